Background: an optimization exercise with open tools, aiming at small area. Do not read the settings as production practice.
In this exercise RTL edits were held to simulation tests only and were not proved equivalent to the original.
Order is by start time. A run may have started before the one above it ended, and the first run may already hold edits.
Some runs may be left out. An edit can pass the tests and still lose a function that they never use.
No activity file was given, so power comes from the tool's default toggle rates.

===== config.mk =====
export PLATFORM = sky130hd
export DESIGN_NAME = flash_adc_encoder_top
export DESIGN_NICKNAME = flash_adc_encoder_top
export VERILOG_FILES = /design/flow/design.v
export SDC_FILE = /design/flow/constraint.sdc
export NUM_CORES = 4
export LEC_CHECK = 0
export CAP_MARGIN = 20
export CORE_AREA = 2.5 2.5 107.5 107.5
export DIE_AREA = 0 0 110 110
export SLEW_MARGIN = 20

===== run.sh =====
#!/bin/bash
# synth_recipe.tcl (not shown) runs the flow's synth.tcl, then flattens the netlist and writes it again
# the make line also repeats each setting of config.mk as NAME=value (left out here)
make -C /OpenROAD-flow-scripts/flow DESIGN_CONFIG=/design/flow/config.mk WORK_HOME=/design/flow/orfs CLKGATE_MAP_FILE= SYNTH_SCRIPT=/design/flow/synth_recipe.tcl finish

===== constraint.sdc =====
create_clock -name core_clock -period 3.0 [get_ports {clk}]
set_input_delay 0.6000 -clock core_clock [delete_from_list [all_inputs] [get_ports {clk}]]
set_output_delay 0.6000 -clock core_clock [all_outputs]
set_load 0.01 [all_outputs]

===== design.v =====
`timescale 1ns / 1ps
module bubble_corrector#(parameter N = 255)(input  [N-1:0] therm_in,
    output [N-1:0] therm_clean
    );
    genvar i;
    generate
        for (i = 0; i < N; i = i + 1) begin : bubble_fix
            if (i == 0) begin
                assign therm_clean[i] = therm_in[i] | therm_in[i+1];
            end
            else if (i == N-1) begin
                assign therm_clean[i] = therm_in[i] | therm_in[i-1];
            end
            else begin
                assign therm_clean[i] =
                    therm_in[i] | (therm_in[i-1] & therm_in[i+1]);
            end
        end
    endgenerate
endmodule
`timescale 1ns / 1ps
module priority_encoder #(parameter N = 255)(
    input  [N-1:0] therm,
    output reg [7:0] bin_out
);
    integer i;
    always @(*) begin
        bin_out = 8'd0;
        for (i = 0; i < N; i = i + 1) begin
            if (therm[i] == 1'b1)
                bin_out = i;    
        end
    end
endmodule
`timescale 1ns / 1ps
module flash_adc_encoder_top #(parameter N = 255)(
    input               clk,
    input  [N-1:0]      therm_in,
    output reg [7:0]    code_out
);
    wire [N-1:0] therm_clean;
    wire [7:0]   bin_code;
    bubble_corrector #(N) u1 (
        .therm_in(therm_in),
        .therm_clean(therm_clean)
    );
    priority_encoder #(N) u2 (
        .therm(therm_clean),
        .bin_out(bin_code)
    );
    always @(posedge clk) begin
        code_out <= bin_code;
    end
endmodule

==> results.py, run 1 <==
metrics = {
    "worst_setup_path": {
        "worst_setup_path_start_kind": "input port",
        "max_stage_delay_ns": 0.49,
        "crit_slowest_cell": "clkdlybuf4s50_1",
        "path_depth": 9,
        "worst-path-buf-inv": 2,
        "end_kind": "flip-flop",
        "crit_top_cell": "o21ai_0",
        "crit_family": "compound AO/OA/AOI/OAI gates",
        "cp.arrival_ns": 2.93,
        "path_max_fanout": 5,
        "cp_cell_sequence": "clkdlybuf4s50_1 > o21ai_0 > nor4b_1 > o2111ai_1 > a2111oi_1 > buf_4 > a21boi_0 > o21ai_0 > o211ai_1",
        "cp_data_required_time_ns": 3.15,
        "critical_path_class": "input port to flip-flop",
    },
    "sta": {
        "worst_pin_slew_ns": 0.6556,
        "maxSlewViolCount": 0,
        "setup_viol": 0,
        "timing.fmax_ghz": 0.3608,
        "rsz0062_at_grt": "no",
        "finalSetupTns_ns": 0,
        "fin_crit_sh_pct": 92.39,
        "relSlewSlack_pct": 55.16,
        "finalHoldViolations": 0,
        "setup_ws_ns": 0.2282,
        "hold_ws_ns": 1.145,
        "min_period_ns": 2.772,
    },
    "routing": {
        "routed_via_density": 6.109,
        "final_antenna_net_count": 0,
        "vias": 6757,
        "wl_um": 18540,
        "wl_per_cell_um": 16.77,
        "drc_errors": 0,
        "firstDrtPassIters": 5,
        "first_iter_violations": 477,
    },
    "cells_and_area": {
        "reg.largest.list": "code_out (8)",
        "fillers": 1005,
        "largest_reg_flops": 8,
        "nets": 1224,
        "post_route_cells_drive_above_1_share_pct": 4.555,
        "seq_area_sq_um": 160.2,
        "n_antenna_cell": 0,
        "final_common_cell": "clkdlybuf4s50_1",
        "synthToLayoutAreaGrowth_pct": 73.65,
        "multiInputGateArea_sq_um": 3809,
        "top_register": "code_out",
        "final_cell_mix": "clkdlybuf4s50_1 (262), nor2_1 (98), nor4_1 (65), nor3_1 (58), nand2_1 (55)",
    },
    "die": {
        "dieWidth_um": 110,
        "start_util_pct": 37.53,
        "num_io_pins": 264,
        "rows": 38,
        "dieArea_sq_um": 12100,
        "core_sq_um": 10790,
        "die_h_um": 110,
    },
    "cts": {
        "cts.clk_slew.worst_paths_ns": 0.04,
        "cts.htree.levels": 1,
        "cts_root_buffer": "clkbuf_8",
        "cts_setup_buffers": 0,
        "ctsHoldBuffers": 0,
        "cts_buffers": 3,
        "cts_tree": "done",
        "cts.sinks": 8,
        "clock_path_buffers": 2,
    },
    "power": {
        "peakVddDrop_mv": 0.1043,
        "power-per-cell-area_nw_per_um2": 138.2,
        "p_leak_nw": 2.167,
    },
    "logic_synthesis": {
        "synth_largest_area_cell": "nor4_1",
        "synth-edff-count": 0,
        "async_flop_share_pct": 0,
        "synth_cell_types": 61,
        "ys_ff_latch": 8,
        "synth.cell_area_sq_um": 4050,
        "synth_top_area_share_pct": 10.04,
        "syn_avg_cell_area_sq_um": 5.939,
        "netlist_top_cells_area": "nor4_1 (10%), nor2_1 (9.1%), nor3_1 (7.2%)",
        "synthesis.nets": 938,
        "ys.flop_type": "dfxtp_1",
        "synthCells": 682,
        "yosys_warnings": 2,
        "synth_seq_area_share_pct": 3.954,
    },
    "grt": {
        "grt_max_degree": 8,
        "grt_pass1_wl_um": 28410,
        "track_usage_pct": 28.66,
        "antenna_found_initial": 0,
        "globalRouteOverflowTotal": 0,
        "grt_pass1_vias": 6385,
    },
    "place": {
        "place_ws_ns": -0.07039,
        "detailed_place_hpwl_um": 16010,
        "io_buffers": 262,
        "finalWeightedCongestion": 0.9241,
    },
    "worst_hold_path": {
        "min_path_type": "input port to flip-flop",
        "hold_depth": 4,
        "min_from": "therm_in[254]",
        "min_delay_worst_endpoint": "code_out[1]",
    },
    "status": {
        "status": "timing/DRC/antenna clean",
    },
    "flow_run": {
        "drv_cap": 0,
    },
}
## cell usage after synthesis (6+ instances only)
library cell and n:
a31oi_1 10, nor4_1 65, a211oi_1 16, o31ai_1 38, nor2b_1 32, inv_1 22, nand3_1 28, o2111ai_1 10
or4_1 15, a21oi_1 36, nor3_1 58, nor2_1 98, dfxtp_1 8, nand4_1 11, o21ai_1 7, o21a_1 6
nand2_1 55, o21ai_0 52, nand2b_1 29
## power breakdown
group | total [W] | switching [W] | internal, W
sequential | 0.000110 | 0.000000893 | 0.000109
clock | 0.000130 | 0.0000427 | 0.0000869
combinational | 0.000733 | 0.000317 | 0.000415
total | 0.000972 | 0.000361 | 0.000611
## metal layers
layer  routed length, um  GRT usage [%]
met5                   0              0
met1                7369          33.30
met4                 552          8.839
met2                9297          54.49
met3                1324          3.092
## logic make-up (layout without fill, tap and decap cells)
logic type	after synthesis	in the layout	synth area share (%)
buffers and inverters	22	306	2.039
muxes	1	1	0.2472
and+or+nand+nor	424	424	55.98
DFF	8	8	3.954
AOI/OAI and AO/OA	227	227	37.78
## worst max-delay path by stage
stage	start	to	slack, ns
detailed placement	therm_in[173]	code_out[0]	-0.07
finish	therm_in[173]	code_out[0]	0.23
CTS	therm_in[173]	code_out[0]	0.13
global route	therm_in[173]	code_out[0]	0.02
floorplan	therm_in[34]	code_out[4]	0.85
global placement	therm_in[173]	code_out[0]	-0.04
## stage by stage
| stage | util [%] | instance area (sq um) | power [W] | instances |
|---|---|---|---|---|
| finish | 65.16 | 7033 | 0.0009721 | 1106 |
| global route | 65.16 | 7033 | 0.001034 | 1106 |
| CTS | 65.15 | 7032 | 0.0009601 | 1106 |
| detailed placement | 64.77 | 6990 | 0.0008311 | 1103 |
| global placement | 64.77 | 6990 | 0.0008187 | 1103 |
| floorplan | - | 4050 | 0.0003027 | 682 |
## cell type report
cell class / count / share of cell area (%)
clock buffer: 3 / 0.5871
inverter: 22 / 1.174
multi-input combinational: 652 / 54.15
sequential: 8 / 2.277
tap: 140 / 2.491
timing repair buffer: 281 / 39.32
## what timing repair did
item | CTS | global route
gates resized for setup | 0 | 1
hold endpoints to repair | 0 | 0
endpoints found under the setup margin | 0 | 1
==> run 2, diff against run 1 <==
==> design.v (replaced) <==
module flash_adc_encoder_top #(parameter N = 255)(
    input               clk,
    input  [N-1:0]      therm_in,
    output reg [7:0]    code_out
);
    wire [255:0] x;
    assign x[0] = 1'b0;
    assign x[252:1] = therm_in[252:1];
    assign x[253] = 1'b0;
    assign x[254] = therm_in[254] | therm_in[253];
    assign x[255] = 1'b0;
    wire v1_0 = x[1] | x[0];
    wire v1_1 = x[3] | x[2];
    wire v1_2 = x[5] | x[4];
    wire v1_3 = x[7] | x[6];
    wire v1_4 = x[9] | x[8];
    wire v1_5 = x[11] | x[10];
    wire v1_6 = x[13] | x[12];
    wire v1_7 = x[15] | x[14];
    wire v1_8 = x[17] | x[16];
    wire v1_9 = x[19] | x[18];
    wire v1_10 = x[21] | x[20];
    wire v1_11 = x[23] | x[22];
    wire v1_12 = x[25] | x[24];
    wire v1_13 = x[27] | x[26];
    wire v1_14 = x[29] | x[28];
    wire v1_15 = x[31] | x[30];
    wire v1_16 = x[33] | x[32];
    wire v1_17 = x[35] | x[34];
    wire v1_18 = x[37] | x[36];
    wire v1_19 = x[39] | x[38];
    wire v1_20 = x[41] | x[40];
    wire v1_21 = x[43] | x[42];
    wire v1_22 = x[45] | x[44];
    wire v1_23 = x[47] | x[46];
    wire v1_24 = x[49] | x[48];
    wire v1_25 = x[51] | x[50];
    wire v1_26 = x[53] | x[52];
    wire v1_27 = x[55] | x[54];
    wire v1_28 = x[57] | x[56];
    wire v1_29 = x[59] | x[58];
    wire v1_30 = x[61] | x[60];
    wire v1_31 = x[63] | x[62];
    wire v1_32 = x[65] | x[64];
    wire v1_33 = x[67] | x[66];
    wire v1_34 = x[69] | x[68];
    wire v1_35 = x[71] | x[70];
    wire v1_36 = x[73] | x[72];
    wire v1_37 = x[75] | x[74];
    wire v1_38 = x[77] | x[76];
    wire v1_39 = x[79] | x[78];
    wire v1_40 = x[81] | x[80];
    wire v1_41 = x[83] | x[82];
    wire v1_42 = x[85] | x[84];
    wire v1_43 = x[87] | x[86];
    wire v1_44 = x[89] | x[88];
    wire v1_45 = x[91] | x[90];
    wire v1_46 = x[93] | x[92];
    wire v1_47 = x[95] | x[94];
    wire v1_48 = x[97] | x[96];
    wire v1_49 = x[99] | x[98];
    wire v1_50 = x[101] | x[100];
    wire v1_51 = x[103] | x[102];
    wire v1_52 = x[105] | x[104];
    wire v1_53 = x[107] | x[106];
    wire v1_54 = x[109] | x[108];
    wire v1_55 = x[111] | x[110];
    wire v1_56 = x[113] | x[112];
    wire v1_57 = x[115] | x[114];
    wire v1_58 = x[117] | x[116];
    wire v1_59 = x[119] | x[118];
    wire v1_60 = x[121] | x[120];
    wire v1_61 = x[123] | x[122];
    wire v1_62 = x[125] | x[124];
    wire v1_63 = x[127] | x[126];
    wire v1_64 = x[129] | x[128];
    wire v1_65 = x[131] | x[130];
    wire v1_66 = x[133] | x[132];
    wire v1_67 = x[135] | x[134];
    wire v1_68 = x[137] | x[136];
    wire v1_69 = x[139] | x[138];
    wire v1_70 = x[141] | x[140];
    wire v1_71 = x[143] | x[142];
    wire v1_72 = x[145] | x[144];
    wire v1_73 = x[147] | x[146];
    wire v1_74 = x[149] | x[148];
    wire v1_75 = x[151] | x[150];
    wire v1_76 = x[153] | x[152];
    wire v1_77 = x[155] | x[154];
    wire v1_78 = x[157] | x[156];
    wire v1_79 = x[159] | x[158];
    wire v1_80 = x[161] | x[160];
    wire v1_81 = x[163] | x[162];
    wire v1_82 = x[165] | x[164];
    wire v1_83 = x[167] | x[166];
    wire v1_84 = x[169] | x[168];
    wire v1_85 = x[171] | x[170];
    wire v1_86 = x[173] | x[172];
    wire v1_87 = x[175] | x[174];
    wire v1_88 = x[177] | x[176];
    wire v1_89 = x[179] | x[178];
    wire v1_90 = x[181] | x[180];
    wire v1_91 = x[183] | x[182];
    wire v1_92 = x[185] | x[184];
    wire v1_93 = x[187] | x[186];
    wire v1_94 = x[189] | x[188];
    wire v1_95 = x[191] | x[190];
    wire v1_96 = x[193] | x[192];
    wire v1_97 = x[195] | x[194];
    wire v1_98 = x[197] | x[196];
    wire v1_99 = x[199] | x[198];
    wire v1_100 = x[201] | x[200];
    wire v1_101 = x[203] | x[202];
    wire v1_102 = x[205] | x[204];
    wire v1_103 = x[207] | x[206];
    wire v1_104 = x[209] | x[208];
    wire v1_105 = x[211] | x[210];
    wire v1_106 = x[213] | x[212];
    wire v1_107 = x[215] | x[214];
    wire v1_108 = x[217] | x[216];
    wire v1_109 = x[219] | x[218];
    wire v1_110 = x[221] | x[220];
    wire v1_111 = x[223] | x[222];
    wire v1_112 = x[225] | x[224];
    wire v1_113 = x[227] | x[226];
    wire v1_114 = x[229] | x[228];
    wire v1_115 = x[231] | x[230];
    wire v1_116 = x[233] | x[232];
    wire v1_117 = x[235] | x[234];
    wire v1_118 = x[237] | x[236];
    wire v1_119 = x[239] | x[238];
    wire v1_120 = x[241] | x[240];
    wire v1_121 = x[243] | x[242];
    wire v1_122 = x[245] | x[244];
    wire v1_123 = x[247] | x[246];
    wire v1_124 = x[249] | x[248];
    wire v1_125 = x[251] | x[250];
    wire v1_126 = x[253] | x[252];
    wire v1_127 = x[255] | x[254];
    wire v2_0 = v1_1 | v1_0;
    wire p2_0_0 = x[3] | (~v1_1 & x[1]);
    wire v2_1 = v1_3 | v1_2;
    wire p2_1_0 = x[7] | (~v1_3 & x[5]);
    wire v2_2 = v1_5 | v1_4;
    wire p2_2_0 = x[11] | (~v1_5 & x[9]);
    wire v2_3 = v1_7 | v1_6;
    wire p2_3_0 = x[15] | (~v1_7 & x[13]);
    wire v2_4 = v1_9 | v1_8;
    wire p2_4_0 = x[19] | (~v1_9 & x[17]);
    wire v2_5 = v1_11 | v1_10;
    wire p2_5_0 = x[23] | (~v1_11 & x[21]);
    wire v2_6 = v1_13 | v1_12;
    wire p2_6_0 = x[27] | (~v1_13 & x[25]);
    wire v2_7 = v1_15 | v1_14;
    wire p2_7_0 = x[31] | (~v1_15 & x[29]);
    wire v2_8 = v1_17 | v1_16;
    wire p2_8_0 = x[35] | (~v1_17 & x[33]);
    wire v2_9 = v1_19 | v1_18;
    wire p2_9_0 = x[39] | (~v1_19 & x[37]);
    wire v2_10 = v1_21 | v1_20;
    wire p2_10_0 = x[43] | (~v1_21 & x[41]);
    wire v2_11 = v1_23 | v1_22;
    wire p2_11_0 = x[47] | (~v1_23 & x[45]);
    wire v2_12 = v1_25 | v1_24;
    wire p2_12_0 = x[51] | (~v1_25 & x[49]);
    wire v2_13 = v1_27 | v1_26;
    wire p2_13_0 = x[55] | (~v1_27 & x[53]);
    wire v2_14 = v1_29 | v1_28;
    wire p2_14_0 = x[59] | (~v1_29 & x[57]);
    wire v2_15 = v1_31 | v1_30;
    wire p2_15_0 = x[63] | (~v1_31 & x[61]);
    wire v2_16 = v1_33 | v1_32;
    wire p2_16_0 = x[67] | (~v1_33 & x[65]);
    wire v2_17 = v1_35 | v1_34;
    wire p2_17_0 = x[71] | (~v1_35 & x[69]);
    wire v2_18 = v1_37 | v1_36;
    wire p2_18_0 = x[75] | (~v1_37 & x[73]);
    wire v2_19 = v1_39 | v1_38;
    wire p2_19_0 = x[79] | (~v1_39 & x[77]);
    wire v2_20 = v1_41 | v1_40;
    wire p2_20_0 = x[83] | (~v1_41 & x[81]);
    wire v2_21 = v1_43 | v1_42;
    wire p2_21_0 = x[87] | (~v1_43 & x[85]);
    wire v2_22 = v1_45 | v1_44;
    wire p2_22_0 = x[91] | (~v1_45 & x[89]);
    wire v2_23 = v1_47 | v1_46;
    wire p2_23_0 = x[95] | (~v1_47 & x[93]);
    wire v2_24 = v1_49 | v1_48;
    wire p2_24_0 = x[99] | (~v1_49 & x[97]);
    wire v2_25 = v1_51 | v1_50;
    wire p2_25_0 = x[103] | (~v1_51 & x[101]);
    wire v2_26 = v1_53 | v1_52;
    wire p2_26_0 = x[107] | (~v1_53 & x[105]);
    wire v2_27 = v1_55 | v1_54;
    wire p2_27_0 = x[111] | (~v1_55 & x[109]);
    wire v2_28 = v1_57 | v1_56;
    wire p2_28_0 = x[115] | (~v1_57 & x[113]);
    wire v2_29 = v1_59 | v1_58;
    wire p2_29_0 = x[119] | (~v1_59 & x[117]);
    wire v2_30 = v1_61 | v1_60;
    wire p2_30_0 = x[123] | (~v1_61 & x[121]);
    wire v2_31 = v1_63 | v1_62;
    wire p2_31_0 = x[127] | (~v1_63 & x[125]);
    wire v2_32 = v1_65 | v1_64;
    wire p2_32_0 = x[131] | (~v1_65 & x[129]);
    wire v2_33 = v1_67 | v1_66;
    wire p2_33_0 = x[135] | (~v1_67 & x[133]);
    wire v2_34 = v1_69 | v1_68;
    wire p2_34_0 = x[139] | (~v1_69 & x[137]);
    wire v2_35 = v1_71 | v1_70;
    wire p2_35_0 = x[143] | (~v1_71 & x[141]);
    wire v2_36 = v1_73 | v1_72;
    wire p2_36_0 = x[147] | (~v1_73 & x[145]);
    wire v2_37 = v1_75 | v1_74;
    wire p2_37_0 = x[151] | (~v1_75 & x[149]);
    wire v2_38 = v1_77 | v1_76;
    wire p2_38_0 = x[155] | (~v1_77 & x[153]);
    wire v2_39 = v1_79 | v1_78;
    wire p2_39_0 = x[159] | (~v1_79 & x[157]);
    wire v2_40 = v1_81 | v1_80;
    wire p2_40_0 = x[163] | (~v1_81 & x[161]);
    wire v2_41 = v1_83 | v1_82;
    wire p2_41_0 = x[167] | (~v1_83 & x[165]);
    wire v2_42 = v1_85 | v1_84;
    wire p2_42_0 = x[171] | (~v1_85 & x[169]);
    wire v2_43 = v1_87 | v1_86;
    wire p2_43_0 = x[175] | (~v1_87 & x[173]);
    wire v2_44 = v1_89 | v1_88;
    wire p2_44_0 = x[179] | (~v1_89 & x[177]);
    wire v2_45 = v1_91 | v1_90;
    wire p2_45_0 = x[183] | (~v1_91 & x[181]);
    wire v2_46 = v1_93 | v1_92;
    wire p2_46_0 = x[187] | (~v1_93 & x[185]);
    wire v2_47 = v1_95 | v1_94;
    wire p2_47_0 = x[191] | (~v1_95 & x[189]);
    wire v2_48 = v1_97 | v1_96;
    wire p2_48_0 = x[195] | (~v1_97 & x[193]);
    wire v2_49 = v1_99 | v1_98;
    wire p2_49_0 = x[199] | (~v1_99 & x[197]);
    wire v2_50 = v1_101 | v1_100;
    wire p2_50_0 = x[203] | (~v1_101 & x[201]);
    wire v2_51 = v1_103 | v1_102;
    wire p2_51_0 = x[207] | (~v1_103 & x[205]);
    wire v2_52 = v1_105 | v1_104;
    wire p2_52_0 = x[211] | (~v1_105 & x[209]);
    wire v2_53 = v1_107 | v1_106;
    wire p2_53_0 = x[215] | (~v1_107 & x[213]);
    wire v2_54 = v1_109 | v1_108;
    wire p2_54_0 = x[219] | (~v1_109 & x[217]);
    wire v2_55 = v1_111 | v1_110;
    wire p2_55_0 = x[223] | (~v1_111 & x[221]);
    wire v2_56 = v1_113 | v1_112;
    wire p2_56_0 = x[227] | (~v1_113 & x[225]);
    wire v2_57 = v1_115 | v1_114;
    wire p2_57_0 = x[231] | (~v1_115 & x[229]);
    wire v2_58 = v1_117 | v1_116;
    wire p2_58_0 = x[235] | (~v1_117 & x[233]);
    wire v2_59 = v1_119 | v1_118;
    wire p2_59_0 = x[239] | (~v1_119 & x[237]);
    wire v2_60 = v1_121 | v1_120;
    wire p2_60_0 = x[243] | (~v1_121 & x[241]);
    wire v2_61 = v1_123 | v1_122;
    wire p2_61_0 = x[247] | (~v1_123 & x[245]);
    wire v2_62 = v1_125 | v1_124;
    wire p2_62_0 = x[251] | (~v1_125 & x[249]);
    wire v2_63 = v1_127 | v1_126;
    wire p2_63_0 = x[255] | (~v1_127 & x[253]);
    wire v3_0 = v2_1 | v2_0;
    wire p3_0_0 = v1_3 | (~v2_1 & v1_1);
    wire p3_0_1 = p2_1_0 | (~v2_1 & p2_0_0);
    wire v3_1 = v2_3 | v2_2;
    wire p3_1_0 = v1_7 | (~v2_3 & v1_5);
    wire p3_1_1 = p2_3_0 | (~v2_3 & p2_2_0);
    wire v3_2 = v2_5 | v2_4;
    wire p3_2_0 = v1_11 | (~v2_5 & v1_9);
    wire p3_2_1 = p2_5_0 | (~v2_5 & p2_4_0);
    wire v3_3 = v2_7 | v2_6;
    wire p3_3_0 = v1_15 | (~v2_7 & v1_13);
    wire p3_3_1 = p2_7_0 | (~v2_7 & p2_6_0);
    wire v3_4 = v2_9 | v2_8;
    wire p3_4_0 = v1_19 | (~v2_9 & v1_17);
    wire p3_4_1 = p2_9_0 | (~v2_9 & p2_8_0);
    wire v3_5 = v2_11 | v2_10;
    wire p3_5_0 = v1_23 | (~v2_11 & v1_21);
    wire p3_5_1 = p2_11_0 | (~v2_11 & p2_10_0);
    wire v3_6 = v2_13 | v2_12;
    wire p3_6_0 = v1_27 | (~v2_13 & v1_25);
    wire p3_6_1 = p2_13_0 | (~v2_13 & p2_12_0);
    wire v3_7 = v2_15 | v2_14;
    wire p3_7_0 = v1_31 | (~v2_15 & v1_29);
    wire p3_7_1 = p2_15_0 | (~v2_15 & p2_14_0);
    wire v3_8 = v2_17 | v2_16;
    wire p3_8_0 = v1_35 | (~v2_17 & v1_33);
    wire p3_8_1 = p2_17_0 | (~v2_17 & p2_16_0);
    wire v3_9 = v2_19 | v2_18;
    wire p3_9_0 = v1_39 | (~v2_19 & v1_37);
    wire p3_9_1 = p2_19_0 | (~v2_19 & p2_18_0);
    wire v3_10 = v2_21 | v2_20;
    wire p3_10_0 = v1_43 | (~v2_21 & v1_41);
    wire p3_10_1 = p2_21_0 | (~v2_21 & p2_20_0);
    wire v3_11 = v2_23 | v2_22;
    wire p3_11_0 = v1_47 | (~v2_23 & v1_45);
    wire p3_11_1 = p2_23_0 | (~v2_23 & p2_22_0);
    wire v3_12 = v2_25 | v2_24;
    wire p3_12_0 = v1_51 | (~v2_25 & v1_49);
    wire p3_12_1 = p2_25_0 | (~v2_25 & p2_24_0);
    wire v3_13 = v2_27 | v2_26;
    wire p3_13_0 = v1_55 | (~v2_27 & v1_53);
    wire p3_13_1 = p2_27_0 | (~v2_27 & p2_26_0);
    wire v3_14 = v2_29 | v2_28;
    wire p3_14_0 = v1_59 | (~v2_29 & v1_57);
    wire p3_14_1 = p2_29_0 | (~v2_29 & p2_28_0);
    wire v3_15 = v2_31 | v2_30;
    wire p3_15_0 = v1_63 | (~v2_31 & v1_61);
    wire p3_15_1 = p2_31_0 | (~v2_31 & p2_30_0);
    wire v3_16 = v2_33 | v2_32;
    wire p3_16_0 = v1_67 | (~v2_33 & v1_65);
    wire p3_16_1 = p2_33_0 | (~v2_33 & p2_32_0);
    wire v3_17 = v2_35 | v2_34;
    wire p3_17_0 = v1_71 | (~v2_35 & v1_69);
    wire p3_17_1 = p2_35_0 | (~v2_35 & p2_34_0);
    wire v3_18 = v2_37 | v2_36;
    wire p3_18_0 = v1_75 | (~v2_37 & v1_73);
    wire p3_18_1 = p2_37_0 | (~v2_37 & p2_36_0);
    wire v3_19 = v2_39 | v2_38;
    wire p3_19_0 = v1_79 | (~v2_39 & v1_77);
    wire p3_19_1 = p2_39_0 | (~v2_39 & p2_38_0);
    wire v3_20 = v2_41 | v2_40;
    wire p3_20_0 = v1_83 | (~v2_41 & v1_81);
    wire p3_20_1 = p2_41_0 | (~v2_41 & p2_40_0);
    wire v3_21 = v2_43 | v2_42;
    wire p3_21_0 = v1_87 | (~v2_43 & v1_85);
    wire p3_21_1 = p2_43_0 | (~v2_43 & p2_42_0);
    wire v3_22 = v2_45 | v2_44;
    wire p3_22_0 = v1_91 | (~v2_45 & v1_89);
    wire p3_22_1 = p2_45_0 | (~v2_45 & p2_44_0);
    wire v3_23 = v2_47 | v2_46;
    wire p3_23_0 = v1_95 | (~v2_47 & v1_93);
    wire p3_23_1 = p2_47_0 | (~v2_47 & p2_46_0);
    wire v3_24 = v2_49 | v2_48;
    wire p3_24_0 = v1_99 | (~v2_49 & v1_97);
    wire p3_24_1 = p2_49_0 | (~v2_49 & p2_48_0);
    wire v3_25 = v2_51 | v2_50;
    wire p3_25_0 = v1_103 | (~v2_51 & v1_101);
    wire p3_25_1 = p2_51_0 | (~v2_51 & p2_50_0);
    wire v3_26 = v2_53 | v2_52;
    wire p3_26_0 = v1_107 | (~v2_53 & v1_105);
    wire p3_26_1 = p2_53_0 | (~v2_53 & p2_52_0);
    wire v3_27 = v2_55 | v2_54;
    wire p3_27_0 = v1_111 | (~v2_55 & v1_109);
    wire p3_27_1 = p2_55_0 | (~v2_55 & p2_54_0);
    wire v3_28 = v2_57 | v2_56;
    wire p3_28_0 = v1_115 | (~v2_57 & v1_113);
    wire p3_28_1 = p2_57_0 | (~v2_57 & p2_56_0);
    wire v3_29 = v2_59 | v2_58;
    wire p3_29_0 = v1_119 | (~v2_59 & v1_117);
    wire p3_29_1 = p2_59_0 | (~v2_59 & p2_58_0);
    wire v3_30 = v2_61 | v2_60;
    wire p3_30_0 = v1_123 | (~v2_61 & v1_121);
    wire p3_30_1 = p2_61_0 | (~v2_61 & p2_60_0);
    wire v3_31 = v2_63 | v2_62;
    wire p3_31_0 = v1_127 | (~v2_63 & v1_125);
    wire p3_31_1 = p2_63_0 | (~v2_63 & p2_62_0);
    wire v4_0 = v3_1 | v3_0;
    wire p4_0_0 = v2_3 | (~v3_1 & v2_1);
    wire p4_0_1 = p3_1_0 | (~v3_1 & p3_0_0);
    wire p4_0_2 = p3_1_1 | (~v3_1 & p3_0_1);
    wire v4_1 = v3_3 | v3_2;
    wire p4_1_0 = v2_7 | (~v3_3 & v2_5);
    wire p4_1_1 = p3_3_0 | (~v3_3 & p3_2_0);
    wire p4_1_2 = p3_3_1 | (~v3_3 & p3_2_1);
    wire v4_2 = v3_5 | v3_4;
    wire p4_2_0 = v2_11 | (~v3_5 & v2_9);
    wire p4_2_1 = p3_5_0 | (~v3_5 & p3_4_0);
    wire p4_2_2 = p3_5_1 | (~v3_5 & p3_4_1);
    wire v4_3 = v3_7 | v3_6;
    wire p4_3_0 = v2_15 | (~v3_7 & v2_13);
    wire p4_3_1 = p3_7_0 | (~v3_7 & p3_6_0);
    wire p4_3_2 = p3_7_1 | (~v3_7 & p3_6_1);
    wire v4_4 = v3_9 | v3_8;
    wire p4_4_0 = v2_19 | (~v3_9 & v2_17);
    wire p4_4_1 = p3_9_0 | (~v3_9 & p3_8_0);
    wire p4_4_2 = p3_9_1 | (~v3_9 & p3_8_1);
    wire v4_5 = v3_11 | v3_10;
    wire p4_5_0 = v2_23 | (~v3_11 & v2_21);
    wire p4_5_1 = p3_11_0 | (~v3_11 & p3_10_0);
    wire p4_5_2 = p3_11_1 | (~v3_11 & p3_10_1);
    wire v4_6 = v3_13 | v3_12;
    wire p4_6_0 = v2_27 | (~v3_13 & v2_25);
    wire p4_6_1 = p3_13_0 | (~v3_13 & p3_12_0);
    wire p4_6_2 = p3_13_1 | (~v3_13 & p3_12_1);
    wire v4_7 = v3_15 | v3_14;
    wire p4_7_0 = v2_31 | (~v3_15 & v2_29);
    wire p4_7_1 = p3_15_0 | (~v3_15 & p3_14_0);
    wire p4_7_2 = p3_15_1 | (~v3_15 & p3_14_1);
    wire v4_8 = v3_17 | v3_16;
    wire p4_8_0 = v2_35 | (~v3_17 & v2_33);
    wire p4_8_1 = p3_17_0 | (~v3_17 & p3_16_0);
    wire p4_8_2 = p3_17_1 | (~v3_17 & p3_16_1);
    wire v4_9 = v3_19 | v3_18;
    wire p4_9_0 = v2_39 | (~v3_19 & v2_37);
    wire p4_9_1 = p3_19_0 | (~v3_19 & p3_18_0);
    wire p4_9_2 = p3_19_1 | (~v3_19 & p3_18_1);
    wire v4_10 = v3_21 | v3_20;
    wire p4_10_0 = v2_43 | (~v3_21 & v2_41);
    wire p4_10_1 = p3_21_0 | (~v3_21 & p3_20_0);
    wire p4_10_2 = p3_21_1 | (~v3_21 & p3_20_1);
    wire v4_11 = v3_23 | v3_22;
    wire p4_11_0 = v2_47 | (~v3_23 & v2_45);
    wire p4_11_1 = p3_23_0 | (~v3_23 & p3_22_0);
    wire p4_11_2 = p3_23_1 | (~v3_23 & p3_22_1);
    wire v4_12 = v3_25 | v3_24;
    wire p4_12_0 = v2_51 | (~v3_25 & v2_49);
    wire p4_12_1 = p3_25_0 | (~v3_25 & p3_24_0);
    wire p4_12_2 = p3_25_1 | (~v3_25 & p3_24_1);
    wire v4_13 = v3_27 | v3_26;
    wire p4_13_0 = v2_55 | (~v3_27 & v2_53);
    wire p4_13_1 = p3_27_0 | (~v3_27 & p3_26_0);
    wire p4_13_2 = p3_27_1 | (~v3_27 & p3_26_1);
    wire v4_14 = v3_29 | v3_28;
    wire p4_14_0 = v2_59 | (~v3_29 & v2_57);
    wire p4_14_1 = p3_29_0 | (~v3_29 & p3_28_0);
    wire p4_14_2 = p3_29_1 | (~v3_29 & p3_28_1);
    wire v4_15 = v3_31 | v3_30;
    wire p4_15_0 = v2_63 | (~v3_31 & v2_61);
    wire p4_15_1 = p3_31_0 | (~v3_31 & p3_30_0);
    wire p4_15_2 = p3_31_1 | (~v3_31 & p3_30_1);
    wire v5_0 = v4_1 | v4_0;
    wire p5_0_0 = v3_3 | (~v4_1 & v3_1);
    wire p5_0_1 = p4_1_0 | (~v4_1 & p4_0_0);
    wire p5_0_2 = p4_1_1 | (~v4_1 & p4_0_1);
    wire p5_0_3 = p4_1_2 | (~v4_1 & p4_0_2);
    wire v5_1 = v4_3 | v4_2;
    wire p5_1_0 = v3_7 | (~v4_3 & v3_5);
    wire p5_1_1 = p4_3_0 | (~v4_3 & p4_2_0);
    wire p5_1_2 = p4_3_1 | (~v4_3 & p4_2_1);
    wire p5_1_3 = p4_3_2 | (~v4_3 & p4_2_2);
    wire v5_2 = v4_5 | v4_4;
    wire p5_2_0 = v3_11 | (~v4_5 & v3_9);
    wire p5_2_1 = p4_5_0 | (~v4_5 & p4_4_0);
    wire p5_2_2 = p4_5_1 | (~v4_5 & p4_4_1);
    wire p5_2_3 = p4_5_2 | (~v4_5 & p4_4_2);
    wire v5_3 = v4_7 | v4_6;
    wire p5_3_0 = v3_15 | (~v4_7 & v3_13);
    wire p5_3_1 = p4_7_0 | (~v4_7 & p4_6_0);
    wire p5_3_2 = p4_7_1 | (~v4_7 & p4_6_1);
    wire p5_3_3 = p4_7_2 | (~v4_7 & p4_6_2);
    wire v5_4 = v4_9 | v4_8;
    wire p5_4_0 = v3_19 | (~v4_9 & v3_17);
    wire p5_4_1 = p4_9_0 | (~v4_9 & p4_8_0);
    wire p5_4_2 = p4_9_1 | (~v4_9 & p4_8_1);
    wire p5_4_3 = p4_9_2 | (~v4_9 & p4_8_2);
    wire v5_5 = v4_11 | v4_10;
    wire p5_5_0 = v3_23 | (~v4_11 & v3_21);
    wire p5_5_1 = p4_11_0 | (~v4_11 & p4_10_0);
    wire p5_5_2 = p4_11_1 | (~v4_11 & p4_10_1);
    wire p5_5_3 = p4_11_2 | (~v4_11 & p4_10_2);
    wire v5_6 = v4_13 | v4_12;
    wire p5_6_0 = v3_27 | (~v4_13 & v3_25);
    wire p5_6_1 = p4_13_0 | (~v4_13 & p4_12_0);
    wire p5_6_2 = p4_13_1 | (~v4_13 & p4_12_1);
    wire p5_6_3 = p4_13_2 | (~v4_13 & p4_12_2);
    wire v5_7 = v4_15 | v4_14;
    wire p5_7_0 = v3_31 | (~v4_15 & v3_29);
    wire p5_7_1 = p4_15_0 | (~v4_15 & p4_14_0);
    wire p5_7_2 = p4_15_1 | (~v4_15 & p4_14_1);
    wire p5_7_3 = p4_15_2 | (~v4_15 & p4_14_2);
    wire v6_0 = v5_1 | v5_0;
    wire p6_0_0 = v4_3 | (~v5_1 & v4_1);
    wire p6_0_1 = p5_1_0 | (~v5_1 & p5_0_0);
    wire p6_0_2 = p5_1_1 | (~v5_1 & p5_0_1);
    wire p6_0_3 = p5_1_2 | (~v5_1 & p5_0_2);
    wire p6_0_4 = p5_1_3 | (~v5_1 & p5_0_3);
    wire v6_1 = v5_3 | v5_2;
    wire p6_1_0 = v4_7 | (~v5_3 & v4_5);
    wire p6_1_1 = p5_3_0 | (~v5_3 & p5_2_0);
    wire p6_1_2 = p5_3_1 | (~v5_3 & p5_2_1);
    wire p6_1_3 = p5_3_2 | (~v5_3 & p5_2_2);
    wire p6_1_4 = p5_3_3 | (~v5_3 & p5_2_3);
    wire v6_2 = v5_5 | v5_4;
    wire p6_2_0 = v4_11 | (~v5_5 & v4_9);
    wire p6_2_1 = p5_5_0 | (~v5_5 & p5_4_0);
    wire p6_2_2 = p5_5_1 | (~v5_5 & p5_4_1);
    wire p6_2_3 = p5_5_2 | (~v5_5 & p5_4_2);
    wire p6_2_4 = p5_5_3 | (~v5_5 & p5_4_3);
    wire v6_3 = v5_7 | v5_6;
    wire p6_3_0 = v4_15 | (~v5_7 & v4_13);
    wire p6_3_1 = p5_7_0 | (~v5_7 & p5_6_0);
    wire p6_3_2 = p5_7_1 | (~v5_7 & p5_6_1);
    wire p6_3_3 = p5_7_2 | (~v5_7 & p5_6_2);
    wire p6_3_4 = p5_7_3 | (~v5_7 & p5_6_3);
    wire v7_0 = v6_1 | v6_0;
    wire p7_0_0 = v5_3 | (~v6_1 & v5_1);
    wire p7_0_1 = p6_1_0 | (~v6_1 & p6_0_0);
    wire p7_0_2 = p6_1_1 | (~v6_1 & p6_0_1);
    wire p7_0_3 = p6_1_2 | (~v6_1 & p6_0_2);
    wire p7_0_4 = p6_1_3 | (~v6_1 & p6_0_3);
    wire p7_0_5 = p6_1_4 | (~v6_1 & p6_0_4);
    wire v7_1 = v6_3 | v6_2;
    wire p7_1_0 = v5_7 | (~v6_3 & v5_5);
    wire p7_1_1 = p6_3_0 | (~v6_3 & p6_2_0);
    wire p7_1_2 = p6_3_1 | (~v6_3 & p6_2_1);
    wire p7_1_3 = p6_3_2 | (~v6_3 & p6_2_2);
    wire p7_1_4 = p6_3_3 | (~v6_3 & p6_2_3);
    wire p7_1_5 = p6_3_4 | (~v6_3 & p6_2_4);
    wire v8_0 = v7_1 | v7_0;
    wire p8_0_0 = v6_3 | (~v7_1 & v6_1);
    wire p8_0_1 = p7_1_0 | (~v7_1 & p7_0_0);
    wire p8_0_2 = p7_1_1 | (~v7_1 & p7_0_1);
    wire p8_0_3 = p7_1_2 | (~v7_1 & p7_0_2);
    wire p8_0_4 = p7_1_3 | (~v7_1 & p7_0_3);
    wire p8_0_5 = p7_1_4 | (~v7_1 & p7_0_4);
    wire p8_0_6 = p7_1_5 | (~v7_1 & p7_0_5);
    wire [7:0] bin_code = {v7_1, p8_0_0, p8_0_1, p8_0_2, p8_0_3, p8_0_4, p8_0_5, p8_0_6};
    always @(posedge clk) begin
        code_out <= bin_code;
    end
endmodule
==> flow/run.sh (new file) <==
#!/bin/bash
# Layout flow: the standard ORFS flow, with two changes.
#  - Synthesis maps with an area-oriented ABC script (flow/abc_area.script):
#    the same ORFS synthesis otherwise, so the registers and their names match.
#  - The port buffers are sky130_fd_sc_hd__buf_1 cells.
set -euo pipefail
cd "$(dirname "$0")/.."
rm -rf scripts_own
cp -r "$FLOW_HOME/scripts" scripts_own
cp flow/abc_area.script scripts_own/abc_area.script
bash standard.sh SCRIPTS_DIR="$PWD/scripts_own" ABC_AREA=1 \
  "BUFFER_PORTS_ARGS=-buffer_cell sky130_fd_sc_hd__buf_1" finish > standard.log 2>&1
==> flow/abc_area.script (new file) <==
strash; &get -n; &st; &nf -a -R 1000; &put; topo; stime -c
==> standard.sh (new file) <==
#!/bin/bash
# synth_recipe.tcl (not shown) runs the flow's synth.tcl, then flattens the netlist and writes it again
# the make line also repeats each setting of config.mk as NAME=value (left out here)
make -C /OpenROAD-flow-scripts/flow DESIGN_CONFIG=/design/flow/config.mk WORK_HOME=/design/flow/orfs CLKGATE_MAP_FILE= SYNTH_SCRIPT=/design/flow/synth_recipe.tcl "${@:-finish}"
removed: run.sh
==> run 2 against run 1 <==
Net effect: still clean; wire length shrank 42%; maximum frequency up 15%; design area decreased by 49%; die area is the same; clock-buffer cell count did not move; global-route usage fell by 13 points; sequential power about the same; critical endpoint is now code_out[5]; highest routed layer unchanged.
==> results.py, run 2 <==
metrics = {
    "worst_setup_path": {
        "crit_slowest_cell": "or3_1",
        "path_depth": 8,
        "cp.arrival_ns": 2.55,
        "cp_data_required_time_ns": 3.14,
        "crit_top_cell": "nand2_1",
        "startpoint": "therm_in[253]",
        "path_max_fanout": 8,
        "max_stage_delay_ns": 0.43,
        "critical_path_class": "input port to flip-flop",
        "end_kind": "flip-flop",
        "cp_cell_sequence": "buf_1 > or3_1 > nor4b_1 > nand2_1 > nor2_1 > and2_0 > nand2_1 > o211ai_1",
        "setup.worst_path.end": "code_out[5]",
        "worst_setup_path_start_kind": "input port",
        "crit_family": "simple AND/OR/NAND/NOR gates",
        "worst-path-buf-inv": 1,
    },
    "die": {
        "die_h_um": 110,
        "dieWidth_um": 110,
        "num_io_pins": 264,
        "rows": 38,
        "dieArea_sq_um": 12100,
        "start_util_pct": 20.77,
        "core_sq_um": 10790,
    },
    "routing": {
        "first_iter_violations": 158,
        "wl_per_cell_um": 13.05,
        "drc_errors": 0,
        "final_antenna_net_count": 0,
        "routed_via_density": 4.956,
        "firstDrtPassIters": 4,
        "vias": 4069,
        "wl_um": 10710,
    },
    "logic_synthesis": {
        "yosys_warnings": 1,
        "synth_cell_types": 22,
        "netlist_top_cells_area": "a21oi_1 (20%), nor2_1 (17%), o21ai_0 (14%)",
        "async_flop_share_pct": 0,
        "synth.cell_area_sq_um": 2242,
        "synthCells": 399,
        "synth-edff-count": 0,
        "synthTopCellsByCount": "nor2_1 (100), a21oi_1 (91), o21ai_0 (64)",
        "synth.most_common_cell": "nor2_1",
        "synth_top_area_share_pct": 20.31,
        "synth_seq_area_share_pct": 7.143,
        "synth_largest_area_cell": "a21oi_1",
        "ys.flop_type": "dfxtp_1",
        "synthesis.nets": 655,
        "syn_avg_cell_area_sq_um": 5.619,
        "ys_ff_latch": 8,
    },
    "cells_and_area": {
        "nets": 939,
        "final_common_cell": "buf_1",
        "top_register": "code_out",
        "final_cell_area_sq_um": 3570,
        "reg.largest.list": "code_out (8)",
        "final_cells": 821,
        "post_route_cells_drive_above_1_share_pct": 2.937,
        "n_antenna_cell": 0,
        "largest_reg_flops": 8,
        "synthToLayoutAreaGrowth_pct": 59.21,
        "final_cell_mix": "buf_1 (262), nor2_1 (100), a21oi_1 (91), o21ai_0 (64), nand2_1 (38)",
    },
    "grt": {
        "antenna_found_initial": 0,
        "grt_pass1_wl_um": 15610,
        "track_usage_pct": 16.09,
        "globalRouteOverflowTotal": 0,
        "grt_max_degree": 9,
        "grt_pass1_vias": 3619,
    },
    "flow_run": {
        "drv_cap": 0,
    },
    "cts": {
        "ctsHoldBuffers": 0,
        "cts_tree": "done",
        "cts.sinks": 8,
        "cts.clk_slew.worst_paths_ns": 0.04,
        "clock_path_buffers": 2,
        "cts_resized": 0,
        "cts_setup_buffers": 0,
        "cts_root_buffer": "clkbuf_8",
        "cts.htree.levels": 1,
        "cts_buffers": 3,
    },
    "sta": {
        "relSlewSlack_pct": 54.29,
        "fin_crit_sh_pct": 80.25,
        "rsz0062_at_grt": "no",
        "finalSetupTns_ns": 0,
        "worst_pin_slew_ns": 0.6761,
        "finalHoldViolations": 0,
        "min_period_ns": 2.407,
        "timing.fmax_ghz": 0.4154,
        "maxSlewViolCount": 0,
        "setup_viol": 0,
    },
    "status": {
        "status": "timing/DRC/antenna clean",
    },
    "worst_hold_path": {
        "min_path_type": "input port to flip-flop",
        "hold_depth": 5,
    },
    "place": {
        "place_inst": 818,
        "placed_area_sq_um": 3528,
        "finalWeightedCongestion": 0.9088,
        "detailed_place_hpwl_um": 9838,
        "io_buffers": 262,
    },
    "power": {
        "p_leak_nw": 1.068,
        "peakVddDrop_mv": 0.05220,
        "power-per-cell-area_nw_per_um2": 151.6,
    },
}
==> run 2: stage by stage <==
| step | util (%) | power, W | hold WS, ns | worst slack, ns |
|---|---|---|---|---|
| floorplan | - | 0.0002388 | 0.8165 | 0.08707 |
| global placement | 32.69 | 0.0004143 | 1.006 | 0.3752 |
| detailed placement | 32.69 | 0.0004158 | 1.006 | 0.3466 |
| CTS | 33.07 | 0.0005473 | 0.7973 | 0.5738 |
| global route | 33.07 | 0.0005976 | 0.8697 | 0.2973 |
| finish | 33.07 | 0.0005410 | 0.8105 | 0.5926 |
==> run 2: metal layers <==
metal	wire (um)	GRT usage (%)	vias up	share of wire (%)
met5	0	0	-	0
met4	111	3.214	0	1.0
met3	707	1.984	10	6.6
met2	5132	29.53	154	48
met1	4758	20.11	1752	44
li1	-	-	2153	-
==> run 2: final cells by class <==
| class | count | area [sq um] |
|---|---|---|
| fillers | 1233 | 7223 |
| multi-input cells | 391 | 2082 |
| repair buffers | 279 | 1111 |
| well taps | 140 | 175.2 |
| flip-flops and latches | 8 | 160.2 |
| clock buffers | 3 | 41.29 |
==> run 2: worst min-delay path by stage <==
| stage | start | endpoint | slack, ns |
|---|---|---|---|
| final | therm_in[253] | code_out[1] | 0.81 |
| after global routing | therm_in[253] | code_out[1] | 0.87 |
| after CTS | therm_in[253] | code_out[1] | 0.80 |
| after detailed placement | code_out[4] | code_out[4] | 1.01 |
| after global placement | code_out[4] | code_out[4] | 1.01 |
| after floorplan | therm_in[253] | code_out[1] | 0.82 |
==> run 2: kinds of logic after synthesis <==
family             synth area share [%]
AOI/OAI and AO/OA                 53.79
and+or+nand+nor                   39.06
DFF                               7.143
==> run 2: power by group <==
part,switching [W],internal (W),total (W)
sequential,0.000000640,0.000109,0.000109
combinational,0.000165,0.000140,0.000305
clock,0.0000398,0.0000867,0.000126
total,0.000206,0.000335,0.000541
==> run 3, diff against run 2 <==
--- a/config.mk
+++ b/config.mk
@@ -6,6 +6,6 @@
 export NUM_CORES = 4
 export LEC_CHECK = 0
 export CAP_MARGIN = 20
-export CORE_AREA = 2.5 2.5 107.5 107.5
-export DIE_AREA = 0 0 110 110
+export CORE_AREA = 2.5 2.5 65.5 65.5
+export DIE_AREA = 0 0 68 68
 export SLEW_MARGIN = 20
==> run 3 against run 2 <==
Net effect: the run now fails in I/O pin placement (3_2_place_iop); area after synthesis did not move; synthesized cell count did not move.
==> results.py, run 3 <==
metrics = {
    "logic_synthesis": {
        "synthesis.nets": 655,
        "synth.most_common_cell": "nor2_1",
        "synthTopCellsByCount": "nor2_1 (100), a21oi_1 (91), o21ai_0 (64)",
        "netlist_top_cells_area": "a21oi_1 (20%), nor2_1 (17%), o21ai_0 (14%)",
        "syn_avg_cell_area_sq_um": 5.619,
        "synth_seq_area_share_pct": 7.143,
        "synthCells": 399,
        "ys_ff_latch": 8,
        "synth_largest_area_cell": "a21oi_1",
        "yosys_warnings": 1,
        "ys.flop_type": "dfxtp_1",
        "async_flop_share_pct": 0,
        "synth_cell_types": 22,
        "synth_top_area_share_pct": 20.31,
        "synth-edff-count": 0,
        "synth.cell_area_sq_um": 2242,
    },
    "die": {
        "rows": 23,
        "start_util_pct": 57.29,
        "die_h_um": 68,
        "dieWidth_um": 68,
    },
    "status": {
        "status": "did not finish",
        "firstError": "[ERROR PPL-0024] Number of IO pins (264) exceeds maximum number of available positions (236). Increase the die perimeter from 272.00um to 359.04um.",
        "haltStage": "I/O pin placement (3_2_place_iop)",
    },
}
[run 3: cell counts after synthesis]
Identical to the previous run, type by type.
[run 3: logic make-up after synthesis]
kind of cell    after synthesis  synth area share (%)
compound gates              206                 53.79
flops                         8                 7.143
simple gates                185                 39.06
==> run 4, diff against run 3 <==
--- a/config.mk
+++ b/config.mk
@@ -6,6 +6,10 @@
 export NUM_CORES = 4
 export LEC_CHECK = 0
 export CAP_MARGIN = 20
-export CORE_AREA = 2.5 2.5 65.5 65.5
-export DIE_AREA = 0 0 68 68
+export CORE_AREA = 2.5 2.5 107.5 107.5
+export CTS_BUF_LIST = sky130_fd_sc_hd__clkbuf_4
+export CTS_CLUSTER_DIAMETER = 200
+export CTS_CLUSTER_SIZE = 8
+export DIE_AREA = 0 0 110 110
+export GPL_TIMING_DRIVEN = 0
 export SLEW_MARGIN = 20
==> run 4 against run 3 <==
Net effect: the run now finishes clean; area after synthesis is the same; synthesized cell count stayed put.
==> results.py, run 4 <==
metrics = {
    "sta": {
        "rsz0062_at_grt": "no",
        "relSlewSlack_pct": 34.43,
        "min_period_ns": 2.756,
        "maxSlewViolCount": 0,
        "finalHoldViolations": 0,
        "setup_viol": 0,
        "worst_pin_slew_ns": 0.9700,
        "finalSetupTns_ns": 0,
        "fin_crit_sh_pct": 91.88,
        "timing.fmax_ghz": 0.3628,
    },
    "cells_and_area": {
        "final_common_cell": "buf_1",
        "fillers": 1269,
        "n_antenna_cell": 0,
        "post_route_cells_drive_above_1_share_pct": 1.958,
        "largest_reg_flops": 8,
        "nets": 922,
        "top_register": "code_out",
        "synthToLayoutAreaGrowth_pct": 55.47,
        "reg.largest.list": "code_out (8)",
        "final_cell_mix": "buf_1 (262), nor2_1 (99), a21oi_1 (91), o21ai_0 (64), nand2_1 (38)",
    },
    "place": {
        "detailed_place_hpwl_um": 9617,
        "io_buffers": 262,
        "finalWeightedCongestion": 0.8599,
    },
    "power": {
        "power-per-cell-area_nw_per_um2": 145.2,
        "power.total_w": 0.0005062,
        "peakVddDrop_mv": 0.04396,
        "p_leak_nw": 0.9959,
    },
    "cts": {
        "cts.htree.levels": 1,
        "cts_tree": "done",
        "cts_buffers": 3,
        "cts_root_buffer": "clkbuf_4",
        "cts_setup_buffers": 0,
        "cts.sinks": 8,
        "clock_path_buffers": 2,
        "cts.clk_slew.worst_paths_ns": 0.06,
    },
    "logic_synthesis": {
        "netlist_top_cells_area": "a21oi_1 (20%), nor2_1 (17%), o21ai_0 (14%)",
        "synth_compound_area_share_pct": 53.79,
        "ys_ff_latch": 8,
        "synth_xor_area_share_pct": 0,
        "synth.cell_area_sq_um": 2242,
        "ys.flop_type": "dfxtp_1",
        "synth_mux_area_share_pct": 0,
        "synthSimpleGateAreaFrac_pct": 39.06,
        "synth_largest_area_cell": "a21oi_1",
        "synth_top_area_share_pct": 20.31,
        "synth-edff-count": 0,
        "synthAdderAreaFrac_pct": 0,
        "synthTopCellsByCount": "nor2_1 (100), a21oi_1 (91), o21ai_0 (64)",
        "synth_top_family_by_area": "compound AO/OA/AOI/OAI gates",
        "yosys_warnings": 1,
        "synth.most_common_cell": "nor2_1",
        "syn_avg_cell_area_sq_um": 5.619,
        "synthesis.nets": 655,
        "synthCells": 399,
        "async_flop_share_pct": 0,
        "synth_seq_area_share_pct": 7.143,
        "synth_cell_types": 22,
    },
    "worst_hold_path": {
        "hold_depth": 5,
        "min_path_type": "input port to flip-flop",
    },
    "grt": {
        "track_usage_pct": 16.13,
        "globalRouteOverflowTotal": 0,
        "grt_pass1_vias": 3546,
        "antenna_found_initial": 0,
        "grt_max_degree": 9,
        "grt_pass1_wl_um": 15610,
    },
    "worst_setup_path": {
        "worst_setup_path_start_kind": "input port",
        "path_max_fanout": 8,
        "critical_path_class": "input port to flip-flop",
        "cp_data_required_time_ns": 3.18,
        "crit_slowest_cell": "nor4b_2",
        "crit_top_cell": "nand2_1",
        "path_depth": 8,
        "end_kind": "flip-flop",
        "cp.arrival_ns": 2.93,
        "crit_family": "simple AND/OR/NAND/NOR gates",
        "cp_cell_sequence": "buf_1 > or3_1 > nor4b_2 > nand2_1 > nor2_2 > and2_2 > nand2_1 > o21ai_0",
        "worst-path-buf-inv": 1,
        "max_stage_delay_ns": 0.44,
    },
    "die": {
        "rows": 38,
        "die_h_um": 110,
        "dieWidth_um": 110,
        "core_sq_um": 10790,
        "start_util_pct": 20.77,
        "num_io_pins": 264,
        "dieArea_sq_um": 12100,
    },
    "routing": {
        "firstDrtPassIters": 6,
        "routed_via_density": 5.065,
        "final_antenna_net_count": 0,
        "drc_errors": 0,
        "vias": 4072,
        "wl_per_cell_um": 13.32,
        "wl_um": 10710,
        "first_iter_violations": 217,
    },
    "flow_run": {
        "drv_cap": 0,
    },
    "status": {
        "status": "timing/DRC/antenna clean",
    },
}
==> run 4: layout make-up <==
cell class                      count  area [sq um]  share of cell area, %
Multi-Input combinational cell    391          2145                  61.52
Sequential cell                     8         160.2                  4.594
Timing Repair Buffer              262         983.4                  28.21
Clock buffer                        3         22.52                 0.6461
Tap cell                          140         175.2                  5.025
==> run 4: report_power, final <==
part,internal (W),total [W],switching (W)
Clock,0.0000462,0.0000895,0.0000433
Combinational,0.000140,0.000308,0.000168
Sequential,0.000108,0.000108,0.000000443
Total,0.000294,0.000506,0.000212
==> run 4: layer usage <==
layer | up-vias | GRT usage, % | share of wire, %
li1 | 2114 | - | -
met4 | 0 | 3.036 | 0.64
met2 | 151 | 29.36 | 48
met1 | 1803 | 20.63 | 44
met5 | - | 0 | 0
met3 | 4 | 1.634 | 7.0
==> run 4: cell families after synthesis <==
logic type	Yosys count
compound gates	206
simple gates	185
flops	8
==> run 4: path summary, 6_finish.rpt <==
check	slack (ns)	endpoint	start
hold / removal	0.69	code_out[5]	therm_in[224]
setup / recovery	0.24	code_out[6]	therm_in[253]
==> run 4: stage by stage <==
stage	cells	hold slack [ns]	worst slack, ns	util, %	area [sq um]
after floorplan	399	0.8165	0.08707	-	2242
after global routing	804	0.7125	0.008901	32.30	3486
after detailed placement	801	0.9951	-0.7031	31.51	3401
after CTS	804	0.7202	0.05730	31.95	3448
final	804	0.6941	0.2437	32.30	3486
after global placement	801	1.002	-0.7788	31.51	3401
==> run 4: repair_timing <==
item	CTS	global route
endpoints found under the setup margin	8	8
hold buffers	0	0
gates resized for setup	5	7
==> run 5, diff against run 4 <==
--- a/config.mk
+++ b/config.mk
@@ -7,9 +7,7 @@
 export LEC_CHECK = 0
 export CAP_MARGIN = 20
 export CORE_AREA = 2.5 2.5 107.5 107.5
-export CTS_BUF_LIST = sky130_fd_sc_hd__clkbuf_4
-export CTS_CLUSTER_DIAMETER = 200
-export CTS_CLUSTER_SIZE = 8
+export CTS_BUF_LIST = sky130_fd_sc_hd__clkbuf_2
 export DIE_AREA = 0 0 110 110
 export GPL_TIMING_DRIVEN = 0
 export SLEW_MARGIN = 20
==> run 5 against run 4 <==
Net effect: highest routed layer unchanged; flip-flop and latch count is the same; worst hold slack gained 0.012 ns; core utilization is 0.070 points lower; synthesized cell count unchanged; clock-buffer cell count did not move; still clean; non-clock buffer count is the same; first-iteration DRC count unchanged.
==> results.py, run 5 <==
metrics = {
    "routing": {
        "drc_errors": 0,
        "routed_via_density": 5.065,
        "drt-met1-wl_um": 4715,
        "firstDrtPassIters": 6,
        "wl_met2_um": 5181,
        "first_iter_violations": 217,
        "maxUsedRoutingLayer": "met4",
        "final_antenna_net_count": 0,
        "wl_um": 10710,
        "wl_per_cell_um": 13.32,
        "wl_met3_um": 747,
        "vias": 4072,
    },
    "logic_synthesis": {
        "syn_avg_cell_area_sq_um": 5.619,
        "synth_cell_types": 22,
        "synth.most_common_cell": "nor2_1",
        "synth_seq_area_share_pct": 7.143,
        "yosys_warnings": 1,
        "synthCells": 399,
        "ys.flop_type": "dfxtp_1",
        "async_flop_share_pct": 0,
        "synth.cell_area_sq_um": 2242,
        "synth-edff-count": 0,
        "netlist_top_cells_area": "a21oi_1 (20%), nor2_1 (17%), o21ai_0 (14%)",
        "synth_top_area_share_pct": 20.31,
        "synth_largest_area_cell": "a21oi_1",
        "synthesis.nets": 655,
        "ys_ff_latch": 8,
        "synthTopCellsByCount": "nor2_1 (100), a21oi_1 (91), o21ai_0 (64)",
    },
    "power": {
        "peakVddDrop_mv": 0.04390,
        "power-per-cell-area_nw_per_um2": 140.1,
        "power.total_w": 0.0004873,
        "p_leak_nw": 0.9945,
    },
    "sta": {
        "maxSlewViolCount": 0,
        "relSlewSlack_pct": 34.43,
        "setup_viol": 0,
        "finalHoldViolations": 0,
        "min_period_ns": 2.768,
        "fin_crit_sh_pct": 92.26,
        "rsz0062_at_grt": "no",
        "worst_pin_slew_ns": 0.9700,
        "timing.fmax_ghz": 0.3613,
        "finalSetupTns_ns": 0,
    },
    "place": {
        "detailed_place_hpwl_um": 9617,
        "finalWeightedCongestion": 0.8599,
        "io_buffers": 262,
    },
    "cells_and_area": {
        "final_common_cell": "buf_1",
        "synthToLayoutAreaGrowth_pct": 55.13,
        "post_route_cells_drive_above_1_share_pct": 1.958,
        "reg.largest.list": "code_out (8)",
        "fillers": 1270,
        "n_antenna_cell": 0,
        "final_cell_mix": "buf_1 (262), nor2_1 (99), a21oi_1 (91), o21ai_0 (64), nand2_1 (38)",
        "top_register": "code_out",
        "nets": 922,
        "multiInputGateArea_sq_um": 2145,
        "seq_area_sq_um": 160.2,
        "largest_reg_flops": 8,
    },
    "worst_setup_path": {
        "end_kind": "flip-flop",
        "critical_path_class": "input port to flip-flop",
        "worst_setup_path_start_kind": "input port",
        "path_max_fanout": 8,
        "cp_data_required_time_ns": 3.16,
        "cp.arrival_ns": 2.93,
    },
    "grt": {
        "antenna_found_initial": 0,
        "globalRouteOverflowTotal": 0,
        "grt_pass1_wl_um": 15610,
        "grt_pass1_vias": 3546,
        "grt_max_degree": 9,
        "track_usage_pct": 16.13,
    },
    "die": {
        "dieWidth_um": 110,
        "core_sq_um": 10790,
        "start_util_pct": 20.77,
        "die_h_um": 110,
        "dieArea_sq_um": 12100,
        "num_io_pins": 264,
        "rows": 38,
    },
    "cts": {
        "cts_root_buffer": "clkbuf_2",
        "cts.clk_slew.worst_paths_ns": 0.10,
        "cts_buffers": 3,
        "cts.htree.levels": 1,
        "cts_setup_buffers": 0,
        "cts.sinks": 8,
        "cts_tree": "done",
        "clock_path_buffers": 2,
    },
    "worst_hold_path": {
        "min_path_type": "input port to flip-flop",
        "hold_depth": 5,
    },
    "status": {
        "status": "timing/DRC/antenna clean",
    },
    "flow_run": {
        "drv_cap": 0,
    },
}
[run 5: per-layer routing]
| layer | global-route usage [%] | vias up |
|---|---|---|
| met5 | 0 | - |
| met2 | 29.36 | 151 |
| met3 | 1.634 | 4 |
| met1 | 20.63 | 1803 |
| met4 | 3.036 | 0 |
| li1 | - | 2114 |
[run 5: cell type report]
| type | instances | area share [%] |
|---|---|---|
| clock buffers | 3 | 0.4317 |
| repair buffers | 262 | 28.27 |
| well taps | 140 | 5.036 |
| multi-input cells | 391 | 61.65 |
| flip-flops and latches | 8 | 4.604 |
[run 5: critical path, cell delays in order]
cell and delay (ns):
buf_1 0.07, or3_1 0.43, nor4b_2 0.44, nand2_1 0.25
nor2_2 0.30, and2_2 0.31, nand2_1 0.26, o21ai_0 0.26
[run 5: cells by family (layout without fill, tap and decap cells)]
group           Yosys count  in the layout  synth area share, %
compound gates          206            206                53.79
simple gates            185            185                39.06
flops                     8              8                7.143
buf+inv                   0            265                    0
[run 5: timing repair]
action / 4_1_cts / 5_1_grt
endpoints found under the setup margin: 8 / 8
resized for setup: 5 / 7
hold buffers: 0 / 0
[run 5: path summary, 6_finish.rpt]
path	from	to	slack (ns)
max	therm_in[253]	code_out[6]	0.23
min	therm_in[224]	code_out[5]	0.71
[run 5: stage by stage]
step	util [%]	hold slack (ns)	worst slack [ns]	cell area [sq um]	instances
final	32.23	0.7065	0.2322	3478	804
after global routing	32.23	0.7181	0.003885	3478	804
after CTS	31.88	0.7248	0.05929	3441	804
after detailed placement	31.51	0.9951	-0.7031	3401	801
after global placement	31.51	1.002	-0.7788	3401	801
after floorplan	-	0.8165	0.08707	2242	399
[run 5: power by group]
group / total (W) / switching (W) / internal, W
sequential: 0.000108 / 0.000000443 / 0.000108
clock: 0.0000706 / 0.0000433 / 0.0000273
combinational: 0.000308 / 0.000168 / 0.000140
==> run 6, diff against run 5 <==
==> design.v (replaced) <==
module flash_adc_encoder_top #(parameter N = 255)(
    input               clk,
    input  [N-1:0]      therm_in,
    output reg [7:0]    code_out
);
    wire n1 = ~(therm_in[254] | therm_in[253]);
    wire n2 = ~n1;
    wire n3 = ~(therm_in[251] | therm_in[250]);
    wire n4 = ~therm_in[252];
    wire n5 = ~(n1 & n4);
    wire n6 = ~((n5 | n3) & n1);
    wire n7 = ~((n3 & therm_in[249]) | therm_in[251]);
    wire n8 = ~(n5 | n7);
    wire n9 = ~(therm_in[247] | therm_in[246]);
    wire n10 = ~(therm_in[243] | therm_in[242]);
    wire n11 = ~(therm_in[245] | therm_in[244]);
    wire n12 = ~(n9 & n11);
    wire n13 = ~((n12 | n10) & n9);
    wire n14 = ~((n9 & therm_in[245]) | therm_in[247]);
    wire n15 = ~((n10 & therm_in[241]) | therm_in[243]);
    wire n16 = ~((n12 | n15) & n14);
    wire n17 = ~(therm_in[249] | therm_in[248] | n5 | ~n3);
    wire n18 = ~((n17 & n16) | n8);
    wire n19 = ~((n17 & n13) | n6);
    wire n20 = ~((n17 & n12) | n5);
    wire n21 = ~(therm_in[239] | therm_in[238]);
    wire n22 = ~(therm_in[235] | therm_in[234]);
    wire n23 = ~(therm_in[237] | therm_in[236]);
    wire n24 = ~(n21 & n23);
    wire n25 = ~((n24 | n22) & n21);
    wire n26 = ~((n21 & therm_in[237]) | therm_in[239]);
    wire n27 = ~((n22 & therm_in[233]) | therm_in[235]);
    wire n28 = ~((n24 | n27) & n26);
    wire n29 = ~(therm_in[231] | therm_in[230]);
    wire n30 = ~(therm_in[227] | therm_in[226]);
    wire n31 = ~(therm_in[229] | therm_in[228]);
    wire n32 = ~(n29 & n31);
    wire n33 = ~((n32 | n30) & n29);
    wire n34 = ~((n29 & therm_in[229]) | therm_in[231]);
    wire n35 = ~((n30 & therm_in[225]) | therm_in[227]);
    wire n36 = ~((n32 | n35) & n34);
    wire n37 = ~(therm_in[233] | therm_in[232] | n24 | ~n22);
    wire n38 = ~((n37 & n36) | n28);
    wire n39 = ~((n37 & n33) | n25);
    wire n40 = ~((n37 & n32) | n24);
    wire n41 = ~(therm_in[241] | therm_in[240] | n12 | ~n10);
    wire n42 = ~(n17 & n41);
    wire n43 = ~((n42 | n38) & n18);
    wire n44 = ~((n42 | n39) & n19);
    wire n45 = ~((n42 | n40) & n20);
    wire n46 = ~((n42 | n37) & n17);
    wire n47 = ~(therm_in[223] | therm_in[222]);
    wire n48 = ~(therm_in[219] | therm_in[218]);
    wire n49 = ~(therm_in[221] | therm_in[220]);
    wire n50 = ~(n47 & n49);
    wire n51 = ~((n50 | n48) & n47);
    wire n52 = ~((n47 & therm_in[221]) | therm_in[223]);
    wire n53 = ~((n48 & therm_in[217]) | therm_in[219]);
    wire n54 = ~((n50 | n53) & n52);
    wire n55 = ~(therm_in[215] | therm_in[214]);
    wire n56 = ~(therm_in[211] | therm_in[210]);
    wire n57 = ~(therm_in[213] | therm_in[212]);
    wire n58 = ~(n55 & n57);
    wire n59 = ~((n58 | n56) & n55);
    wire n60 = ~((n55 & therm_in[213]) | therm_in[215]);
    wire n61 = ~((n56 & therm_in[209]) | therm_in[211]);
    wire n62 = ~((n58 | n61) & n60);
    wire n63 = ~(therm_in[217] | therm_in[216] | n50 | ~n48);
    wire n64 = ~((n63 & n62) | n54);
    wire n65 = ~((n63 & n59) | n51);
    wire n66 = ~((n63 & n58) | n50);
    wire n67 = ~(therm_in[207] | therm_in[206]);
    wire n68 = ~(therm_in[203] | therm_in[202]);
    wire n69 = ~(therm_in[205] | therm_in[204]);
    wire n70 = ~(n67 & n69);
    wire n71 = ~((n70 | n68) & n67);
    wire n72 = ~((n67 & therm_in[205]) | therm_in[207]);
    wire n73 = ~((n68 & therm_in[201]) | therm_in[203]);
    wire n74 = ~((n70 | n73) & n72);
    wire n75 = ~(therm_in[199] | therm_in[198]);
    wire n76 = ~(therm_in[195] | therm_in[194]);
    wire n77 = ~(therm_in[197] | therm_in[196]);
    wire n78 = ~(n75 & n77);
    wire n79 = ~((n78 | n76) & n75);
    wire n80 = ~((n75 & therm_in[197]) | therm_in[199]);
    wire n81 = ~((n76 & therm_in[193]) | therm_in[195]);
    wire n82 = ~((n78 | n81) & n80);
    wire n83 = ~(therm_in[201] | therm_in[200] | n70 | ~n68);
    wire n84 = ~((n83 & n82) | n74);
    wire n85 = ~((n83 & n79) | n71);
    wire n86 = ~((n83 & n78) | n70);
    wire n87 = ~(therm_in[209] | therm_in[208] | n58 | ~n56);
    wire n88 = ~(n63 & n87);
    wire n89 = ~((n88 | n84) & n64);
    wire n90 = ~((n88 | n85) & n65);
    wire n91 = ~((n88 | n86) & n66);
    wire n92 = ~((n88 | n83) & n63);
    wire n93 = ~(therm_in[225] | therm_in[224] | n32 | ~n30);
    wire n94 = ~(n37 & n93);
    wire n95 = ~(n42 | n94);
    wire n96 = ~((n95 & n89) | n43);
    wire n97 = ~((n95 & n90) | n44);
    wire n98 = ~((n95 & n91) | n45);
    wire n99 = ~((n95 & n92) | n46);
    wire n100 = ~((n95 & n88) | n42);
    wire n101 = ~(therm_in[191] | therm_in[190]);
    wire n102 = ~(therm_in[187] | therm_in[186]);
    wire n103 = ~(therm_in[189] | therm_in[188]);
    wire n104 = ~(n101 & n103);
    wire n105 = ~((n104 | n102) & n101);
    wire n106 = ~((n101 & therm_in[189]) | therm_in[191]);
    wire n107 = ~((n102 & therm_in[185]) | therm_in[187]);
    wire n108 = ~((n104 | n107) & n106);
    wire n109 = ~(therm_in[183] | therm_in[182]);
    wire n110 = ~(therm_in[179] | therm_in[178]);
    wire n111 = ~(therm_in[181] | therm_in[180]);
    wire n112 = ~(n109 & n111);
    wire n113 = ~((n112 | n110) & n109);
    wire n114 = ~((n109 & therm_in[181]) | therm_in[183]);
    wire n115 = ~((n110 & therm_in[177]) | therm_in[179]);
    wire n116 = ~((n112 | n115) & n114);
    wire n117 = ~(therm_in[185] | therm_in[184] | n104 | ~n102);
    wire n118 = ~((n117 & n116) | n108);
    wire n119 = ~((n117 & n113) | n105);
    wire n120 = ~((n117 & n112) | n104);
    wire n121 = ~(therm_in[175] | therm_in[174]);
    wire n122 = ~(therm_in[171] | therm_in[170]);
    wire n123 = ~(therm_in[173] | therm_in[172]);
    wire n124 = ~(n121 & n123);
    wire n125 = ~((n124 | n122) & n121);
    wire n126 = ~((n121 & therm_in[173]) | therm_in[175]);
    wire n127 = ~((n122 & therm_in[169]) | therm_in[171]);
    wire n128 = ~((n124 | n127) & n126);
    wire n129 = ~(therm_in[167] | therm_in[166]);
    wire n130 = ~(therm_in[163] | therm_in[162]);
    wire n131 = ~(therm_in[165] | therm_in[164]);
    wire n132 = ~(n129 & n131);
    wire n133 = ~((n132 | n130) & n129);
    wire n134 = ~((n129 & therm_in[165]) | therm_in[167]);
    wire n135 = ~((n130 & therm_in[161]) | therm_in[163]);
    wire n136 = ~((n132 | n135) & n134);
    wire n137 = ~(therm_in[169] | therm_in[168] | n124 | ~n122);
    wire n138 = ~((n137 & n136) | n128);
    wire n139 = ~((n137 & n133) | n125);
    wire n140 = ~((n137 & n132) | n124);
    wire n141 = ~(therm_in[177] | therm_in[176] | n112 | ~n110);
    wire n142 = ~(n117 & n141);
    wire n143 = ~((n142 | n138) & n118);
    wire n144 = ~((n142 | n139) & n119);
    wire n145 = ~((n142 | n140) & n120);
    wire n146 = ~((n142 | n137) & n117);
    wire n147 = ~(therm_in[159] | therm_in[158]);
    wire n148 = ~(therm_in[155] | therm_in[154]);
    wire n149 = ~(therm_in[157] | therm_in[156]);
    wire n150 = ~(n147 & n149);
    wire n151 = ~((n150 | n148) & n147);
    wire n152 = ~((n147 & therm_in[157]) | therm_in[159]);
    wire n153 = ~((n148 & therm_in[153]) | therm_in[155]);
    wire n154 = ~((n150 | n153) & n152);
    wire n155 = ~(therm_in[151] | therm_in[150]);
    wire n156 = ~(therm_in[147] | therm_in[146]);
    wire n157 = ~(therm_in[149] | therm_in[148]);
    wire n158 = ~(n155 & n157);
    wire n159 = ~((n158 | n156) & n155);
    wire n160 = ~((n155 & therm_in[149]) | therm_in[151]);
    wire n161 = ~((n156 & therm_in[145]) | therm_in[147]);
    wire n162 = ~((n158 | n161) & n160);
    wire n163 = ~(therm_in[153] | therm_in[152] | n150 | ~n148);
    wire n164 = ~((n163 & n162) | n154);
    wire n165 = ~((n163 & n159) | n151);
    wire n166 = ~((n163 & n158) | n150);
    wire n167 = ~(therm_in[143] | therm_in[142]);
    wire n168 = ~(therm_in[139] | therm_in[138]);
    wire n169 = ~(therm_in[141] | therm_in[140]);
    wire n170 = ~(n167 & n169);
    wire n171 = ~((n170 | n168) & n167);
    wire n172 = ~((n167 & therm_in[141]) | therm_in[143]);
    wire n173 = ~((n168 & therm_in[137]) | therm_in[139]);
    wire n174 = ~((n170 | n173) & n172);
    wire n175 = ~(therm_in[135] | therm_in[134]);
    wire n176 = ~(therm_in[131] | therm_in[130]);
    wire n177 = ~(therm_in[133] | therm_in[132]);
    wire n178 = ~(n175 & n177);
    wire n179 = ~((n178 | n176) & n175);
    wire n180 = ~((n175 & therm_in[133]) | therm_in[135]);
    wire n181 = ~((n176 & therm_in[129]) | therm_in[131]);
    wire n182 = ~((n178 | n181) & n180);
    wire n183 = ~(therm_in[137] | therm_in[136] | n170 | ~n168);
    wire n184 = ~((n183 & n182) | n174);
    wire n185 = ~((n183 & n179) | n171);
    wire n186 = ~((n183 & n178) | n170);
    wire n187 = ~(therm_in[145] | therm_in[144] | n158 | ~n156);
    wire n188 = ~(n163 & n187);
    wire n189 = ~((n188 | n184) & n164);
    wire n190 = ~((n188 | n185) & n165);
    wire n191 = ~((n188 | n186) & n166);
    wire n192 = ~((n188 | n183) & n163);
    wire n193 = ~(therm_in[161] | therm_in[160] | n132 | ~n130);
    wire n194 = ~(n137 & n193);
    wire n195 = ~(n142 | n194);
    wire n196 = ~((n195 & n189) | n143);
    wire n197 = ~((n195 & n190) | n144);
    wire n198 = ~((n195 & n191) | n145);
    wire n199 = ~((n195 & n192) | n146);
    wire n200 = ~((n195 & n188) | n142);
    wire n201 = ~(therm_in[193] | therm_in[192] | n78 | ~n76);
    wire n202 = ~(n83 & n201);
    wire n203 = ~(n88 | n202);
    wire n204 = ~(n95 & n203);
    wire n205 = ~((n204 | n196) & n96);
    wire n206 = ~((n204 | n197) & n97);
    wire n207 = ~((n204 | n198) & n98);
    wire n208 = ~((n204 | n199) & n99);
    wire n209 = ~((n204 | n200) & n100);
    wire n210 = ~((n204 | n195) & n95);
    wire n211 = ~(therm_in[127] | therm_in[126]);
    wire n212 = ~(therm_in[123] | therm_in[122]);
    wire n213 = ~(therm_in[125] | therm_in[124]);
    wire n214 = ~(n211 & n213);
    wire n215 = ~((n214 | n212) & n211);
    wire n216 = ~((n211 & therm_in[125]) | therm_in[127]);
    wire n217 = ~((n212 & therm_in[121]) | therm_in[123]);
    wire n218 = ~((n214 | n217) & n216);
    wire n219 = ~(therm_in[119] | therm_in[118]);
    wire n220 = ~(therm_in[115] | therm_in[114]);
    wire n221 = ~(therm_in[117] | therm_in[116]);
    wire n222 = ~(n219 & n221);
    wire n223 = ~((n222 | n220) & n219);
    wire n224 = ~((n219 & therm_in[117]) | therm_in[119]);
    wire n225 = ~((n220 & therm_in[113]) | therm_in[115]);
    wire n226 = ~((n222 | n225) & n224);
    wire n227 = ~(therm_in[121] | therm_in[120] | n214 | ~n212);
    wire n228 = ~((n227 & n226) | n218);
    wire n229 = ~((n227 & n223) | n215);
    wire n230 = ~((n227 & n222) | n214);
    wire n231 = ~(therm_in[111] | therm_in[110]);
    wire n232 = ~(therm_in[107] | therm_in[106]);
    wire n233 = ~(therm_in[109] | therm_in[108]);
    wire n234 = ~(n231 & n233);
    wire n235 = ~((n234 | n232) & n231);
    wire n236 = ~((n231 & therm_in[109]) | therm_in[111]);
    wire n237 = ~((n232 & therm_in[105]) | therm_in[107]);
    wire n238 = ~((n234 | n237) & n236);
    wire n239 = ~(therm_in[103] | therm_in[102]);
    wire n240 = ~(therm_in[99] | therm_in[98]);
    wire n241 = ~(therm_in[101] | therm_in[100]);
    wire n242 = ~(n239 & n241);
    wire n243 = ~((n242 | n240) & n239);
    wire n244 = ~((n239 & therm_in[101]) | therm_in[103]);
    wire n245 = ~((n240 & therm_in[97]) | therm_in[99]);
    wire n246 = ~((n242 | n245) & n244);
    wire n247 = ~(therm_in[105] | therm_in[104] | n234 | ~n232);
    wire n248 = ~((n247 & n246) | n238);
    wire n249 = ~((n247 & n243) | n235);
    wire n250 = ~((n247 & n242) | n234);
    wire n251 = ~(therm_in[113] | therm_in[112] | n222 | ~n220);
    wire n252 = ~(n227 & n251);
    wire n253 = ~((n252 | n248) & n228);
    wire n254 = ~((n252 | n249) & n229);
    wire n255 = ~((n252 | n250) & n230);
    wire n256 = ~((n252 | n247) & n227);
    wire n257 = ~(therm_in[95] | therm_in[94]);
    wire n258 = ~(therm_in[91] | therm_in[90]);
    wire n259 = ~(therm_in[93] | therm_in[92]);
    wire n260 = ~(n257 & n259);
    wire n261 = ~((n260 | n258) & n257);
    wire n262 = ~((n257 & therm_in[93]) | therm_in[95]);
    wire n263 = ~((n258 & therm_in[89]) | therm_in[91]);
    wire n264 = ~((n260 | n263) & n262);
    wire n265 = ~(therm_in[87] | therm_in[86]);
    wire n266 = ~(therm_in[83] | therm_in[82]);
    wire n267 = ~(therm_in[85] | therm_in[84]);
    wire n268 = ~(n265 & n267);
    wire n269 = ~((n268 | n266) & n265);
    wire n270 = ~((n265 & therm_in[85]) | therm_in[87]);
    wire n271 = ~((n266 & therm_in[81]) | therm_in[83]);
    wire n272 = ~((n268 | n271) & n270);
    wire n273 = ~(therm_in[89] | therm_in[88] | n260 | ~n258);
    wire n274 = ~((n273 & n272) | n264);
    wire n275 = ~((n273 & n269) | n261);
    wire n276 = ~((n273 & n268) | n260);
    wire n277 = ~(therm_in[79] | therm_in[78]);
    wire n278 = ~(therm_in[75] | therm_in[74]);
    wire n279 = ~(therm_in[77] | therm_in[76]);
    wire n280 = ~(n277 & n279);
    wire n281 = ~((n280 | n278) & n277);
    wire n282 = ~((n277 & therm_in[77]) | therm_in[79]);
    wire n283 = ~((n278 & therm_in[73]) | therm_in[75]);
    wire n284 = ~((n280 | n283) & n282);
    wire n285 = ~(therm_in[71] | therm_in[70]);
    wire n286 = ~(therm_in[67] | therm_in[66]);
    wire n287 = ~(therm_in[69] | therm_in[68]);
    wire n288 = ~(n285 & n287);
    wire n289 = ~((n288 | n286) & n285);
    wire n290 = ~((n285 & therm_in[69]) | therm_in[71]);
    wire n291 = ~((n286 & therm_in[65]) | therm_in[67]);
    wire n292 = ~((n288 | n291) & n290);
    wire n293 = ~(therm_in[73] | therm_in[72] | n280 | ~n278);
    wire n294 = ~((n293 & n292) | n284);
    wire n295 = ~((n293 & n289) | n281);
    wire n296 = ~((n293 & n288) | n280);
    wire n297 = ~(therm_in[81] | therm_in[80] | n268 | ~n266);
    wire n298 = ~(n273 & n297);
    wire n299 = ~((n298 | n294) & n274);
    wire n300 = ~((n298 | n295) & n275);
    wire n301 = ~((n298 | n296) & n276);
    wire n302 = ~((n298 | n293) & n273);
    wire n303 = ~(therm_in[97] | therm_in[96] | n242 | ~n240);
    wire n304 = ~(n247 & n303);
    wire n305 = ~(n252 | n304);
    wire n306 = ~((n305 & n299) | n253);
    wire n307 = ~((n305 & n300) | n254);
    wire n308 = ~((n305 & n301) | n255);
    wire n309 = ~((n305 & n302) | n256);
    wire n310 = ~((n305 & n298) | n252);
    wire n311 = ~(therm_in[63] | therm_in[62]);
    wire n312 = ~(therm_in[59] | therm_in[58]);
    wire n313 = ~(therm_in[61] | therm_in[60]);
    wire n314 = ~(n311 & n313);
    wire n315 = ~((n314 | n312) & n311);
    wire n316 = ~((n311 & therm_in[61]) | therm_in[63]);
    wire n317 = ~((n312 & therm_in[57]) | therm_in[59]);
    wire n318 = ~((n314 | n317) & n316);
    wire n319 = ~(therm_in[55] | therm_in[54]);
    wire n320 = ~(therm_in[51] | therm_in[50]);
    wire n321 = ~(therm_in[53] | therm_in[52]);
    wire n322 = ~(n319 & n321);
    wire n323 = ~((n322 | n320) & n319);
    wire n324 = ~((n319 & therm_in[53]) | therm_in[55]);
    wire n325 = ~((n320 & therm_in[49]) | therm_in[51]);
    wire n326 = ~((n322 | n325) & n324);
    wire n327 = ~(therm_in[57] | therm_in[56] | n314 | ~n312);
    wire n328 = ~((n327 & n326) | n318);
    wire n329 = ~((n327 & n323) | n315);
    wire n330 = ~((n327 & n322) | n314);
    wire n331 = ~(therm_in[47] | therm_in[46]);
    wire n332 = ~(therm_in[43] | therm_in[42]);
    wire n333 = ~(therm_in[45] | therm_in[44]);
    wire n334 = ~(n331 & n333);
    wire n335 = ~((n334 | n332) & n331);
    wire n336 = ~((n331 & therm_in[45]) | therm_in[47]);
    wire n337 = ~((n332 & therm_in[41]) | therm_in[43]);
    wire n338 = ~((n334 | n337) & n336);
    wire n339 = ~(therm_in[39] | therm_in[38]);
    wire n340 = ~(therm_in[35] | therm_in[34]);
    wire n341 = ~(therm_in[37] | therm_in[36]);
    wire n342 = ~(n339 & n341);
    wire n343 = ~((n342 | n340) & n339);
    wire n344 = ~((n339 & therm_in[37]) | therm_in[39]);
    wire n345 = ~((n340 & therm_in[33]) | therm_in[35]);
    wire n346 = ~((n342 | n345) & n344);
    wire n347 = ~(therm_in[41] | therm_in[40] | n334 | ~n332);
    wire n348 = ~((n347 & n346) | n338);
    wire n349 = ~((n347 & n343) | n335);
    wire n350 = ~((n347 & n342) | n334);
    wire n351 = ~(therm_in[49] | therm_in[48] | n322 | ~n320);
    wire n352 = ~(n327 & n351);
    wire n353 = ~((n352 | n348) & n328);
    wire n354 = ~((n352 | n349) & n329);
    wire n355 = ~((n352 | n350) & n330);
    wire n356 = ~((n352 | n347) & n327);
    wire n357 = ~(therm_in[31] | therm_in[30]);
    wire n358 = ~(therm_in[27] | therm_in[26]);
    wire n359 = ~(therm_in[29] | therm_in[28]);
    wire n360 = ~(n357 & n359);
    wire n361 = ~((n360 | n358) & n357);
    wire n362 = ~((n357 & therm_in[29]) | therm_in[31]);
    wire n363 = ~((n358 & therm_in[25]) | therm_in[27]);
    wire n364 = ~((n360 | n363) & n362);
    wire n365 = ~(therm_in[23] | therm_in[22]);
    wire n366 = ~(therm_in[19] | therm_in[18]);
    wire n367 = ~(therm_in[21] | therm_in[20]);
    wire n368 = ~(n365 & n367);
    wire n369 = ~((n368 | n366) & n365);
    wire n370 = ~((n365 & therm_in[21]) | therm_in[23]);
    wire n371 = ~((n366 & therm_in[17]) | therm_in[19]);
    wire n372 = ~((n368 | n371) & n370);
    wire n373 = ~(therm_in[25] | therm_in[24] | n360 | ~n358);
    wire n374 = ~((n373 & n372) | n364);
    wire n375 = ~((n373 & n369) | n361);
    wire n376 = ~((n373 & n368) | n360);
    wire n377 = ~(therm_in[15] | therm_in[14]);
    wire n378 = ~(therm_in[11] | therm_in[10]);
    wire n379 = ~(therm_in[13] | therm_in[12]);
    wire n380 = ~(n377 & n379);
    wire n381 = ~((n380 | n378) & n377);
    wire n382 = ~((n377 & therm_in[13]) | therm_in[15]);
    wire n383 = ~((n378 & therm_in[9]) | therm_in[11]);
    wire n384 = ~((n380 | n383) & n382);
    wire n385 = ~(therm_in[7] | therm_in[6]);
    wire n386 = ~(therm_in[3] | therm_in[2]);
    wire n387 = ~(therm_in[5] | therm_in[4]);
    wire n388 = ~(n385 & n387);
    wire n389 = ~((n388 | n386) & n385);
    wire n390 = ~((n385 & therm_in[5]) | therm_in[7]);
    wire n391 = ~((n386 & therm_in[1]) | therm_in[3]);
    wire n392 = ~((n388 | n391) & n390);
    wire n393 = ~(therm_in[9] | therm_in[8] | n380 | ~n378);
    wire n394 = ~((n393 & n392) | n384);
    wire n395 = ~((n393 & n389) | n381);
    wire n396 = ~((n393 & n388) | n380);
    wire n397 = ~(therm_in[17] | therm_in[16] | n368 | ~n366);
    wire n398 = ~(n373 & n397);
    wire n399 = ~((n398 | n394) & n374);
    wire n400 = ~((n398 | n395) & n375);
    wire n401 = ~((n398 | n396) & n376);
    wire n402 = ~((n398 | n393) & n373);
    wire n403 = ~(therm_in[33] | therm_in[32] | n342 | ~n340);
    wire n404 = ~(n347 & n403);
    wire n405 = ~(n352 | n404);
    wire n406 = ~((n405 & n399) | n353);
    wire n407 = ~((n405 & n400) | n354);
    wire n408 = ~((n405 & n401) | n355);
    wire n409 = ~((n405 & n402) | n356);
    wire n410 = ~((n405 & n398) | n352);
    wire n411 = ~(therm_in[65] | therm_in[64] | n288 | ~n286);
    wire n412 = ~(n293 & n411);
    wire n413 = ~(n298 | n412);
    wire n414 = ~(n305 & n413);
    wire n415 = ~((n414 | n406) & n306);
    wire n416 = ~((n414 | n407) & n307);
    wire n417 = ~((n414 | n408) & n308);
    wire n418 = ~((n414 | n409) & n309);
    wire n419 = ~((n414 | n410) & n310);
    wire n420 = ~((n414 | n405) & n305);
    wire n421 = ~(therm_in[129] | therm_in[128] | n178 | ~n176);
    wire n422 = ~(n183 & n421);
    wire n423 = ~(n188 | n422);
    wire n424 = ~(n195 & n423);
    wire n425 = ~(n204 | n424);
    wire n426 = (n425 & n415) | n205;
    wire n427 = (n425 & n416) | n206;
    wire n428 = (n425 & n417) | n207;
    wire n429 = (n425 & n418) | n208;
    wire n430 = (n425 & n419) | n209;
    wire n431 = (n425 & n420) | n210;
    wire n432 = (n425 & n414) | n204;
    wire n433 = ~n425;
    wire [7:0] bin_code = {n433, n432, n431, n430, n429, n428, n427, n426};
    always @(posedge clk) begin
        code_out <= bin_code;
    end
endmodule
==> flow/abc_area.script (replaced) <==
strash; &get -n; &st; &nf -a -R 1000 -F 8 -A 8; &put; topo; stime -c
==> run 6 against run 5 <==
Net effect: still clean on timing, DRC and antenna; area after synthesis down 2.5%; worst setup slack better by 0.033 ns; synthesized cell count up 3.5%; first-iteration DRC count down 18%; maximum frequency up 1.2%; global-route usage down 1.1 points; core utilization down 0.58 points; final cell count up 1.7%; die area unchanged; total power down 3.5%; sequential share of layout area up 0.084 points; via count down 0.66%; largest cell class unchanged; largest power group unchanged.
==> results.py, run 6 <==
metrics = {
    "sta": {
        "setup_ws_ns": 0.2650,
        "relSlewSlack_pct": 43.09,
        "fin_crit_sh_pct": 91.17,
        "hold_ws_ns": 0.7790,
        "timing.fmax_ghz": 0.3656,
        "setup_viol": 0,
        "maxSlewViolCount": 0,
        "rsz0062_at_grt": "no",
        "min_period_ns": 2.735,
        "finalHoldViolations": 0,
        "worst_pin_slew_ns": 0.8419,
    },
    "grt": {
        "grtUsageMet2_pct": 28.22,
        "antenna_found_initial": 0,
        "grt-busiest-layer": "met2",
        "use_met3_pct": 1.809,
        "grt_use_met1_pct": 18.73,
        "globalRouteOverflowTotal": 0,
        "grt_pass1_wl_um": 14860,
        "grt_pass1_vias": 3517,
        "grt_max_degree": 9,
        "track_usage_pct": 15.02,
    },
    "power": {
        "peakVddDrop_mv": 0.06117,
        "power-per-cell-area_nw_per_um2": 137.7,
        "power.total_w": 0.0004703,
        "p_leak_nw": 0.9886,
    },
    "cts": {
        "cts_root_buffer": "clkbuf_2",
        "cts_tree": "done",
        "cts_setup_buffers": 0,
        "clock_path_buffers": 2,
        "cts.sinks": 8,
        "cts.htree.levels": 1,
        "cts_buffers": 3,
        "cts.clk_slew.worst_paths_ns": 0.07,
    },
    "die": {
        "start_util_pct": 20.26,
        "rows": 38,
        "dieWidth_um": 110,
        "num_io_pins": 264,
        "die_h_um": 110,
        "core_sq_um": 10790,
        "dieArea_sq_um": 12100,
    },
    "routing": {
        "vias": 4045,
        "final_antenna_net_count": 0,
        "wl_um": 10090,
        "wl_per_cell_um": 12.33,
        "first_iter_violations": 179,
        "drc_errors": 0,
        "firstDrtPassIters": 7,
        "routed_via_density": 4.945,
    },
    "logic_synthesis": {
        "synth.most_common_cell": "a21oi_1",
        "syn_avg_cell_area_sq_um": 5.296,
        "synth_seq_area_share_pct": 7.323,
        "synth.cell_area_sq_um": 2187,
        "synthesis.nets": 669,
        "synthTopCellsByCount": "a21oi_1 (111), nor2_1 (99), o21ai_0 (82)",
        "ys.flop_type": "dfxtp_1",
        "yosys_warnings": 1,
        "synth_largest_area_cell": "a21oi_1",
        "synthCells": 413,
        "netlist_top_cells_area": "a21oi_1 (25%), o21ai_0 (19%), nor2_1 (17%)",
        "ys_ff_latch": 8,
        "synth_top_area_share_pct": 25.40,
        "synth-edff-count": 0,
        "async_flop_share_pct": 0,
        "synth_cell_types": 20,
    },
    "worst_hold_path": {
        "hold_depth": 5,
        "min_delay_worst_endpoint": "code_out[5]",
        "min_from": "therm_in[224]",
        "min_path_type": "input port to flip-flop",
    },
    "cells_and_area": {
        "fillers": 1257,
        "nets": 936,
        "largest_reg_flops": 8,
        "top_register": "code_out",
        "final_common_cell": "buf_1",
        "post_route_cells_drive_above_1_share_pct": 1.622,
        "fin_util_pct": 31.65,
        "final_cell_mix": "buf_1 (262), a21oi_1 (111), nor2_1 (98), o21ai_0 (82), nand2_1 (33)",
        "n_antenna_cell": 0,
        "reg.largest.list": "code_out (8)",
        "synthToLayoutAreaGrowth_pct": 56.18,
    },
    "worst_setup_path": {
        "worst_setup_path_start_kind": "input port",
        "critical_path_class": "input port to flip-flop",
        "end_kind": "flip-flop",
        "path_max_fanout": 6,
        "cp.arrival_ns": 2.83,
        "cp_data_required_time_ns": 3.10,
    },
    "place": {
        "place_ws_ns": -0.7929,
        "io_buffers": 262,
        "detailed_place_hpwl_um": 9213,
        "finalWeightedCongestion": 0.8185,
    },
    "status": {
        "status": "timing/DRC/antenna clean",
    },
    "flow_run": {
        "drv_cap": 0,
    },
}
[run 6: area by class of cell]
| class | instances | area [sq um] | area share, % |
|---|---|---|---|
| Inverter | 1 | 3.754 | 0.1099 |
| Tap cell | 140 | 175.2 | 5.128 |
| Timing Repair Buffer | 262 | 983.4 | 28.79 |
| Multi-Input combinational cell | 404 | 2078 | 60.84 |
| Sequential cell | 8 | 160.2 | 4.689 |
| Clock buffer | 3 | 15.01 | 0.4396 |
[run 6: critical path: stages]
cell	delay, ns
buf_1	0.08
nor2_1	0.16
nand2_1	0.13
nor4b_1	0.75
nand3_1	0.28
nor2_1	0.35
a21boi_0	0.34
o221ai_1	0.14
[run 6: report_power, final]
| part | switching (W) | internal (W) | total [W] |
|---|---|---|---|
| sequential | 0.000000409 | 0.000108 | 0.000108 |
| clock | 0.0000333 | 0.0000272 | 0.0000606 |
| combinational | 0.000166 | 0.000136 | 0.000301 |
| total | 0.000199 | 0.000271 | 0.000470 |
[run 6: how the worst max path moves through the flow]
stage,to,depth (start not counted),from,slack (ns)
final,code_out[5],8,therm_in[111],0.26
after detailed placement,code_out[2],8,therm_in[126],-0.79
after CTS,code_out[4],10,therm_in[63],0.08
after floorplan,code_out[5],6,therm_in[252],0.28
after global placement,code_out[2],8,therm_in[126],-0.80
after global routing,code_out[5],8,therm_in[110],0.02
[run 6: per-stage QoR]
step | TNS (ns) | instance area [sq um] | cells
floorplan | 0 | 2187 | 413
global placement | -5.176 | 3346 | 815
detailed placement | -5.175 | 3346 | 815
CTS | 0 | 3379 | 818
global route | 0 | 3416 | 818
finish | 0 | 3416 | 818
[run 6: cells by family (layout without fill, tap and decap cells)]
group,after synthesis,after routing,synth area share (%)
DFF,8,8,7.322
buffers and inverters,1,266,0.1715
and+or+nand+nor,182,182,37.01
AOI/OAI and AO/OA,222,222,55.49
[run 6: routing by layer]
layer | vias to the layer above | wire length [um]
li1 | 2124 | -
met4 | 0 | 39
met3 | 4 | 873
met1 | 1746 | 4280
met2 | 171 | 4892
met5 | - | 0
[run 6: timing repair]
item,4_1_cts,5_1_grt
gates cloned,0,0
endpoints found under the setup margin,7,7
hold buffers,0,0
gates resized for setup,3,6
hold endpoints to repair,0,0
==> run 7, diff against run 6 <==
--- a/config.mk
+++ b/config.mk
@@ -6,8 +6,8 @@
 export NUM_CORES = 4
 export LEC_CHECK = 0
 export CAP_MARGIN = 20
-export CORE_AREA = 2.5 2.5 107.5 107.5
+export CORE_AREA = 2.5 2.5 87.5 87.5
 export CTS_BUF_LIST = sky130_fd_sc_hd__clkbuf_2
-export DIE_AREA = 0 0 110 110
+export DIE_AREA = 0 0 90 90
 export GPL_TIMING_DRIVEN = 0
 export SLEW_MARGIN = 20
==> run 7 against run 6 <==
Net effect: still clean on timing, DRC and antenna; sequential share of layout area is 0.080 points higher; wire length decreased by 0.74%; maximum frequency decreased by 0.55%; design area down 1.7%; final cell count shrank 5.0%; critical path type unchanged.
==> results.py, run 7 <==
metrics = {
    "status": {
        "status": "timing/DRC/antenna clean",
    },
    "worst_setup_path": {
        "cp.arrival_ns": 2.89,
        "critical_path_class": "input port to flip-flop",
        "worst_setup_path_start_kind": "input port",
        "cp_data_required_time_ns": 3.14,
        "path_max_fanout": 7,
        "end_kind": "flip-flop",
    },
    "sta": {
        "timing.fmax_ghz": 0.3636,
        "min_period_ns": 2.750,
        "setup_viol": 0,
        "rsz0062_at_grt": "no",
        "maxSlewViolCount": 0,
        "finalSetupTns_ns": 0,
        "fin_crit_sh_pct": 91.67,
        "relSlewSlack_pct": 49.39,
        "worst_pin_slew_ns": 0.7486,
        "finalHoldViolations": 0,
    },
    "logic_synthesis": {
        "synth.most_common_cell": "a21oi_1",
        "synth-edff-count": 0,
        "syn_avg_cell_area_sq_um": 5.296,
        "synthTopCellsByCount": "a21oi_1 (111), nor2_1 (99), o21ai_0 (82)",
        "ys_ff_latch": 8,
        "synthesis.nets": 669,
        "synth_seq_area_share_pct": 7.323,
        "synth_top_area_share_pct": 25.40,
        "ys.flop_type": "dfxtp_1",
        "yosys_warnings": 1,
        "netlist_top_cells_area": "a21oi_1 (25%), o21ai_0 (19%), nor2_1 (17%)",
        "synth.cell_area_sq_um": 2187,
        "synth_largest_area_cell": "a21oi_1",
        "synth_cell_types": 20,
        "async_flop_share_pct": 0,
        "synthCells": 413,
    },
    "cells_and_area": {
        "nets": 936,
        "seq_area_sq_um": 160.2,
        "multiInputGateArea_sq_um": 2072,
        "fillers": 826,
        "largest_reg_flops": 8,
        "top_register": "code_out",
        "reg.largest.list": "code_out (8)",
        "post_route_cells_drive_above_1_share_pct": 1.475,
        "synthToLayoutAreaGrowth_pct": 53.55,
        "final_cell_mix": "buf_1 (262), a21oi_1 (111), nor2_1 (98), o21ai_0 (82), nand2_1 (33)",
        "final_common_cell": "buf_1",
        "n_antenna_cell": 0,
    },
    "cts": {
        "cts_setup_buffers": 0,
        "cts.htree.levels": 1,
        "cts.sinks": 8,
        "clock_path_buffers": 2,
        "cts_buffers": 3,
        "cts_tree": "done",
        "cts_resized": 2,
        "ctsHoldBuffers": 0,
        "cts_root_buffer": "clkbuf_2",
        "cts.clk_slew.worst_paths_ns": 0.06,
    },
    "die": {
        "core_sq_um": 7137,
        "start_util_pct": 30.65,
        "die_h_um": 90,
        "num_io_pins": 264,
        "dieWidth_um": 90,
        "rows": 31,
        "dieArea_sq_um": 8100,
    },
    "routing": {
        "vias": 4174,
        "wl_per_cell_um": 12.88,
        "wl_met2_um": 5092,
        "routed_via_density": 5.372,
        "wl_met3_um": 746,
        "maxUsedRoutingLayer": "met4",
        "final_antenna_net_count": 0,
        "drt-met1-wl_um": 4031,
        "wl_um": 10010,
        "first_iter_violations": 110,
        "drc_errors": 0,
        "firstDrtPassIters": 4,
    },
    "place": {
        "finalWeightedCongestion": 0.8673,
        "detailed_place_hpwl_um": 8850,
        "io_buffers": 262,
    },
    "power": {
        "peakVddDrop_mv": 0.08524,
        "power.total_w": 0.0004710,
        "power-per-cell-area_nw_per_um2": 140.3,
        "p_leak_nw": 0.9764,
    },
    "grt": {
        "track_usage_pct": 21.84,
        "grt_pass1_wl_um": 15410,
        "grt_max_degree": 9,
        "antenna_found_initial": 0,
        "globalRouteOverflowTotal": 0,
        "grt_pass1_vias": 3770,
    },
    "worst_hold_path": {
        "min_path_type": "input port to flip-flop",
    },
    "flow_run": {
        "drv_cap": 0,
    },
}
==> run 7: critical path, stage by stage <==
cell and delay, ns:
buf_1 0.09, nor2_1 0.15, nand2_1 0.12, nor4b_1 0.64
nand3_1 0.17, nor4_2 0.63, a221oi_1 0.27, o221ai_1 0.21
==> run 7: cell type report <==
class | count | share of cell area, %
Tap cell | 99 | 3.689
Sequential cell | 8 | 4.769
Timing Repair Buffer | 262 | 29.28
Clock buffer | 3 | 0.4471
Inverter | 1 | 0.1118
Multi-Input combinational cell | 404 | 61.70
==> run 7: cells by family (layout without fill, tap and decap cells) <==
logic type | count (synthesis) | in the layout | share of synthesized area, %
AO/OA/AOI/OAI | 222 | 222 | 55.49
AND/OR/NAND/NOR | 182 | 182 | 37.01
flip-flops | 8 | 8 | 7.322
buffers and inverters | 1 | 266 | 0.1715
==> run 7: worst paths after layout <==
path | start | end | cells after the start
worst max-delay path | therm_in[79] | code_out[3] | 8
worst min-delay path | therm_in[254] | code_out[1] | 5
==> run 7: power breakdown <==
| group | internal, W | switching (W) |
|---|---|---|
| Combinational | 0.000136 | 0.000169 |
| Sequential | 0.000108 | 0.000000486 |
| Clock | 0.0000272 | 0.0000305 |
==> run 7: metrics by stage <==
step | instance area, sq um | std cells | hold slack [ns] | setup WS (ns) | utilization [%]
after floorplan | 2187 | 413 | 0.8126 | 0.2808 | -
after global placement | 3294 | 774 | 0.9622 | -0.4871 | 46.16
after detailed placement | 3294 | 774 | 0.9648 | -0.5205 | 46.16
after CTS | 3322 | 777 | 0.7219 | 0.03066 | 46.55
after global routing | 3358 | 777 | 0.8118 | 0.07298 | 47.05
final | 3358 | 777 | 0.7383 | 0.2499 | 47.05
==> run 7: metal layers <==
layer	vias to the layer above	GRT usage (%)
li1	2118	-
met1	1850	25.46
met2	192	42.17
met3	14	2.850
met4	0	4.487
met5	-	0
==> run 8, diff against run 7 <==
--- a/flow/run.sh
+++ b/flow/run.sh
@@ -9,4 +9,5 @@
 cp -r "$FLOW_HOME/scripts" scripts_own
 cp flow/abc_area.script scripts_own/abc_area.script
 bash standard.sh SCRIPTS_DIR="$PWD/scripts_own" ABC_AREA=1 \
-  "BUFFER_PORTS_ARGS=-buffer_cell sky130_fd_sc_hd__buf_1" finish > standard.log 2>&1
+  "BUFFER_PORTS_ARGS=-buffer_cell sky130_fd_sc_hd__buf_1" \
+  SKIP_CTS_REPAIR_TIMING=1 RECOVER_POWER=100 finish > standard.log 2>&1
==> run 8 against run 7 <==
Net effect: still clean on timing, DRC and antenna; first-iteration DRC count did not move; sequential share of layout area did not move; combinational power barely moved; via count did not move; clock-buffer cell count did not move.
==> results.py, run 8 <==
metrics = {
    "logic_synthesis": {
        "synth_xor_area_share_pct": 0,
        "synthesis.nets": 669,
        "synthCells": 413,
        "ys_ff_latch": 8,
        "synth.cell_area_sq_um": 2187,
        "synth_seq_area_share_pct": 7.323,
        "synth.most_common_cell": "a21oi_1",
        "netlist_top_cells_area": "a21oi_1 (25%), o21ai_0 (19%), nor2_1 (17%)",
        "ys.flop_type": "dfxtp_1",
        "synth_compound_area_share_pct": 55.49,
        "synth_top_family_by_area": "compound AO/OA/AOI/OAI gates",
        "synth_cell_types": 20,
        "synthSimpleGateAreaFrac_pct": 37.01,
        "synth_largest_area_cell": "a21oi_1",
        "synthTopCellsByCount": "a21oi_1 (111), nor2_1 (99), o21ai_0 (82)",
        "syn_avg_cell_area_sq_um": 5.296,
        "synth_top_area_share_pct": 25.40,
        "yosys_warnings": 1,
        "synth_mux_area_share_pct": 0,
        "synth-edff-count": 0,
        "synthAdderAreaFrac_pct": 0,
        "async_flop_share_pct": 0,
    },
    "die": {
        "die_h_um": 90,
        "num_io_pins": 264,
        "dieArea_sq_um": 8100,
        "core_sq_um": 7137,
        "rows": 31,
        "start_util_pct": 30.65,
        "dieWidth_um": 90,
    },
    "routing": {
        "wl_per_cell_um": 12.88,
        "firstDrtPassIters": 4,
        "vias": 4174,
        "first_iter_violations": 110,
        "wl_um": 10010,
        "drc_errors": 0,
        "final_antenna_net_count": 0,
        "routed_via_density": 5.372,
    },
    "grt": {
        "globalRouteOverflowTotal": 0,
        "grt_pass1_vias": 3770,
        "antenna_found_initial": 0,
        "track_usage_pct": 21.84,
        "grt_max_degree": 9,
        "grt_pass1_wl_um": 15410,
    },
    "cells_and_area": {
        "final_cell_mix": "buf_1 (262), a21oi_1 (111), nor2_1 (98), o21ai_0 (82), nand2_1 (33)",
        "n_antenna_cell": 0,
        "final_common_cell": "buf_1",
        "fillers": 826,
        "post_route_cells_drive_above_1_share_pct": 1.475,
        "largest_reg_flops": 8,
        "final_cell_area_sq_um": 3358,
        "reg.largest.list": "code_out (8)",
        "synthToLayoutAreaGrowth_pct": 53.55,
        "top_register": "code_out",
        "nets": 936,
    },
    "power": {
        "switching_share_pct": 42.42,
        "pwr-share-comb_pct": 64.7,
        "power_frac_seq_pct": 23.0,
        "power-per-cell-area_nw_per_um2": 140.3,
        "clkPwrFrac_pct": 12.2,
        "switching_power_w": 0.0001998,
        "p_int_w": 0.0002712,
        "peakVddDrop_mv": 0.08524,
        "p_leak_nw": 0.9764,
    },
    "cts": {
        "cts_tree": "done",
        "clock_path_buffers": 2,
        "cts_buffers": 3,
        "cts.sinks": 8,
        "cts_root_buffer": "clkbuf_2",
        "cts.clk_slew.worst_paths_ns": 0.06,
        "cts.htree.levels": 1,
    },
    "sta": {
        "hold_ws_ns": 0.7383,
        "setup_ws_ns": 0.2499,
        "setup_viol": 0,
        "rsz0062_at_grt": "no",
        "worst_pin_slew_ns": 0.7486,
        "maxSlewViolCount": 0,
        "relSlewSlack_pct": 49.39,
        "fin_crit_sh_pct": 91.67,
        "finalSetupTns_ns": 0,
        "timing.fmax_ghz": 0.3636,
        "finalHoldViolations": 0,
        "min_period_ns": 2.750,
    },
    "place": {
        "finalWeightedCongestion": 0.8673,
        "place_ws_ns": -0.5205,
        "placed_area_sq_um": 3294,
        "io_buffers": 262,
        "detailed_place_hpwl_um": 8850,
    },
    "worst_setup_path": {
        "end_kind": "flip-flop",
        "cp.arrival_ns": 2.89,
        "cp_data_required_time_ns": 3.14,
        "path_max_fanout": 7,
        "worst_setup_path_start_kind": "input port",
        "critical_path_class": "input port to flip-flop",
    },
    "flow_run": {
        "drv_cap": 0,
    },
    "status": {
        "status": "timing/DRC/antenna clean",
    },
    "worst_hold_path": {
        "min_path_type": "input port to flip-flop",
    },
}
==> run 8: critical path, stage by stage <==
cell and delay [ns]:
buf_1 0.09, nor2_1 0.15, nand2_1 0.12, nor4b_1 0.64, nand3_1 0.17, nor4_2 0.63, a221oi_1 0.27, o221ai_1 0.21
==> run 8: final timing paths <==
path                           to  cells past startpoint  slack, ns           from
worst min-delay path  code_out[1]                      5       0.74  therm_in[254]
worst max-delay path  code_out[3]                      8       0.25   therm_in[79]
==> run 8: power groups by stage <==
| stage | combinational, W | clock (W) | sequential, W |
|---|---|---|---|
| after global placement | 0.000292 | 0 | 0.000111 |
| final | 0.000305 | 0.0000577 | 0.000109 |
| after global routing | 0.000346 | 0.0000682 | 0.000109 |
| after floorplan | 0.000124 | 0 | 0.000112 |
| after detailed placement | 0.000297 | 0 | 0.000111 |
| after CTS | 0.000299 | 0.0000609 | 0.000109 |
==> run 8: cells by family after synthesis <==
group | after synthesis
compound gates | 222
flops | 8
buf+inv | 1
simple gates | 182
==> run 8: routing by layer <==
| metal | vias up | track usage (%) | part of all wire [%] |
|---|---|---|---|
| li1 | 2118 | - | - |
| met1 | 1850 | 25.46 | 40 |
| met2 | 192 | 42.17 | 51 |
| met3 | 14 | 2.850 | 7.5 |
| met4 | 0 | 4.487 | 1.4 |
| met5 | - | 0 | 0 |
==> run 8: through the flow <==
step	total power (W)	utilization, %	instances
floorplan	0.0002356	-	413
global placement	0.0004027	46.16	774
detailed placement	0.0004083	46.16	774
CTS	0.0004687	46.37	777
global route	0.0005231	47.05	777
finish	0.0004710	47.05	777
==> run 8: layout make-up <==
type | instances | area (sq um) | share of cell area (%)
Tap cell | 99 | 123.9 | 3.689
Clock buffer | 3 | 15.01 | 0.4471
Sequential cell | 8 | 160.2 | 4.769
Inverter | 1 | 3.754 | 0.1118
Timing Repair Buffer | 262 | 983.4 | 29.28
Multi-Input combinational cell | 404 | 2072 | 61.70
==> run 9, diff against run 8 <==
--- a/config.mk
+++ b/config.mk
@@ -10,4 +10,5 @@
 export CTS_BUF_LIST = sky130_fd_sc_hd__clkbuf_2
 export DIE_AREA = 0 0 90 90
 export GPL_TIMING_DRIVEN = 0
+export SETUP_SLACK_MARGIN = -0.08
 export SLEW_MARGIN = 20
==> run 9 against run 8 <==
Net effect: still clean on timing, DRC and antenna; non-clock buffer count unchanged; synthesized cell count unchanged; wire length decreased by 0.13%; via count about the same; maximum frequency shrank 1.4%; design area shrank 0.26%; final cell count stayed put; total power down 0.28%; area after synthesis unchanged; clock-buffer cell count is the same; clock power about the same; core utilization fell by 0.12 points; critical endpoint is now code_out[5]; largest cell class unchanged; largest power group unchanged; highest routed layer unchanged.
==> results.py, run 9 <==
metrics = {
    "status": {
        "status": "timing/DRC/antenna clean",
    },
    "routing": {
        "vias": 4171,
        "final_antenna_net_count": 0,
        "wl_um": 9997,
        "drc_errors": 0,
        "firstDrtPassIters": 6,
        "first_iter_violations": 108,
        "routed_via_density": 5.368,
        "wl_per_cell_um": 12.87,
    },
    "worst_setup_path": {
        "crit_slowest_cell": "nor4b_2",
        "cp_data_required_time_ns": 3.14,
        "end_kind": "flip-flop",
        "cp.arrival_ns": 2.93,
        "path_max_fanout": 8,
        "worst_setup_path_start_kind": "input port",
        "cp_cell_sequence": "buf_1 > or3_1 > nor4b_2 > nand3_1 > nor2_2 > nand4_1 > o221ai_1",
        "critical_path_class": "input port to flip-flop",
        "max_stage_delay_ns": 0.53,
    },
    "cells_and_area": {
        "reg.largest.list": "code_out (8)",
        "synthToLayoutAreaGrowth_pct": 53.15,
        "largest_reg_flops": 8,
        "nets": 936,
        "final_cell_mix": "buf_1 (262), a21oi_1 (111), nor2_1 (98), o21ai_0 (82), nand2_1 (33)",
        "post_route_cells_drive_above_1_share_pct": 1.475,
        "fin_util_pct": 46.93,
        "n_antenna_cell": 0,
        "fillers": 827,
        "final_common_cell": "buf_1",
        "top_register": "code_out",
    },
    "place": {
        "io_buffers": 262,
        "place_ws_ns": -0.5205,
        "finalWeightedCongestion": 0.8673,
        "detailed_place_hpwl_um": 8850,
    },
    "sta": {
        "relSlewSlack_pct": 47.98,
        "maxSlewViolCount": 0,
        "finalHoldViolations": 0,
        "timing.fmax_ghz": 0.3584,
        "setup_viol": 0,
        "worst_pin_slew_ns": 0.7695,
        "fin_crit_sh_pct": 93.01,
        "setup_ws_ns": 0.2097,
        "min_period_ns": 2.790,
        "finalSetupTns_ns": 0,
    },
    "logic_synthesis": {
        "synthAdderAreaFrac_pct": 0,
        "ys_ff_latch": 8,
        "netlist_top_cells_area": "a21oi_1 (25%), o21ai_0 (19%), nor2_1 (17%)",
        "synthTopCellsByCount": "a21oi_1 (111), nor2_1 (99), o21ai_0 (82)",
        "synth_compound_area_share_pct": 55.49,
        "ys.flop_type": "dfxtp_1",
        "yosys_warnings": 1,
        "synthesis.nets": 669,
        "syn_avg_cell_area_sq_um": 5.296,
        "synth_largest_area_cell": "a21oi_1",
        "synth-edff-count": 0,
        "synth_xor_area_share_pct": 0,
        "synth.most_common_cell": "a21oi_1",
        "synthSimpleGateAreaFrac_pct": 37.01,
        "synth_seq_area_share_pct": 7.323,
        "synthCells": 413,
        "synth.cell_area_sq_um": 2187,
        "synth_cell_types": 20,
        "synth_top_area_share_pct": 25.40,
        "synth_mux_area_share_pct": 0,
        "async_flop_share_pct": 0,
        "synth_top_family_by_area": "compound AO/OA/AOI/OAI gates",
    },
    "die": {
        "die_h_um": 90,
        "start_util_pct": 30.65,
        "rows": 31,
        "num_io_pins": 264,
        "dieArea_sq_um": 8100,
        "core_sq_um": 7137,
        "dieWidth_um": 90,
    },
    "grt": {
        "grt_max_degree": 9,
        "antenna_found_initial": 0,
        "track_usage_pct": 21.84,
        "grt_pass1_vias": 3770,
        "globalRouteOverflowTotal": 0,
        "grt_pass1_wl_um": 15410,
    },
    "power": {
        "pwr-share-comb_pct": 64.6,
        "switching_share_pct": 42.33,
        "clkPwrFrac_pct": 12.3,
        "switching_power_w": 0.0001988,
        "p_leak_nw": 0.9712,
        "peakVddDrop_mv": 0.08527,
        "power-per-cell-area_nw_per_um2": 140.2,
        "power_frac_seq_pct": 23.1,
        "p_int_w": 0.0002709,
    },
    "cts": {
        "cts_root_buffer": "clkbuf_2",
        "cts_tree": "done",
        "cts_buffers": 3,
        "cts.clk_slew.worst_paths_ns": 0.06,
        "cts.sinks": 8,
        "cts.htree.levels": 1,
        "clock_path_buffers": 2,
    },
    "flow_run": {
        "drv_cap": 0,
    },
    "worst_hold_path": {
        "min_path_type": "input port to flip-flop",
    },
}
[run 9: final cells by class]
class / instances / area (sq um) / share of cell area, %
Inverter: 1 / 3.754 / 0.1121
Sequential cell: 8 / 160.2 / 4.781
Clock buffer: 3 / 15.01 / 0.4483
Tap cell: 99 / 123.9 / 3.698
Multi-Input combinational cell: 404 / 2063 / 61.60
Timing Repair Buffer: 262 / 983.4 / 29.36
[run 9: final timing paths]
kind / startpoint / cells after the start / to / slack, ns
worst max-delay path: therm_in[252] / 7 / code_out[5] / 0.21
worst min-delay path: therm_in[254] / 5 / code_out[1] / 0.74
[run 9: worst max-delay path: cells and delay by family]
kind | cells | cell delay, ns
buffers and inverters | 1 | 0.09
AOI/OAI and AO/OA | 1 | 0.27
and+or+nand+nor | 5 | 1.97
[run 9: per-stage QoR]
step	hold slack, ns	cell area [sq um]	total power, W	instances
floorplan	0.8126	2187	0.0002356	413
global placement	0.9622	3294	0.0004027	774
detailed placement	0.9648	3294	0.0004083	774
CTS	0.7219	3309	0.0004687	777
global route	0.8118	3349	0.0005217	777
finish	0.7437	3349	0.0004697	777
[run 9: metal layers]
metal / routed length (um) / GRT usage [%] / share of wire (%)
met1: 4034 / 25.46 / 40
met2: 5123 / 42.17 / 51
met3: 697 / 2.850 / 7.0
met4: 141 / 4.487 / 1.4
met5: 0 / 0 / 0
[run 9: kinds of logic after synthesis]
| group | count (synthesis) |
|---|---|
| compound gates | 222 |
| simple gates | 182 |
| flops | 8 |
| buf+inv | 1 |
[run 9: power groups by stage]
stage / clock (W) / combinational, W / sequential [W]
after CTS: 0.0000609 / 0.000299 / 0.000109
after detailed placement: 0 / 0.000297 / 0.000111
after floorplan: 0 / 0.000124 / 0.000112
after global routing: 0.0000682 / 0.000345 / 0.000109
after global placement: 0 / 0.000292 / 0.000111
final: 0.0000577 / 0.000304 / 0.000109
==> run 10, diff against run 9 <==
--- a/flow/run.sh
+++ b/flow/run.sh
@@ -9,5 +9,4 @@
 cp -r "$FLOW_HOME/scripts" scripts_own
 cp flow/abc_area.script scripts_own/abc_area.script
 bash standard.sh SCRIPTS_DIR="$PWD/scripts_own" ABC_AREA=1 \
-  "BUFFER_PORTS_ARGS=-buffer_cell sky130_fd_sc_hd__buf_1" \
-  SKIP_CTS_REPAIR_TIMING=1 RECOVER_POWER=100 finish > standard.log 2>&1
+  "BUFFER_PORTS_ARGS=-buffer_cell sky130_fd_sc_hd__buf_1" finish > standard.log 2>&1
--- a/config.mk
+++ b/config.mk
@@ -10,5 +10,6 @@
 export CTS_BUF_LIST = sky130_fd_sc_hd__clkbuf_2
 export DIE_AREA = 0 0 90 90
 export GPL_TIMING_DRIVEN = 0
+export PLACE_DENSITY = 0.8
 export SETUP_SLACK_MARGIN = -0.08
 export SLEW_MARGIN = 20
==> run 10 against run 9 <==
Net effect: still clean on timing, DRC and antenna; via count down 2.4%; clock power is 12% higher; maximum frequency is 0.23% higher; global-route usage fell by 0.17 points; non-clock buffer count did not move; first-iteration DRC count grew 26%; total power increased by 0.84%; design area is 0.19% lower; critical path depth rose by 1; sequential power hardly changed; largest cell class unchanged.
==> results.py, run 10 <==
metrics = {
    "die": {
        "core_sq_um": 7137,
        "num_io_pins": 264,
        "start_util_pct": 30.65,
        "rows": 31,
        "dieArea_sq_um": 8100,
        "dieWidth_um": 90,
        "die_h_um": 90,
    },
    "cells_and_area": {
        "final_cells": 777,
        "post_route_cells_drive_above_1_share_pct": 1.327,
        "fin_util_pct": 46.84,
        "synthToLayoutAreaGrowth_pct": 52.86,
        "final_common_cell": "buf_1",
        "largest_reg_flops": 8,
        "multiInputGateArea_sq_um": 2057,
        "n_antenna_cell": 0,
        "final_cell_area_sq_um": 3343,
        "reg.largest.list": "code_out (8)",
        "top_register": "code_out",
        "final_cell_mix": "buf_1 (262), a21oi_1 (111), nor2_1 (98), o21ai_0 (82), nand2_1 (33)",
        "fillers": 798,
        "seq_area_sq_um": 160.2,
        "nets": 936,
    },
    "sta": {
        "fin_crit_sh_pct": 92.80,
        "worst_pin_slew_ns": 0.8612,
        "maxSlewViolCount": 0,
        "finalSetupTns_ns": 0,
        "timing.fmax_ghz": 0.3592,
        "relSlewSlack_pct": 41.78,
        "min_period_ns": 2.784,
        "finalHoldViolations": 0,
        "setup_viol": 0,
        "hold_ws_ns": 0.7358,
    },
    "worst_hold_path": {
        "min_delay_worst_endpoint": "code_out[3]",
        "hold_depth": 5,
        "min_from": "therm_in[248]",
        "min_path_type": "input port to flip-flop",
    },
    "worst_setup_path": {
        "critical_path_class": "input port to flip-flop",
        "path_max_fanout": 7,
        "crit_family": "simple AND/OR/NAND/NOR gates",
        "cp_data_required_time_ns": 3.16,
        "max_stage_delay_ns": 0.77,
        "end_kind": "flip-flop",
        "cp_cell_sequence": "buf_1 > nor2_1 > nand2_1 > nor4b_1 > nand3_1 > nor4_2 > a221oi_1 > o221ai_1",
        "worst-path-buf-inv": 1,
        "worst_setup_path_start_kind": "input port",
        "crit_slowest_cell": "nor4b_1",
        "cp.arrival_ns": 2.94,
    },
    "cts": {
        "cts.sinks": 8,
        "cts_root_buffer": "clkbuf_2",
        "cts_tree": "done",
        "cts.clk_slew.worst_paths_ns": 0.07,
        "cts.htree.levels": 1,
        "cts_buffers": 3,
        "ctsHoldBuffers": 0,
        "clock_path_buffers": 2,
    },
    "routing": {
        "routed_via_density": 5.239,
        "first_iter_violations": 136,
        "vias": 4071,
        "drc_errors": 0,
        "firstDrtPassIters": 5,
        "maxUsedRoutingLayer": "met4",
        "final_antenna_net_count": 0,
        "wl_met2_um": 4580,
        "drt-met1-wl_um": 3967,
        "wl_um": 9451,
        "wl_per_cell_um": 12.16,
        "wl_met3_um": 753,
    },
    "place": {
        "place_inst": 774,
        "placed_area_sq_um": 3294,
        "detailed_place_hpwl_um": 8508,
        "finalWeightedCongestion": 0.9625,
        "io_buffers": 262,
    },
    "grt": {
        "grt_pass1_vias": 3607,
        "grt_max_degree": 9,
        "track_usage_pct": 21.67,
        "antenna_found_initial": 0,
        "grt_pass1_wl_um": 14910,
        "globalRouteOverflowTotal": 0,
    },
    "logic_synthesis": {
        "synth.most_common_cell": "a21oi_1",
        "syn_avg_cell_area_sq_um": 5.296,
        "synth_seq_area_share_pct": 7.323,
        "synth_top_area_share_pct": 25.40,
        "synthCells": 413,
        "synth-edff-count": 0,
        "synth_largest_area_cell": "a21oi_1",
        "ys_ff_latch": 8,
        "synth_cell_types": 20,
        "synthesis.nets": 669,
        "synthTopCellsByCount": "a21oi_1 (111), nor2_1 (99), o21ai_0 (82)",
        "ys.flop_type": "dfxtp_1",
        "async_flop_share_pct": 0,
        "netlist_top_cells_area": "a21oi_1 (25%), o21ai_0 (19%), nor2_1 (17%)",
        "synth.cell_area_sq_um": 2187,
        "yosys_warnings": 1,
    },
    "power": {
        "peakVddDrop_mv": 0.07206,
        "power-per-cell-area_nw_per_um2": 141.7,
        "p_leak_nw": 0.9706,
    },
    "status": {
        "status": "timing/DRC/antenna clean",
    },
    "flow_run": {
        "drv_cap": 0,
    },
}
==> run 10: cells by family after synthesis <==
| family | Yosys count | synth area share [%] |
|---|---|---|
| AO/OA/AOI/OAI | 222 | 55.49 |
| buffers and inverters | 1 | 0.1715 |
| flip-flops | 8 | 7.322 |
| AND/OR/NAND/NOR | 182 | 37.01 |
==> run 10: how the worst max path moves through the flow <==
stage | startpoint | endpoint | slack [ns] | depth (start not counted)
floorplan | therm_in[252] | code_out[5] | 0.28 | 6
global placement | therm_in[127] | code_out[1] | -0.58 | 8
detailed placement | therm_in[127] | code_out[2] | -0.60 | 8
CTS | therm_in[127] | code_out[2] | -0.03 | 8
global route | therm_in[111] | code_out[1] | -0.06 | 8
finish | therm_in[111] | code_out[1] | 0.22 | 8
==> run 10: report_power, final <==
group / total [W] / switching, W / leakage, nW / internal [W]
sequential: 0.000109 / 0.000000551 / 0.0652 / 0.000108
combinational: 0.000300 / 0.000165 / 0.893 / 0.000136
clock: 0.0000647 / 0.0000375 / 0.0125 / 0.0000272
total: 0.000474 / 0.000203 / 0.971 / 0.000271
==> run 10: layout make-up <==
type | count | area share, %
multi-input cells | 404 | 61.53
well taps | 99 | 3.705
repair buffers | 262 | 29.42
flip-flops and latches | 8 | 4.790
clock buffers | 3 | 0.4491
inverters | 1 | 0.1123
==> run 10: routing by layer <==
layer	global-route usage [%]	up-vias
li1	-	2127
met1	25.89	1730
met2	40.29	194
met3	4.023	20
met4	4.231	0
met5	0	-
==> run 10: stage by stage <==
step | power (W) | setup slack (ns)
global route | 0.0005238 | -0.06028
finish | 0.0004737 | 0.2161
detailed placement | 0.0004054 | -0.6035
global placement | 0.0004030 | -0.5768
CTS | 0.0004700 | -0.03072
floorplan | 0.0002356 | 0.2808
==> run 10: timing repair <==
item                                    CTS  global route
endpoints found under the setup margin    8             7
gates resized for setup                   2             4
setup buffers                             0             0
==> run 11, diff against run 10 <==
--- a/config.mk
+++ b/config.mk
@@ -10,6 +10,5 @@
 export CTS_BUF_LIST = sky130_fd_sc_hd__clkbuf_2
 export DIE_AREA = 0 0 90 90
 export GPL_TIMING_DRIVEN = 0
-export PLACE_DENSITY = 0.8
-export SETUP_SLACK_MARGIN = -0.08
+export SETUP_SLACK_MARGIN = -0.16
 export SLEW_MARGIN = 20
==> run 11 against run 10 <==
Net effect: highest routed layer unchanged; sequential share of layout area hardly changed; clock power is 11% lower; core utilization is 0.088 points lower; still clean; synthesized cell count stayed put; clock-buffer cell count stayed put; maximum frequency is 2.7% lower; first-iteration DRC count is 28% lower; total power is 0.92% lower; wire length is 5.7% higher; via count is 2.4% higher.
==> results.py, run 11 <==
metrics = {
    "status": {
        "status": "timing/DRC/antenna clean",
    },
    "logic_synthesis": {
        "netlist_top_cells_area": "a21oi_1 (25%), o21ai_0 (19%), nor2_1 (17%)",
        "ys.flop_type": "dfxtp_1",
        "synth.most_common_cell": "a21oi_1",
        "synthTopCellsByCount": "a21oi_1 (111), nor2_1 (99), o21ai_0 (82)",
        "synthesis.nets": 669,
        "synth_mux_area_share_pct": 0,
        "synth_cell_types": 20,
        "synth_seq_area_share_pct": 7.323,
        "synthCells": 413,
        "synth-edff-count": 0,
        "synth_largest_area_cell": "a21oi_1",
        "synth_top_area_share_pct": 25.40,
        "syn_avg_cell_area_sq_um": 5.296,
        "synth_xor_area_share_pct": 0,
        "synth_top_family_by_area": "compound AO/OA/AOI/OAI gates",
        "ys_ff_latch": 8,
        "synth_compound_area_share_pct": 55.49,
        "synthAdderAreaFrac_pct": 0,
        "synth.cell_area_sq_um": 2187,
        "async_flop_share_pct": 0,
        "yosys_warnings": 1,
        "synthSimpleGateAreaFrac_pct": 37.01,
    },
    "worst_hold_path": {
        "hold_depth": 5,
        "min_path_type": "input port to flip-flop",
    },
    "cells_and_area": {
        "n_antenna_cell": 0,
        "synthToLayoutAreaGrowth_pct": 52.57,
        "post_route_cells_drive_above_1_share_pct": 1.180,
        "final_cells": 777,
        "final_cell_mix": "buf_1 (262), a21oi_1 (111), nor2_1 (98), o21ai_0 (82), nand2_1 (33)",
        "fin_util_pct": 46.76,
        "reg.largest.list": "code_out (8)",
        "nets": 936,
        "final_common_cell": "buf_1",
        "largest_reg_flops": 8,
        "fillers": 829,
        "top_register": "code_out",
    },
    "sta": {
        "maxSlewViolCount": 0,
        "finalHoldViolations": 0,
        "min_period_ns": 2.862,
        "relSlewSlack_pct": 48.49,
        "timing.fmax_ghz": 0.3495,
        "setup_viol": 0,
        "finalSetupTns_ns": 0,
        "hold_ws_ns": 0.7409,
        "fin_crit_sh_pct": 95.39,
        "worst_pin_slew_ns": 0.7619,
    },
    "grt": {
        "globalRouteOverflowTotal": 0,
        "grt_pass1_vias": 3770,
        "grt_use_met1_pct": 25.46,
        "track_usage_pct": 21.84,
        "use_met3_pct": 2.850,
        "antenna_found_initial": 0,
        "grtUsageMet2_pct": 42.17,
        "grt-busiest-layer": "met2",
        "grt_pass1_wl_um": 15410,
        "grt_max_degree": 9,
    },
    "routing": {
        "wl_per_cell_um": 12.85,
        "firstDrtPassIters": 5,
        "vias": 4168,
        "first_iter_violations": 98,
        "routed_via_density": 5.364,
        "drc_errors": 0,
        "wl_um": 9985,
        "final_antenna_net_count": 0,
    },
    "worst_setup_path": {
        "path_depth": 8,
        "critical_path_class": "input port to flip-flop",
        "max_stage_delay_ns": 0.64,
        "cp_cell_sequence": "buf_1 > nor2_1 > nand2_1 > nor4b_1 > nand3_1 > nor4_2 > a221oi_1 > o221ai_1",
        "cp_data_required_time_ns": 3.14,
        "worst-path-buf-inv": 1,
        "crit_family": "simple AND/OR/NAND/NOR gates",
        "cp.arrival_ns": 3.00,
        "path_max_fanout": 7,
        "crit_slowest_cell": "nor4_2",
        "worst_setup_path_start_kind": "input port",
        "end_kind": "flip-flop",
    },
    "cts": {
        "cts_setup_buffers": 0,
        "cts_tree": "done",
        "cts.clk_slew.worst_paths_ns": 0.06,
        "ctsHoldBuffers": 0,
        "clock_path_buffers": 2,
        "cts_resized": 2,
        "cts.sinks": 8,
        "cts.htree.levels": 1,
        "cts_buffers": 3,
        "cts_root_buffer": "clkbuf_2",
    },
    "power": {
        "power.total_w": 0.0004693,
        "switching_power_w": 0.0001986,
        "p_int_w": 0.0002707,
        "power-per-cell-area_nw_per_um2": 140.6,
        "peakVddDrop_mv": 0.08537,
        "power_frac_seq_pct": 23.1,
        "clkPwrFrac_pct": 12.3,
        "switching_share_pct": 42.32,
        "p_leak_nw": 0.9701,
        "pwr-share-comb_pct": 64.5,
    },
    "place": {
        "place_inst": 774,
        "finalWeightedCongestion": 0.8673,
        "detailed_place_hpwl_um": 8850,
        "io_buffers": 262,
    },
    "die": {
        "die_h_um": 90,
        "rows": 31,
        "dieWidth_um": 90,
        "num_io_pins": 264,
        "start_util_pct": 30.65,
        "core_sq_um": 7137,
        "dieArea_sq_um": 8100,
    },
    "flow_run": {
        "drv_cap": 0,
    },
}
## run 11: cell counts after synthesis
No cell type changed its count.
## run 11: layer usage
metal / vias up / routed length, um / share of wire (%)
li1: 2123 / - / -
met1: 1846 / 4026 / 40
met2: 185 / 5102 / 51
met3: 14 / 717 / 7.2
met4: 0 / 139 / 1.4
met5: - / 0 / 0
## run 11: worst paths after layout
path                     startpoint          end
worst max-delay path   therm_in[95]  code_out[3]
worst min-delay path  therm_in[254]  code_out[1]
## run 11: metrics by stage
stage	setup slack, ns	cell area (sq um)
3_5_place_dp	-0.5205	3294
5_1_grt	-0.1423	3337
6_report	0.1384	3337
2_1_floorplan	0.2808	2187
3_3_place_gp	-0.4871	3294
4_1_cts	0.03066	3322
## run 11: area by class of cell
cell class / count / area [sq um] / share of cell area [%]
multi-input combinational: 404 / 2051 / 61.45
timing repair buffer: 262 / 983.4 / 29.47
sequential: 8 / 160.2 / 4.799
tap: 99 / 123.9 / 3.712
clock buffer: 3 / 15.01 / 0.4499
inverter: 1 / 3.754 / 0.1125
## run 11: kinds of logic after synthesis
kind of cell,after synthesis
AO/OA/AOI/OAI,222
buffers and inverters,1
AND/OR/NAND/NOR,182
flip-flops,8
## run 11: power by group through the flow
stage          sequential (W)  combinational, W  clock [W]
5_1_grt              0.000109          0.000344  0.0000682
4_1_cts              0.000109          0.000300  0.0000609
3_3_place_gp         0.000111          0.000292          0
2_1_floorplan        0.000112          0.000124          0
6_report             0.000109          0.000303  0.0000578
3_5_place_dp         0.000111          0.000297          0
==> run 12, diff against run 11 <==
--- a/config.mk
+++ b/config.mk
@@ -10,5 +10,6 @@
 export CTS_BUF_LIST = sky130_fd_sc_hd__clkbuf_2
 export DIE_AREA = 0 0 90 90
 export GPL_TIMING_DRIVEN = 0
+export PLACE_DENSITY = 0.8
 export SETUP_SLACK_MARGIN = -0.16
 export SLEW_MARGIN = 20
==> run 12 against run 11 <==
Net effect: largest cell class unchanged; critical path depth stayed put; non-clock buffer count stayed put; largest power group unchanged; via count is 2.4% lower; still clean on timing, DRC and antenna; design area is 0.19% lower; core utilization is 0.088 points lower; combinational power hardly changed; synthesized cell count stayed put; flip-flop and latch count stayed put; wire length is 5.3% lower; area after synthesis stayed put.
==> results.py, run 12 <==
metrics = {
    "status": {
        "status": "timing/DRC/antenna clean",
    },
    "place": {
        "finalWeightedCongestion": 0.9625,
        "placed_area_sq_um": 3294,
        "io_buffers": 262,
        "detailed_place_hpwl_um": 8508,
        "place_inst": 774,
    },
    "power": {
        "p_leak_nw": 0.9695,
        "peakVddDrop_mv": 0.07191,
        "power-per-cell-area_nw_per_um2": 142.0,
        "clkPwrFrac_pct": 13.7,
        "switching_share_pct": 42.79,
        "power_frac_seq_pct": 23.0,
        "switching_power_w": 0.0002023,
        "power.total_w": 0.0004729,
        "pwr-share-comb_pct": 63.4,
        "p_int_w": 0.0002705,
    },
    "sta": {
        "worst_pin_slew_ns": 0.8556,
        "min_period_ns": 2.880,
        "maxSlewViolCount": 0,
        "timing.fmax_ghz": 0.3472,
        "relSlewSlack_pct": 42.16,
        "fin_crit_sh_pct": 96.01,
        "finalHoldViolations": 0,
        "setup_viol": 0,
        "hold_ws_ns": 0.7340,
    },
    "logic_synthesis": {
        "synth_cell_types": 20,
        "async_flop_share_pct": 0,
        "synth.cell_area_sq_um": 2187,
        "synth.most_common_cell": "a21oi_1",
        "synth-edff-count": 0,
        "syn_avg_cell_area_sq_um": 5.296,
        "synthTopCellsByCount": "a21oi_1 (111), nor2_1 (99), o21ai_0 (82)",
        "synthCells": 413,
        "netlist_top_cells_area": "a21oi_1 (25%), o21ai_0 (19%), nor2_1 (17%)",
        "synth_seq_area_share_pct": 7.323,
        "ys.flop_type": "dfxtp_1",
        "synthesis.nets": 669,
        "ys_ff_latch": 8,
        "synth_top_area_share_pct": 25.40,
        "synth_largest_area_cell": "a21oi_1",
        "yosys_warnings": 1,
    },
    "worst_setup_path": {
        "cp.arrival_ns": 3.04,
        "path_max_fanout": 7,
        "worst_setup_path_start_kind": "input port",
        "startpoint": "therm_in[94]",
        "setup.worst_path.end": "code_out[1]",
        "cp_data_required_time_ns": 3.16,
        "critical_path_class": "input port to flip-flop",
        "end_kind": "flip-flop",
    },
    "cts": {
        "cts.htree.levels": 1,
        "cts.clk_slew.worst_paths_ns": 0.07,
        "cts_buffers": 3,
        "clock_path_buffers": 2,
        "cts_root_buffer": "clkbuf_2",
        "cts.sinks": 8,
        "cts_resized": 2,
        "cts_tree": "done",
        "ctsHoldBuffers": 0,
        "cts_setup_buffers": 0,
    },
    "cells_and_area": {
        "post_route_cells_drive_above_1_share_pct": 1.032,
        "final_cells": 777,
        "reg.largest.list": "code_out (8)",
        "final_common_cell": "buf_1",
        "largest_reg_flops": 8,
        "final_cell_area_sq_um": 3331,
        "synthToLayoutAreaGrowth_pct": 52.29,
        "fillers": 802,
        "fin_util_pct": 46.67,
        "final_cell_mix": "buf_1 (262), a21oi_1 (111), nor2_1 (98), o21ai_0 (82), nand2_1 (33)",
        "n_antenna_cell": 0,
        "top_register": "code_out",
        "nets": 936,
    },
    "die": {
        "dieWidth_um": 90,
        "die_h_um": 90,
        "rows": 31,
        "core_sq_um": 7137,
        "num_io_pins": 264,
        "dieArea_sq_um": 8100,
        "start_util_pct": 30.65,
    },
    "routing": {
        "routed_via_density": 5.233,
        "firstDrtPassIters": 5,
        "wl_um": 9452,
        "wl_met3_um": 795,
        "drc_errors": 0,
        "wl_per_cell_um": 12.16,
        "final_antenna_net_count": 0,
        "first_iter_violations": 157,
        "vias": 4066,
        "drt-met1-wl_um": 3949,
        "maxUsedRoutingLayer": "met4",
        "wl_met2_um": 4602,
    },
    "grt": {
        "grt_max_degree": 9,
        "grt_pass1_wl_um": 14910,
        "globalRouteOverflowTotal": 0,
        "grt_pass1_vias": 3607,
        "antenna_found_initial": 0,
        "track_usage_pct": 21.67,
    },
    "worst_hold_path": {
        "min_path_type": "input port to flip-flop",
        "hold_depth": 5,
    },
    "flow_run": {
        "drv_cap": 0,
    },
}
==> run 12: changes by cell type in the layout (fill, tap and decap cells not counted) <==
cell / delta
nor4b_1: +1
nor4b_2: -1
==> run 12: per-stage QoR <==
| step | worst slack [ns] | TNS (ns) |
|---|---|---|
| 4_1_cts | -0.03072 | -0.05151 |
| 2_1_floorplan | 0.2808 | 0 |
| 5_1_grt | -0.1532 | -0.7233 |
| 3_3_place_gp | -0.5768 | -4.048 |
| 6_report | 0.1197 | 0 |
| 3_5_place_dp | -0.6035 | -4.293 |
==> run 12: power groups by stage <==
stage	combinational, W	clock, W	sequential (W)
2_1_floorplan	0.000124	0	0.000112
3_3_place_gp	0.000292	0	0.000111
3_5_place_dp	0.000294	0	0.000111
4_1_cts	0.000297	0.0000648	0.000109
5_1_grt	0.000343	0.0000708	0.000109
6_report	0.000300	0.0000646	0.000109
==> run 12: per-layer routing <==
layer / global-route usage (%) / up-vias
met4: 4.231 / 0
met2: 40.29 / 197
met3: 4.023 / 14
li1: - / 2126
met1: 25.89 / 1729
met5: 0 / -
==> run 12: worst max-delay path, stage by stage <==
cell	delay [ns]
buf_1	0.10
nor2_1	0.16
nand2_1	0.12
nor4b_1	0.65
nand3_1	0.32
nor4_2	0.63
a221oi_1	0.25
o221ai_1	0.21
==> run 12: how the worst min path moves through the flow <==
stage                  startpoint           to  slack (ns)
global route        therm_in[224]  code_out[5]        0.78
global placement    therm_in[253]  code_out[1]        0.99
CTS                 therm_in[253]  code_out[1]        0.73
floorplan           therm_in[254]  code_out[1]        0.81
finish              therm_in[248]  code_out[3]        0.73
detailed placement  therm_in[253]  code_out[1]        0.99
==> run 12: cells by family (layout without fill, tap and decap cells) <==
kind of cell | after synthesis | count (layout) | share of synthesized area (%)
flip-flops | 8 | 8 | 7.322
AND/OR/NAND/NOR | 182 | 182 | 37.01
AO/OA/AOI/OAI | 222 | 222 | 55.49
buffers and inverters | 1 | 266 | 0.1715
==> run 12: final cells by class <==
cell class	count	area, sq um	area share, %
clock buffer	3	15.01	0.4508
timing repair buffer	262	983.4	29.53
inverter	1	3.754	0.1127
multi-input combinational	404	2044	61.38
sequential	8	160.2	4.808
tap	99	123.9	3.719
==> run 13, diff against run 12 <==
--- a/config.mk
+++ b/config.mk
@@ -10,6 +10,6 @@
 export CTS_BUF_LIST = sky130_fd_sc_hd__clkbuf_2
 export DIE_AREA = 0 0 90 90
 export GPL_TIMING_DRIVEN = 0
-export PLACE_DENSITY = 0.8
+export PLACE_DENSITY = 0.9
 export SETUP_SLACK_MARGIN = -0.16
 export SLEW_MARGIN = 20
==> run 13 against run 12 <==
Net effect: still clean; area after synthesis stayed put; total power fell by 0.88%; clock-buffer cell count unchanged; core utilization grew 0.21 points; die area stayed put; synthesized cell count is the same; sequential power barely moved; sequential share of layout area barely moved; wire length increased by 4.1%; critical path type unchanged; highest routed layer unchanged.
==> results.py, run 13 <==
metrics = {
    "status": {
        "status": "timing/DRC/antenna clean",
    },
    "routing": {
        "drc_errors": 0,
        "first_iter_violations": 147,
        "firstDrtPassIters": 5,
        "vias": 4141,
        "wl_um": 9843,
        "routed_via_density": 5.329,
        "final_antenna_net_count": 0,
        "wl_per_cell_um": 12.67,
    },
    "logic_synthesis": {
        "syn_avg_cell_area_sq_um": 5.296,
        "synth_largest_area_cell": "a21oi_1",
        "async_flop_share_pct": 0,
        "synth_cell_types": 20,
        "synthesis.nets": 669,
        "ys_ff_latch": 8,
        "synthTopCellsByCount": "a21oi_1 (111), nor2_1 (99), o21ai_0 (82)",
        "synth.most_common_cell": "a21oi_1",
        "ys.flop_type": "dfxtp_1",
        "synth-edff-count": 0,
        "netlist_top_cells_area": "a21oi_1 (25%), o21ai_0 (19%), nor2_1 (17%)",
        "synth.cell_area_sq_um": 2187,
        "yosys_warnings": 1,
        "synth_top_area_share_pct": 25.40,
        "synth_seq_area_share_pct": 7.323,
        "synthCells": 413,
    },
    "cts": {
        "cts_root_buffer": "clkbuf_2",
        "cts_tree": "done",
        "cts_setup_buffers": 0,
        "cts.clk_slew.worst_paths_ns": 0.07,
        "cts.sinks": 8,
        "cts.htree.levels": 1,
        "clock_path_buffers": 2,
        "cts_buffers": 3,
    },
    "place": {
        "io_buffers": 262,
        "detailed_place_hpwl_um": 8813,
        "finalWeightedCongestion": 0.9308,
        "placed_area_sq_um": 3294,
    },
    "worst_setup_path": {
        "critical_path_class": "input port to flip-flop",
        "cp_data_required_time_ns": 3.14,
        "end_kind": "flip-flop",
        "startpoint": "therm_in[63]",
        "worst_setup_path_start_kind": "input port",
        "cp.arrival_ns": 2.93,
        "path_max_fanout": 6,
    },
    "cells_and_area": {
        "largest_reg_flops": 8,
        "top_register": "code_out",
        "final_common_cell": "buf_1",
        "reg.largest.list": "code_out (8)",
        "nets": 936,
        "final_cell_mix": "buf_1 (262), a21oi_1 (111), nor2_1 (98), o21ai_0 (82), nand2_1 (33)",
        "synthToLayoutAreaGrowth_pct": 52.97,
        "n_antenna_cell": 0,
        "final_cell_area_sq_um": 3346,
        "post_route_cells_drive_above_1_share_pct": 1.180,
    },
    "die": {
        "rows": 31,
        "num_io_pins": 264,
        "start_util_pct": 30.65,
        "dieArea_sq_um": 8100,
        "die_h_um": 90,
        "core_sq_um": 7137,
        "dieWidth_um": 90,
    },
    "sta": {
        "worst_pin_slew_ns": 0.7847,
        "fin_crit_sh_pct": 93.26,
        "relSlewSlack_pct": 46.95,
        "finalHoldViolations": 0,
        "maxSlewViolCount": 0,
        "hold_ws_ns": 0.7685,
        "finalSetupTns_ns": 0,
        "setup_viol": 0,
        "timing.fmax_ghz": 0.3574,
        "min_period_ns": 2.798,
    },
    "grt": {
        "grt_pass1_vias": 3746,
        "track_usage_pct": 22.55,
        "globalRouteOverflowTotal": 0,
        "antenna_found_initial": 0,
        "grt_max_degree": 9,
        "grt_pass1_wl_um": 15700,
    },
    "worst_hold_path": {
        "min_path_type": "input port to flip-flop",
        "min_delay_worst_endpoint": "code_out[1]",
        "hold_depth": 5,
        "min_from": "therm_in[254]",
    },
    "power": {
        "peakVddDrop_mv": 0.05933,
        "p_leak_nw": 0.9870,
        "power-per-cell-area_nw_per_um2": 140.1,
    },
    "flow_run": {
        "drv_cap": 0,
    },
}
run 13: changes by cell type in the layout (fill, tap and decap cells not counted):
cell | previous run | this run
nor4_2 | 1 | 0
nor4_4 | 0 | 1
nor4b_2 | 2 | 3
nor4b_1 | 13 | 12
run 13: cell type report:
type / count / area, sq um
Multi-Input combinational cell: 404 / 2059
Timing Repair Buffer: 262 / 983.4
Sequential cell: 8 / 160.2
Inverter: 1 / 3.754
Clock buffer: 3 / 15.01
Fill cell: 794 / 3791
Tap cell: 99 / 123.9
run 13: logic make-up after synthesis:
group,after synthesis,share of synthesized area (%)
AND/OR/NAND/NOR,182,37.01
AO/OA/AOI/OAI,222,55.49
flip-flops,8,7.322
buffers and inverters,1,0.1715
run 13: repair_timing:
item | CTS | global route
resized for setup | 1 | 5
setup endpoints to repair | 6 | 8
hold buffers | 0 | 0
run 13: routing by layer:
metal | vias up | GRT usage (%) | share of wire [%]
met5 | - | 0 | 0
met4 | 0 | 6.282 | 2.0
met3 | 22 | 5.532 | 8.8
met2 | 193 | 41.54 | 49
met1 | 1796 | 25.70 | 41
li1 | 2130 | - | -
run 13: power by group:
group | internal, W | total, W | switching (W)
combinational | 0.000135 | 0.000300 | 0.000164
sequential | 0.000108 | 0.000108 | 0.000000425
clock | 0.0000272 | 0.0000605 | 0.0000333
run 13: worst max-delay path by stage:
stage                              to  slack [ns]  cells after the start
after global routing      code_out[2]       -0.14                     10
after floorplan           code_out[5]        0.28                      6
after detailed placement  code_out[2]       -0.50                      8
after CTS                 code_out[4]       -0.06                      7
after global placement    code_out[2]       -0.47                      8
final                     code_out[2]        0.20                     10
run 13: worst max-delay path, stage by stage:
cell and delay [ns]:
buf_1 0.08, nor2_1 0.15, nand2_1 0.13, nor4b_1 0.61, nand3_1 0.30, clkinv_1 0.12
nand4_1 0.22, o221ai_1 0.34, a221oi_1 0.16, o221ai_1 0.22
run 13: stage by stage:
stage	setup slack, ns	cells	total power [W]	utilization, %
floorplan	0.2808	413	0.0002356	-
global placement	-0.4702	774	0.0004000	46.16
detailed placement	-0.5020	774	0.0004047	46.16
CTS	-0.05828	777	0.0004652	46.46
global route	-0.1399	777	0.0005219	46.88
finish	0.2023	777	0.0004687	46.88
==> run 14, diff against run 13 <==
--- a/config.mk
+++ b/config.mk
@@ -6,10 +6,10 @@
 export NUM_CORES = 4
 export LEC_CHECK = 0
 export CAP_MARGIN = 20
-export CORE_AREA = 2.5 2.5 87.5 87.5
+export CORE_AREA = 2.5 2.5 97.5 97.5
 export CTS_BUF_LIST = sky130_fd_sc_hd__clkbuf_2
-export DIE_AREA = 0 0 90 90
+export DIE_AREA = 0 0 100 100
 export GPL_TIMING_DRIVEN = 0
-export PLACE_DENSITY = 0.9
+export PLACE_DENSITY = 0.8
 export SETUP_SLACK_MARGIN = -0.16
 export SLEW_MARGIN = 20
==> run 14 against run 13 <==
Net effect: critical path depth decreased by 2; combinational power hardly changed; sequential share of layout area hardly changed; die area rose by 23%; sequential power hardly changed; largest cell class unchanged; design area rose by 0.26%; flip-flop and latch count unchanged; worst setup slack lost 0.063 ns; clock-buffer cell count is the same; still clean; via count decreased by 0.39%.
==> results.py, run 14 <==
metrics = {
    "worst_setup_path": {
        "end_kind": "flip-flop",
        "critical_path_class": "input port to flip-flop",
        "cp_data_required_time_ns": 3.15,
        "worst_setup_path_start_kind": "input port",
        "cp.arrival_ns": 3.01,
        "path_max_fanout": 8,
    },
    "cts": {
        "cts.sinks": 8,
        "cts_buffers": 3,
        "cts_root_buffer": "clkbuf_2",
        "clock_path_buffers": 2,
        "cts.clk_slew.worst_paths_ns": 0.07,
        "cts_setup_buffers": 0,
        "cts.htree.levels": 1,
        "cts_tree": "done",
        "ctsHoldBuffers": 0,
    },
    "power": {
        "clkPwrFrac_pct": 14.1,
        "p_int_w": 0.0002707,
        "p_leak_nw": 0.9870,
        "switching_power_w": 0.0002065,
        "power-per-cell-area_nw_per_um2": 142.2,
        "pwr-share-comb_pct": 63.1,
        "switching_share_pct": 43.27,
        "power_frac_seq_pct": 22.7,
        "peakVddDrop_mv": 0.1140,
    },
    "sta": {
        "hold_ws_ns": 0.7745,
        "worst_pin_slew_ns": 0.8126,
        "min_period_ns": 2.861,
        "finalSetupTns_ns": 0,
        "setup_viol": 0,
        "maxSlewViolCount": 0,
        "relSlewSlack_pct": 45.06,
        "fin_crit_sh_pct": 95.35,
        "finalHoldViolations": 0,
        "timing.fmax_ghz": 0.3496,
    },
    "logic_synthesis": {
        "syn_avg_cell_area_sq_um": 5.296,
        "async_flop_share_pct": 0,
        "synthesis.nets": 669,
        "synth_cell_types": 20,
        "synth_seq_area_share_pct": 7.323,
        "synthTopCellsByCount": "a21oi_1 (111), nor2_1 (99), o21ai_0 (82)",
        "synth_top_area_share_pct": 25.40,
        "yosys_warnings": 1,
        "ys.flop_type": "dfxtp_1",
        "synth.cell_area_sq_um": 2187,
        "netlist_top_cells_area": "a21oi_1 (25%), o21ai_0 (19%), nor2_1 (17%)",
        "synthCells": 413,
        "ys_ff_latch": 8,
        "synth-edff-count": 0,
        "synth.most_common_cell": "a21oi_1",
        "synth_largest_area_cell": "a21oi_1",
    },
    "worst_hold_path": {
        "min_delay_worst_endpoint": "code_out[1]",
        "min_path_type": "input port to flip-flop",
        "min_from": "therm_in[253]",
        "hold_depth": 5,
    },
    "cells_and_area": {
        "final_cells": 786,
        "nets": 936,
        "synthToLayoutAreaGrowth_pct": 53.38,
        "n_antenna_cell": 0,
        "final_common_cell": "buf_1",
        "top_register": "code_out",
        "post_route_cells_drive_above_1_share_pct": 1.032,
        "largest_reg_flops": 8,
        "fin_util_pct": 38.46,
        "reg.largest.list": "code_out (8)",
        "final_cell_mix": "buf_1 (262), a21oi_1 (111), nor2_1 (99), o21ai_0 (82), nand2_1 (33)",
    },
    "place": {
        "finalWeightedCongestion": 0.9949,
        "place_inst": 783,
        "io_buffers": 262,
        "detailed_place_hpwl_um": 8958,
    },
    "routing": {
        "routed_via_density": 5.248,
        "first_iter_violations": 190,
        "wl_um": 10140,
        "drc_errors": 0,
        "final_antenna_net_count": 0,
        "vias": 4125,
        "wl_per_cell_um": 12.90,
        "firstDrtPassIters": 4,
    },
    "die": {
        "num_io_pins": 264,
        "core_sq_um": 8721,
        "rows": 34,
        "start_util_pct": 25.08,
        "die_h_um": 100,
        "dieArea_sq_um": 10000,
        "dieWidth_um": 100,
    },
    "grt": {
        "antenna_found_initial": 0,
        "grt_pass1_wl_um": 15410,
        "globalRouteOverflowTotal": 0,
        "grt_pass1_vias": 3787,
        "grt_max_degree": 9,
        "track_usage_pct": 18.55,
    },
    "status": {
        "status": "timing/DRC/antenna clean",
    },
    "flow_run": {
        "drv_cap": 0,
    },
}
## run 14: cell counts after synthesis
Identical to the previous run, type by type.
## run 14: kinds of logic (layout without fill, tap and decap cells)
group | Yosys count | after routing | share of synthesized area (%)
flip-flops | 8 | 8 | 7.322
AND/OR/NAND/NOR | 182 | 182 | 37.01
AO/OA/AOI/OAI | 222 | 222 | 55.49
buffers and inverters | 1 | 266 | 0.1715
## run 14: layer usage
| metal | part of all wire, % | up-vias | routed length, um | GRT usage, % |
|---|---|---|---|---|
| met5 | 0 | - | 0 | 0 |
| met4 | 1.4 | 0 | 139 | 4.262 |
| met3 | 8.9 | 12 | 902 | 3.134 |
| met2 | 49 | 192 | 4943 | 34.38 |
| met1 | 41 | 1791 | 4158 | 22.29 |
| li1 | - | 2130 | - | - |
## run 14: power groups by stage
stage,Sequential [W],Clock (W),Combinational (W)
final,0.000109,0.0000673,0.000301
after global routing,0.000109,0.0000758,0.000346
after CTS,0.000108,0.0000695,0.000298
after detailed placement,0.000111,0,0.000296
after global placement,0.000111,0,0.000292
after floorplan,0.000112,0,0.000124
## run 14: final cells by class
class	count	area, sq um
clock buffers	3	15.01
repair buffers	262	983.4
inverters	1	3.754
well taps	108	135.1
fillers	980	5366
multi-input cells	404	2057
flip-flops and latches	8	160.2
## run 14: stage by stage
stage	total power [W]	instance area (sq um)	setup slack (ns)
final	0.0004771	3354	0.1395
after global routing	0.0005304	3354	-0.1331
after CTS	0.0004760	3327	-0.1255
after detailed placement	0.0004071	3306	-0.6131
after global placement	0.0004029	3306	-0.5586
after floorplan	0.0002356	2187	0.2808
## run 14: how the worst max path moves through the flow
| stage | start | to | slack, ns | cells past startpoint |
|---|---|---|---|---|
| after detailed placement | therm_in[127] | code_out[2] | -0.61 | 8 |
| final | therm_in[191] | code_out[5] | 0.14 | 8 |
| after floorplan | therm_in[252] | code_out[5] | 0.28 | 6 |
| after CTS | therm_in[252] | code_out[5] | -0.13 | 7 |
| after global routing | therm_in[190] | code_out[1] | -0.13 | 8 |
| after global placement | therm_in[127] | code_out[2] | -0.56 | 8 |
## run 14: repair_timing
action,CTS,global route
hold endpoints to repair,0,0
gates resized for setup,1,4
setup endpoints to repair,6,8
## run 14: critical path, stage by stage
cell and delay (ns):
buf_1 0.08, nor2_1 0.14, nand2_1 0.13, nor4b_1 0.64, nand3_1 0.30, nor2_1 0.46
nand4_1 0.39, o221ai_1 0.27

## separate check: timing with driven ports
How much do the figures lean on ideal ports? The routed layouts below were timed once more, with nothing changed but the port constraints. Step 1, drivers: a clkbuf_16 drives clk and a buf_2 each remaining input, both assumed. Step 2, shift: input delay + t, output delay - t, t = (earliest + latest rising clock arrival at the registers) / 2. This alone moves slack from input paths to output paths. a / b / c = ideal ports / drivers / drivers and shift; a / b = the first two.
| run | t (ns) | setup WS [ns] | worst hold slack (ns) |
|---|---|---|---|
| run 1 | 0.266 | 0.228 / 0.237 / -0.029 | 1.145 / 1.138 / 1.373 |
| run 2 | 0.252 | 0.593 / 0.602 / 0.350 | 0.811 / 0.803 / 1.018 |
| run 4 | 0.285 | 0.244 / 0.251 / -0.034 | 0.694 / 0.702 / 0.987 |
| run 5 | 0.268 | 0.232 / 0.239 / -0.028 | 0.707 / 0.715 / 0.982 |
| run 6 | 0.248 | 0.265 / 0.266 / 0.018 | 0.779 / 0.781 / 1.015 |
| run 7 | 0.240 | 0.250 / 0.251 / 0.011 | 0.738 / 0.741 / 0.981 |
| run 8 | 0.240 | 0.250 / 0.251 / 0.011 | 0.738 / 0.741 / 0.981 |
| run 9 | 0.240 | 0.210 / 0.206 / -0.034 | 0.744 / 0.747 / 0.987 |
| run 10 | 0.267 | 0.216 / 0.218 / -0.048 | 0.736 / 0.737 / 1.003 |
| run 11 | 0.241 | 0.138 / 0.139 / -0.102 | 0.741 / 0.744 / 0.985 |
| run 12 | 0.266 | 0.120 / 0.123 / -0.143 | 0.734 / 0.735 / 1.000 |
| run 13 | 0.248 | 0.202 / 0.203 / -0.045 | 0.769 / 0.771 / 1.019 |
| run 14 | 0.263 | 0.139 / 0.142 / -0.121 | 0.775 / 0.786 / 1.034 |
With both steps, setup timing fails in 9 of these runs, where it was met with ideal ports. The setup slack of run 4, which loses most, moves by +0.007 ns with the drivers and by -0.278 ns with both steps.
